This design comes from an exercise in tuning for small area and a short achievable clock period on the open sky130 flow, not from production work.
In this exercise RTL edits were held to simulation tests only and were not proved equivalent to the original.
Runs are listed by start time; runs that overlapped did not see each other's results, and the first one shown may already differ from the original design.
The series may have gaps, and a smaller design here may also do less where the tests do not look.

### flow/design.v
module micro_theta #(
    parameter WIDTH = 32
) (
    input  logic             clk,
    input  logic             rst_n,
    input  logic [WIDTH-1:0] x_in,
    output logic [WIDTH-1:0] x_out
);
    logic [WIDTH-1:0] reg_a;
    logic [WIDTH-1:0] reg_b;
    assign x_out = reg_a ^ reg_b;
    always_ff @(posedge clk or negedge rst_n) begin
        if (!rst_n) begin
            reg_a <= '0;
            reg_b <= '0;
        end else begin
            reg_a <= x_in;
            reg_b <= x_in >> 4;
        end
    end
endmodule
module micro_iota #(
    parameter WIDTH = 32
) (
    input  logic             clk,
    input  logic             rst_n,
    input  logic [WIDTH-1:0] y_in,
    output logic [WIDTH-1:0] y_out
);
    logic [WIDTH-1:0] accumulator;
    logic [WIDTH-1:0] shifted;
    assign shifted = {y_in[WIDTH-2:0], y_in[WIDTH-1]};
    assign y_out = accumulator | shifted;
    always_ff @(posedge clk or negedge rst_n) begin
        if (!rst_n) begin
            accumulator <= '0;
        end else begin
            accumulator <= accumulator + y_in;
        end
    end
endmodule
module micro_kappa #(
    parameter WIDTH = 32
) (
    input  logic             clk,
    input  logic             rst_n,
    input  logic [WIDTH-1:0] z_in,
    output logic [WIDTH-1:0] z_out
);
    logic [WIDTH-1:0] buffer_0;
    logic [WIDTH-1:0] buffer_1;
    logic [WIDTH-1:0] mixed;
    assign mixed = buffer_0 & buffer_1;
    assign z_out = mixed ^ z_in;
    always_ff @(posedge clk or negedge rst_n) begin
        if (!rst_n) begin
            buffer_0 <= '0;
            buffer_1 <= '0;
        end else begin
            buffer_0 <= z_in + mixed;
            buffer_1 <= buffer_0 | z_in;
        end
    end
endmodule
module leaf_lambda #(
    parameter WIDTH = 32
) (
    input  logic             clk,
    input  logic             rst_n,
    input  logic [WIDTH-1:0] data_in,
    output logic [WIDTH-1:0] data_out
);
    logic [WIDTH-1:0] theta_out;
    logic [WIDTH-1:0] iota_out;
    logic [WIDTH-1:0] combined;
    assign combined = theta_out + iota_out;
    assign data_out = combined ^ data_in;
    micro_theta #(
        .WIDTH(WIDTH)
    ) u_theta (
        .clk    (clk),
        .rst_n  (rst_n),
        .x_in   (data_in),
        .x_out  (theta_out)
    );
    micro_iota #(
        .WIDTH(WIDTH)
    ) u_iota (
        .clk    (clk),
        .rst_n  (rst_n),
        .y_in   (data_in),
        .y_out  (iota_out)
    );
endmodule
module leaf_mu #(
    parameter WIDTH = 32
) (
    input  logic             clk,
    input  logic             rst_n,
    input  logic [WIDTH-1:0] signal_in,
    output logic [WIDTH-1:0] signal_out
);
    logic [WIDTH-1:0] kappa_out;
    logic [WIDTH-1:0] processed;
    logic [WIDTH-1:0] feedback;
    logic [WIDTH-1:0] kappa_q;
    assign processed = signal_in << 1;
    assign signal_out = kappa_out & processed;
    assign feedback = kappa_q | signal_in;
    always_ff @(posedge clk or negedge rst_n) begin
        if (!rst_n) begin
            kappa_q <= '0;
        end else begin
            kappa_q <= kappa_out;
        end
    end
    micro_kappa #(
        .WIDTH(WIDTH)
    ) u_kappa (
        .clk    (clk),
        .rst_n  (rst_n),
        .z_in   (feedback),
        .z_out  (kappa_out)
    );
endmodule
module leaf_xi #(
    parameter WIDTH = 32
) (
    input  logic             clk,
    input  logic             rst_n,
    input  logic [WIDTH-1:0] packet_in,
    output logic [WIDTH-1:0] packet_out
);
    logic [WIDTH-1:0] stage_0;
    logic [WIDTH-1:0] stage_1;
    logic [WIDTH-1:0] stage_2;
    assign packet_out = stage_2 ^ packet_in;
    always_ff @(posedge clk or negedge rst_n) begin
        if (!rst_n) begin
            stage_0 <= '0;
            stage_1 <= '0;
            stage_2 <= '0;
        end else begin
            stage_0 <= packet_in;
            stage_1 <= stage_0 >> 2;
            stage_2 <= stage_1 + stage_0;
        end
    end
endmodule
module leaf_omicron #(
    parameter WIDTH = 32
) (
    input  logic             clk,
    input  logic             rst_n,
    input  logic [WIDTH-1:0] token_in,
    output logic [WIDTH-1:0] token_out
);
    logic [WIDTH-1:0] memory [3:0];
    logic [1:0]       ptr;
    logic [WIDTH-1:0] selected;
    assign selected = memory[ptr];
    assign token_out = selected ^ token_in;
    always_ff @(posedge clk or negedge rst_n) begin
        if (!rst_n) begin
            memory[0] <= '0;
            memory[1] <= '0;
            memory[2] <= '0;
            memory[3] <= '0;
            ptr <= 2'b00;
        end else begin
            memory[ptr] <= token_in;
            ptr <= ptr + 1'b1;
        end
    end
endmodule
module branch_nu #(
    parameter WIDTH = 32
) (
    input  logic             clk,
    input  logic             rst_n,
    input  logic [WIDTH-1:0] vec_in_0,
    input  logic [WIDTH-1:0] vec_in_1,
    output logic [WIDTH-1:0] vec_out_0,
    output logic [WIDTH-1:0] vec_out_1
);
    logic [WIDTH-1:0] lambda_out[3];
    logic [WIDTH-1:0] mu_out[2];
    logic [WIDTH-1:0] merge_0;
    logic [WIDTH-1:0] merge_1;
    logic [WIDTH-1:0] merge_2;
    assign merge_0 = vec_in_0 ^ vec_in_1;
    assign merge_1 = lambda_out[0] + mu_out[0];
    assign merge_2 = lambda_out[1] & lambda_out[2];
    assign vec_out_0 = (lambda_out[0] & merge_0) | merge_2;
    assign vec_out_1 = (mu_out[0] | merge_1) ^ mu_out[1];
    leaf_lambda #(
        .WIDTH(WIDTH)
    ) u_lambda_0 (
        .clk      (clk),
        .rst_n    (rst_n),
        .data_in  (merge_0),
        .data_out (lambda_out[0])
    );
    leaf_lambda #(
        .WIDTH(WIDTH)
    ) u_lambda_1 (
        .clk      (clk),
        .rst_n    (rst_n),
        .data_in  (vec_in_0),
        .data_out (lambda_out[1])
    );
    leaf_lambda #(
        .WIDTH(WIDTH)
    ) u_lambda_2 (
        .clk      (clk),
        .rst_n    (rst_n),
        .data_in  (mu_out[0]),
        .data_out (lambda_out[2])
    );
    leaf_mu #(
        .WIDTH(WIDTH)
    ) u_mu_0 (
        .clk        (clk),
        .rst_n      (rst_n),
        .signal_in  (vec_in_1),
        .signal_out (mu_out[0])
    );
    leaf_mu #(
        .WIDTH(WIDTH)
    ) u_mu_1 (
        .clk        (clk),
        .rst_n      (rst_n),
        .signal_in  (lambda_out[0]),
        .signal_out (mu_out[1])
    );
endmodule
module branch_pi #(
    parameter WIDTH = 32
) (
    input  logic             clk,
    input  logic             rst_n,
    input  logic [WIDTH-1:0] flow_in,
    output logic [WIDTH-1:0] flow_out_a,
    output logic [WIDTH-1:0] flow_out_b
);
    logic [WIDTH-1:0] xi_out[3];
    logic [WIDTH-1:0] omicron_out[2];
    logic [WIDTH-1:0] cross_connect;
    logic [WIDTH-1:0] cross_connect_2;
    logic [WIDTH-1:0] omicron_q;
    assign cross_connect = xi_out[0] ^ omicron_q;
    assign cross_connect_2 = xi_out[1] | xi_out[2];
    assign flow_out_a = (xi_out[0] + cross_connect) ^ omicron_out[1];
    assign flow_out_b = (omicron_out[0] ^ flow_in) | cross_connect_2;
    always_ff @(posedge clk or negedge rst_n) begin
        if (!rst_n) begin
            omicron_q <= '0;
        end else begin
            omicron_q <= omicron_out[0];
        end
    end
    leaf_xi #(
        .WIDTH(WIDTH)
    ) u_xi_0 (
        .clk        (clk),
        .rst_n      (rst_n),
        .packet_in  (flow_in),
        .packet_out (xi_out[0])
    );
    leaf_xi #(
        .WIDTH(WIDTH)
    ) u_xi_1 (
        .clk        (clk),
        .rst_n      (rst_n),
        .packet_in  (cross_connect),
        .packet_out (xi_out[1])
    );
    leaf_xi #(
        .WIDTH(WIDTH)
    ) u_xi_2 (
        .clk        (clk),
        .rst_n      (rst_n),
        .packet_in  (omicron_out[0]),
        .packet_out (xi_out[2])
    );
    leaf_omicron #(
        .WIDTH(WIDTH)
    ) u_omicron_0 (
        .clk       (clk),
        .rst_n     (rst_n),
        .token_in  (cross_connect),
        .token_out (omicron_out[0])
    );
    leaf_omicron #(
        .WIDTH(WIDTH)
    ) u_omicron_1 (
        .clk       (clk),
        .rst_n     (rst_n),
        .token_in  (xi_out[1]),
        .token_out (omicron_out[1])
    );
endmodule
module node_rho #(
    parameter WIDTH = 32
) (
    input  logic             clk,
    input  logic             rst_n,
    input  logic [WIDTH-1:0] bundle_in_0,
    input  logic [WIDTH-1:0] bundle_in_1,
    output logic [WIDTH-1:0] bundle_out
);
    logic [WIDTH-1:0] nu_out_0[3];
    logic [WIDTH-1:0] nu_out_1[3];
    logic [WIDTH-1:0] pi_out_a[3];
    logic [WIDTH-1:0] pi_out_b[3];
    logic [WIDTH-1:0] aggregate;
    logic [WIDTH-1:0] sub_mix_0;
    logic [WIDTH-1:0] sub_mix_1;
    assign sub_mix_0 = (nu_out_0[0] + nu_out_1[0]) ^ (pi_out_a[0] | pi_out_b[0]);
    assign sub_mix_1 = (nu_out_0[1] & nu_out_1[1]) | (pi_out_a[1] + pi_out_b[1]);
    assign aggregate = sub_mix_0 ^ sub_mix_1 ^ (nu_out_0[2] | pi_out_a[2]);
    assign bundle_out = aggregate & bundle_in_0;
    branch_nu #(
        .WIDTH(WIDTH)
    ) u_nu_0 (
        .clk       (clk),
        .rst_n     (rst_n),
        .vec_in_0  (bundle_in_0),
        .vec_in_1  (bundle_in_1),
        .vec_out_0 (nu_out_0[0]),
        .vec_out_1 (nu_out_1[0])
    );
    branch_nu #(
        .WIDTH(WIDTH)
    ) u_nu_1 (
        .clk       (clk),
        .rst_n     (rst_n),
        .vec_in_0  (bundle_in_1),
        .vec_in_1  (nu_out_0[0]),
        .vec_out_0 (nu_out_0[1]),
        .vec_out_1 (nu_out_1[1])
    );
    branch_nu #(
        .WIDTH(WIDTH)
    ) u_nu_2 (
        .clk       (clk),
        .rst_n     (rst_n),
        .vec_in_0  (sub_mix_0),
        .vec_in_1  (bundle_in_0),
        .vec_out_0 (nu_out_0[2]),
        .vec_out_1 (nu_out_1[2])
    );
    branch_pi #(
        .WIDTH(WIDTH)
    ) u_pi_0 (
        .clk        (clk),
        .rst_n      (rst_n),
        .flow_in    (nu_out_0[0]),
        .flow_out_a (pi_out_a[0]),
        .flow_out_b (pi_out_b[0])
    );
    branch_pi #(
        .WIDTH(WIDTH)
    ) u_pi_1 (
        .clk        (clk),
        .rst_n      (rst_n),
        .flow_in    (nu_out_1[1]),
        .flow_out_a (pi_out_a[1]),
        .flow_out_b (pi_out_b[1])
    );
    branch_pi #(
        .WIDTH(WIDTH)
    ) u_pi_2 (
        .clk        (clk),
        .rst_n      (rst_n),
        .flow_in    (sub_mix_1),
        .flow_out_a (pi_out_a[2]),
        .flow_out_b (pi_out_b[2])
    );
endmodule
module node_sigma #(
    parameter WIDTH = 32
) (
    input  logic             clk,
    input  logic             rst_n,
    input  logic [WIDTH-1:0] channel_in,
    output logic [WIDTH-1:0] channel_out_p,
    output logic [WIDTH-1:0] channel_out_q
);
    logic [WIDTH-1:0] pipe_stage_0;
    logic [WIDTH-1:0] pipe_stage_1;
    logic [WIDTH-1:0] pipe_stage_2;
    logic [WIDTH-1:0] feedback_path;
    assign feedback_path = pipe_stage_2 >> 5;
    assign channel_out_p = pipe_stage_1 + feedback_path;
    assign channel_out_q = pipe_stage_0 ^ pipe_stage_2;
    always_ff @(posedge clk or negedge rst_n) begin
        if (!rst_n) begin
            pipe_stage_0 <= '0;
            pipe_stage_1 <= '0;
            pipe_stage_2 <= '0;
        end else begin
            pipe_stage_0 <= channel_in;
            pipe_stage_1 <= pipe_stage_0 | feedback_path;
            pipe_stage_2 <= pipe_stage_1 & channel_in;
        end
    end
endmodule
module cluster_tau #(
    parameter WIDTH = 32
) (
    input  logic             clk,
    input  logic             rst_n,
    input  logic [WIDTH-1:0] input_0,
    input  logic [WIDTH-1:0] input_1,
    input  logic [WIDTH-1:0] input_2,
    output logic [WIDTH-1:0] output_0,
    output logic [WIDTH-1:0] output_1
);
    logic [WIDTH-1:0] rho_out;
    logic [WIDTH-1:0] sigma_out_p;
    logic [WIDTH-1:0] sigma_out_q;
    logic [WIDTH-1:0] interconnect_0;
    logic [WIDTH-1:0] interconnect_1;
    assign interconnect_0 = input_0 ^ input_2;
    assign interconnect_1 = rho_out + sigma_out_p;
    assign output_0 = interconnect_1 & sigma_out_q;
    assign output_1 = rho_out | sigma_out_p;
    node_rho #(
        .WIDTH(WIDTH)
    ) u_rho (
        .clk         (clk),
        .rst_n       (rst_n),
        .bundle_in_0 (input_0),
        .bundle_in_1 (input_1),
        .bundle_out  (rho_out)
    );
    node_sigma #(
        .WIDTH(WIDTH)
    ) u_sigma (
        .clk           (clk),
        .rst_n         (rst_n),
        .channel_in    (input_2),
        .channel_out_p (sigma_out_p),
        .channel_out_q (sigma_out_q)
    );
endmodule
module top_advanced #(
    parameter WIDTH = 16
) (
    input  logic             clk,
    input  logic             rst_n,
    input  logic [WIDTH-1:0] primary_input_a,
    input  logic [WIDTH-1:0] primary_input_b,
    input  logic [WIDTH-1:0] primary_input_c,
    input  logic [WIDTH-1:0] primary_input_d,
    output logic [WIDTH-1:0] primary_output_x,
    output logic [WIDTH-1:0] primary_output_y,
    output logic [WIDTH-1:0] primary_output_z
);
    logic [WIDTH-1:0] tau_out_0[3];
    logic [WIDTH-1:0] tau_out_1[3];
    logic [WIDTH-1:0] rho_direct_out[4];
    logic [WIDTH-1:0] sigma_out_p[3];
    logic [WIDTH-1:0] sigma_out_q[3];
    logic [WIDTH-1:0] top_level_mix_0;
    logic [WIDTH-1:0] top_level_mix_1;
    logic [WIDTH-1:0] top_level_mix_2;
    logic [WIDTH-1:0] top_level_mix_3;
    assign top_level_mix_0 = primary_input_a ^ primary_input_d;
    assign top_level_mix_1 = tau_out_0[0] + rho_direct_out[0];
    assign top_level_mix_2 = sigma_out_p[0] & sigma_out_q[0];
    assign top_level_mix_3 = tau_out_1[1] ^ rho_direct_out[2];
    assign primary_output_x = (top_level_mix_0 | tau_out_1[0]) ^ top_level_mix_1;
    assign primary_output_y = (top_level_mix_1 & rho_direct_out[1]) + sigma_out_p[1];
    assign primary_output_z = tau_out_0[2] ^ (top_level_mix_2 | primary_input_b);
    cluster_tau #(
        .WIDTH(WIDTH)
    ) u_tau_0 (
        .clk      (clk),
        .rst_n    (rst_n),
        .input_0  (primary_input_a),
        .input_1  (primary_input_b),
        .input_2  (primary_input_c),
        .output_0 (tau_out_0[0]),
        .output_1 (tau_out_1[0])
    );
    cluster_tau #(
        .WIDTH(WIDTH)
    ) u_tau_1 (
        .clk      (clk),
        .rst_n    (rst_n),
        .input_0  (primary_input_b),
        .input_1  (primary_input_c),
        .input_2  (primary_input_d),
        .output_0 (tau_out_0[1]),
        .output_1 (tau_out_1[1])
    );
    cluster_tau #(
        .WIDTH(WIDTH)
    ) u_tau_2 (
        .clk      (clk),
        .rst_n    (rst_n),
        .input_0  (primary_input_c),
        .input_1  (primary_input_d),
        .input_2  (primary_input_a),
        .output_0 (tau_out_0[2]),
        .output_1 (tau_out_1[2])
    );
    node_rho #(
        .WIDTH(WIDTH)
    ) u_rho_direct_0 (
        .clk         (clk),
        .rst_n       (rst_n),
        .bundle_in_0 (primary_input_c),
        .bundle_in_1 (primary_input_d),
        .bundle_out  (rho_direct_out[0])
    );
    node_rho #(
        .WIDTH(WIDTH)
    ) u_rho_direct_1 (
        .clk         (clk),
        .rst_n       (rst_n),
        .bundle_in_0 (tau_out_0[0]),
        .bundle_in_1 (primary_input_a),
        .bundle_out  (rho_direct_out[1])
    );
    node_rho #(
        .WIDTH(WIDTH)
    ) u_rho_direct_2 (
        .clk         (clk),
        .rst_n       (rst_n),
        .bundle_in_0 (tau_out_1[1]),
        .bundle_in_1 (primary_input_b),
        .bundle_out  (rho_direct_out[2])
    );
    node_rho #(
        .WIDTH(WIDTH)
    ) u_rho_direct_3 (
        .clk         (clk),
        .rst_n       (rst_n),
        .bundle_in_0 (sigma_out_p[0]),
        .bundle_in_1 (primary_input_d),
        .bundle_out  (rho_direct_out[3])
    );
    node_sigma #(
        .WIDTH(WIDTH)
    ) u_sigma_direct_0 (
        .clk           (clk),
        .rst_n         (rst_n),
        .channel_in    (top_level_mix_0),
        .channel_out_p (sigma_out_p[0]),
        .channel_out_q (sigma_out_q[0])
    );
    node_sigma #(
        .WIDTH(WIDTH)
    ) u_sigma_direct_1 (
        .clk           (clk),
        .rst_n         (rst_n),
        .channel_in    (rho_direct_out[0]),
        .channel_out_p (sigma_out_p[1]),
        .channel_out_q (sigma_out_q[1])
    );
    node_sigma #(
        .WIDTH(WIDTH)
    ) u_sigma_direct_2 (
        .clk           (clk),
        .rst_n         (rst_n),
        .channel_in    (tau_out_1[2]),
        .channel_out_p (sigma_out_p[2]),
        .channel_out_q (sigma_out_q[2])
    );
endmodule
### flow/run.sh
#!/bin/bash
# synth_recipe.tcl (not shown) runs the flow's synth.tcl, then flattens the netlist and writes it again
# the make line also repeats each setting of config.mk as NAME=value (left out here)
make -C /OpenROAD-flow-scripts/flow DESIGN_CONFIG=/design/flow/config.mk WORK_HOME=/design/flow/orfs CLKGATE_MAP_FILE= SYNTH_SCRIPT=/design/flow/synth_recipe.tcl finish
### flow/config.mk
export PLATFORM = sky130hd
export DESIGN_NAME = top_advanced
export DESIGN_NICKNAME = top_advanced
export VERILOG_FILES = /design/flow/design.v
export SDC_FILE = /design/flow/constraint.sdc
export NUM_CORES = 4
export LEC_CHECK = 0
export CAP_MARGIN = 20
export CORE_MARGIN = 2
export CORE_UTILIZATION = 35
export SLEW_MARGIN = 20
### flow/constraint.sdc
create_clock -name core_clock -period 55.0 [get_ports {clk}]
set_input_delay 11.0000 -clock core_clock [delete_from_list [all_inputs] [get_ports {clk}]]
set_output_delay 11.0000 -clock core_clock [all_outputs]
set_load 0.01 [all_outputs]
==> results of run 1 <==
cell usage in the layout (no fill, tap or decap), types with 38 or more instances in the layout:
cell,count
ha_1,2536
o22ai_1,38
clkdlybuf4s50_1,64
a21oi_1,1901
a31oi_1,66
o21ai_0,737
a211oi_1,84
o211ai_1,58
fa_1,168
a222oi_1,384
xor2_1,1273
mux2_2,1127
clkbuf_16,591
a211o_1,46
mux2i_1,509
clkbuf_8,119
xnor2_1,2902
buf_4,373
or2_2,723
and2_1,490
nand2_1,704
a21boi_0,63
o21bai_1,778
or3_1,354
buf_2,47
nand2b_1,523
bufinv_16,51
clkbuf_1,117
o21a_1,131
and3_1,124
dfrtp_1,5279
nor3_1,168
nor2_1,1122
nand3_1,197
nor2b_1,249
a21o_1,620
clkinv_2,89
inv_1,2364
routing by layer:
layer | vias up | track usage [%]
li1 | 94400 | -
met1 | 100000 | 25.9
met2 | 3901 | 30.1
met3 | 1087 | 2.74
met4 | 8 | 4.84
met5 | - | 0
timing repair:
action	CTS	global route
setup endpoints to repair	0	8
resized for setup	0	21
buffers inserted	0	1
hold buffers	0	0
final timing paths:
check / cells past startpoint / end / from / slack [ns]
hold reg to reg: 0 / u_sigma_direct_1.pipe_stage_1[15]$_DFF_PN0_ / u_sigma_direct_1.pipe_stage_0[15]$_DFF_PN0_ / 0.33
hold / removal: 0 / u_sigma_direct_1.pipe_stage_1[15]$_DFF_PN0_ / u_sigma_direct_1.pipe_stage_0[15]$_DFF_PN0_ / 0.33
max in group asynchronous: 8 / u_rho_direct_1.u_nu_1.u_mu_1.u_kappa.buffer_0[12]$_DFF_PN0_ / rst_n / 39.56
setup / recovery: 143 / primary_output_y[15] / primary_input_b[15] / 2.05
min in group asynchronous: 1 / u_rho_direct_0.u_pi_1.u_omicron_0.memory[3][15]$_DFFE_PN0N_ / rst_n / 9.84
setup reg to reg: 132 / u_rho_direct_1.u_pi_2.u_omicron_1.memory[1][15]$_DFFE_PN0N_ / u_tau_0.u_rho.u_nu_0.u_lambda_0.u_theta.reg_a[5]$_DFF_PN0_ / 26.04
logic make-up (layout without fill, tap and decap cells):
kind of cell	count (synthesis)	after routing	synth area share, %
AOI/OAI and AO/OA	5442	5442	12.2
xor gates and xnor gates	4247	4247	12.8
adders and majority gates	2713	2713	11.9
buffers and inverters	2937	3946	3.75
DFF	5279	5279	44.6
muxes	1643	1643	6.04
other	0	24	0
and+or+nand+nor	4895	4895	8.76
cell usage after synthesis, types with 32 or more instances:
cell type	instances	share of area (%)
a211o_1	46	0.14
a211oi_1	86	0.22
a21boi_0	65	0.16
a21o_1	620	1.6
a21oi_1	1903	3.2
a222oi_1	384	1.3
a311oi_1	33	0.098
a31oi_1	68	0.14
and2_1	490	1.0
and3_1	124	0.26
buf_1	129	0.16
clkbuf_1	386	0.49
dfrtp_1	5279	45
fa_1	168	1.1
ha_1	2545	11
inv_1	2364	3.0
mux2_2	1127	4.3
mux2i_1	509	1.7
nand2_1	704	0.89
nand2b_1	523	1.1
nand3_1	197	0.33
nor2_1	1124	1.4
nor2b_1	249	0.53
nor3_1	171	0.29
nor3b_1	39	0.099
nor4_1	32	0.068
o211ai_1	58	0.15
o21a_1	131	0.33
o21ai_0	741	1.3
o21bai_1	778	2.0
o22ai_1	38	0.080
o31ai_1	36	0.091
or2_2	723	1.5
or3_1	354	0.75
xnor2_1	2918	8.6
xor2_1	1277	3.8
area by class of cell:
| type | instances | area share [%] |
|---|---|---|
| diodes | 24 | 0.0181 |
| clock buffers | 827 | 5.07 |
| clock inverters | 226 | 0.961 |
| inverters | 2389 | 2.70 |
| multi-input cells | 18900 | 46.1 |
| flip-flops and latches | 5279 | 39.7 |
| well taps | 11200 | 4.21 |
| repair buffers | 504 | 1.21 |
stage by stage:
step	std cells	area, sq um
global placement	38300	312000
floorplan	27200	296000
global route	39400	333000
CTS	39300	332000
finish	39400	333000
detailed placement	38300	312000
==> impl_results.md, run 1 <==
* Slew @ Worst Pin at 1.28 ns
* Most used cell along the critical path: a21oi_1
* Max frequency at 0.0189 GHz
* Site row count at 337
* Seq/Total Area, Yosys at 44.6%
* Max-slew violations at 0
* GRT overflow at 0
* DRC Markers at 0
* IO buf count at 113
* Syn avg cell area at 10.9 sq um
* Top Family by Delay on Critical Path: compound AO/OA/AOI/OAI gates
* Clock-pin slew on the worst setup and hold paths at 0.06 ns
* Clk_skew at 0.0645 ns
* Total of max-cap violations at 0
* Synth Register Bits at 5279
* Top Metal Used: met5
* Fin nets at 30500
* Initial antenna violation count at 73
* Critical Path AT at 41.95 ns
* Hold Crit Class: reg2reg
* Clock latency (worst-skew pair) at 1.13 ns
* Status: complete, no violations
* Drt first pass iters at 10
* Post-Synthesis Cell Area at 296000 sq um
* Num CTS Buffers at 586
* DRT Wirelength at 807000 um
* Dpl ws at 0.889 ns
* Maximum clock path buffer count at 4
* Required @ worst endpoint at 44.00 ns
* Largest net degree at the start of global routing at 183
* Worst-case hold slack at 0.333 ns
* Via density at 5.06
* Max stage delay on crit path at 0.69 ns
* EDFF count, synth at 0
* Setup TNS at 0 ns
* Asr flop ratio synth at 100%
* Final HPWL from detailed placement at 618000 um
* Final Util at 39.5%
* Synth unique cells at 142
* Remaining antenna violation count after routing at 0
* Top Ports at 114
* Initial DRC count at 15100
* CTS sink cnt at 5279
* Wire length per cell at 20.5 um
* Global-route wire length before repair at 1240000 um
* Post-synthesis net count at 29900
* Max FO, Critical Path at 8
* Crit path launch type: input pin
* # fillers at 80700
* Clock root buffer: clkbuf_16
* Register Area at 132000 sq um
* # setup viols final at 0
* Die Y at 924 um
* Fin crit share at 96.3%
* Buffers & Inverters on Critical Path at 9
* Final worst slack at 2.05 ns
* Vias at 199000
* CP Class: in2out
* Worst Setup End Kind: output pin
* Full die area at 854000 sq um
* Met2 wire length at 370000 um
* Gate Count Post-Synth at 27200
* Post-synth top flop: dfrtp_1
* Share of cells above drive strength 1 at 12.3%
* Die Width at 924 um
* Vias in the first global route at 204000
* H-tree depth at 6
* P&R area growth vs syn at 12.3%
* CTS tree: done
* CP max-delay cell: clkdlybuf4s50_1
* Met3 wire len at 44100 um
* Ys Warns at 25
* Global Route Usage Sum at 18.5%
* Multi-input gate area at 153000 sq um
* Initial Util at 35.1%
* RD Place Congestion at 0.895
* Final Hold Fails at 0
* M1 wire length at 370000 um
* Core area at 843000 sq um
* Min Tclk post-route at 52.95 ns
* Slew HR at 13.9%
Power of run 1 is not shown: default switching activity piles up to over one toggle a cycle in this logic, so the estimate is an artifact.
==> run 2, diff against run 1 <==
==> flow/design.v (replaced) <==
module top_advanced (
    input  logic        clk,
    input  logic        rst_n,
    input  logic [15:0] primary_input_a,
    input  logic [15:0] primary_input_b,
    input  logic [15:0] primary_input_c,
    input  logic [15:0] primary_input_d,
    output logic [15:0] primary_output_x,
    output logic [15:0] primary_output_y,
    output logic [15:0] primary_output_z
);
    logic [15:0] n4;
    logic [15:0] n5;
    logic [15:0] r6;
    logic [15:0] n7;
    logic [15:0] n8;
    logic [15:0] r9;
    logic [15:0] n10;
    logic [15:0] n11;
    logic [15:0] n12;
    logic [15:0] n13;
    logic [15:0] n14;
    logic [15:0] r15;
    logic [15:0] n16;
    logic [15:0] n17;
    logic [15:0] r18;
    logic [15:0] n19;
    logic [15:0] n20;
    logic [15:0] n21;
    logic [15:0] n22;
    logic [15:0] n23;
    logic [15:0] r24;
    logic [15:0] n25;
    logic [15:0] r26;
    logic [15:0] r27;
    logic [15:0] n28;
    logic [15:0] n29;
    logic [15:0] n30;
    logic [15:0] n31;
    logic [15:0] n32;
    logic [15:0] n33;
    logic [15:0] r34;
    logic [15:0] n35;
    logic [15:0] n36;
    logic [15:0] r37;
    logic [15:0] n38;
    logic [15:0] n39;
    logic [15:0] n40;
    logic [15:0] n41;
    logic [15:0] n42;
    logic [15:0] r43;
    logic [15:0] n44;
    logic [15:0] r45;
    logic [15:0] r46;
    logic [15:0] n47;
    logic [15:0] n48;
    logic [15:0] n49;
    logic [15:0] n50;
    logic [15:0] n51;
    logic [15:0] n52;
    logic [15:0] n53;
    logic [15:0] n54;
    logic [15:0] n55;
    logic [15:0] n56;
    logic [15:0] n57;
    logic [15:0] n58;
    logic [15:0] n59;
    logic [15:0] r60;
    logic [15:0] n61;
    logic [15:0] n62;
    logic [15:0] r63;
    logic [15:0] n64;
    logic [15:0] n65;
    logic [15:0] n66;
    logic [15:0] n67;
    logic [15:0] n68;
    logic [15:0] r69;
    logic [15:0] n70;
    logic [15:0] n71;
    logic [15:0] r72;
    logic [15:0] n73;
    logic [15:0] n74;
    logic [15:0] n75;
    logic [15:0] n76;
    logic [15:0] n77;
    logic [15:0] r78;
    logic [15:0] n79;
    logic [15:0] r80;
    logic [15:0] r81;
    logic [15:0] n82;
    logic [15:0] n83;
    logic [15:0] n84;
    logic [15:0] n85;
    logic [15:0] n86;
    logic [15:0] n87;
    logic [15:0] r88;
    logic [15:0] n89;
    logic [15:0] n90;
    logic [15:0] r91;
    logic [15:0] n92;
    logic [15:0] n93;
    logic [15:0] n94;
    logic [15:0] n95;
    logic [15:0] n96;
    logic [15:0] r97;
    logic [15:0] n98;
    logic [15:0] r99;
    logic [15:0] r100;
    logic [15:0] n101;
    logic [15:0] n102;
    logic [15:0] n103;
    logic [15:0] n104;
    logic [15:0] n105;
    logic [15:0] n106;
    logic [15:0] n107;
    logic [15:0] n108;
    logic [15:0] n109;
    logic [15:0] n110;
    logic [15:0] n111;
    logic [15:0] n112;
    logic [15:0] r113;
    logic [15:0] r114;
    logic [15:0] n115;
    logic [15:0] r116;
    logic [15:0] n117;
    logic [15:0] r118;
    logic [15:0] n119;
    logic [15:0] n120;
    logic [15:0] r121;
    logic [15:0] n122;
    logic [15:0] r123;
    logic [15:0] n124;
    logic [15:0] r125;
    logic [15:0] n126;
    logic [15:0] r127;
    logic [15:0] r128;
    logic [15:0] r129;
    logic [15:0] n130;
    logic [15:0] r131;
    logic [15:0] n132;
    logic [15:0] r133;
    logic [15:0] n134;
    logic [15:0] r135;
    logic [15:0] n136;
    logic [15:0] r137;
    logic [15:0] r138;
    logic [15:0] r139;
    logic [15:0] r140;
    logic [15:0] n141;
    logic [15:0] n142;
    logic [15:0] n143;
    logic [15:0] n144;
    logic [15:0] n145;
    logic [15:0] n146;
    logic [15:0] r147;
    logic [15:0] r148;
    logic [15:0] n149;
    logic [15:0] r150;
    logic [15:0] n151;
    logic [15:0] r152;
    logic [15:0] n153;
    logic [15:0] n154;
    logic [15:0] r155;
    logic [15:0] n156;
    logic [15:0] r157;
    logic [15:0] n158;
    logic [15:0] r159;
    logic [15:0] n160;
    logic [15:0] r161;
    logic [15:0] r162;
    logic [15:0] r163;
    logic [15:0] n164;
    logic [15:0] r165;
    logic [15:0] n166;
    logic [15:0] r167;
    logic [15:0] n168;
    logic [15:0] r169;
    logic [15:0] n170;
    logic [15:0] r171;
    logic [15:0] r172;
    logic [15:0] r173;
    logic [15:0] r174;
    logic [15:0] n175;
    logic [15:0] n176;
    logic [15:0] n177;
    logic [15:0] n178;
    logic [15:0] n179;
    logic [15:0] n180;
    logic [15:0] n181;
    logic [15:0] n182;
    logic [15:0] n183;
    logic [15:0] n184;
    logic [15:0] n185;
    logic [15:0] n186;
    logic [15:0] n187;
    logic [15:0] r188;
    logic [15:0] n189;
    logic [15:0] n190;
    logic [15:0] r191;
    logic [15:0] n192;
    logic [15:0] n193;
    logic [15:0] n194;
    logic [15:0] n195;
    logic [15:0] n196;
    logic [15:0] r197;
    logic [15:0] n198;
    logic [15:0] n199;
    logic [15:0] r200;
    logic [15:0] n201;
    logic [15:0] n202;
    logic [15:0] n203;
    logic [15:0] n204;
    logic [15:0] n205;
    logic [15:0] r206;
    logic [15:0] n207;
    logic [15:0] r208;
    logic [15:0] r209;
    logic [15:0] n210;
    logic [15:0] n211;
    logic [15:0] n212;
    logic [15:0] n213;
    logic [15:0] n214;
    logic [15:0] n215;
    logic [15:0] r216;
    logic [15:0] n217;
    logic [15:0] n218;
    logic [15:0] r219;
    logic [15:0] n220;
    logic [15:0] n221;
    logic [15:0] n222;
    logic [15:0] n223;
    logic [15:0] n224;
    logic [15:0] n236;
    logic [15:0] n237;
    logic [15:0] n238;
    logic [15:0] r241;
    logic [15:0] r242;
    logic [15:0] n243;
    logic [15:0] r244;
    logic [15:0] n245;
    logic [15:0] r246;
    logic [15:0] n247;
    logic [15:0] n248;
    logic [15:0] r249;
    logic [15:0] n250;
    logic [15:0] r251;
    logic [15:0] n252;
    logic [15:0] r253;
    logic [15:0] n254;
    logic [15:0] r255;
    logic [15:0] r256;
    logic [15:0] r257;
    logic [15:0] n258;
    logic [15:0] r265;
    logic [15:0] r266;
    logic [15:0] r267;
    logic [15:0] r268;
    logic [15:0] n269;
    logic [15:0] n270;
    logic [15:0] n271;
    logic [15:0] n275;
    logic [15:0] n276;
    logic [15:0] n277;
    logic [15:0] n278;
    logic [15:0] r279;
    logic [15:0] r280;
    logic [15:0] r281;
    logic [15:0] n282;
    logic [15:0] n283;
    logic [15:0] n284;
    logic [15:0] n285;
    logic [15:0] n286;
    logic [15:0] n287;
    logic [15:0] n288;
    logic [15:0] n289;
    logic [15:0] r300;
    logic [15:0] n301;
    logic [15:0] r302;
    logic [15:0] r303;
    logic [15:0] n304;
    logic [15:0] n305;
    logic [15:0] n306;
    logic [15:0] n307;
    logic [15:0] n308;
    logic [15:0] n309;
    logic [15:0] r310;
    logic [15:0] n311;
    logic [15:0] n312;
    logic [15:0] r313;
    logic [15:0] n314;
    logic [15:0] n315;
    logic [15:0] n316;
    logic [15:0] n317;
    logic [15:0] n318;
    logic [15:0] n345;
    logic [15:0] n346;
    logic [15:0] r347;
    logic [15:0] n348;
    logic [15:0] n349;
    logic [15:0] n350;
    logic [15:0] n351;
    logic [15:0] n352;
    logic [15:0] r535;
    logic [15:0] n546;
    logic [15:0] r547;
    logic [15:0] n548;
    logic [15:0] n549;
    logic [15:0] r550;
    logic [15:0] n551;
    logic [15:0] n552;
    logic [15:0] n553;
    logic [15:0] n554;
    logic [15:0] n555;
    logic [15:0] r556;
    logic [15:0] n557;
    logic [15:0] r558;
    logic [15:0] r559;
    logic [15:0] n560;
    logic [15:0] n561;
    logic [15:0] n562;
    logic [15:0] n563;
    logic [15:0] n564;
    logic [15:0] n565;
    logic [15:0] r566;
    logic [15:0] n567;
    logic [15:0] n568;
    logic [15:0] r569;
    logic [15:0] n570;
    logic [15:0] n571;
    logic [15:0] n572;
    logic [15:0] n573;
    logic [15:0] n574;
    logic [15:0] r575;
    logic [15:0] n576;
    logic [15:0] r577;
    logic [15:0] r578;
    logic [15:0] n579;
    logic [15:0] n580;
    logic [15:0] n581;
    logic [15:0] n582;
    logic [15:0] n583;
    logic [15:0] n584;
    logic [15:0] n585;
    logic [15:0] n586;
    logic [15:0] n587;
    logic [15:0] n588;
    logic [15:0] n589;
    logic [15:0] n590;
    logic [15:0] n591;
    logic [15:0] r592;
    logic [15:0] n593;
    logic [15:0] n594;
    logic [15:0] r595;
    logic [15:0] n596;
    logic [15:0] n597;
    logic [15:0] n598;
    logic [15:0] n599;
    logic [15:0] n600;
    logic [15:0] n601;
    logic [15:0] n602;
    logic [15:0] r603;
    logic [15:0] n604;
    logic [15:0] n605;
    logic [15:0] n606;
    logic [15:0] n607;
    logic [15:0] n608;
    logic [15:0] r609;
    logic [15:0] n610;
    logic [15:0] r611;
    logic [15:0] r612;
    logic [15:0] n613;
    logic [15:0] n614;
    logic [15:0] n615;
    logic [15:0] n616;
    logic [15:0] n617;
    logic [15:0] n618;
    logic [15:0] r619;
    logic [15:0] n620;
    logic [15:0] n621;
    logic [15:0] r622;
    logic [15:0] n623;
    logic [15:0] n624;
    logic [15:0] n625;
    logic [15:0] n626;
    logic [15:0] n627;
    logic [15:0] r628;
    logic [15:0] n629;
    logic [15:0] r630;
    logic [15:0] r631;
    logic [15:0] n632;
    logic [15:0] n633;
    logic [15:0] n634;
    logic [15:0] n635;
    logic [15:0] n636;
    logic [15:0] n637;
    logic [15:0] n638;
    logic [15:0] n639;
    logic [15:0] n640;
    logic [15:0] n641;
    logic [15:0] n642;
    logic [15:0] n643;
    logic [15:0] r644;
    logic [15:0] r645;
    logic [15:0] n646;
    logic [15:0] r647;
    logic [15:0] n648;
    logic [15:0] r649;
    logic [15:0] n650;
    logic [15:0] n651;
    logic [15:0] r652;
    logic [15:0] n653;
    logic [15:0] r654;
    logic [15:0] n655;
    logic [15:0] r656;
    logic [15:0] n657;
    logic [15:0] r658;
    logic [15:0] r659;
    logic [15:0] r660;
    logic [15:0] n661;
    logic [15:0] r662;
    logic [15:0] n663;
    logic [15:0] r664;
    logic [15:0] n665;
    logic [15:0] r666;
    logic [15:0] n667;
    logic [15:0] r668;
    logic [15:0] r669;
    logic [15:0] r670;
    logic [15:0] r671;
    logic [15:0] n672;
    logic [15:0] n673;
    logic [15:0] n674;
    logic [15:0] n675;
    logic [15:0] n676;
    logic [15:0] n677;
    logic [15:0] r678;
    logic [15:0] r679;
    logic [15:0] n680;
    logic [15:0] r681;
    logic [15:0] n682;
    logic [15:0] r683;
    logic [15:0] n684;
    logic [15:0] n685;
    logic [15:0] r686;
    logic [15:0] n687;
    logic [15:0] r688;
    logic [15:0] n689;
    logic [15:0] r690;
    logic [15:0] n691;
    logic [15:0] r692;
    logic [15:0] r693;
    logic [15:0] r694;
    logic [15:0] n695;
    logic [15:0] r696;
    logic [15:0] n697;
    logic [15:0] r698;
    logic [15:0] n699;
    logic [15:0] r700;
    logic [15:0] n701;
    logic [15:0] r702;
    logic [15:0] r703;
    logic [15:0] r704;
    logic [15:0] r705;
    logic [15:0] n706;
    logic [15:0] n707;
    logic [15:0] n708;
    logic [15:0] n709;
    logic [15:0] n710;
    logic [15:0] n711;
    logic [15:0] n712;
    logic [15:0] n713;
    logic [15:0] n714;
    logic [15:0] n715;
    logic [15:0] n716;
    logic [15:0] n717;
    logic [15:0] n718;
    logic [15:0] r719;
    logic [15:0] n720;
    logic [15:0] n721;
    logic [15:0] r722;
    logic [15:0] n723;
    logic [15:0] n724;
    logic [15:0] n725;
    logic [15:0] n726;
    logic [15:0] n727;
    logic [15:0] r728;
    logic [15:0] n729;
    logic [15:0] n730;
    logic [15:0] r731;
    logic [15:0] n732;
    logic [15:0] n733;
    logic [15:0] n734;
    logic [15:0] n735;
    logic [15:0] n736;
    logic [15:0] n748;
    logic [15:0] n749;
    logic [15:0] n750;
    logic [15:0] r753;
    logic [15:0] r754;
    logic [15:0] n755;
    logic [15:0] r756;
    logic [15:0] n757;
    logic [15:0] r758;
    logic [15:0] n759;
    logic [15:0] n760;
    logic [15:0] r761;
    logic [15:0] n762;
    logic [15:0] r763;
    logic [15:0] n764;
    logic [15:0] r765;
    logic [15:0] n766;
    logic [15:0] r767;
    logic [15:0] r768;
    logic [15:0] r769;
    logic [15:0] n770;
    logic [15:0] r777;
    logic [15:0] r778;
    logic [15:0] r779;
    logic [15:0] r780;
    logic [15:0] n781;
    logic [15:0] n782;
    logic [15:0] n783;
    logic [15:0] n787;
    logic [15:0] n788;
    logic [15:0] n789;
    logic [15:0] n790;
    logic [15:0] r791;
    logic [15:0] r792;
    logic [15:0] n793;
    logic [15:0] n794;
    logic [15:0] n795;
    logic [15:0] n796;
    logic [15:0] n797;
    logic [15:0] n798;
    logic [15:0] n799;
    logic [15:0] n801;
    logic [15:0] r802;
    logic [15:0] n803;
    logic [15:0] n804;
    logic [15:0] r805;
    logic [15:0] n806;
    logic [15:0] n807;
    logic [15:0] n808;
    logic [15:0] n809;
    logic [15:0] n810;
    logic [15:0] r811;
    logic [15:0] n812;
    logic [15:0] n813;
    logic [15:0] r814;
    logic [15:0] n815;
    logic [15:0] n816;
    logic [15:0] n817;
    logic [15:0] n818;
    logic [15:0] n819;
    logic [15:0] r820;
    logic [15:0] n821;
    logic [15:0] r822;
    logic [15:0] r823;
    logic [15:0] n824;
    logic [15:0] n825;
    logic [15:0] n826;
    logic [15:0] n827;
    logic [15:0] n828;
    logic [15:0] n829;
    logic [15:0] n830;
    logic [15:0] n831;
    logic [15:0] n832;
    logic [15:0] n833;
    logic [15:0] n834;
    logic [15:0] n835;
    logic [15:0] n836;
    logic [15:0] r837;
    logic [15:0] n838;
    logic [15:0] n839;
    logic [15:0] r840;
    logic [15:0] n841;
    logic [15:0] n842;
    logic [15:0] n843;
    logic [15:0] n844;
    logic [15:0] n845;
    logic [15:0] r846;
    logic [15:0] n847;
    logic [15:0] r848;
    logic [15:0] r849;
    logic [15:0] n850;
    logic [15:0] n851;
    logic [15:0] n852;
    logic [15:0] n853;
    logic [15:0] n854;
    logic [15:0] n855;
    logic [15:0] r856;
    logic [15:0] n857;
    logic [15:0] n858;
    logic [15:0] r859;
    logic [15:0] n860;
    logic [15:0] n861;
    logic [15:0] n862;
    logic [15:0] n863;
    logic [15:0] n864;
    logic [15:0] r865;
    logic [15:0] n866;
    logic [15:0] r867;
    logic [15:0] r868;
    logic [15:0] n869;
    logic [15:0] n870;
    logic [15:0] n871;
    logic [15:0] n872;
    logic [15:0] n873;
    logic [15:0] n874;
    logic [15:0] n875;
    logic [15:0] n876;
    logic [15:0] n877;
    logic [15:0] n878;
    logic [15:0] n879;
    logic [15:0] n880;
    logic [15:0] r881;
    logic [15:0] r882;
    logic [15:0] n883;
    logic [15:0] r884;
    logic [15:0] n885;
    logic [15:0] r886;
    logic [15:0] n887;
    logic [15:0] n888;
    logic [15:0] r889;
    logic [15:0] n890;
    logic [15:0] r891;
    logic [15:0] n892;
    logic [15:0] r893;
    logic [15:0] n894;
    logic [15:0] r895;
    logic [15:0] r896;
    logic [15:0] r897;
    logic [15:0] n898;
    logic [15:0] r899;
    logic [15:0] n900;
    logic [15:0] r901;
    logic [15:0] n902;
    logic [15:0] r903;
    logic [15:0] n904;
    logic [15:0] r905;
    logic [15:0] r906;
    logic [15:0] r907;
    logic [15:0] r908;
    logic [15:0] n909;
    logic [15:0] n910;
    logic [15:0] n911;
    logic [15:0] n912;
    logic [15:0] n913;
    logic [15:0] n914;
    logic [15:0] r915;
    logic [15:0] r916;
    logic [15:0] n917;
    logic [15:0] r918;
    logic [15:0] n919;
    logic [15:0] r920;
    logic [15:0] n921;
    logic [15:0] n922;
    logic [15:0] r923;
    logic [15:0] n924;
    logic [15:0] r925;
    logic [15:0] n926;
    logic [15:0] r927;
    logic [15:0] n928;
    logic [15:0] r929;
    logic [15:0] r930;
    logic [15:0] r931;
    logic [15:0] n932;
    logic [15:0] r933;
    logic [15:0] n934;
    logic [15:0] r935;
    logic [15:0] n936;
    logic [15:0] r937;
    logic [15:0] n938;
    logic [15:0] r939;
    logic [15:0] r940;
    logic [15:0] r941;
    logic [15:0] r942;
    logic [15:0] n943;
    logic [15:0] n944;
    logic [15:0] n945;
    logic [15:0] n946;
    logic [15:0] n947;
    logic [15:0] n948;
    logic [15:0] n949;
    logic [15:0] n950;
    logic [15:0] n951;
    logic [15:0] n952;
    logic [15:0] n953;
    logic [15:0] n954;
    logic [15:0] n955;
    logic [15:0] r956;
    logic [15:0] n957;
    logic [15:0] n958;
    logic [15:0] r959;
    logic [15:0] n960;
    logic [15:0] n961;
    logic [15:0] n962;
    logic [15:0] n963;
    logic [15:0] n964;
    logic [15:0] r965;
    logic [15:0] n966;
    logic [15:0] n967;
    logic [15:0] r968;
    logic [15:0] n969;
    logic [15:0] n970;
    logic [15:0] n971;
    logic [15:0] n972;
    logic [15:0] n973;
    logic [15:0] r974;
    logic [15:0] n975;
    logic [15:0] r976;
    logic [15:0] r977;
    logic [15:0] n978;
    logic [15:0] n979;
    logic [15:0] n980;
    logic [15:0] n981;
    logic [15:0] n982;
    logic [15:0] n983;
    logic [15:0] r984;
    logic [15:0] n985;
    logic [15:0] n986;
    logic [15:0] r987;
    logic [15:0] n988;
    logic [15:0] n989;
    logic [15:0] n990;
    logic [15:0] n991;
    logic [15:0] n992;
    logic [15:0] n1004;
    logic [15:0] n1005;
    logic [15:0] n1006;
    logic [15:0] r1009;
    logic [15:0] r1010;
    logic [15:0] n1011;
    logic [15:0] r1012;
    logic [15:0] n1013;
    logic [15:0] r1014;
    logic [15:0] n1015;
    logic [15:0] n1016;
    logic [15:0] r1017;
    logic [15:0] n1018;
    logic [15:0] r1019;
    logic [15:0] n1020;
    logic [15:0] r1021;
    logic [15:0] n1022;
    logic [15:0] r1023;
    logic [15:0] r1024;
    logic [15:0] r1025;
    logic [15:0] n1026;
    logic [15:0] r1033;
    logic [15:0] r1034;
    logic [15:0] r1035;
    logic [15:0] r1036;
    logic [15:0] n1037;
    logic [15:0] n1038;
    logic [15:0] n1039;
    logic [15:0] n1043;
    logic [15:0] n1044;
    logic [15:0] n1045;
    logic [15:0] n1046;
    logic [15:0] r1293;
    logic [15:0] r1294;
    logic [15:0] r1295;
    logic [15:0] n1296;
    logic [15:0] n1297;
    logic [15:0] n1298;
    logic [15:0] n1299;
    logic [15:0] n1300;
    logic [15:0] r1301;
    logic [15:0] r1302;
    logic [15:0] r1303;
    logic [15:0] n1304;
    logic [15:0] n1305;
    logic [15:0] n1306;
    logic [15:0] n1307;
    logic [15:0] n1309;
    logic [15:0] n1310;
    logic [15:0] n1311;
    logic [15:0] n1312;
    logic [15:0] n1313;
    logic [15:0] n1314;
    logic [15:0] n1315;
    logic [15:0] n1316;
    assign n4 = primary_input_a ^ primary_input_d;
    assign n5 = primary_input_a ^ primary_input_b;
    assign n7 = r6 >> 4;
    assign n8 = r6 ^ n7;
    assign n10 = n5 + r9;
    assign n11 = {n5[14:0], n5[15]};
    assign n12 = r9 | n11;
    assign n13 = n8 + n12;
    assign n14 = n5 ^ n13;
    assign n16 = r15 >> 4;
    assign n17 = r15 ^ n16;
    assign n19 = primary_input_a + r18;
    assign n20 = {primary_input_a[14:0], primary_input_a[15]};
    assign n21 = r18 | n20;
    assign n22 = n17 + n21;
    assign n23 = primary_input_a ^ n22;
    assign n25 = primary_input_b | r24;
    assign n28 = r26 & r27;
    assign n29 = n25 + n28;
    assign n30 = n25 | r26;
    assign n31 = n25 ^ n28;
    assign n32 = primary_input_b << 1;
    assign n33 = n31 & n32;
    assign n35 = r34 >> 4;
    assign n36 = r34 ^ n35;
    assign n38 = n33 + r37;
    assign n39 = {n33[14:0], n33[15]};
    assign n40 = r37 | n39;
    assign n41 = n36 + n40;
    assign n42 = n33 ^ n41;
    assign n44 = n14 | r43;
    assign n47 = r45 & r46;
    assign n48 = n44 + n47;
    assign n49 = n44 | r45;
    assign n50 = n44 ^ n47;
    assign n51 = n14 << 1;
    assign n52 = n50 & n51;
    assign n53 = n14 + n33;
    assign n54 = n23 & n42;
    assign n55 = n5 & n14;
    assign n56 = n54 | n55;
    assign n57 = n33 | n53;
    assign n58 = n52 ^ n57;
    assign n59 = primary_input_b ^ n56;
    assign n61 = r60 >> 4;
    assign n62 = r60 ^ n61;
    assign n64 = n59 + r63;
    assign n65 = {n59[14:0], n59[15]};
    assign n66 = r63 | n65;
    assign n67 = n62 + n66;
    assign n68 = n59 ^ n67;
    assign n70 = r69 >> 4;
    assign n71 = r69 ^ n70;
    assign n73 = primary_input_b + r72;
    assign n74 = {primary_input_b[14:0], primary_input_b[15]};
    assign n75 = r72 | n74;
    assign n76 = n71 + n75;
    assign n77 = primary_input_b ^ n76;
    assign n79 = n56 | r78;
    assign n82 = r80 & r81;
    assign n83 = n79 + n82;
    assign n84 = n79 | r80;
    assign n85 = n79 ^ n82;
    assign n86 = n56 << 1;
    assign n87 = n85 & n86;
    assign n89 = r88 >> 4;
    assign n90 = r88 ^ n89;
    assign n92 = n87 + r91;
    assign n93 = {n87[14:0], n87[15]};
    assign n94 = r91 | n93;
    assign n95 = n90 + n94;
    assign n96 = n87 ^ n95;
    assign n98 = n68 | r97;
    assign n101 = r99 & r100;
    assign n102 = n98 + n101;
    assign n103 = n98 | r99;
    assign n104 = n98 ^ n101;
    assign n105 = n68 << 1;
    assign n106 = n104 & n105;
    assign n107 = n68 + n87;
    assign n108 = n77 & n96;
    assign n109 = n59 & n68;
    assign n110 = n108 | n109;
    assign n111 = n87 | n107;
    assign n112 = n106 ^ n111;
    assign n115 = r114 >> 2;
    assign n117 = r114 + r116;
    assign n119 = n56 ^ r118;
    assign n120 = r113 ^ n119;
    assign n122 = r121 >> 2;
    assign n124 = r121 + r123;
    assign n126 = n120 ^ r125;
    assign n130 = n120 ^ r129;
    assign n132 = r131 >> 2;
    assign n134 = r131 + r133;
    assign n136 = n130 ^ r135;
    assign n141 = n126 ^ r140;
    assign n142 = n119 + n120;
    assign n143 = n141 ^ n142;
    assign n144 = n56 ^ n130;
    assign n145 = n126 | n136;
    assign n146 = n144 | n145;
    assign n149 = r148 >> 2;
    assign n151 = r148 + r150;
    assign n153 = n112 ^ r152;
    assign n154 = r147 ^ n153;
    assign n156 = r155 >> 2;
    assign n158 = r155 + r157;
    assign n160 = n154 ^ r159;
    assign n164 = n154 ^ r163;
    assign n166 = r165 >> 2;
    assign n168 = r165 + r167;
    assign n170 = n164 ^ r169;
    assign n175 = n160 ^ r174;
    assign n176 = n153 + n154;
    assign n177 = n175 ^ n176;
    assign n178 = n112 ^ n164;
    assign n179 = n160 | n170;
    assign n180 = n178 | n179;
    assign n181 = n56 + n58;
    assign n182 = n143 | n146;
    assign n183 = n181 ^ n182;
    assign n184 = n110 & n112;
    assign n185 = n177 + n180;
    assign n186 = n184 | n185;
    assign n187 = primary_input_a ^ n183;
    assign n189 = r188 >> 4;
    assign n190 = r188 ^ n189;
    assign n192 = n187 + r191;
    assign n193 = {n187[14:0], n187[15]};
    assign n194 = r191 | n193;
    assign n195 = n190 + n194;
    assign n196 = n187 ^ n195;
    assign n198 = r197 >> 4;
    assign n199 = r197 ^ n198;
    assign n201 = n183 + r200;
    assign n202 = {n183[14:0], n183[15]};
    assign n203 = r200 | n202;
    assign n204 = n199 + n203;
    assign n205 = n183 ^ n204;
    assign n207 = primary_input_a | r206;
    assign n210 = r208 & r209;
    assign n211 = n207 + n210;
    assign n212 = n207 | r208;
    assign n213 = n207 ^ n210;
    assign n214 = primary_input_a << 1;
    assign n215 = n213 & n214;
    assign n217 = r216 >> 4;
    assign n218 = r216 ^ n217;
    assign n220 = n215 + r219;
    assign n221 = {n215[14:0], n215[15]};
    assign n222 = r219 | n221;
    assign n223 = n218 + n222;
    assign n224 = n215 ^ n223;
    assign n236 = n205 & n224;
    assign n237 = n187 & n196;
    assign n238 = n236 | n237;
    assign n243 = r242 >> 2;
    assign n245 = r242 + r244;
    assign n247 = n186 ^ r246;
    assign n248 = r241 ^ n247;
    assign n250 = r249 >> 2;
    assign n252 = r249 + r251;
    assign n254 = n248 ^ r253;
    assign n258 = n248 ^ r257;
    assign n269 = n254 ^ r268;
    assign n270 = n247 + n248;
    assign n271 = n269 ^ n270;
    assign n275 = n183 ^ n186;
    assign n276 = n238 | n271;
    assign n277 = n275 ^ n276;
    assign n278 = primary_input_a & n277;
    assign n282 = r281 >> 5;
    assign n283 = r279 | n282;
    assign n284 = primary_input_c & r280;
    assign n285 = r280 + n282;
    assign n286 = r279 ^ r281;
    assign n287 = n278 + n285;
    assign n288 = n286 & n287;
    assign n289 = n278 | n285;
    assign n301 = primary_input_c | r300;
    assign n304 = r302 & r303;
    assign n305 = n301 + n304;
    assign n306 = n301 | r302;
    assign n307 = n301 ^ n304;
    assign n308 = primary_input_c << 1;
    assign n309 = n307 & n308;
    assign n311 = r310 >> 4;
    assign n312 = r310 ^ n311;
    assign n314 = n309 + r313;
    assign n315 = {n309[14:0], n309[15]};
    assign n316 = r313 | n315;
    assign n317 = n312 + n316;
    assign n318 = n309 ^ n317;
    assign n345 = r279 >> 4;
    assign n346 = r279 ^ n345;
    assign n348 = primary_input_c + r347;
    assign n349 = {primary_input_c[14:0], primary_input_c[15]};
    assign n350 = r347 | n349;
    assign n351 = n346 + n350;
    assign n352 = primary_input_c ^ n351;
    assign n546 = primary_input_c ^ primary_input_d;
    assign n548 = r547 >> 4;
    assign n549 = r547 ^ n548;
    assign n551 = n546 + r550;
    assign n552 = {n546[14:0], n546[15]};
    assign n553 = r550 | n552;
    assign n554 = n549 + n553;
    assign n555 = n546 ^ n554;
    assign n557 = primary_input_d | r556;
    assign n560 = r558 & r559;
    assign n561 = n557 + n560;
    assign n562 = n557 | r558;
    assign n563 = n557 ^ n560;
    assign n564 = primary_input_d << 1;
    assign n565 = n563 & n564;
    assign n567 = r566 >> 4;
    assign n568 = r566 ^ n567;
    assign n570 = n565 + r569;
    assign n571 = {n565[14:0], n565[15]};
    assign n572 = r569 | n571;
    assign n573 = n568 + n572;
    assign n574 = n565 ^ n573;
    assign n576 = n555 | r575;
    assign n579 = r577 & r578;
    assign n580 = n576 + n579;
    assign n581 = n576 | r577;
    assign n582 = n576 ^ n579;
    assign n583 = n555 << 1;
    assign n584 = n582 & n583;
    assign n585 = n555 + n565;
    assign n586 = n352 & n574;
    assign n587 = n546 & n555;
    assign n588 = n586 | n587;
    assign n589 = n565 | n585;
    assign n590 = n584 ^ n589;
    assign n591 = primary_input_d ^ n588;
    assign n593 = r592 >> 4;
    assign n594 = r592 ^ n593;
    assign n596 = n591 + r595;
    assign n597 = {n591[14:0], n591[15]};
    assign n598 = r595 | n597;
    assign n599 = n594 + n598;
    assign n600 = n591 ^ n599;
    assign n601 = r535 >> 4;
    assign n602 = r535 ^ n601;
    assign n604 = primary_input_d + r603;
    assign n605 = {primary_input_d[14:0], primary_input_d[15]};
    assign n606 = r603 | n605;
    assign n607 = n602 + n606;
    assign n608 = primary_input_d ^ n607;
    assign n610 = n588 | r609;
    assign n613 = r611 & r612;
    assign n614 = n610 + n613;
    assign n615 = n610 | r611;
    assign n616 = n610 ^ n613;
    assign n617 = n588 << 1;
    assign n618 = n616 & n617;
    assign n620 = r619 >> 4;
    assign n621 = r619 ^ n620;
    assign n623 = n618 + r622;
    assign n624 = {n618[14:0], n618[15]};
    assign n625 = r622 | n624;
    assign n626 = n621 + n625;
    assign n627 = n618 ^ n626;
    assign n629 = n600 | r628;
    assign n632 = r630 & r631;
    assign n633 = n629 + n632;
    assign n634 = n629 | r630;
    assign n635 = n629 ^ n632;
    assign n636 = n600 << 1;
    assign n637 = n635 & n636;
    assign n638 = n600 + n618;
    assign n639 = n608 & n627;
    assign n640 = n591 & n600;
    assign n641 = n639 | n640;
    assign n642 = n618 | n638;
    assign n643 = n637 ^ n642;
    assign n646 = r645 >> 2;
    assign n648 = r645 + r647;
    assign n650 = n588 ^ r649;
    assign n651 = r644 ^ n650;
    assign n653 = r652 >> 2;
    assign n655 = r652 + r654;
    assign n657 = n651 ^ r656;
    assign n661 = n651 ^ r660;
    assign n663 = r662 >> 2;
    assign n665 = r662 + r664;
    assign n667 = n661 ^ r666;
    assign n672 = n657 ^ r671;
    assign n673 = n650 + n651;
    assign n674 = n672 ^ n673;
    assign n675 = n588 ^ n661;
    assign n676 = n657 | n667;
    assign n677 = n675 | n676;
    assign n680 = r679 >> 2;
    assign n682 = r679 + r681;
    assign n684 = n643 ^ r683;
    assign n685 = r678 ^ n684;
    assign n687 = r686 >> 2;
    assign n689 = r686 + r688;
    assign n691 = n685 ^ r690;
    assign n695 = n685 ^ r694;
    assign n697 = r696 >> 2;
    assign n699 = r696 + r698;
    assign n701 = n695 ^ r700;
    assign n706 = n691 ^ r705;
    assign n707 = n684 + n685;
    assign n708 = n706 ^ n707;
    assign n709 = n643 ^ n695;
    assign n710 = n691 | n701;
    assign n711 = n709 | n710;
    assign n712 = n588 + n590;
    assign n713 = n674 | n677;
    assign n714 = n712 ^ n713;
    assign n715 = n641 & n643;
    assign n716 = n708 + n711;
    assign n717 = n715 | n716;
    assign n718 = primary_input_c ^ n714;
    assign n720 = r719 >> 4;
    assign n721 = r719 ^ n720;
    assign n723 = n718 + r722;
    assign n724 = {n718[14:0], n718[15]};
    assign n725 = r722 | n724;
    assign n726 = n721 + n725;
    assign n727 = n718 ^ n726;
    assign n729 = r728 >> 4;
    assign n730 = r728 ^ n729;
    assign n732 = n714 + r731;
    assign n733 = {n714[14:0], n714[15]};
    assign n734 = r731 | n733;
    assign n735 = n730 + n734;
    assign n736 = n714 ^ n735;
    assign n748 = n318 & n736;
    assign n749 = n718 & n727;
    assign n750 = n748 | n749;
    assign n755 = r754 >> 2;
    assign n757 = r754 + r756;
    assign n759 = n717 ^ r758;
    assign n760 = r753 ^ n759;
    assign n762 = r761 >> 2;
    assign n764 = r761 + r763;
    assign n766 = n760 ^ r765;
    assign n770 = n760 ^ r769;
    assign n781 = n766 ^ r780;
    assign n782 = n759 + n760;
    assign n783 = n781 ^ n782;
    assign n787 = n714 ^ n717;
    assign n788 = n750 | n783;
    assign n789 = n787 ^ n788;
    assign n790 = primary_input_c & n789;
    assign n793 = r792 >> 5;
    assign n794 = r15 | n793;
    assign n795 = primary_input_a & r791;
    assign n796 = r791 + n793;
    assign n797 = r15 ^ r792;
    assign n798 = n790 + n796;
    assign n799 = n797 & n798;
    assign n801 = primary_input_a ^ n288;
    assign n803 = r802 >> 4;
    assign n804 = r802 ^ n803;
    assign n806 = n801 + r805;
    assign n807 = {n801[14:0], n801[15]};
    assign n808 = r805 | n807;
    assign n809 = n804 + n808;
    assign n810 = n801 ^ n809;
    assign n812 = r811 >> 4;
    assign n813 = r811 ^ n812;
    assign n815 = n288 + r814;
    assign n816 = {n288[14:0], n288[15]};
    assign n817 = r814 | n816;
    assign n818 = n813 + n817;
    assign n819 = n288 ^ n818;
    assign n821 = n810 | r820;
    assign n824 = r822 & r823;
    assign n825 = n821 + n824;
    assign n826 = n821 | r822;
    assign n827 = n821 ^ n824;
    assign n828 = n810 << 1;
    assign n829 = n827 & n828;
    assign n830 = n215 + n810;
    assign n831 = n224 & n819;
    assign n832 = n801 & n810;
    assign n833 = n831 | n832;
    assign n834 = n215 | n830;
    assign n835 = n829 ^ n834;
    assign n836 = primary_input_a ^ n833;
    assign n838 = r837 >> 4;
    assign n839 = r837 ^ n838;
    assign n841 = n836 + r840;
    assign n842 = {n836[14:0], n836[15]};
    assign n843 = r840 | n842;
    assign n844 = n839 + n843;
    assign n845 = n836 ^ n844;
    assign n847 = n833 | r846;
    assign n850 = r848 & r849;
    assign n851 = n847 + n850;
    assign n852 = n847 | r848;
    assign n853 = n847 ^ n850;
    assign n854 = n833 << 1;
    assign n855 = n853 & n854;
    assign n857 = r856 >> 4;
    assign n858 = r856 ^ n857;
    assign n860 = n855 + r859;
    assign n861 = {n855[14:0], n855[15]};
    assign n862 = r859 | n861;
    assign n863 = n858 + n862;
    assign n864 = n855 ^ n863;
    assign n866 = n845 | r865;
    assign n869 = r867 & r868;
    assign n870 = n866 + n869;
    assign n871 = n866 | r867;
    assign n872 = n866 ^ n869;
    assign n873 = n845 << 1;
    assign n874 = n872 & n873;
    assign n875 = n845 + n855;
    assign n876 = n23 & n864;
    assign n877 = n836 & n845;
    assign n878 = n876 | n877;
    assign n879 = n855 | n875;
    assign n880 = n874 ^ n879;
    assign n883 = r882 >> 2;
    assign n885 = r882 + r884;
    assign n887 = n833 ^ r886;
    assign n888 = r881 ^ n887;
    assign n890 = r889 >> 2;
    assign n892 = r889 + r891;
    assign n894 = n888 ^ r893;
    assign n898 = n888 ^ r897;
    assign n900 = r899 >> 2;
    assign n902 = r899 + r901;
    assign n904 = n898 ^ r903;
    assign n909 = n894 ^ r908;
    assign n910 = n887 + n888;
    assign n911 = n909 ^ n910;
    assign n912 = n833 ^ n898;
    assign n913 = n894 | n904;
    assign n914 = n912 | n913;
    assign n917 = r916 >> 2;
    assign n919 = r916 + r918;
    assign n921 = n880 ^ r920;
    assign n922 = r915 ^ n921;
    assign n924 = r923 >> 2;
    assign n926 = r923 + r925;
    assign n928 = n922 ^ r927;
    assign n932 = n922 ^ r931;
    assign n934 = r933 >> 2;
    assign n936 = r933 + r935;
    assign n938 = n932 ^ r937;
    assign n943 = n928 ^ r942;
    assign n944 = n921 + n922;
    assign n945 = n943 ^ n944;
    assign n946 = n880 ^ n932;
    assign n947 = n928 | n938;
    assign n948 = n946 | n947;
    assign n949 = n833 + n835;
    assign n950 = n911 | n914;
    assign n951 = n949 ^ n950;
    assign n952 = n878 & n880;
    assign n953 = n945 + n948;
    assign n954 = n952 | n953;
    assign n955 = n288 ^ n951;
    assign n957 = r956 >> 4;
    assign n958 = r956 ^ n957;
    assign n960 = n955 + r959;
    assign n961 = {n955[14:0], n955[15]};
    assign n962 = r959 | n961;
    assign n963 = n958 + n962;
    assign n964 = n955 ^ n963;
    assign n966 = r965 >> 4;
    assign n967 = r965 ^ n966;
    assign n969 = n951 + r968;
    assign n970 = {n951[14:0], n951[15]};
    assign n971 = r968 | n970;
    assign n972 = n967 + n971;
    assign n973 = n951 ^ n972;
    assign n975 = n288 | r974;
    assign n978 = r976 & r977;
    assign n979 = n975 + n978;
    assign n980 = n975 | r976;
    assign n981 = n975 ^ n978;
    assign n982 = n288 << 1;
    assign n983 = n981 & n982;
    assign n985 = r984 >> 4;
    assign n986 = r984 ^ n985;
    assign n988 = n983 + r987;
    assign n989 = {n983[14:0], n983[15]};
    assign n990 = r987 | n989;
    assign n991 = n986 + n990;
    assign n992 = n983 ^ n991;
    assign n1004 = n973 & n992;
    assign n1005 = n955 & n964;
    assign n1006 = n1004 | n1005;
    assign n1011 = r1010 >> 2;
    assign n1013 = r1010 + r1012;
    assign n1015 = n954 ^ r1014;
    assign n1016 = r1009 ^ n1015;
    assign n1018 = r1017 >> 2;
    assign n1020 = r1017 + r1019;
    assign n1022 = n1016 ^ r1021;
    assign n1026 = n1016 ^ r1025;
    assign n1037 = n1022 ^ r1036;
    assign n1038 = n1015 + n1016;
    assign n1039 = n1037 ^ n1038;
    assign n1043 = n951 ^ n954;
    assign n1044 = n1006 | n1039;
    assign n1045 = n1043 ^ n1044;
    assign n1046 = n288 & n1045;
    assign n1296 = r1295 >> 5;
    assign n1297 = r1293 | n1296;
    assign n1298 = n4 & r1294;
    assign n1299 = r1294 + n1296;
    assign n1300 = r1293 ^ r1295;
    assign n1304 = r1303 >> 5;
    assign n1305 = r1301 | n1304;
    assign n1306 = n790 & r1302;
    assign n1307 = r1302 + n1304;
    assign n1309 = n288 + n790;
    assign n1310 = n1299 & n1300;
    assign n1311 = n4 | n289;
    assign n1312 = n1309 ^ n1311;
    assign n1313 = n1046 & n1309;
    assign n1314 = n1307 + n1313;
    assign n1315 = primary_input_b | n1310;
    assign n1316 = n799 ^ n1315;
    assign primary_output_x = n1312;
    assign primary_output_y = n1314;
    assign primary_output_z = n1316;
    always_ff @(posedge clk or negedge rst_n) begin
        if (!rst_n) begin
            r6 <= 16'd0;
            r9 <= 16'd0;
            r15 <= 16'd0;
            r18 <= 16'd0;
            r24 <= 16'd0;
            r26 <= 16'd0;
            r27 <= 16'd0;
            r34 <= 16'd0;
            r37 <= 16'd0;
            r43 <= 16'd0;
            r45 <= 16'd0;
            r46 <= 16'd0;
            r60 <= 16'd0;
            r63 <= 16'd0;
            r69 <= 16'd0;
            r72 <= 16'd0;
            r78 <= 16'd0;
            r80 <= 16'd0;
            r81 <= 16'd0;
            r88 <= 16'd0;
            r91 <= 16'd0;
            r97 <= 16'd0;
            r99 <= 16'd0;
            r100 <= 16'd0;
            r113 <= 16'd0;
            r114 <= 16'd0;
            r116 <= 16'd0;
            r118 <= 16'd0;
            r121 <= 16'd0;
            r123 <= 16'd0;
            r125 <= 16'd0;
            r127 <= 16'd0;
            r128 <= 16'd0;
            r129 <= 16'd0;
            r131 <= 16'd0;
            r133 <= 16'd0;
            r135 <= 16'd0;
            r137 <= 16'd0;
            r138 <= 16'd0;
            r139 <= 16'd0;
            r140 <= 16'd0;
            r147 <= 16'd0;
            r148 <= 16'd0;
            r150 <= 16'd0;
            r152 <= 16'd0;
            r155 <= 16'd0;
            r157 <= 16'd0;
            r159 <= 16'd0;
            r161 <= 16'd0;
            r162 <= 16'd0;
            r163 <= 16'd0;
            r165 <= 16'd0;
            r167 <= 16'd0;
            r169 <= 16'd0;
            r171 <= 16'd0;
            r172 <= 16'd0;
            r173 <= 16'd0;
            r174 <= 16'd0;
            r188 <= 16'd0;
            r191 <= 16'd0;
            r197 <= 16'd0;
            r200 <= 16'd0;
            r206 <= 16'd0;
            r208 <= 16'd0;
            r209 <= 16'd0;
            r216 <= 16'd0;
            r219 <= 16'd0;
            r241 <= 16'd0;
            r242 <= 16'd0;
            r244 <= 16'd0;
            r246 <= 16'd0;
            r249 <= 16'd0;
            r251 <= 16'd0;
            r253 <= 16'd0;
            r255 <= 16'd0;
            r256 <= 16'd0;
            r257 <= 16'd0;
            r265 <= 16'd0;
            r266 <= 16'd0;
            r267 <= 16'd0;
            r268 <= 16'd0;
            r279 <= 16'd0;
            r280 <= 16'd0;
            r281 <= 16'd0;
            r300 <= 16'd0;
            r302 <= 16'd0;
            r303 <= 16'd0;
            r310 <= 16'd0;
            r313 <= 16'd0;
            r347 <= 16'd0;
            r535 <= 16'd0;
            r547 <= 16'd0;
            r550 <= 16'd0;
            r556 <= 16'd0;
            r558 <= 16'd0;
            r559 <= 16'd0;
            r566 <= 16'd0;
            r569 <= 16'd0;
            r575 <= 16'd0;
            r577 <= 16'd0;
            r578 <= 16'd0;
            r592 <= 16'd0;
            r595 <= 16'd0;
            r603 <= 16'd0;
            r609 <= 16'd0;
            r611 <= 16'd0;
            r612 <= 16'd0;
            r619 <= 16'd0;
            r622 <= 16'd0;
            r628 <= 16'd0;
            r630 <= 16'd0;
            r631 <= 16'd0;
            r644 <= 16'd0;
            r645 <= 16'd0;
            r647 <= 16'd0;
            r649 <= 16'd0;
            r652 <= 16'd0;
            r654 <= 16'd0;
            r656 <= 16'd0;
            r658 <= 16'd0;
            r659 <= 16'd0;
            r660 <= 16'd0;
            r662 <= 16'd0;
            r664 <= 16'd0;
            r666 <= 16'd0;
            r668 <= 16'd0;
            r669 <= 16'd0;
            r670 <= 16'd0;
            r671 <= 16'd0;
            r678 <= 16'd0;
            r679 <= 16'd0;
            r681 <= 16'd0;
            r683 <= 16'd0;
            r686 <= 16'd0;
            r688 <= 16'd0;
            r690 <= 16'd0;
            r692 <= 16'd0;
            r693 <= 16'd0;
            r694 <= 16'd0;
            r696 <= 16'd0;
            r698 <= 16'd0;
            r700 <= 16'd0;
            r702 <= 16'd0;
            r703 <= 16'd0;
            r704 <= 16'd0;
            r705 <= 16'd0;
            r719 <= 16'd0;
            r722 <= 16'd0;
            r728 <= 16'd0;
            r731 <= 16'd0;
            r753 <= 16'd0;
            r754 <= 16'd0;
            r756 <= 16'd0;
            r758 <= 16'd0;
            r761 <= 16'd0;
            r763 <= 16'd0;
            r765 <= 16'd0;
            r767 <= 16'd0;
            r768 <= 16'd0;
            r769 <= 16'd0;
            r777 <= 16'd0;
            r778 <= 16'd0;
            r779 <= 16'd0;
            r780 <= 16'd0;
            r791 <= 16'd0;
            r792 <= 16'd0;
            r802 <= 16'd0;
            r805 <= 16'd0;
            r811 <= 16'd0;
            r814 <= 16'd0;
            r820 <= 16'd0;
            r822 <= 16'd0;
            r823 <= 16'd0;
            r837 <= 16'd0;
            r840 <= 16'd0;
            r846 <= 16'd0;
            r848 <= 16'd0;
            r849 <= 16'd0;
            r856 <= 16'd0;
            r859 <= 16'd0;
            r865 <= 16'd0;
            r867 <= 16'd0;
            r868 <= 16'd0;
            r881 <= 16'd0;
            r882 <= 16'd0;
            r884 <= 16'd0;
            r886 <= 16'd0;
            r889 <= 16'd0;
            r891 <= 16'd0;
            r893 <= 16'd0;
            r895 <= 16'd0;
            r896 <= 16'd0;
            r897 <= 16'd0;
            r899 <= 16'd0;
            r901 <= 16'd0;
            r903 <= 16'd0;
            r905 <= 16'd0;
            r906 <= 16'd0;
            r907 <= 16'd0;
            r908 <= 16'd0;
            r915 <= 16'd0;
            r916 <= 16'd0;
            r918 <= 16'd0;
            r920 <= 16'd0;
            r923 <= 16'd0;
            r925 <= 16'd0;
            r927 <= 16'd0;
            r929 <= 16'd0;
            r930 <= 16'd0;
            r931 <= 16'd0;
            r933 <= 16'd0;
            r935 <= 16'd0;
            r937 <= 16'd0;
            r939 <= 16'd0;
            r940 <= 16'd0;
            r941 <= 16'd0;
            r942 <= 16'd0;
            r956 <= 16'd0;
            r959 <= 16'd0;
            r965 <= 16'd0;
            r968 <= 16'd0;
            r974 <= 16'd0;
            r976 <= 16'd0;
            r977 <= 16'd0;
            r984 <= 16'd0;
            r987 <= 16'd0;
            r1009 <= 16'd0;
            r1010 <= 16'd0;
            r1012 <= 16'd0;
            r1014 <= 16'd0;
            r1017 <= 16'd0;
            r1019 <= 16'd0;
            r1021 <= 16'd0;
            r1023 <= 16'd0;
            r1024 <= 16'd0;
            r1025 <= 16'd0;
            r1033 <= 16'd0;
            r1034 <= 16'd0;
            r1035 <= 16'd0;
            r1036 <= 16'd0;
            r1293 <= 16'd0;
            r1294 <= 16'd0;
            r1295 <= 16'd0;
            r1301 <= 16'd0;
            r1302 <= 16'd0;
            r1303 <= 16'd0;
        end else begin
            r6 <= n5;
            r9 <= n10;
            r15 <= primary_input_a;
            r18 <= n19;
            r24 <= n31;
            r26 <= n29;
            r27 <= n30;
            r34 <= n33;
            r37 <= n38;
            r43 <= n50;
            r45 <= n48;
            r46 <= n49;
            r60 <= n59;
            r63 <= n64;
            r69 <= primary_input_b;
            r72 <= n73;
            r78 <= n85;
            r80 <= n83;
            r81 <= n84;
            r88 <= n87;
            r91 <= n92;
            r97 <= n104;
            r99 <= n102;
            r100 <= n103;
            r113 <= n130;
            r114 <= n56;
            r116 <= n115;
            r118 <= n117;
            r121 <= n120;
            r123 <= n122;
            r125 <= n124;
            r127 <= r121;
            r128 <= r127;
            r129 <= r128;
            r131 <= n130;
            r133 <= n132;
            r135 <= n134;
            r137 <= n126;
            r138 <= r137;
            r139 <= r138;
            r140 <= r139;
            r147 <= n164;
            r148 <= n112;
            r150 <= n149;
            r152 <= n151;
            r155 <= n154;
            r157 <= n156;
            r159 <= n158;
            r161 <= r155;
            r162 <= r161;
            r163 <= r162;
            r165 <= n164;
            r167 <= n166;
            r169 <= n168;
            r171 <= n160;
            r172 <= r171;
            r173 <= r172;
            r174 <= r173;
            r188 <= n187;
            r191 <= n192;
            r197 <= n183;
            r200 <= n201;
            r206 <= n213;
            r208 <= n211;
            r209 <= n212;
            r216 <= n215;
            r219 <= n220;
            r241 <= n258;
            r242 <= n186;
            r244 <= n243;
            r246 <= n245;
            r249 <= n248;
            r251 <= n250;
            r253 <= n252;
            r255 <= r249;
            r256 <= r255;
            r257 <= r256;
            r265 <= n254;
            r266 <= r265;
            r267 <= r266;
            r268 <= r267;
            r279 <= primary_input_c;
            r280 <= n283;
            r281 <= n284;
            r300 <= n307;
            r302 <= n305;
            r303 <= n306;
            r310 <= n309;
            r313 <= n314;
            r347 <= n348;
            r535 <= primary_input_d;
            r547 <= n546;
            r550 <= n551;
            r556 <= n563;
            r558 <= n561;
            r559 <= n562;
            r566 <= n565;
            r569 <= n570;
            r575 <= n582;
            r577 <= n580;
            r578 <= n581;
            r592 <= n591;
            r595 <= n596;
            r603 <= n604;
            r609 <= n616;
            r611 <= n614;
            r612 <= n615;
            r619 <= n618;
            r622 <= n623;
            r628 <= n635;
            r630 <= n633;
            r631 <= n634;
            r644 <= n661;
            r645 <= n588;
            r647 <= n646;
            r649 <= n648;
            r652 <= n651;
            r654 <= n653;
            r656 <= n655;
            r658 <= r652;
            r659 <= r658;
            r660 <= r659;
            r662 <= n661;
            r664 <= n663;
            r666 <= n665;
            r668 <= n657;
            r669 <= r668;
            r670 <= r669;
            r671 <= r670;
            r678 <= n695;
            r679 <= n643;
            r681 <= n680;
            r683 <= n682;
            r686 <= n685;
            r688 <= n687;
            r690 <= n689;
            r692 <= r686;
            r693 <= r692;
            r694 <= r693;
            r696 <= n695;
            r698 <= n697;
            r700 <= n699;
            r702 <= n691;
            r703 <= r702;
            r704 <= r703;
            r705 <= r704;
            r719 <= n718;
            r722 <= n723;
            r728 <= n714;
            r731 <= n732;
            r753 <= n770;
            r754 <= n717;
            r756 <= n755;
            r758 <= n757;
            r761 <= n760;
            r763 <= n762;
            r765 <= n764;
            r767 <= r761;
            r768 <= r767;
            r769 <= r768;
            r777 <= n766;
            r778 <= r777;
            r779 <= r778;
            r780 <= r779;
            r791 <= n794;
            r792 <= n795;
            r802 <= n801;
            r805 <= n806;
            r811 <= n288;
            r814 <= n815;
            r820 <= n827;
            r822 <= n825;
            r823 <= n826;
            r837 <= n836;
            r840 <= n841;
            r846 <= n853;
            r848 <= n851;
            r849 <= n852;
            r856 <= n855;
            r859 <= n860;
            r865 <= n872;
            r867 <= n870;
            r868 <= n871;
            r881 <= n898;
            r882 <= n833;
            r884 <= n883;
            r886 <= n885;
            r889 <= n888;
            r891 <= n890;
            r893 <= n892;
            r895 <= r889;
            r896 <= r895;
            r897 <= r896;
            r899 <= n898;
            r901 <= n900;
            r903 <= n902;
            r905 <= n894;
            r906 <= r905;
            r907 <= r906;
            r908 <= r907;
            r915 <= n932;
            r916 <= n880;
            r918 <= n917;
            r920 <= n919;
            r923 <= n922;
            r925 <= n924;
            r927 <= n926;
            r929 <= r923;
            r930 <= r929;
            r931 <= r930;
            r933 <= n932;
            r935 <= n934;
            r937 <= n936;
            r939 <= n928;
            r940 <= r939;
            r941 <= r940;
            r942 <= r941;
            r956 <= n955;
            r959 <= n960;
            r965 <= n951;
            r968 <= n969;
            r974 <= n981;
            r976 <= n979;
            r977 <= n980;
            r984 <= n983;
            r987 <= n988;
            r1009 <= n1026;
            r1010 <= n954;
            r1012 <= n1011;
            r1014 <= n1013;
            r1017 <= n1016;
            r1019 <= n1018;
            r1021 <= n1020;
            r1023 <= r1017;
            r1024 <= r1023;
            r1025 <= r1024;
            r1033 <= n1022;
            r1034 <= r1033;
            r1035 <= r1034;
            r1036 <= r1035;
            r1293 <= n4;
            r1294 <= n1297;
            r1295 <= n1298;
            r1301 <= n790;
            r1302 <= n1305;
            r1303 <= n1306;
        end
    end
endmodule
==> run 2 against run 1 <==
  * Design area decreased by 35%
  * Critical path depth increased by 3
  * Count of clock-buffer cells in the layout decreased by 269
  * Die area decreased by 35%
  * Register-to-register slack improved by 1.1 ns
  * Flip-flop and latch count decreased by 1648
  * Sequential share of layout area increased by 2.1 points
  * Non-clock buffer count decreased by 139
  * Synthesized cell count decreased by 36%
  * Global-route usage increased by 0.36 points
  * Synthesized area decreased by 35%
  * Clock skew increased by 0.065 ns
==> impl_results.md, run 2 <==
* Status: complete, no violations
* Worst-case hold slack at 0.264 ns (-0.0682 ns)
* Commonest non-fill, non-tap cell in the layout: dfrtp_1
* Full die area at 552000 sq um (-35%)
* Die Width at 743 um (-20%)
* Inst Count DP at 24800 (-35%)
* Largest net degree at the start of global routing at 183 (unchanged)
* Initial antenna violation count at 42 (-42%)
* Min Tclk post-route at 52.75 ns (-0.204 ns)
* Initial Util at 35.1% (about the same)
* Synth unique cells at 110 (-23%)
* Most used cell along the critical path: a21oi_1
* Post-synth top flop: dfrtp_1
* P&R area growth vs syn at 13.7%
* Clock root buffer: clkbuf_16
* Num CTS Buffers at 395 (-33%)
* CP max-delay cell: clkdlybuf4s50_1
* DRC Markers at 0 (unchanged)
* GRT overflow at 0 (unchanged)
* Maximum clock path buffer count at 4 (unchanged)
* Asr flop ratio synth at 100% (unchanged)
* Synth top area cells: dfrtp_1 (48%), ha_1 (12%), xnor2_1 (9.6%)
* Max FO, Critical Path at 8 (unchanged)
* Required @ worst endpoint at 44.00 ns (about the same)
* DRT Wirelength at 526000 um (-35%)
* Post-Synthesis Cell Area at 191000 sq um (-35%)
* CTS tree: done
* Hold Crit Class: reg2reg
* Global Route Usage Sum at 18.9% (+0.36 points)
* Drt first pass iters at 6 (-4)
* Slew @ Worst Pin at 1.23 ns (-0.0499 ns)
* Synth cell count leaders: dfrtp_1 (3631), xnor2_1 (2091), ha_1 (1772), inv_1 (1511), a21oi_1 (1230)
* Top Ports at 114 (unchanged)
* EDFF count, synth at 0 (unchanged)
* Buffers & Inverters on Critical Path at 9 (unchanged)
* Clock latency (worst-skew pair) at 1.05 ns (-0.08 ns)
* Share of cells above drive strength 1 at 8.75% (-3.6 points)
* Site row count at 271 (-20%)
* Final Non-Filler Cells at 25500 (-35%)
* CP Class: in2out
* CTS sink cnt at 3631 (-31%)
* Wire length per cell at 20.6 um (+0.63%)
* Max stage delay on crit path at 0.65 ns (-0.04 ns)
* Compound-Gate Fraction of Synth Area at 11.5% (-0.70 points)
* Max frequency at 0.0190 GHz (+0.39%)
* Max-slew violations at 0 (unchanged)
* Post-route cell area at 217000 sq um (-35%)
* Synth Register Bits at 3631 (-31%)
* Die Y at 743 um (-20%)
* Multiplexer share of the synthesized area at 0.517% (-5.5 points)
* Critical Path AT at 41.75 ns (-0.20 ns)
* Final Hold Fails at 0 (unchanged)
* Global-route wire length before repair at 793000 um (-36%)
* Clk_skew at 0.130 ns (+0.0651 ns)
* Total of max-cap violations at 0 (unchanged)
* Clock-pin slew on the worst setup and hold paths at 0.06 ns (about the same)
* Leading area contributor after synthesis: dfrtp_1
* Most frequent cell after synthesis: dfrtp_1
* Initial DRC count at 8939 (-41%)
* Via density at 4.89 (-3.5%)
* Top Family by Delay on Critical Path: compound AO/OA/AOI/OAI gates
* Final HPWL from detailed placement at 414000 um (-33%)
* Ys Warns at 1 (-96%)
* Largest family of logic cells by synthesized area: XOR/XNOR gates
* Synth Area in XOR/XNOR at 14.6% (+1.9 points)
* Remaining antenna violation count after routing at 0 (unchanged)
* RD Place Congestion at 0.898 (+0.28%)
* Gate Count Post-Synth at 17300 (-36%)
* Seq/Total Area, Yosys at 47.5% (+2.9 points)
* Post-synthesis simple-gate area fraction at 9.69% (+0.93 points)
* Fin crit share at 95.9% (-0.37 points)
* Crit path launch type: input pin
* Hold-fix buffers, CTS at 0 (unchanged)
* Fin nets at 19900 (-35%)
* Slew HR at 16.8% (+2.9 points)
* Setup TNS at 0 ns (unchanged)
* Core area at 545000 sq um (-35%)
* # setup viols final at 0 (unchanged)
* Top cell type's share of synthesized area at 47.5% (+2.9 points)
* Post-synthesis net count at 19200 (-36%)
* IO buf count at 113 (unchanged)
* Placed instance area at 203000 sq um (-35%)
* Adder-Cell Fraction of Synth Area at 12.9% (+1.0 points)
* Worst Setup End Kind: output pin
* Highest-count cells in the layout ignoring fill and taps: dfrtp_1 (3631), xnor2_1 (2062), ha_1 (1772)
* Vias in the first global route at 126000 (-38%)
* Syn avg cell area at 11.1 sq um (+1.5%)
* Vias at 125000 (-37%)
* H-tree depth at 5 (-1)
==> run 2: worst reg2reg max path: cells and delay by family (launching register included) <==
kind | cells | cell delay [ns]
AOI/OAI and AO/OA | 58 | 11.36
and+or+nand+nor | 31 | 5.61
adders and majority gates | 15 | 4.53
xor gates and xnor gates | 20 | 4.52
buffers and inverters | 7 | 0.89
DFF | 1 | 0.39
muxes | 1 | 0.39
==> run 2: repair_timing <==
| item | CTS | global route |
|---|---|---|
| resized for setup | 0 | 23 |
| setup endpoints to repair | 0 | 10 |
| buffers inserted | 0 | 4 |
==> run 2: per-layer routing <==
layer  vias to the layer above  GRT usage [%]  wire length, um
met2                      2395           29.5           233000
met3                       689           2.93            26900
met1                     61700           26.8           247000
met5                         -              0               74
met4                        12           6.10            19400
li1                      59800              -                -
==> run 2: area by class of cell <==
class,instances,area [sq um]
diodes,18,45.0
clock buffers,558,11500
clock inverters,167,2550
fillers,52200,327000
inverters,1518,5700
multi-input cells,12000,94600
flip-flops and latches,3631,90900
well taps,7234,9050
repair buffers,365,3140
==> run 2: path summary, 6_finish.rpt <==
kind | from | slack (ns) | cells after the start | end
worst max-delay path | primary_input_a[0] | 2.25 | 146 | primary_output_y[15]
min in group asynchronous | rst_n | 9.93 | 1 | r686[15]$_DFF_PN0_
worst min-delay path | r1301[13]$_DFF_PN0_ | 0.26 | 0 | r1302[13]$_DFF_PN0_
max in group asynchronous | rst_n | 39.00 | 8 | r159[11]$_DFF_PN0_
worst max register to register | r9[1]$_DFF_PN0_ | 27.16 | 132 | r1009[14]$_DFF_PN0_
worst min register to register | r1301[13]$_DFF_PN0_ | 0.26 | 0 | r1302[13]$_DFF_PN0_
==> run 2: logic make-up (layout without fill, tap and decap cells) <==
family / after synthesis / count (layout)
buf+inv: 1629 / 2608
mux: 94 / 94
compound gates: 3431 / 3431
xor+xnor: 3144 / 3144
other cells: 0 / 18
simple gates: 3441 / 3441
fa+ha+maj: 1900 / 1900
flops: 3631 / 3631
==> run 2: stage by stage <==
step                utilization (%)  setup WS [ns]
floorplan                         -           7.21
global placement               37.3          0.870
detailed placement             37.3          0.576
CTS                            39.9          0.394
global route                   39.9        -0.0718
finish                         39.9           2.25
Power of run 2 is left out for the same reason.
==> run 3, diff against run 2 <==
==> flow/design.v (replaced) <==
module top_advanced (
    input  logic        clk,
    input  logic        rst_n,
    input  logic [15:0] primary_input_a,
    input  logic [15:0] primary_input_b,
    input  logic [15:0] primary_input_c,
    input  logic [15:0] primary_input_d,
    output logic [15:0] primary_output_x,
    output logic [15:0] primary_output_y,
    output logic [15:0] primary_output_z
);
    logic [15:0] r2_1;
    logic [15:0] r301_1;
    logic [15:0] n2;
    logic [15:0] r0_1;
    logic [15:0] n5;
    logic [15:0] n6;
    logic [15:0] r21_1;
    logic [15:0] n8;
    logic [15:0] n9;
    logic [15:0] n10;
    logic [15:0] n11;
    logic [15:0] r36_1;
    logic [15:0] n14;
    logic [15:0] r34_1;
    logic [15:0] r35_1;
    logic [15:0] n17;
    logic [15:0] n18;
    logic [15:0] n19;
    logic [15:0] n20;
    logic [15:0] r1_1;
    logic [15:0] n22;
    logic [15:0] n23;
    logic [15:0] n24;
    logic [15:0] n25;
    logic [15:0] r44_1;
    logic [15:0] n27;
    logic [15:0] n28;
    logic [15:0] n29;
    logic [15:0] n30;
    logic [15:0] n31;
    logic [15:0] n32;
    logic [15:0] n33;
    logic [15:0] n34;
    logic [15:0] n35;
    logic [15:0] r11_1;
    logic [15:0] n37;
    logic [15:0] n38;
    logic [15:0] n39;
    logic [15:0] n40;
    logic [15:0] n41;
    logic [15:0] n42;
    logic [15:0] r59_1;
    logic [15:0] n44;
    logic [15:0] r57_1;
    logic [15:0] r58_1;
    logic [15:0] n47;
    logic [15:0] n48;
    logic [15:0] n49;
    logic [15:0] n50;
    logic [15:0] n51;
    logic [15:0] n52;
    logic [15:0] n53;
    logic [15:0] n54;
    logic [15:0] r139_1;
    logic [15:0] r139_5;
    logic [15:0] n57;
    logic [15:0] r136_1;
    logic [15:0] n59;
    logic [15:0] n60;
    logic [15:0] r139_2;
    logic [15:0] r139_3;
    logic [15:0] n63;
    logic [15:0] n64;
    logic [15:0] n65;
    logic [15:0] r139_4;
    logic [15:0] r139_6;
    logic [15:0] r139_7;
    logic [15:0] n69;
    logic [15:0] n70;
    logic [15:0] n71;
    logic [15:0] n72;
    logic [15:0] n73;
    logic [15:0] n74;
    logic [15:0] n75;
    logic [15:0] n76;
    logic [15:0] n77;
    logic [15:0] n78;
    logic [15:0] n79;
    logic [15:0] n80;
    logic [15:0] n81;
    logic [15:0] n82;
    logic [15:0] n83;
    logic [15:0] n84;
    logic [15:0] n85;
    logic [15:0] n86;
    logic [15:0] n87;
    logic [15:0] r84_1;
    logic [15:0] n89;
    logic [15:0] n90;
    logic [15:0] n91;
    logic [15:0] n92;
    logic [15:0] r99_1;
    logic [15:0] n94;
    logic [15:0] r97_1;
    logic [15:0] r98_1;
    logic [15:0] n97;
    logic [15:0] n98;
    logic [15:0] n99;
    logic [15:0] n100;
    logic [15:0] r65_1;
    logic [15:0] n102;
    logic [15:0] n103;
    logic [15:0] n104;
    logic [15:0] n105;
    logic [15:0] r107_1;
    logic [15:0] n107;
    logic [15:0] n108;
    logic [15:0] n109;
    logic [15:0] n110;
    logic [15:0] n111;
    logic [15:0] n112;
    logic [15:0] n113;
    logic [15:0] n114;
    logic [15:0] n115;
    logic [15:0] r74_1;
    logic [15:0] n117;
    logic [15:0] n118;
    logic [15:0] n119;
    logic [15:0] n120;
    logic [15:0] n121;
    logic [15:0] n122;
    logic [15:0] r122_1;
    logic [15:0] n124;
    logic [15:0] r120_1;
    logic [15:0] r121_1;
    logic [15:0] n127;
    logic [15:0] n128;
    logic [15:0] n129;
    logic [15:0] n130;
    logic [15:0] n131;
    logic [15:0] n132;
    logic [15:0] n133;
    logic [15:0] n134;
    logic [15:0] r169_1;
    logic [15:0] r169_5;
    logic [15:0] n137;
    logic [15:0] r166_1;
    logic [15:0] n139;
    logic [15:0] n140;
    logic [15:0] r169_2;
    logic [15:0] r169_3;
    logic [15:0] n143;
    logic [15:0] n144;
    logic [15:0] n145;
    logic [15:0] r169_4;
    logic [15:0] r169_6;
    logic [15:0] r169_7;
    logic [15:0] n149;
    logic [15:0] n150;
    logic [15:0] n151;
    logic [15:0] n152;
    logic [15:0] n153;
    logic [15:0] n154;
    logic [15:0] n155;
    logic [15:0] n156;
    logic [15:0] n157;
    logic [15:0] n158;
    logic [15:0] n159;
    logic [15:0] n160;
    logic [15:0] n161;
    logic [15:0] n162;
    logic [15:0] n163;
    logic [15:0] n164;
    logic [15:0] n165;
    logic [15:0] n166;
    logic [15:0] r193_1;
    logic [15:0] n168;
    logic [15:0] n169;
    logic [15:0] r213_1;
    logic [15:0] n171;
    logic [15:0] n172;
    logic [15:0] n173;
    logic [15:0] n174;
    logic [15:0] r228_1;
    logic [15:0] n176;
    logic [15:0] r226_1;
    logic [15:0] r227_1;
    logic [15:0] n179;
    logic [15:0] n180;
    logic [15:0] n181;
    logic [15:0] n182;
    logic [15:0] n183;
    logic [15:0] n184;
    logic [15:0] n185;
    logic [15:0] n186;
    logic [15:0] r236_1;
    logic [15:0] n188;
    logic [15:0] n189;
    logic [15:0] n190;
    logic [15:0] n191;
    logic [15:0] n192;
    logic [15:0] n193;
    logic [15:0] n194;
    logic [15:0] n195;
    logic [15:0] n196;
    logic [15:0] r203_1;
    logic [15:0] n198;
    logic [15:0] n199;
    logic [15:0] n200;
    logic [15:0] n201;
    logic [15:0] n202;
    logic [15:0] n203;
    logic [15:0] r268_1;
    logic [15:0] r268_5;
    logic [15:0] n206;
    logic [15:0] r265_1;
    logic [15:0] n208;
    logic [15:0] n209;
    logic [15:0] r268_2;
    logic [15:0] r268_3;
    logic [15:0] n212;
    logic [15:0] n213;
    logic [15:0] n214;
    logic [15:0] r268_4;
    logic [15:0] r268_6;
    logic [15:0] r268_7;
    logic [15:0] n218;
    logic [15:0] n219;
    logic [15:0] n220;
    logic [15:0] n221;
    logic [15:0] n222;
    logic [15:0] n223;
    logic [15:0] n224;
    logic [15:0] n225;
    logic [15:0] n226;
    logic [15:0] r300_1;
    logic [15:0] n228;
    logic [15:0] n229;
    logic [15:0] n230;
    logic [15:0] n231;
    logic [15:0] n233;
    logic [15:0] n234;
    logic [15:0] r375_1;
    logic [15:0] n236;
    logic [15:0] n237;
    logic [15:0] n238;
    logic [15:0] n239;
    logic [15:0] r596_1;
    logic [15:0] n242;
    logic [15:0] r594_1;
    logic [15:0] r595_1;
    logic [15:0] n245;
    logic [15:0] n246;
    logic [15:0] n247;
    logic [15:0] n248;
    logic [15:0] r3_1;
    logic [15:0] n250;
    logic [15:0] n251;
    logic [15:0] n252;
    logic [15:0] n253;
    logic [15:0] r604_1;
    logic [15:0] n255;
    logic [15:0] n256;
    logic [15:0] n257;
    logic [15:0] n258;
    logic [15:0] n259;
    logic [15:0] n260;
    logic [15:0] n261;
    logic [15:0] n262;
    logic [15:0] n263;
    logic [15:0] r581_1;
    logic [15:0] n265;
    logic [15:0] n266;
    logic [15:0] n267;
    logic [15:0] n268;
    logic [15:0] n269;
    logic [15:0] n270;
    logic [15:0] r619_1;
    logic [15:0] n272;
    logic [15:0] r617_1;
    logic [15:0] r618_1;
    logic [15:0] n275;
    logic [15:0] n276;
    logic [15:0] n277;
    logic [15:0] n278;
    logic [15:0] n279;
    logic [15:0] n280;
    logic [15:0] n281;
    logic [15:0] n282;
    logic [15:0] r698_1;
    logic [15:0] r698_5;
    logic [15:0] n285;
    logic [15:0] r695_1;
    logic [15:0] n287;
    logic [15:0] n288;
    logic [15:0] r698_2;
    logic [15:0] r698_3;
    logic [15:0] n291;
    logic [15:0] n292;
    logic [15:0] n293;
    logic [15:0] r698_4;
    logic [15:0] r698_6;
    logic [15:0] r698_7;
    logic [15:0] n297;
    logic [15:0] n298;
    logic [15:0] n299;
    logic [15:0] n300;
    logic [15:0] n301;
    logic [15:0] n302;
    logic [15:0] n303;
    logic [15:0] n304;
    logic [15:0] n305;
    logic [15:0] n306;
    logic [15:0] n307;
    logic [15:0] n308;
    logic [15:0] n309;
    logic [15:0] n310;
    logic [15:0] n311;
    logic [15:0] n312;
    logic [15:0] n313;
    logic [15:0] n314;
    logic [15:0] n315;
    logic [15:0] r643_1;
    logic [15:0] n317;
    logic [15:0] n318;
    logic [15:0] n319;
    logic [15:0] n320;
    logic [15:0] r658_1;
    logic [15:0] n322;
    logic [15:0] r656_1;
    logic [15:0] r657_1;
    logic [15:0] n325;
    logic [15:0] n326;
    logic [15:0] n327;
    logic [15:0] n328;
    logic [15:0] r625_1;
    logic [15:0] n330;
    logic [15:0] n331;
    logic [15:0] n332;
    logic [15:0] n333;
    logic [15:0] r666_1;
    logic [15:0] n335;
    logic [15:0] n336;
    logic [15:0] n337;
    logic [15:0] n338;
    logic [15:0] n339;
    logic [15:0] n340;
    logic [15:0] n341;
    logic [15:0] n342;
    logic [15:0] n343;
    logic [15:0] r634_1;
    logic [15:0] n345;
    logic [15:0] n346;
    logic [15:0] n347;
    logic [15:0] n348;
    logic [15:0] n349;
    logic [15:0] n350;
    logic [15:0] r681_1;
    logic [15:0] n352;
    logic [15:0] r679_1;
    logic [15:0] r680_1;
    logic [15:0] n355;
    logic [15:0] n356;
    logic [15:0] n357;
    logic [15:0] n358;
    logic [15:0] n359;
    logic [15:0] n360;
    logic [15:0] n361;
    logic [15:0] n362;
    logic [15:0] r728_1;
    logic [15:0] r728_5;
    logic [15:0] n365;
    logic [15:0] r725_1;
    logic [15:0] n367;
    logic [15:0] n368;
    logic [15:0] r728_2;
    logic [15:0] r728_3;
    logic [15:0] n371;
    logic [15:0] n372;
    logic [15:0] n373;
    logic [15:0] r728_4;
    logic [15:0] r728_6;
    logic [15:0] r728_7;
    logic [15:0] n377;
    logic [15:0] n378;
    logic [15:0] n379;
    logic [15:0] n380;
    logic [15:0] n381;
    logic [15:0] n382;
    logic [15:0] n383;
    logic [15:0] n384;
    logic [15:0] n385;
    logic [15:0] n386;
    logic [15:0] n387;
    logic [15:0] n388;
    logic [15:0] n389;
    logic [15:0] n390;
    logic [15:0] n391;
    logic [15:0] n392;
    logic [15:0] n393;
    logic [15:0] n394;
    logic [15:0] r328_1;
    logic [15:0] n396;
    logic [15:0] r326_1;
    logic [15:0] r327_1;
    logic [15:0] n399;
    logic [15:0] n400;
    logic [15:0] n401;
    logic [15:0] n402;
    logic [15:0] n403;
    logic [15:0] n404;
    logic [15:0] n405;
    logic [15:0] n406;
    logic [15:0] r336_1;
    logic [15:0] n408;
    logic [15:0] n409;
    logic [15:0] n410;
    logic [15:0] n411;
    logic [15:0] r752_1;
    logic [15:0] n413;
    logic [15:0] n414;
    logic [15:0] r772_1;
    logic [15:0] n416;
    logic [15:0] n417;
    logic [15:0] n418;
    logic [15:0] n419;
    logic [15:0] n420;
    logic [15:0] n421;
    logic [15:0] n422;
    logic [15:0] n423;
    logic [15:0] n424;
    logic [15:0] r762_1;
    logic [15:0] n426;
    logic [15:0] n427;
    logic [15:0] n428;
    logic [15:0] n429;
    logic [15:0] n430;
    logic [15:0] n431;
    logic [15:0] r804_1;
    logic [15:0] r804_5;
    logic [15:0] n434;
    logic [15:0] r801_1;
    logic [15:0] n436;
    logic [15:0] n437;
    logic [15:0] r804_2;
    logic [15:0] r804_3;
    logic [15:0] n440;
    logic [15:0] n441;
    logic [15:0] n442;
    logic [15:0] r804_4;
    logic [15:0] r804_6;
    logic [15:0] r804_7;
    logic [15:0] n446;
    logic [15:0] n447;
    logic [15:0] n448;
    logic [15:0] n449;
    logic [15:0] n450;
    logic [15:0] n451;
    logic [15:0] n452;
    logic [15:0] n453;
    logic [15:0] n454;
    logic [15:0] n455;
    logic [15:0] n456;
    logic [15:0] n457;
    logic [15:0] n458;
    logic [15:0] n459;
    logic [15:0] r1370_1;
    logic [15:0] r1371_1;
    logic [15:0] n462;
    logic [15:0] n463;
    logic [15:0] r305_1;
    logic [15:0] n465;
    logic [15:0] n466;
    logic [15:0] r858_1;
    logic [15:0] n468;
    logic [15:0] n469;
    logic [15:0] n470;
    logic [15:0] n471;
    logic [15:0] n472;
    logic [15:0] n473;
    logic [15:0] n474;
    logic [15:0] n475;
    logic [15:0] n476;
    logic [15:0] r848_1;
    logic [15:0] n478;
    logic [15:0] n479;
    logic [15:0] n480;
    logic [15:0] n481;
    logic [15:0] n482;
    logic [15:0] n483;
    logic [15:0] r873_1;
    logic [15:0] n485;
    logic [15:0] r871_1;
    logic [15:0] r872_1;
    logic [15:0] n488;
    logic [15:0] n489;
    logic [15:0] n490;
    logic [15:0] n491;
    logic [15:0] n492;
    logic [15:0] n493;
    logic [15:0] n494;
    logic [15:0] n495;
    logic [15:0] r943_1;
    logic [15:0] r943_5;
    logic [15:0] n498;
    logic [15:0] r940_1;
    logic [15:0] n500;
    logic [15:0] n501;
    logic [15:0] r943_2;
    logic [15:0] r943_3;
    logic [15:0] n504;
    logic [15:0] n505;
    logic [15:0] n506;
    logic [15:0] r943_4;
    logic [15:0] r943_6;
    logic [15:0] r943_7;
    logic [15:0] n510;
    logic [15:0] n511;
    logic [15:0] n512;
    logic [15:0] n513;
    logic [15:0] n514;
    logic [15:0] n515;
    logic [15:0] n516;
    logic [15:0] n517;
    logic [15:0] n518;
    logic [15:0] n519;
    logic [15:0] n520;
    logic [15:0] n521;
    logic [15:0] n522;
    logic [15:0] n523;
    logic [15:0] n524;
    logic [15:0] n525;
    logic [15:0] n526;
    logic [15:0] r903_1;
    logic [15:0] n528;
    logic [15:0] r901_1;
    logic [15:0] r902_1;
    logic [15:0] n531;
    logic [15:0] n532;
    logic [15:0] n533;
    logic [15:0] n534;
    logic [15:0] r879_1;
    logic [15:0] n536;
    logic [15:0] n537;
    logic [15:0] n538;
    logic [15:0] n539;
    logic [15:0] r911_1;
    logic [15:0] n541;
    logic [15:0] n542;
    logic [15:0] n543;
    logic [15:0] n544;
    logic [15:0] n545;
    logic [15:0] n546;
    logic [15:0] n547;
    logic [15:0] n548;
    logic [15:0] n549;
    logic [15:0] r888_1;
    logic [15:0] n551;
    logic [15:0] n552;
    logic [15:0] n553;
    logic [15:0] n554;
    logic [15:0] n555;
    logic [15:0] n556;
    logic [15:0] r926_1;
    logic [15:0] n558;
    logic [15:0] r924_1;
    logic [15:0] r925_1;
    logic [15:0] n561;
    logic [15:0] n562;
    logic [15:0] n563;
    logic [15:0] n564;
    logic [15:0] n565;
    logic [15:0] n566;
    logic [15:0] n567;
    logic [15:0] n568;
    logic [15:0] r973_1;
    logic [15:0] r973_5;
    logic [15:0] n571;
    logic [15:0] r970_1;
    logic [15:0] n573;
    logic [15:0] n574;
    logic [15:0] r973_2;
    logic [15:0] r973_3;
    logic [15:0] n577;
    logic [15:0] n578;
    logic [15:0] n579;
    logic [15:0] r973_4;
    logic [15:0] r973_6;
    logic [15:0] r973_7;
    logic [15:0] n583;
    logic [15:0] n584;
    logic [15:0] n585;
    logic [15:0] n586;
    logic [15:0] n587;
    logic [15:0] n588;
    logic [15:0] n589;
    logic [15:0] n590;
    logic [15:0] n591;
    logic [15:0] n592;
    logic [15:0] n593;
    logic [15:0] n594;
    logic [15:0] n595;
    logic [15:0] n596;
    logic [15:0] n597;
    logic [15:0] n598;
    logic [15:0] n599;
    logic [15:0] n600;
    logic [15:0] r997_1;
    logic [15:0] n602;
    logic [15:0] n603;
    logic [15:0] r1017_1;
    logic [15:0] n605;
    logic [15:0] n606;
    logic [15:0] n607;
    logic [15:0] n608;
    logic [15:0] r1032_1;
    logic [15:0] n610;
    logic [15:0] r1030_1;
    logic [15:0] r1031_1;
    logic [15:0] n613;
    logic [15:0] n614;
    logic [15:0] n615;
    logic [15:0] n616;
    logic [15:0] n617;
    logic [15:0] n618;
    logic [15:0] n619;
    logic [15:0] n620;
    logic [15:0] r1040_1;
    logic [15:0] n622;
    logic [15:0] n623;
    logic [15:0] n624;
    logic [15:0] n625;
    logic [15:0] n626;
    logic [15:0] n627;
    logic [15:0] n628;
    logic [15:0] n629;
    logic [15:0] n630;
    logic [15:0] r1007_1;
    logic [15:0] n632;
    logic [15:0] n633;
    logic [15:0] n634;
    logic [15:0] n635;
    logic [15:0] n636;
    logic [15:0] n637;
    logic [15:0] r1072_1;
    logic [15:0] r1072_5;
    logic [15:0] n640;
    logic [15:0] r1069_1;
    logic [15:0] n642;
    logic [15:0] n643;
    logic [15:0] r1072_2;
    logic [15:0] r1072_3;
    logic [15:0] n646;
    logic [15:0] n647;
    logic [15:0] n648;
    logic [15:0] r1072_4;
    logic [15:0] r1072_6;
    logic [15:0] r1072_7;
    logic [15:0] n652;
    logic [15:0] n653;
    logic [15:0] n654;
    logic [15:0] n655;
    logic [15:0] n656;
    logic [15:0] n657;
    logic [15:0] n658;
    logic [15:0] n659;
    logic [15:0] n660;
    logic [15:0] n661;
    logic [15:0] n662;
    logic [15:0] r836_1;
    logic [15:0] n664;
    logic [15:0] r835_1;
    logic [15:0] n666;
    logic [15:0] n667;
    logic [15:0] n668;
    logic [15:0] n669;
    logic [15:0] r1360_1;
    logic [15:0] r1361_1;
    logic [15:0] n672;
    logic [15:0] n673;
    logic [15:0] n674;
    logic [15:0] n675;
    logic [15:0] n676;
    logic [15:0] n677;
    logic [15:0] n678;
    logic [15:0] n679;
    logic [15:0] n680;
    logic [15:0] n681;
    logic [15:0] n682;
    logic [15:0] n683;
    logic [15:0] n684;
    logic [15:0] n685;
    logic [15:0] n686;
    logic [15:0] r134_1;
    logic [15:0] n688;
    logic [15:0] n689;
    logic [15:0] n690;
    logic [15:0] n691;
    logic [15:0] n692;
    logic [15:0] n693;
    logic [15:0] n694;
    logic [15:0] n695;
    logic [15:0] r130_1;
    logic [15:0] r164_1;
    logic [15:0] n698;
    logic [15:0] n699;
    logic [15:0] n700;
    logic [15:0] n701;
    logic [15:0] n702;
    logic [15:0] n703;
    logic [15:0] r196_1;
    logic [15:0] r263_1;
    logic [15:0] n706;
    logic [15:0] n707;
    logic [15:0] n708;
    logic [15:0] n709;
    logic [15:0] n710;
    logic [15:0] n711;
    logic [15:0] n712;
    logic [15:0] n713;
    logic [15:0] n714;
    logic [15:0] r693_1;
    logic [15:0] n716;
    logic [15:0] n717;
    logic [15:0] n718;
    logic [15:0] n719;
    logic [15:0] n720;
    logic [15:0] n721;
    logic [15:0] n722;
    logic [15:0] n723;
    logic [15:0] r689_1;
    logic [15:0] r723_1;
    logic [15:0] n726;
    logic [15:0] n727;
    logic [15:0] n728;
    logic [15:0] n729;
    logic [15:0] n730;
    logic [15:0] n731;
    logic [15:0] r755_1;
    logic [15:0] r799_1;
    logic [15:0] n734;
    logic [15:0] r829_1;
    logic [15:0] n736;
    logic [15:0] n737;
    logic [15:0] n738;
    logic [15:0] n739;
    logic [15:0] n740;
    logic [15:0] n741;
    logic [15:0] r938_1;
    logic [15:0] n743;
    logic [15:0] n744;
    logic [15:0] n745;
    logic [15:0] n746;
    logic [15:0] n747;
    logic [15:0] n748;
    logic [15:0] n749;
    logic [15:0] r934_1;
    logic [15:0] r968_1;
    logic [15:0] n752;
    logic [15:0] n753;
    logic [15:0] n754;
    logic [15:0] n755;
    logic [15:0] n756;
    logic [15:0] n757;
    logic [15:0] r1000_1;
    logic [15:0] r1067_1;
    logic [15:0] n760;
    logic [15:0] n761;
    logic [15:0] n762;
    logic [15:0] n763;
    logic [15:0] n764;
    logic [15:0] n765;
    logic [15:0] n766;
    logic [15:0] n767;
    logic [15:0] n768;
    logic [15:0] n769;
    logic [15:0] n770;
    logic [15:0] n771;
    logic [15:0] n772;
    logic [15:0] n773;
    assign n2 = r2_1 ^ r301_1;
    assign n5 = r0_1 >> 4;
    assign n6 = r0_1 ^ n5;
    assign n8 = {primary_input_a[14:0], primary_input_a[15]};
    assign n9 = r21_1 | n8;
    assign n10 = n6 + n9;
    assign n11 = primary_input_a ^ n10;
    assign n14 = primary_input_b | r36_1;
    assign n17 = r34_1 & r35_1;
    assign n18 = n14 ^ n17;
    assign n19 = primary_input_b << 1;
    assign n20 = n18 & n19;
    assign n22 = r1_1 << 1;
    assign n23 = r36_1 & n22;
    assign n24 = n23 >> 4;
    assign n25 = n23 ^ n24;
    assign n27 = {n20[14:0], n20[15]};
    assign n28 = r44_1 | n27;
    assign n29 = n25 + n28;
    assign n30 = n20 ^ n29;
    assign n31 = n11 & n30;
    assign n32 = primary_input_a ^ primary_input_b;
    assign n33 = r0_1 ^ r1_1;
    assign n34 = n33 >> 4;
    assign n35 = n33 ^ n34;
    assign n37 = {n32[14:0], n32[15]};
    assign n38 = r11_1 | n37;
    assign n39 = n35 + n38;
    assign n40 = n32 ^ n39;
    assign n41 = n32 & n40;
    assign n42 = n31 | n41;
    assign n44 = n40 | r59_1;
    assign n47 = r57_1 & r58_1;
    assign n48 = n44 ^ n47;
    assign n49 = n40 << 1;
    assign n50 = n48 & n49;
    assign n51 = n20 + n40;
    assign n52 = n20 | n51;
    assign n53 = n50 ^ n52;
    assign n54 = n42 + n53;
    assign n57 = r139_1 ^ r139_5;
    assign n59 = n42 ^ r136_1;
    assign n60 = n57 ^ n59;
    assign n63 = r139_3 >> 2;
    assign n64 = r139_2 + n63;
    assign n65 = n60 ^ n64;
    assign n69 = r139_7 >> 2;
    assign n70 = r139_6 + n69;
    assign n71 = r139_4 ^ n70;
    assign n72 = n65 ^ n71;
    assign n73 = n59 + n60;
    assign n74 = n72 ^ n73;
    assign n75 = n60 ^ r139_4;
    assign n76 = n42 ^ n75;
    assign n77 = r139_2 ^ r139_6;
    assign n78 = r139_3 ^ r139_7;
    assign n79 = n78 >> 2;
    assign n80 = n77 + n79;
    assign n81 = n75 ^ n80;
    assign n82 = n65 | n81;
    assign n83 = n76 | n82;
    assign n84 = n74 | n83;
    assign n85 = n54 ^ n84;
    assign n86 = r1_1 >> 4;
    assign n87 = r1_1 ^ n86;
    assign n89 = {primary_input_b[14:0], primary_input_b[15]};
    assign n90 = r84_1 | n89;
    assign n91 = n87 + n90;
    assign n92 = primary_input_b ^ n91;
    assign n94 = n42 | r99_1;
    assign n97 = r97_1 & r98_1;
    assign n98 = n94 ^ n97;
    assign n99 = n42 << 1;
    assign n100 = n98 & n99;
    assign n102 = r65_1 << 1;
    assign n103 = r99_1 & n102;
    assign n104 = n103 >> 4;
    assign n105 = n103 ^ n104;
    assign n107 = {n100[14:0], n100[15]};
    assign n108 = r107_1 | n107;
    assign n109 = n105 + n108;
    assign n110 = n100 ^ n109;
    assign n111 = n92 & n110;
    assign n112 = primary_input_b ^ n42;
    assign n113 = r1_1 ^ r65_1;
    assign n114 = n113 >> 4;
    assign n115 = n113 ^ n114;
    assign n117 = {n112[14:0], n112[15]};
    assign n118 = r74_1 | n117;
    assign n119 = n115 + n118;
    assign n120 = n112 ^ n119;
    assign n121 = n112 & n120;
    assign n122 = n111 | n121;
    assign n124 = n120 | r122_1;
    assign n127 = r120_1 & r121_1;
    assign n128 = n124 ^ n127;
    assign n129 = n120 << 1;
    assign n130 = n128 & n129;
    assign n131 = n100 + n120;
    assign n132 = n100 | n131;
    assign n133 = n130 ^ n132;
    assign n134 = n122 & n133;
    assign n137 = r169_1 ^ r169_5;
    assign n139 = n133 ^ r166_1;
    assign n140 = n137 ^ n139;
    assign n143 = r169_3 >> 2;
    assign n144 = r169_2 + n143;
    assign n145 = n140 ^ n144;
    assign n149 = r169_7 >> 2;
    assign n150 = r169_6 + n149;
    assign n151 = r169_4 ^ n150;
    assign n152 = n145 ^ n151;
    assign n153 = n139 + n140;
    assign n154 = n152 ^ n153;
    assign n155 = n140 ^ r169_4;
    assign n156 = n133 ^ n155;
    assign n157 = r169_2 ^ r169_6;
    assign n158 = r169_3 ^ r169_7;
    assign n159 = n158 >> 2;
    assign n160 = n157 + n159;
    assign n161 = n155 ^ n160;
    assign n162 = n145 | n161;
    assign n163 = n156 | n162;
    assign n164 = n154 + n163;
    assign n165 = n134 | n164;
    assign n166 = n85 ^ n165;
    assign n168 = r193_1 >> 4;
    assign n169 = r193_1 ^ n168;
    assign n171 = {n85[14:0], n85[15]};
    assign n172 = r213_1 | n171;
    assign n173 = n169 + n172;
    assign n174 = n85 ^ n173;
    assign n176 = primary_input_a | r228_1;
    assign n179 = r226_1 & r227_1;
    assign n180 = n176 ^ n179;
    assign n181 = primary_input_a << 1;
    assign n182 = n180 & n181;
    assign n183 = r0_1 << 1;
    assign n184 = r228_1 & n183;
    assign n185 = n184 >> 4;
    assign n186 = n184 ^ n185;
    assign n188 = {n182[14:0], n182[15]};
    assign n189 = r236_1 | n188;
    assign n190 = n186 + n189;
    assign n191 = n182 ^ n190;
    assign n192 = n174 & n191;
    assign n193 = primary_input_a ^ n85;
    assign n194 = r0_1 ^ r193_1;
    assign n195 = n194 >> 4;
    assign n196 = n194 ^ n195;
    assign n198 = {n193[14:0], n193[15]};
    assign n199 = r203_1 | n198;
    assign n200 = n196 + n199;
    assign n201 = n193 ^ n200;
    assign n202 = n193 & n201;
    assign n203 = n192 | n202;
    assign n206 = r268_1 ^ r268_5;
    assign n208 = n165 ^ r265_1;
    assign n209 = n206 ^ n208;
    assign n212 = r268_3 >> 2;
    assign n213 = r268_2 + n212;
    assign n214 = n209 ^ n213;
    assign n218 = r268_7 >> 2;
    assign n219 = r268_6 + n218;
    assign n220 = r268_4 ^ n219;
    assign n221 = n214 ^ n220;
    assign n222 = n208 + n209;
    assign n223 = n221 ^ n222;
    assign n224 = n203 | n223;
    assign n225 = n166 ^ n224;
    assign n226 = primary_input_a & n225;
    assign n228 = r301_1 >> 5;
    assign n229 = r300_1 + n228;
    assign n230 = n226 + n229;
    assign n231 = n2 & n230;
    assign n233 = r2_1 >> 4;
    assign n234 = r2_1 ^ n233;
    assign n236 = {primary_input_c[14:0], primary_input_c[15]};
    assign n237 = r375_1 | n236;
    assign n238 = n234 + n237;
    assign n239 = primary_input_c ^ n238;
    assign n242 = primary_input_d | r596_1;
    assign n245 = r594_1 & r595_1;
    assign n246 = n242 ^ n245;
    assign n247 = primary_input_d << 1;
    assign n248 = n246 & n247;
    assign n250 = r3_1 << 1;
    assign n251 = r596_1 & n250;
    assign n252 = n251 >> 4;
    assign n253 = n251 ^ n252;
    assign n255 = {n248[14:0], n248[15]};
    assign n256 = r604_1 | n255;
    assign n257 = n253 + n256;
    assign n258 = n248 ^ n257;
    assign n259 = n239 & n258;
    assign n260 = primary_input_c ^ primary_input_d;
    assign n261 = r2_1 ^ r3_1;
    assign n262 = n261 >> 4;
    assign n263 = n261 ^ n262;
    assign n265 = {n260[14:0], n260[15]};
    assign n266 = r581_1 | n265;
    assign n267 = n263 + n266;
    assign n268 = n260 ^ n267;
    assign n269 = n260 & n268;
    assign n270 = n259 | n269;
    assign n272 = n268 | r619_1;
    assign n275 = r617_1 & r618_1;
    assign n276 = n272 ^ n275;
    assign n277 = n268 << 1;
    assign n278 = n276 & n277;
    assign n279 = n248 + n268;
    assign n280 = n248 | n279;
    assign n281 = n278 ^ n280;
    assign n282 = n270 + n281;
    assign n285 = r698_1 ^ r698_5;
    assign n287 = n270 ^ r695_1;
    assign n288 = n285 ^ n287;
    assign n291 = r698_3 >> 2;
    assign n292 = r698_2 + n291;
    assign n293 = n288 ^ n292;
    assign n297 = r698_7 >> 2;
    assign n298 = r698_6 + n297;
    assign n299 = r698_4 ^ n298;
    assign n300 = n293 ^ n299;
    assign n301 = n287 + n288;
    assign n302 = n300 ^ n301;
    assign n303 = n288 ^ r698_4;
    assign n304 = n270 ^ n303;
    assign n305 = r698_2 ^ r698_6;
    assign n306 = r698_3 ^ r698_7;
    assign n307 = n306 >> 2;
    assign n308 = n305 + n307;
    assign n309 = n303 ^ n308;
    assign n310 = n293 | n309;
    assign n311 = n304 | n310;
    assign n312 = n302 | n311;
    assign n313 = n282 ^ n312;
    assign n314 = r3_1 >> 4;
    assign n315 = r3_1 ^ n314;
    assign n317 = {primary_input_d[14:0], primary_input_d[15]};
    assign n318 = r643_1 | n317;
    assign n319 = n315 + n318;
    assign n320 = primary_input_d ^ n319;
    assign n322 = n270 | r658_1;
    assign n325 = r656_1 & r657_1;
    assign n326 = n322 ^ n325;
    assign n327 = n270 << 1;
    assign n328 = n326 & n327;
    assign n330 = r625_1 << 1;
    assign n331 = r658_1 & n330;
    assign n332 = n331 >> 4;
    assign n333 = n331 ^ n332;
    assign n335 = {n328[14:0], n328[15]};
    assign n336 = r666_1 | n335;
    assign n337 = n333 + n336;
    assign n338 = n328 ^ n337;
    assign n339 = n320 & n338;
    assign n340 = primary_input_d ^ n270;
    assign n341 = r3_1 ^ r625_1;
    assign n342 = n341 >> 4;
    assign n343 = n341 ^ n342;
    assign n345 = {n340[14:0], n340[15]};
    assign n346 = r634_1 | n345;
    assign n347 = n343 + n346;
    assign n348 = n340 ^ n347;
    assign n349 = n340 & n348;
    assign n350 = n339 | n349;
    assign n352 = n348 | r681_1;
    assign n355 = r679_1 & r680_1;
    assign n356 = n352 ^ n355;
    assign n357 = n348 << 1;
    assign n358 = n356 & n357;
    assign n359 = n328 + n348;
    assign n360 = n328 | n359;
    assign n361 = n358 ^ n360;
    assign n362 = n350 & n361;
    assign n365 = r728_1 ^ r728_5;
    assign n367 = n361 ^ r725_1;
    assign n368 = n365 ^ n367;
    assign n371 = r728_3 >> 2;
    assign n372 = r728_2 + n371;
    assign n373 = n368 ^ n372;
    assign n377 = r728_7 >> 2;
    assign n378 = r728_6 + n377;
    assign n379 = r728_4 ^ n378;
    assign n380 = n373 ^ n379;
    assign n381 = n367 + n368;
    assign n382 = n380 ^ n381;
    assign n383 = n368 ^ r728_4;
    assign n384 = n361 ^ n383;
    assign n385 = r728_2 ^ r728_6;
    assign n386 = r728_3 ^ r728_7;
    assign n387 = n386 >> 2;
    assign n388 = n385 + n387;
    assign n389 = n383 ^ n388;
    assign n390 = n373 | n389;
    assign n391 = n384 | n390;
    assign n392 = n382 + n391;
    assign n393 = n362 | n392;
    assign n394 = n313 ^ n393;
    assign n396 = primary_input_c | r328_1;
    assign n399 = r326_1 & r327_1;
    assign n400 = n396 ^ n399;
    assign n401 = primary_input_c << 1;
    assign n402 = n400 & n401;
    assign n403 = r2_1 << 1;
    assign n404 = r328_1 & n403;
    assign n405 = n404 >> 4;
    assign n406 = n404 ^ n405;
    assign n408 = {n402[14:0], n402[15]};
    assign n409 = r336_1 | n408;
    assign n410 = n406 + n409;
    assign n411 = n402 ^ n410;
    assign n413 = r752_1 >> 4;
    assign n414 = r752_1 ^ n413;
    assign n416 = {n313[14:0], n313[15]};
    assign n417 = r772_1 | n416;
    assign n418 = n414 + n417;
    assign n419 = n313 ^ n418;
    assign n420 = n411 & n419;
    assign n421 = primary_input_c ^ n313;
    assign n422 = r2_1 ^ r752_1;
    assign n423 = n422 >> 4;
    assign n424 = n422 ^ n423;
    assign n426 = {n421[14:0], n421[15]};
    assign n427 = r762_1 | n426;
    assign n428 = n424 + n427;
    assign n429 = n421 ^ n428;
    assign n430 = n421 & n429;
    assign n431 = n420 | n430;
    assign n434 = r804_1 ^ r804_5;
    assign n436 = n393 ^ r801_1;
    assign n437 = n434 ^ n436;
    assign n440 = r804_3 >> 2;
    assign n441 = r804_2 + n440;
    assign n442 = n437 ^ n441;
    assign n446 = r804_7 >> 2;
    assign n447 = r804_6 + n446;
    assign n448 = r804_4 ^ n447;
    assign n449 = n442 ^ n448;
    assign n450 = n436 + n437;
    assign n451 = n449 ^ n450;
    assign n452 = n431 | n451;
    assign n453 = n394 ^ n452;
    assign n454 = primary_input_c & n453;
    assign n455 = n231 + n454;
    assign n456 = primary_input_a ^ primary_input_d;
    assign n457 = n226 | n229;
    assign n458 = n456 | n457;
    assign n459 = n455 ^ n458;
    assign n462 = r1371_1 >> 5;
    assign n463 = r1370_1 + n462;
    assign n465 = r305_1 >> 4;
    assign n466 = r305_1 ^ n465;
    assign n468 = {n231[14:0], n231[15]};
    assign n469 = r858_1 | n468;
    assign n470 = n466 + n469;
    assign n471 = n231 ^ n470;
    assign n472 = n191 & n471;
    assign n473 = primary_input_a ^ n231;
    assign n474 = r0_1 ^ r305_1;
    assign n475 = n474 >> 4;
    assign n476 = n474 ^ n475;
    assign n478 = {n473[14:0], n473[15]};
    assign n479 = r848_1 | n478;
    assign n480 = n476 + n479;
    assign n481 = n473 ^ n480;
    assign n482 = n473 & n481;
    assign n483 = n472 | n482;
    assign n485 = n481 | r873_1;
    assign n488 = r871_1 & r872_1;
    assign n489 = n485 ^ n488;
    assign n490 = n481 << 1;
    assign n491 = n489 & n490;
    assign n492 = n182 + n481;
    assign n493 = n182 | n492;
    assign n494 = n491 ^ n493;
    assign n495 = n483 + n494;
    assign n498 = r943_1 ^ r943_5;
    assign n500 = n483 ^ r940_1;
    assign n501 = n498 ^ n500;
    assign n504 = r943_3 >> 2;
    assign n505 = r943_2 + n504;
    assign n506 = n501 ^ n505;
    assign n510 = r943_7 >> 2;
    assign n511 = r943_6 + n510;
    assign n512 = r943_4 ^ n511;
    assign n513 = n506 ^ n512;
    assign n514 = n500 + n501;
    assign n515 = n513 ^ n514;
    assign n516 = n501 ^ r943_4;
    assign n517 = n483 ^ n516;
    assign n518 = r943_2 ^ r943_6;
    assign n519 = r943_3 ^ r943_7;
    assign n520 = n519 >> 2;
    assign n521 = n518 + n520;
    assign n522 = n516 ^ n521;
    assign n523 = n506 | n522;
    assign n524 = n517 | n523;
    assign n525 = n515 | n524;
    assign n526 = n495 ^ n525;
    assign n528 = n483 | r903_1;
    assign n531 = r901_1 & r902_1;
    assign n532 = n528 ^ n531;
    assign n533 = n483 << 1;
    assign n534 = n532 & n533;
    assign n536 = r879_1 << 1;
    assign n537 = r903_1 & n536;
    assign n538 = n537 >> 4;
    assign n539 = n537 ^ n538;
    assign n541 = {n534[14:0], n534[15]};
    assign n542 = r911_1 | n541;
    assign n543 = n539 + n542;
    assign n544 = n534 ^ n543;
    assign n545 = n11 & n544;
    assign n546 = primary_input_a ^ n483;
    assign n547 = r0_1 ^ r879_1;
    assign n548 = n547 >> 4;
    assign n549 = n547 ^ n548;
    assign n551 = {n546[14:0], n546[15]};
    assign n552 = r888_1 | n551;
    assign n553 = n549 + n552;
    assign n554 = n546 ^ n553;
    assign n555 = n546 & n554;
    assign n556 = n545 | n555;
    assign n558 = n554 | r926_1;
    assign n561 = r924_1 & r925_1;
    assign n562 = n558 ^ n561;
    assign n563 = n554 << 1;
    assign n564 = n562 & n563;
    assign n565 = n534 + n554;
    assign n566 = n534 | n565;
    assign n567 = n564 ^ n566;
    assign n568 = n556 & n567;
    assign n571 = r973_1 ^ r973_5;
    assign n573 = n567 ^ r970_1;
    assign n574 = n571 ^ n573;
    assign n577 = r973_3 >> 2;
    assign n578 = r973_2 + n577;
    assign n579 = n574 ^ n578;
    assign n583 = r973_7 >> 2;
    assign n584 = r973_6 + n583;
    assign n585 = r973_4 ^ n584;
    assign n586 = n579 ^ n585;
    assign n587 = n573 + n574;
    assign n588 = n586 ^ n587;
    assign n589 = n574 ^ r973_4;
    assign n590 = n567 ^ n589;
    assign n591 = r973_2 ^ r973_6;
    assign n592 = r973_3 ^ r973_7;
    assign n593 = n592 >> 2;
    assign n594 = n591 + n593;
    assign n595 = n589 ^ n594;
    assign n596 = n579 | n595;
    assign n597 = n590 | n596;
    assign n598 = n588 + n597;
    assign n599 = n568 | n598;
    assign n600 = n526 ^ n599;
    assign n602 = r997_1 >> 4;
    assign n603 = r997_1 ^ n602;
    assign n605 = {n526[14:0], n526[15]};
    assign n606 = r1017_1 | n605;
    assign n607 = n603 + n606;
    assign n608 = n526 ^ n607;
    assign n610 = n231 | r1032_1;
    assign n613 = r1030_1 & r1031_1;
    assign n614 = n610 ^ n613;
    assign n615 = n231 << 1;
    assign n616 = n614 & n615;
    assign n617 = r305_1 << 1;
    assign n618 = r1032_1 & n617;
    assign n619 = n618 >> 4;
    assign n620 = n618 ^ n619;
    assign n622 = {n616[14:0], n616[15]};
    assign n623 = r1040_1 | n622;
    assign n624 = n620 + n623;
    assign n625 = n616 ^ n624;
    assign n626 = n608 & n625;
    assign n627 = n231 ^ n526;
    assign n628 = r305_1 ^ r997_1;
    assign n629 = n628 >> 4;
    assign n630 = n628 ^ n629;
    assign n632 = {n627[14:0], n627[15]};
    assign n633 = r1007_1 | n632;
    assign n634 = n630 + n633;
    assign n635 = n627 ^ n634;
    assign n636 = n627 & n635;
    assign n637 = n626 | n636;
    assign n640 = r1072_1 ^ r1072_5;
    assign n642 = n599 ^ r1069_1;
    assign n643 = n640 ^ n642;
    assign n646 = r1072_3 >> 2;
    assign n647 = r1072_2 + n646;
    assign n648 = n643 ^ n647;
    assign n652 = r1072_7 >> 2;
    assign n653 = r1072_6 + n652;
    assign n654 = r1072_4 ^ n653;
    assign n655 = n648 ^ n654;
    assign n656 = n642 + n643;
    assign n657 = n655 ^ n656;
    assign n658 = n637 | n657;
    assign n659 = n600 ^ n658;
    assign n660 = n231 & n659;
    assign n661 = n455 & n660;
    assign n662 = n463 + n661;
    assign n664 = r0_1 ^ r836_1;
    assign n666 = r836_1 >> 5;
    assign n667 = r835_1 + n666;
    assign n668 = n454 + n667;
    assign n669 = n664 & n668;
    assign n672 = r1361_1 >> 5;
    assign n673 = r1360_1 + n672;
    assign n674 = r0_1 ^ r3_1;
    assign n675 = r1361_1 ^ n674;
    assign n676 = n673 & n675;
    assign n677 = primary_input_b | n676;
    assign n678 = n669 ^ n677;
    assign n679 = r300_1 & primary_input_c;
    assign n680 = primary_input_a + r21_1;
    assign n681 = n14 + n17;
    assign n682 = n14 | r34_1;
    assign n683 = n20 + r44_1;
    assign n684 = n32 + r11_1;
    assign n685 = n44 + n47;
    assign n686 = n44 | r57_1;
    assign n688 = r65_1 + r134_1;
    assign n689 = primary_input_b + r84_1;
    assign n690 = n94 + n97;
    assign n691 = n94 | r97_1;
    assign n692 = n100 + r107_1;
    assign n693 = n112 + r74_1;
    assign n694 = n124 + n127;
    assign n695 = n124 | r120_1;
    assign n698 = r130_1 + r164_1;
    assign n699 = n85 + r213_1;
    assign n700 = n176 + n179;
    assign n701 = n176 | r226_1;
    assign n702 = n182 + r236_1;
    assign n703 = n193 + r203_1;
    assign n706 = r196_1 + r263_1;
    assign n707 = r2_1 | n228;
    assign n708 = primary_input_c + r375_1;
    assign n709 = n242 + n245;
    assign n710 = n242 | r594_1;
    assign n711 = n248 + r604_1;
    assign n712 = n260 + r581_1;
    assign n713 = n272 + n275;
    assign n714 = n272 | r617_1;
    assign n716 = r625_1 + r693_1;
    assign n717 = primary_input_d + r643_1;
    assign n718 = n322 + n325;
    assign n719 = n322 | r656_1;
    assign n720 = n328 + r666_1;
    assign n721 = n340 + r634_1;
    assign n722 = n352 + n355;
    assign n723 = n352 | r679_1;
    assign n726 = r689_1 + r723_1;
    assign n727 = n396 + n399;
    assign n728 = n396 | r326_1;
    assign n729 = n402 + r336_1;
    assign n730 = n313 + r772_1;
    assign n731 = n421 + r762_1;
    assign n734 = r755_1 + r799_1;
    assign n736 = n462 | r829_1;
    assign n737 = n454 & r1370_1;
    assign n738 = n231 + r858_1;
    assign n739 = n473 + r848_1;
    assign n740 = n485 + n488;
    assign n741 = n485 | r871_1;
    assign n743 = r879_1 + r938_1;
    assign n744 = n528 + n531;
    assign n745 = n528 | r901_1;
    assign n746 = n534 + r911_1;
    assign n747 = n546 + r888_1;
    assign n748 = n558 + n561;
    assign n749 = n558 | r924_1;
    assign n752 = r934_1 + r968_1;
    assign n753 = n526 + r1017_1;
    assign n754 = n610 + n613;
    assign n755 = n610 | r1030_1;
    assign n756 = n616 + r1040_1;
    assign n757 = n627 + r1007_1;
    assign n760 = r1000_1 + r1067_1;
    assign n761 = primary_input_a & r835_1;
    assign n762 = r0_1 | n666;
    assign n763 = n672 | n674;
    assign n764 = n456 & r1360_1;
    assign n765 = r65_1 >> 2;
    assign n766 = r130_1 >> 2;
    assign n767 = r196_1 >> 2;
    assign n768 = r625_1 >> 2;
    assign n769 = r689_1 >> 2;
    assign n770 = r755_1 >> 2;
    assign n771 = r879_1 >> 2;
    assign n772 = r934_1 >> 2;
    assign n773 = r1000_1 >> 2;
    assign primary_output_x = n459;
    assign primary_output_y = n662;
    assign primary_output_z = n678;
    always_ff @(posedge clk or negedge rst_n) begin
        if (!rst_n) begin
            r2_1 <= 16'd0;
            r301_1 <= 16'd0;
            r0_1 <= 16'd0;
            r21_1 <= 16'd0;
            r36_1 <= 16'd0;
            r34_1 <= 16'd0;
            r35_1 <= 16'd0;
            r1_1 <= 16'd0;
            r44_1 <= 16'd0;
            r11_1 <= 16'd0;
            r59_1 <= 16'd0;
            r57_1 <= 16'd0;
            r58_1 <= 16'd0;
            r139_1 <= 16'd0;
            r139_5 <= 16'd0;
            r136_1 <= 16'd0;
            r139_2 <= 16'd0;
            r139_3 <= 16'd0;
            r139_4 <= 16'd0;
            r139_6 <= 16'd0;
            r139_7 <= 16'd0;
            r84_1 <= 16'd0;
            r99_1 <= 16'd0;
            r97_1 <= 16'd0;
            r98_1 <= 16'd0;
            r65_1 <= 16'd0;
            r107_1 <= 16'd0;
            r74_1 <= 16'd0;
            r122_1 <= 16'd0;
            r120_1 <= 16'd0;
            r121_1 <= 16'd0;
            r169_1 <= 16'd0;
            r169_5 <= 16'd0;
            r166_1 <= 16'd0;
            r169_2 <= 16'd0;
            r169_3 <= 16'd0;
            r169_4 <= 16'd0;
            r169_6 <= 16'd0;
            r169_7 <= 16'd0;
            r193_1 <= 16'd0;
            r213_1 <= 16'd0;
            r228_1 <= 16'd0;
            r226_1 <= 16'd0;
            r227_1 <= 16'd0;
            r236_1 <= 16'd0;
            r203_1 <= 16'd0;
            r268_1 <= 16'd0;
            r268_5 <= 16'd0;
            r265_1 <= 16'd0;
            r268_2 <= 16'd0;
            r268_3 <= 16'd0;
            r268_4 <= 16'd0;
            r268_6 <= 16'd0;
            r268_7 <= 16'd0;
            r300_1 <= 16'd0;
            r375_1 <= 16'd0;
            r596_1 <= 16'd0;
            r594_1 <= 16'd0;
            r595_1 <= 16'd0;
            r3_1 <= 16'd0;
            r604_1 <= 16'd0;
            r581_1 <= 16'd0;
            r619_1 <= 16'd0;
            r617_1 <= 16'd0;
            r618_1 <= 16'd0;
            r698_1 <= 16'd0;
            r698_5 <= 16'd0;
            r695_1 <= 16'd0;
            r698_2 <= 16'd0;
            r698_3 <= 16'd0;
            r698_4 <= 16'd0;
            r698_6 <= 16'd0;
            r698_7 <= 16'd0;
            r643_1 <= 16'd0;
            r658_1 <= 16'd0;
            r656_1 <= 16'd0;
            r657_1 <= 16'd0;
            r625_1 <= 16'd0;
            r666_1 <= 16'd0;
            r634_1 <= 16'd0;
            r681_1 <= 16'd0;
            r679_1 <= 16'd0;
            r680_1 <= 16'd0;
            r728_1 <= 16'd0;
            r728_5 <= 16'd0;
            r725_1 <= 16'd0;
            r728_2 <= 16'd0;
            r728_3 <= 16'd0;
            r728_4 <= 16'd0;
            r728_6 <= 16'd0;
            r728_7 <= 16'd0;
            r328_1 <= 16'd0;
            r326_1 <= 16'd0;
            r327_1 <= 16'd0;
            r336_1 <= 16'd0;
            r752_1 <= 16'd0;
            r772_1 <= 16'd0;
            r762_1 <= 16'd0;
            r804_1 <= 16'd0;
            r804_5 <= 16'd0;
            r801_1 <= 16'd0;
            r804_2 <= 16'd0;
            r804_3 <= 16'd0;
            r804_4 <= 16'd0;
            r804_6 <= 16'd0;
            r804_7 <= 16'd0;
            r1370_1 <= 16'd0;
            r1371_1 <= 16'd0;
            r305_1 <= 16'd0;
            r858_1 <= 16'd0;
            r848_1 <= 16'd0;
            r873_1 <= 16'd0;
            r871_1 <= 16'd0;
            r872_1 <= 16'd0;
            r943_1 <= 16'd0;
            r943_5 <= 16'd0;
            r940_1 <= 16'd0;
            r943_2 <= 16'd0;
            r943_3 <= 16'd0;
            r943_4 <= 16'd0;
            r943_6 <= 16'd0;
            r943_7 <= 16'd0;
            r903_1 <= 16'd0;
            r901_1 <= 16'd0;
            r902_1 <= 16'd0;
            r879_1 <= 16'd0;
            r911_1 <= 16'd0;
            r888_1 <= 16'd0;
            r926_1 <= 16'd0;
            r924_1 <= 16'd0;
            r925_1 <= 16'd0;
            r973_1 <= 16'd0;
            r973_5 <= 16'd0;
            r970_1 <= 16'd0;
            r973_2 <= 16'd0;
            r973_3 <= 16'd0;
            r973_4 <= 16'd0;
            r973_6 <= 16'd0;
            r973_7 <= 16'd0;
            r997_1 <= 16'd0;
            r1017_1 <= 16'd0;
            r1032_1 <= 16'd0;
            r1030_1 <= 16'd0;
            r1031_1 <= 16'd0;
            r1040_1 <= 16'd0;
            r1007_1 <= 16'd0;
            r1072_1 <= 16'd0;
            r1072_5 <= 16'd0;
            r1069_1 <= 16'd0;
            r1072_2 <= 16'd0;
            r1072_3 <= 16'd0;
            r1072_4 <= 16'd0;
            r1072_6 <= 16'd0;
            r1072_7 <= 16'd0;
            r836_1 <= 16'd0;
            r835_1 <= 16'd0;
            r1360_1 <= 16'd0;
            r1361_1 <= 16'd0;
            r134_1 <= 16'd0;
            r130_1 <= 16'd0;
            r164_1 <= 16'd0;
            r196_1 <= 16'd0;
            r263_1 <= 16'd0;
            r693_1 <= 16'd0;
            r689_1 <= 16'd0;
            r723_1 <= 16'd0;
            r755_1 <= 16'd0;
            r799_1 <= 16'd0;
            r829_1 <= 16'd0;
            r938_1 <= 16'd0;
            r934_1 <= 16'd0;
            r968_1 <= 16'd0;
            r1000_1 <= 16'd0;
            r1067_1 <= 16'd0;
        end else begin
            r2_1 <= primary_input_c;
            r301_1 <= n679;
            r0_1 <= primary_input_a;
            r21_1 <= n680;
            r36_1 <= n18;
            r34_1 <= n681;
            r35_1 <= n682;
            r1_1 <= primary_input_b;
            r44_1 <= n683;
            r11_1 <= n684;
            r59_1 <= n48;
            r57_1 <= n685;
            r58_1 <= n686;
            r139_1 <= n60;
            r139_5 <= r139_4;
            r136_1 <= n688;
            r139_2 <= r139_1;
            r139_3 <= r139_2;
            r139_4 <= r139_3;
            r139_6 <= r139_5;
            r139_7 <= r139_6;
            r84_1 <= n689;
            r99_1 <= n98;
            r97_1 <= n690;
            r98_1 <= n691;
            r65_1 <= n42;
            r107_1 <= n692;
            r74_1 <= n693;
            r122_1 <= n128;
            r120_1 <= n694;
            r121_1 <= n695;
            r169_1 <= n140;
            r169_5 <= r169_4;
            r166_1 <= n698;
            r169_2 <= r169_1;
            r169_3 <= r169_2;
            r169_4 <= r169_3;
            r169_6 <= r169_5;
            r169_7 <= r169_6;
            r193_1 <= n85;
            r213_1 <= n699;
            r228_1 <= n180;
            r226_1 <= n700;
            r227_1 <= n701;
            r236_1 <= n702;
            r203_1 <= n703;
            r268_1 <= n209;
            r268_5 <= r268_4;
            r265_1 <= n706;
            r268_2 <= r268_1;
            r268_3 <= r268_2;
            r268_4 <= r268_3;
            r268_6 <= r268_5;
            r268_7 <= r268_6;
            r300_1 <= n707;
            r375_1 <= n708;
            r596_1 <= n246;
            r594_1 <= n709;
            r595_1 <= n710;
            r3_1 <= primary_input_d;
            r604_1 <= n711;
            r581_1 <= n712;
            r619_1 <= n276;
            r617_1 <= n713;
            r618_1 <= n714;
            r698_1 <= n288;
            r698_5 <= r698_4;
            r695_1 <= n716;
            r698_2 <= r698_1;
            r698_3 <= r698_2;
            r698_4 <= r698_3;
            r698_6 <= r698_5;
            r698_7 <= r698_6;
            r643_1 <= n717;
            r658_1 <= n326;
            r656_1 <= n718;
            r657_1 <= n719;
            r625_1 <= n270;
            r666_1 <= n720;
            r634_1 <= n721;
            r681_1 <= n356;
            r679_1 <= n722;
            r680_1 <= n723;
            r728_1 <= n368;
            r728_5 <= r728_4;
            r725_1 <= n726;
            r728_2 <= r728_1;
            r728_3 <= r728_2;
            r728_4 <= r728_3;
            r728_6 <= r728_5;
            r728_7 <= r728_6;
            r328_1 <= n400;
            r326_1 <= n727;
            r327_1 <= n728;
            r336_1 <= n729;
            r752_1 <= n313;
            r772_1 <= n730;
            r762_1 <= n731;
            r804_1 <= n437;
            r804_5 <= r804_4;
            r801_1 <= n734;
            r804_2 <= r804_1;
            r804_3 <= r804_2;
            r804_4 <= r804_3;
            r804_6 <= r804_5;
            r804_7 <= r804_6;
            r1370_1 <= n736;
            r1371_1 <= n737;
            r305_1 <= n231;
            r858_1 <= n738;
            r848_1 <= n739;
            r873_1 <= n489;
            r871_1 <= n740;
            r872_1 <= n741;
            r943_1 <= n501;
            r943_5 <= r943_4;
            r940_1 <= n743;
            r943_2 <= r943_1;
            r943_3 <= r943_2;
            r943_4 <= r943_3;
            r943_6 <= r943_5;
            r943_7 <= r943_6;
            r903_1 <= n532;
            r901_1 <= n744;
            r902_1 <= n745;
            r879_1 <= n483;
            r911_1 <= n746;
            r888_1 <= n747;
            r926_1 <= n562;
            r924_1 <= n748;
            r925_1 <= n749;
            r973_1 <= n574;
            r973_5 <= r973_4;
            r970_1 <= n752;
            r973_2 <= r973_1;
            r973_3 <= r973_2;
            r973_4 <= r973_3;
            r973_6 <= r973_5;
            r973_7 <= r973_6;
            r997_1 <= n526;
            r1017_1 <= n753;
            r1032_1 <= n614;
            r1030_1 <= n754;
            r1031_1 <= n755;
            r1040_1 <= n756;
            r1007_1 <= n757;
            r1072_1 <= n643;
            r1072_5 <= r1072_4;
            r1069_1 <= n760;
            r1072_2 <= r1072_1;
            r1072_3 <= r1072_2;
            r1072_4 <= r1072_3;
            r1072_6 <= r1072_5;
            r1072_7 <= r1072_6;
            r836_1 <= n761;
            r835_1 <= n762;
            r1360_1 <= n763;
            r1361_1 <= n764;
            r134_1 <= n765;
            r130_1 <= n133;
            r164_1 <= n766;
            r196_1 <= n165;
            r263_1 <= n767;
            r693_1 <= n768;
            r689_1 <= n361;
            r723_1 <= n769;
            r755_1 <= n393;
            r799_1 <= n770;
            r829_1 <= n454;
            r938_1 <= n771;
            r934_1 <= n567;
            r968_1 <= n772;
            r1000_1 <= n599;
            r1067_1 <= n773;
        end
    end
endmodule
==> run 3 against run 2 <==
  * Design area down 7.2%
  * Non-clock buffer count up 18
  * Via count up 3.8%
  * Largest cell class unchanged
  * Global-route usage up 1.7 points
  * Synthesized cell count up 2.8%
  * Cell count down 0.51%
  * Critical path type unchanged
  * Sequential share of layout area down 8.1 points
  * Critical endpoint unchanged
  * Die area down 6.4%
  * Clock skew down 0.016 ns
  * Flip-flop and latch count down 910
  * Still clean on timing, DRC and antenna
  * Utilization down 0.28 points
  * Synthesized area down 6.4%
==> impl_results.md, run 3 <==
* Maximum clock path buffer count at 4 (unchanged)
* GRT overflow at 0 (unchanged)
* Inst Count DP at 24800 (+0.016%)
* Clock root buffer: clkbuf_16
* Most frequent cell after synthesis: dfrtp_1
* Clock latency (worst-skew pair) at 1.01 ns (-0.04 ns)
* Final HPWL from detailed placement at 435000 um (+5.2%)
* DRT Wirelength at 542000 um (+3.1%)
* Leading area contributor after synthesis: dfrtp_1
* Max stage delay on crit path at 0.85 ns (+0.20 ns)
* Post-synth top flop: dfrtp_1
* CTS tree: done
* Initial DRC count at 9083 (+1.6%)
* Buffers & Inverters on Critical Path at 14 (+5)
* Worst-case hold slack at 0.339 ns (+0.0746 ns)
* Seq/Total Area, Yosys at 38.1% (-9.5 points)
* Highest-count cells in the layout ignoring fill and taps: dfrtp_1 (2721), xnor2_1 (2387), ha_1 (1899)
* Remaining antenna violation count after routing at 0 (unchanged)
* Drt first pass iters at 6 (unchanged)
* CP max-delay cell: clkdlybuf4s50_1
* Post-Synthesis Cell Area at 179000 sq um (-6.4%)
* Vias in the first global route at 130000 (+3.8%)
* Initial antenna violation count at 53 (+26%)
* Global Route Usage Sum at 20.5% (+1.7 points)
* Setup TNS at 0 ns (unchanged)
* Top Family by Delay on Critical Path: compound AO/OA/AOI/OAI gates
* Num CTS Buffers at 328 (-17%)
* Die Width at 719 um (-3.3%)
* Via density at 5.10 (+4.3%)
* Synth unique cells at 126 (+15%)
* Core area at 509000 sq um (-6.5%)
* DRC Markers at 0 (unchanged)
* Synth top area cells: dfrtp_1 (38%), ha_1 (13%), xnor2_1 (12%)
* Full die area at 517000 sq um (-6.4%)
* Clk_skew at 0.114 ns (-0.0156 ns)
* CP Class: in2out
* Max FO, Critical Path at 7 (-1)
* Largest net degree at the start of global routing at 175 (-4.4%)
* Required @ worst endpoint at 44.00 ns (about the same)
* Initial Util at 35.1% (about the same)
* P&R area growth vs syn at 12.8%
* Top cell type's share of synthesized area at 38.1% (-9.5 points)
* Die Y at 719 um (-3.3%)
* Ys Warns at 1 (unchanged)
* Share of cells above drive strength 1 at 8.32% (-0.43 points)
* Post-synthesis net count at 19900 (+3.2%)
* CTS sink cnt at 2721 (-25%)
* RD Place Congestion at 0.931 (+3.6%)
* # setup viols final at 0 (unchanged)
* Gate Count Post-Synth at 17800 (+2.8%)
* Max-slew violations at 0 (unchanged)
* # fillers at 49400 (-5.4%)
* Clock-pin slew on the worst setup and hold paths at 0.06 ns (about the same)
* Synth cell count leaders: dfrtp_1 (2721), xnor2_1 (2404), ha_1 (1901), inv_1 (1431), a21oi_1 (1314)
* Fin nets at 20500 (+2.9%)
* Wire length per cell at 21.4 um (+3.6%)
* Worst Setup End Kind: output pin
* Fin crit share at 96.2% (+0.28 points)
* Top Ports at 114 (unchanged)
* Total of max-cap violations at 0 (unchanged)
* EDFF count, synth at 0 (unchanged)
* Commonest non-fill, non-tap cell in the layout: dfrtp_1
* Hold Crit Class: reg2reg
* Slew HR at 15.4% (-1.4 points)
* Most used cell along the critical path: xnor2_1
* Site row count at 262 (-3.3%)
* Status: complete, no violations
* IO buf count at 113 (unchanged)
* Slew @ Worst Pin at 1.26 ns (+0.0328 ns)
* RSZ-0062 raised after global routing: false
* Final Hold Fails at 0 (unchanged)
* Final worst slack at 2.10 ns (-0.156 ns)
* Max frequency at 0.0189 GHz (-0.29%)
* Global-route wire length before repair at 810000 um (+2.1%)
* Dpl ws at 0.226 ns (-0.350 ns)
* Synth Register Bits at 2721 (-25%)
* Final Non-Filler Cells at 25400 (-0.51%)
* Asr flop ratio synth at 100% (unchanged)
* Crit path launch type: input pin
* Syn avg cell area at 10.1 sq um (-9.0%)
* H-tree depth at 5 (unchanged)
* Critical Path AT at 41.90 ns (+0.15 ns)
* Min Tclk post-route at 52.90 ns (+0.156 ns)
* Vias at 129000 (+3.8%)
-- run 3: cell types whose count changed in the layout (fill, tap and decap cells not counted), moves of 65 or more --
cell	before	now
xor2_1	1019	1148
nand2_1	465	668
a21oi_1	1229	1307
and2_1	325	390
inv_1	1511	1431
xnor2_1	2062	2387
nor2_1	676	807
clkbuf_16	400	331
nor3_1	178	256
ha_1	1772	1899
dfrtp_1	3631	2721
-- run 3: path summary, 6_finish.rpt --
path                                          start                     to  slack [ns]  depth (start not counted)
worst min register to register  r268_3[0]$_DFF_PN0_    r268_4[0]$_DFF_PN0_        0.34                          0
min in group asynchronous                     rst_n    r728_4[0]$_DFF_PN0_       10.09                          1
worst max-delay path             primary_input_a[3]   primary_output_y[15]        2.10                        151
max in group asynchronous                     rst_n   r169_2[15]$_DFF_PN0_       39.81                          7
worst min-delay path            r268_3[0]$_DFF_PN0_    r268_4[0]$_DFF_PN0_        0.34                          0
worst max register to register    r0_1[5]$_DFF_PN0_  r1072_1[14]$_DFF_PN0_       27.36                        136
-- run 3: area by class of cell --
| cell class | count | area (sq um) | area share (%) |
|---|---|---|---|
| Sequential cell | 2721 | 68100 | 33.7 |
| Clock buffer | 440 | 9320 | 4.62 |
| Clock inverter | 148 | 1900 | 0.939 |
| Multi-Input combinational cell | 13500 | 105000 | 52.2 |
| Tap cell | 6732 | 8420 | 4.17 |
| Timing Repair Buffer | 383 | 3270 | 1.62 |
| Antenna cell | 21 | 52.6 | 0.0260 |
| Inverter | 1440 | 5410 | 2.68 |
-- run 3: what timing repair did --
item                       CTS  global route
hold buffers                 0             0
resized for setup            0            49
setup endpoints to repair    0            12
hold endpoints to repair     0             0
buffers inserted             0             2
-- run 3: logic make-up (layout without fill, tap and decap cells) --
group / count (synthesis) / after routing / share of synthesized area [%]
and+or+nand+nor: 3993 / 3993 / 11.7
buffers and inverters: 1551 / 2411 / 3.27
adders and majority gates: 2038 / 2038 / 14.8
xor gates and xnor gates: 3604 / 3604 / 18.0
AOI/OAI and AO/OA: 3725 / 3725 / 13.4
DFF: 2721 / 2721 / 38.1
muxes: 125 / 125 / 0.730
other: 0 / 21 / 0
-- run 3: per-stage QoR --
| step | instance area [sq um] | util [%] |
|---|---|---|
| floorplan | 179000 | - |
| CTS | 201000 | 39.6 |
| global route | 202000 | 39.6 |
| finish | 202000 | 39.6 |
| detailed placement | 190000 | 37.4 |
| global placement | 190000 | 37.4 |
-- run 3: layer usage --
metal	vias up	track usage (%)	wire, um
met4	22	8.13	25100
met2	2853	32.7	241000
met3	857	2.70	28600
li1	61900	-	-
met1	63700	28.2	247000
met5	-	0	138
Power of run 3 is left out for the same reason.
==> run 4, diff against run 3 <==
--- a/flow/design.v
+++ b/flow/design.v
@@ -786,3 +786,3 @@
     assign n9 = r21_1 | n8;
-    assign n10 = n6 + n9;
+    add16_sk u_n10 (.a(n6), .b(n9), .s(n10));
     assign n11 = primary_input_a ^ n10;
@@ -799,3 +799,3 @@
     assign n28 = r44_1 | n27;
-    assign n29 = n25 + n28;
+    add16_sk u_n29 (.a(n25), .b(n28), .s(n29));
     assign n30 = n20 ^ n29;
@@ -808,3 +808,3 @@
     assign n38 = r11_1 | n37;
-    assign n39 = n35 + n38;
+    add16_sk u_n39 (.a(n35), .b(n38), .s(n39));
     assign n40 = n32 ^ n39;
@@ -817,6 +817,6 @@
     assign n50 = n48 & n49;
-    assign n51 = n20 + n40;
+    add16_sk u_n51 (.a(n20), .b(n40), .s(n51));
     assign n52 = n20 | n51;
     assign n53 = n50 ^ n52;
-    assign n54 = n42 + n53;
+    add16_sk u_n54 (.a(n42), .b(n53), .s(n54));
     assign n57 = r139_1 ^ r139_5;
@@ -825,9 +825,9 @@
     assign n63 = r139_3 >> 2;
-    assign n64 = r139_2 + n63;
+    add16_sk u_n64 (.a(r139_2), .b(n63), .s(n64));
     assign n65 = n60 ^ n64;
     assign n69 = r139_7 >> 2;
-    assign n70 = r139_6 + n69;
+    add16_sk u_n70 (.a(r139_6), .b(n69), .s(n70));
     assign n71 = r139_4 ^ n70;
     assign n72 = n65 ^ n71;
-    assign n73 = n59 + n60;
+    add16_sk u_n73 (.a(n59), .b(n60), .s(n73));
     assign n74 = n72 ^ n73;
@@ -838,3 +838,3 @@
     assign n79 = n78 >> 2;
-    assign n80 = n77 + n79;
+    add16_sk u_n80 (.a(n77), .b(n79), .s(n80));
     assign n81 = n75 ^ n80;
@@ -848,3 +848,3 @@
     assign n90 = r84_1 | n89;
-    assign n91 = n87 + n90;
+    add16_sk u_n91 (.a(n87), .b(n90), .s(n91));
     assign n92 = primary_input_b ^ n91;
@@ -861,3 +861,3 @@
     assign n108 = r107_1 | n107;
-    assign n109 = n105 + n108;
+    add16_sk u_n109 (.a(n105), .b(n108), .s(n109));
     assign n110 = n100 ^ n109;
@@ -870,3 +870,3 @@
     assign n118 = r74_1 | n117;
-    assign n119 = n115 + n118;
+    add16_sk u_n119 (.a(n115), .b(n118), .s(n119));
     assign n120 = n112 ^ n119;
@@ -879,3 +879,3 @@
     assign n130 = n128 & n129;
-    assign n131 = n100 + n120;
+    add16_sk u_n131 (.a(n100), .b(n120), .s(n131));
     assign n132 = n100 | n131;
@@ -887,9 +887,9 @@
     assign n143 = r169_3 >> 2;
-    assign n144 = r169_2 + n143;
+    add16_sk u_n144 (.a(r169_2), .b(n143), .s(n144));
     assign n145 = n140 ^ n144;
     assign n149 = r169_7 >> 2;
-    assign n150 = r169_6 + n149;
+    add16_sk u_n150 (.a(r169_6), .b(n149), .s(n150));
     assign n151 = r169_4 ^ n150;
     assign n152 = n145 ^ n151;
-    assign n153 = n139 + n140;
+    add16_sk u_n153 (.a(n139), .b(n140), .s(n153));
     assign n154 = n152 ^ n153;
@@ -900,3 +900,3 @@
     assign n159 = n158 >> 2;
-    assign n160 = n157 + n159;
+    add16_sk u_n160 (.a(n157), .b(n159), .s(n160));
     assign n161 = n155 ^ n160;
@@ -904,3 +904,3 @@
     assign n163 = n156 | n162;
-    assign n164 = n154 + n163;
+    add16_sk u_n164 (.a(n154), .b(n163), .s(n164));
     assign n165 = n134 | n164;
@@ -911,3 +911,3 @@
     assign n172 = r213_1 | n171;
-    assign n173 = n169 + n172;
+    add16_sk u_n173 (.a(n169), .b(n172), .s(n173));
     assign n174 = n85 ^ n173;
@@ -924,3 +924,3 @@
     assign n189 = r236_1 | n188;
-    assign n190 = n186 + n189;
+    add16_sk u_n190 (.a(n186), .b(n189), .s(n190));
     assign n191 = n182 ^ n190;
@@ -933,3 +933,3 @@
     assign n199 = r203_1 | n198;
-    assign n200 = n196 + n199;
+    add16_sk u_n200 (.a(n196), .b(n199), .s(n200));
     assign n201 = n193 ^ n200;
@@ -941,9 +941,9 @@
     assign n212 = r268_3 >> 2;
-    assign n213 = r268_2 + n212;
+    add16_sk u_n213 (.a(r268_2), .b(n212), .s(n213));
     assign n214 = n209 ^ n213;
     assign n218 = r268_7 >> 2;
-    assign n219 = r268_6 + n218;
+    add16_sk u_n219 (.a(r268_6), .b(n218), .s(n219));
     assign n220 = r268_4 ^ n219;
     assign n221 = n214 ^ n220;
-    assign n222 = n208 + n209;
+    add16_sk u_n222 (.a(n208), .b(n209), .s(n222));
     assign n223 = n221 ^ n222;
@@ -953,4 +953,4 @@
     assign n228 = r301_1 >> 5;
-    assign n229 = r300_1 + n228;
-    assign n230 = n226 + n229;
+    add16_sk u_n229 (.a(r300_1), .b(n228), .s(n229));
+    add16_sk u_n230 (.a(n226), .b(n229), .s(n230));
     assign n231 = n2 & n230;
@@ -960,3 +960,3 @@
     assign n237 = r375_1 | n236;
-    assign n238 = n234 + n237;
+    add16_sk u_n238 (.a(n234), .b(n237), .s(n238));
     assign n239 = primary_input_c ^ n238;
@@ -973,3 +973,3 @@
     assign n256 = r604_1 | n255;
-    assign n257 = n253 + n256;
+    add16_sk u_n257 (.a(n253), .b(n256), .s(n257));
     assign n258 = n248 ^ n257;
@@ -982,3 +982,3 @@
     assign n266 = r581_1 | n265;
-    assign n267 = n263 + n266;
+    add16_sk u_n267 (.a(n263), .b(n266), .s(n267));
     assign n268 = n260 ^ n267;
@@ -991,6 +991,6 @@
     assign n278 = n276 & n277;
-    assign n279 = n248 + n268;
+    add16_sk u_n279 (.a(n248), .b(n268), .s(n279));
     assign n280 = n248 | n279;
     assign n281 = n278 ^ n280;
-    assign n282 = n270 + n281;
+    add16_sk u_n282 (.a(n270), .b(n281), .s(n282));
     assign n285 = r698_1 ^ r698_5;
@@ -999,9 +999,9 @@
     assign n291 = r698_3 >> 2;
-    assign n292 = r698_2 + n291;
+    add16_sk u_n292 (.a(r698_2), .b(n291), .s(n292));
     assign n293 = n288 ^ n292;
     assign n297 = r698_7 >> 2;
-    assign n298 = r698_6 + n297;
+    add16_sk u_n298 (.a(r698_6), .b(n297), .s(n298));
     assign n299 = r698_4 ^ n298;
     assign n300 = n293 ^ n299;
-    assign n301 = n287 + n288;
+    add16_sk u_n301 (.a(n287), .b(n288), .s(n301));
     assign n302 = n300 ^ n301;
@@ -1012,3 +1012,3 @@
     assign n307 = n306 >> 2;
-    assign n308 = n305 + n307;
+    add16_sk u_n308 (.a(n305), .b(n307), .s(n308));
     assign n309 = n303 ^ n308;
@@ -1022,3 +1022,3 @@
     assign n318 = r643_1 | n317;
-    assign n319 = n315 + n318;
+    add16_sk u_n319 (.a(n315), .b(n318), .s(n319));
     assign n320 = primary_input_d ^ n319;
@@ -1035,3 +1035,3 @@
     assign n336 = r666_1 | n335;
-    assign n337 = n333 + n336;
+    add16_sk u_n337 (.a(n333), .b(n336), .s(n337));
     assign n338 = n328 ^ n337;
@@ -1044,3 +1044,3 @@
     assign n346 = r634_1 | n345;
-    assign n347 = n343 + n346;
+    add16_sk u_n347 (.a(n343), .b(n346), .s(n347));
     assign n348 = n340 ^ n347;
@@ -1053,3 +1053,3 @@
     assign n358 = n356 & n357;
-    assign n359 = n328 + n348;
+    add16_sk u_n359 (.a(n328), .b(n348), .s(n359));
     assign n360 = n328 | n359;
@@ -1061,9 +1061,9 @@
     assign n371 = r728_3 >> 2;
-    assign n372 = r728_2 + n371;
+    add16_sk u_n372 (.a(r728_2), .b(n371), .s(n372));
     assign n373 = n368 ^ n372;
     assign n377 = r728_7 >> 2;
-    assign n378 = r728_6 + n377;
+    add16_sk u_n378 (.a(r728_6), .b(n377), .s(n378));
     assign n379 = r728_4 ^ n378;
     assign n380 = n373 ^ n379;
-    assign n381 = n367 + n368;
+    add16_sk u_n381 (.a(n367), .b(n368), .s(n381));
     assign n382 = n380 ^ n381;
@@ -1074,3 +1074,3 @@
     assign n387 = n386 >> 2;
-    assign n388 = n385 + n387;
+    add16_sk u_n388 (.a(n385), .b(n387), .s(n388));
     assign n389 = n383 ^ n388;
@@ -1078,3 +1078,3 @@
     assign n391 = n384 | n390;
-    assign n392 = n382 + n391;
+    add16_sk u_n392 (.a(n382), .b(n391), .s(n392));
     assign n393 = n362 | n392;
@@ -1092,3 +1092,3 @@
     assign n409 = r336_1 | n408;
-    assign n410 = n406 + n409;
+    add16_sk u_n410 (.a(n406), .b(n409), .s(n410));
     assign n411 = n402 ^ n410;
@@ -1098,3 +1098,3 @@
     assign n417 = r772_1 | n416;
-    assign n418 = n414 + n417;
+    add16_sk u_n418 (.a(n414), .b(n417), .s(n418));
     assign n419 = n313 ^ n418;
@@ -1107,3 +1107,3 @@
     assign n427 = r762_1 | n426;
-    assign n428 = n424 + n427;
+    add16_sk u_n428 (.a(n424), .b(n427), .s(n428));
     assign n429 = n421 ^ n428;
@@ -1115,9 +1115,9 @@
     assign n440 = r804_3 >> 2;
-    assign n441 = r804_2 + n440;
+    add16_sk u_n441 (.a(r804_2), .b(n440), .s(n441));
     assign n442 = n437 ^ n441;
     assign n446 = r804_7 >> 2;
-    assign n447 = r804_6 + n446;
+    add16_sk u_n447 (.a(r804_6), .b(n446), .s(n447));
     assign n448 = r804_4 ^ n447;
     assign n449 = n442 ^ n448;
-    assign n450 = n436 + n437;
+    add16_sk u_n450 (.a(n436), .b(n437), .s(n450));
     assign n451 = n449 ^ n450;
@@ -1126,3 +1126,3 @@
     assign n454 = primary_input_c & n453;
-    assign n455 = n231 + n454;
+    add16_sk u_n455 (.a(n231), .b(n454), .s(n455));
     assign n456 = primary_input_a ^ primary_input_d;
@@ -1132,3 +1132,3 @@
     assign n462 = r1371_1 >> 5;
-    assign n463 = r1370_1 + n462;
+    add16_sk u_n463 (.a(r1370_1), .b(n462), .s(n463));
     assign n465 = r305_1 >> 4;
@@ -1137,3 +1137,3 @@
     assign n469 = r858_1 | n468;
-    assign n470 = n466 + n469;
+    add16_sk u_n470 (.a(n466), .b(n469), .s(n470));
     assign n471 = n231 ^ n470;
@@ -1146,3 +1146,3 @@
     assign n479 = r848_1 | n478;
-    assign n480 = n476 + n479;
+    add16_sk u_n480 (.a(n476), .b(n479), .s(n480));
     assign n481 = n473 ^ n480;
@@ -1155,6 +1155,6 @@
     assign n491 = n489 & n490;
-    assign n492 = n182 + n481;
+    add16_sk u_n492 (.a(n182), .b(n481), .s(n492));
     assign n493 = n182 | n492;
     assign n494 = n491 ^ n493;
-    assign n495 = n483 + n494;
+    add16_sk u_n495 (.a(n483), .b(n494), .s(n495));
     assign n498 = r943_1 ^ r943_5;
@@ -1163,9 +1163,9 @@
     assign n504 = r943_3 >> 2;
-    assign n505 = r943_2 + n504;
+    add16_sk u_n505 (.a(r943_2), .b(n504), .s(n505));
     assign n506 = n501 ^ n505;
     assign n510 = r943_7 >> 2;
-    assign n511 = r943_6 + n510;
+    add16_sk u_n511 (.a(r943_6), .b(n510), .s(n511));
     assign n512 = r943_4 ^ n511;
     assign n513 = n506 ^ n512;
-    assign n514 = n500 + n501;
+    add16_sk u_n514 (.a(n500), .b(n501), .s(n514));
     assign n515 = n513 ^ n514;
@@ -1176,3 +1176,3 @@
     assign n520 = n519 >> 2;
-    assign n521 = n518 + n520;
+    add16_sk u_n521 (.a(n518), .b(n520), .s(n521));
     assign n522 = n516 ^ n521;
@@ -1193,3 +1193,3 @@
     assign n542 = r911_1 | n541;
-    assign n543 = n539 + n542;
+    add16_sk u_n543 (.a(n539), .b(n542), .s(n543));
     assign n544 = n534 ^ n543;
@@ -1202,3 +1202,3 @@
     assign n552 = r888_1 | n551;
-    assign n553 = n549 + n552;
+    add16_sk u_n553 (.a(n549), .b(n552), .s(n553));
     assign n554 = n546 ^ n553;
@@ -1211,3 +1211,3 @@
     assign n564 = n562 & n563;
-    assign n565 = n534 + n554;
+    add16_sk u_n565 (.a(n534), .b(n554), .s(n565));
     assign n566 = n534 | n565;
@@ -1219,9 +1219,9 @@
     assign n577 = r973_3 >> 2;
-    assign n578 = r973_2 + n577;
+    add16_sk u_n578 (.a(r973_2), .b(n577), .s(n578));
     assign n579 = n574 ^ n578;
     assign n583 = r973_7 >> 2;
-    assign n584 = r973_6 + n583;
+    add16_sk u_n584 (.a(r973_6), .b(n583), .s(n584));
     assign n585 = r973_4 ^ n584;
     assign n586 = n579 ^ n585;
-    assign n587 = n573 + n574;
+    add16_sk u_n587 (.a(n573), .b(n574), .s(n587));
     assign n588 = n586 ^ n587;
@@ -1232,3 +1232,3 @@
     assign n593 = n592 >> 2;
-    assign n594 = n591 + n593;
+    add16_sk u_n594 (.a(n591), .b(n593), .s(n594));
     assign n595 = n589 ^ n594;
@@ -1236,3 +1236,3 @@
     assign n597 = n590 | n596;
-    assign n598 = n588 + n597;
+    add16_sk u_n598 (.a(n588), .b(n597), .s(n598));
     assign n599 = n568 | n598;
@@ -1243,3 +1243,3 @@
     assign n606 = r1017_1 | n605;
-    assign n607 = n603 + n606;
+    add16_sk u_n607 (.a(n603), .b(n606), .s(n607));
     assign n608 = n526 ^ n607;
@@ -1256,3 +1256,3 @@
     assign n623 = r1040_1 | n622;
-    assign n624 = n620 + n623;
+    add16_sk u_n624 (.a(n620), .b(n623), .s(n624));
     assign n625 = n616 ^ n624;
@@ -1265,3 +1265,3 @@
     assign n633 = r1007_1 | n632;
-    assign n634 = n630 + n633;
+    add16_sk u_n634 (.a(n630), .b(n633), .s(n634));
     assign n635 = n627 ^ n634;
@@ -1273,9 +1273,9 @@
     assign n646 = r1072_3 >> 2;
-    assign n647 = r1072_2 + n646;
+    add16_sk u_n647 (.a(r1072_2), .b(n646), .s(n647));
     assign n648 = n643 ^ n647;
     assign n652 = r1072_7 >> 2;
-    assign n653 = r1072_6 + n652;
+    add16_sk u_n653 (.a(r1072_6), .b(n652), .s(n653));
     assign n654 = r1072_4 ^ n653;
     assign n655 = n648 ^ n654;
-    assign n656 = n642 + n643;
+    add16_sk u_n656 (.a(n642), .b(n643), .s(n656));
     assign n657 = n655 ^ n656;
@@ -1285,10 +1285,10 @@
     assign n661 = n455 & n660;
-    assign n662 = n463 + n661;
+    add16_sk u_n662 (.a(n463), .b(n661), .s(n662));
     assign n664 = r0_1 ^ r836_1;
     assign n666 = r836_1 >> 5;
-    assign n667 = r835_1 + n666;
-    assign n668 = n454 + n667;
+    add16_sk u_n667 (.a(r835_1), .b(n666), .s(n667));
+    add16_sk u_n668 (.a(n454), .b(n667), .s(n668));
     assign n669 = n664 & n668;
     assign n672 = r1361_1 >> 5;
-    assign n673 = r1360_1 + n672;
+    add16_sk u_n673 (.a(r1360_1), .b(n672), .s(n673));
     assign n674 = r0_1 ^ r3_1;
@@ -1299,67 +1299,67 @@
     assign n679 = r300_1 & primary_input_c;
-    assign n680 = primary_input_a + r21_1;
-    assign n681 = n14 + n17;
+    add16_sk u_n680 (.a(primary_input_a), .b(r21_1), .s(n680));
+    add16_sk u_n681 (.a(n14), .b(n17), .s(n681));
     assign n682 = n14 | r34_1;
-    assign n683 = n20 + r44_1;
-    assign n684 = n32 + r11_1;
-    assign n685 = n44 + n47;
+    add16_sk u_n683 (.a(n20), .b(r44_1), .s(n683));
+    add16_sk u_n684 (.a(n32), .b(r11_1), .s(n684));
+    add16_sk u_n685 (.a(n44), .b(n47), .s(n685));
     assign n686 = n44 | r57_1;
-    assign n688 = r65_1 + r134_1;
-    assign n689 = primary_input_b + r84_1;
-    assign n690 = n94 + n97;
+    add16_sk u_n688 (.a(r65_1), .b(r134_1), .s(n688));
+    add16_sk u_n689 (.a(primary_input_b), .b(r84_1), .s(n689));
+    add16_sk u_n690 (.a(n94), .b(n97), .s(n690));
     assign n691 = n94 | r97_1;
-    assign n692 = n100 + r107_1;
-    assign n693 = n112 + r74_1;
-    assign n694 = n124 + n127;
+    add16_sk u_n692 (.a(n100), .b(r107_1), .s(n692));
+    add16_sk u_n693 (.a(n112), .b(r74_1), .s(n693));
+    add16_sk u_n694 (.a(n124), .b(n127), .s(n694));
     assign n695 = n124 | r120_1;
-    assign n698 = r130_1 + r164_1;
-    assign n699 = n85 + r213_1;
-    assign n700 = n176 + n179;
+    add16_sk u_n698 (.a(r130_1), .b(r164_1), .s(n698));
+    add16_sk u_n699 (.a(n85), .b(r213_1), .s(n699));
+    add16_sk u_n700 (.a(n176), .b(n179), .s(n700));
     assign n701 = n176 | r226_1;
-    assign n702 = n182 + r236_1;
-    assign n703 = n193 + r203_1;
-    assign n706 = r196_1 + r263_1;
+    add16_sk u_n702 (.a(n182), .b(r236_1), .s(n702));
+    add16_sk u_n703 (.a(n193), .b(r203_1), .s(n703));
+    add16_sk u_n706 (.a(r196_1), .b(r263_1), .s(n706));
     assign n707 = r2_1 | n228;
-    assign n708 = primary_input_c + r375_1;
-    assign n709 = n242 + n245;
+    add16_sk u_n708 (.a(primary_input_c), .b(r375_1), .s(n708));
+    add16_sk u_n709 (.a(n242), .b(n245), .s(n709));
     assign n710 = n242 | r594_1;
-    assign n711 = n248 + r604_1;
-    assign n712 = n260 + r581_1;
-    assign n713 = n272 + n275;
+    add16_sk u_n711 (.a(n248), .b(r604_1), .s(n711));
+    add16_sk u_n712 (.a(n260), .b(r581_1), .s(n712));
+    add16_sk u_n713 (.a(n272), .b(n275), .s(n713));
     assign n714 = n272 | r617_1;
-    assign n716 = r625_1 + r693_1;
-    assign n717 = primary_input_d + r643_1;
-    assign n718 = n322 + n325;
+    add16_sk u_n716 (.a(r625_1), .b(r693_1), .s(n716));
+    add16_sk u_n717 (.a(primary_input_d), .b(r643_1), .s(n717));
+    add16_sk u_n718 (.a(n322), .b(n325), .s(n718));
     assign n719 = n322 | r656_1;
-    assign n720 = n328 + r666_1;
-    assign n721 = n340 + r634_1;
-    assign n722 = n352 + n355;
+    add16_sk u_n720 (.a(n328), .b(r666_1), .s(n720));
+    add16_sk u_n721 (.a(n340), .b(r634_1), .s(n721));
+    add16_sk u_n722 (.a(n352), .b(n355), .s(n722));
     assign n723 = n352 | r679_1;
-    assign n726 = r689_1 + r723_1;
-    assign n727 = n396 + n399;
+    add16_sk u_n726 (.a(r689_1), .b(r723_1), .s(n726));
+    add16_sk u_n727 (.a(n396), .b(n399), .s(n727));
     assign n728 = n396 | r326_1;
-    assign n729 = n402 + r336_1;
-    assign n730 = n313 + r772_1;
-    assign n731 = n421 + r762_1;
-    assign n734 = r755_1 + r799_1;
+    add16_sk u_n729 (.a(n402), .b(r336_1), .s(n729));
+    add16_sk u_n730 (.a(n313), .b(r772_1), .s(n730));
+    add16_sk u_n731 (.a(n421), .b(r762_1), .s(n731));
+    add16_sk u_n734 (.a(r755_1), .b(r799_1), .s(n734));
     assign n736 = n462 | r829_1;
     assign n737 = n454 & r1370_1;
-    assign n738 = n231 + r858_1;
-    assign n739 = n473 + r848_1;
-    assign n740 = n485 + n488;
+    add16_sk u_n738 (.a(n231), .b(r858_1), .s(n738));
+    add16_sk u_n739 (.a(n473), .b(r848_1), .s(n739));
+    add16_sk u_n740 (.a(n485), .b(n488), .s(n740));
     assign n741 = n485 | r871_1;
-    assign n743 = r879_1 + r938_1;
-    assign n744 = n528 + n531;
+    add16_sk u_n743 (.a(r879_1), .b(r938_1), .s(n743));
+    add16_sk u_n744 (.a(n528), .b(n531), .s(n744));
     assign n745 = n528 | r901_1;
-    assign n746 = n534 + r911_1;
-    assign n747 = n546 + r888_1;
-    assign n748 = n558 + n561;
+    add16_sk u_n746 (.a(n534), .b(r911_1), .s(n746));
+    add16_sk u_n747 (.a(n546), .b(r888_1), .s(n747));
+    add16_sk u_n748 (.a(n558), .b(n561), .s(n748));
     assign n749 = n558 | r924_1;
-    assign n752 = r934_1 + r968_1;
-    assign n753 = n526 + r1017_1;
-    assign n754 = n610 + n613;
+    add16_sk u_n752 (.a(r934_1), .b(r968_1), .s(n752));
+    add16_sk u_n753 (.a(n526), .b(r1017_1), .s(n753));
+    add16_sk u_n754 (.a(n610), .b(n613), .s(n754));
     assign n755 = n610 | r1030_1;
-    assign n756 = n616 + r1040_1;
-    assign n757 = n627 + r1007_1;
-    assign n760 = r1000_1 + r1067_1;
+    add16_sk u_n756 (.a(n616), .b(r1040_1), .s(n756));
+    add16_sk u_n757 (.a(n627), .b(r1007_1), .s(n757));
+    add16_sk u_n760 (.a(r1000_1), .b(r1067_1), .s(n760));
     assign n761 = primary_input_a & r835_1;
@@ -1734 +1734,71 @@
 endmodule
+module add16_ks (
+    input  logic [15:0] a,
+    input  logic [15:0] b,
+    output logic [15:0] s
+);
+    logic [15:0] p0, g0, p1, g1, p2, g2, p3, g3, g4;
+    assign p0 = a ^ b;
+    assign g0 = a & b;
+    genvar i;
+    generate
+        for (i = 0; i < 16; i++) begin : l1
+            if (i >= 1) begin
+                assign g1[i] = g0[i] | (p0[i] & g0[i-1]);
+                assign p1[i] = p0[i] & p0[i-1];
+            end else begin
+                assign g1[i] = g0[i];
+                assign p1[i] = p0[i];
+            end
+            if (i >= 2) begin
+                assign g2[i] = g1[i] | (p1[i] & g1[i-2]);
+                assign p2[i] = p1[i] & p1[i-2];
+            end else begin
+                assign g2[i] = g1[i];
+                assign p2[i] = p1[i];
+            end
+            if (i >= 4) begin
+                assign g3[i] = g2[i] | (p2[i] & g2[i-4]);
+                assign p3[i] = p2[i] & p2[i-4];
+            end else begin
+                assign g3[i] = g2[i];
+                assign p3[i] = p2[i];
+            end
+            if (i >= 8) begin
+                assign g4[i] = g3[i] | (p3[i] & g3[i-8]);
+            end else begin
+                assign g4[i] = g3[i];
+            end
+        end
+    endgenerate
+    assign s = p0 ^ {g4[14:0], 1'b0};
+endmodule
+module add16_sk (
+    input  logic [15:0] a,
+    input  logic [15:0] b,
+    output logic [15:0] s
+);
+    logic [15:0] p0, g0;
+    logic [15:0] gl [0:4];
+    logic [15:0] pl [0:4];
+    assign p0 = a ^ b;
+    assign g0 = a & b;
+    assign gl[0] = g0;
+    assign pl[0] = p0;
+    genvar l, i;
+    generate
+        for (l = 0; l < 4; l++) begin : lev
+            for (i = 0; i < 16; i++) begin : bit_
+                if ((i >> l) & 1) begin
+                    localparam int J = ((i >> l) << l) - 1;
+                    assign gl[l+1][i] = gl[l][i] | (pl[l][i] & gl[l][J]);
+                    assign pl[l+1][i] = pl[l][i] & pl[l][J];
+                end else begin
+                    assign gl[l+1][i] = gl[l][i];
+                    assign pl[l+1][i] = pl[l][i];
+                end
+            end
+        end
+    endgenerate
+    assign s = p0 ^ {gl[4][14:0], 1'b0};
+endmodule
--- a/flow/config.mk
+++ b/flow/config.mk
@@ -7,2 +7,3 @@
 export LEC_CHECK = 0
+export ABC_AREA = 1
 export CAP_MARGIN = 20
==> run 4 against run 3 <==
  * Global-route usage is 1.3 points lower
  * Design area fell by 4.9%
  * Die area decreased by 4.6%
  * Count of clock-buffer cells in the layout down 5
  * Highest routed layer unchanged
  * Critical path depth increased by 2
  * Cell count shrank 2.1%
  * Fmax is 2.8% higher
==> impl_results.md, run 4 <==
* Status: complete, no violations
* Highest-count cells in the layout ignoring fill and taps: nand2_1 (2809), dfrtp_1 (2721), inv_1 (2470)
* EDFF count, synth at 0 (unchanged)
* Most used cell along the critical path: nand2_1
* CTS tree: done
* Critical Path AT at 40.47 ns (-1.43 ns)
* Clock root buffer: clkbuf_16
* Fin crit share at 93.6% (-2.6 points)
* Synth unique cells at 89 (-29%)
* Post-Synthesis Cell Area at 171000 sq um (-4.7%)
* Setup TNS at 0 ns (unchanged)
* Ys Warns at 4 (+3)
* Postcts setup bufs at 0 (unchanged)
* Setup crit start: primary_input_a[15]
* Seq/Total Area, Yosys at 39.9% (+1.9 points)
* Gate Count Post-Synth at 17600 (-0.78%)
* Slew @ Worst Pin at 1.27 ns (+0.00888 ns)
* Clk_skew at 0.0876 ns (-0.0264 ns)
* Max FO, Critical Path at 11 (+4)
* Synth cell count leaders: nand2_1 (2809), dfrtp_1 (2721), inv_1 (2470), xor2_1 (1844), ha_1 (1762)
* Top Ports at 114 (unchanged)
* Synth top area cells: dfrtp_1 (40%), ha_1 (13%), xor2_1 (9.5%)
* Share of cells above drive strength 1 at 10.2% (+1.8 points)
* Crit path launch type: input pin
* Clock latency (worst-skew pair) at 1.00 ns (about the same)
* Core area at 486000 sq um (-4.6%)
* CP max-delay cell: clkdlybuf4s50_1
* Post-synth top flop: dfrtp_1
* Num CTS Buffers at 318 (-3.0%)
* Leading area contributor after synthesis: dfrtp_1
* Full die area at 493000 sq um (-4.6%)
* Global-route wire length before repair at 722000 um (-11%)
* Worst Setup End Kind: output pin
* Total of max-cap violations at 0 (unchanged)
* CP Class: in2out
* Maximum clock path buffer count at 4 (unchanged)
* # setup viols final at 0 (unchanged)
* Placed instance area at 181000 sq um (-5.0%)
* R2R depth at 141 (+3.7%)
* Hold-fix buffers, CTS at 0 (unchanged)
* Hold Crit Class: reg2reg
* DRT Wirelength at 473000 um (-13%)
* CTS sink cnt at 2721 (unchanged)
* Required @ worst endpoint at 44.00 ns (about the same)
* Final Hold Fails at 0 (unchanged)
* Final worst slack at 3.53 ns (+1.44 ns)
* IO buf count at 113 (unchanged)
* Dpl ws at 3.75 ns (+3.52 ns)
* Global Route Usage Sum at 19.3% (-1.3 points)
* Vias in the first global route at 119000 (-8.6%)
* Vias at 116000 (-10%)
* Initial antenna violation count at 43 (-19%)
* Initial Util at 35.1% (-0.040 points)
* Post-route cell area at 192000 sq um (-4.9%)
* Commonest non-fill, non-tap cell in the layout: nand2_1
* Most frequent cell after synthesis: nand2_1
* Site row count at 256 (-2.3%)
* Top cell type's share of synthesized area at 39.9% (+1.9 points)
* Initial DRC count at 7833 (-14%)
* Asr flop ratio synth at 100% (unchanged)
* Post-cts repair resize count at 0 (unchanged)
* Final HPWL from detailed placement at 380000 um (-13%)
* Syn avg cell area at 9.68 sq um (-3.9%)
* Worst R2R Start: r0_1[0]$_DFF_PN0_
* Max stage delay on crit path at 0.55 ns (-0.30 ns)
* GRT overflow at 0 (unchanged)
* Wire length per cell at 19.0 um (-11%)
* Clock-pin slew on the worst setup and hold paths at 0.07 ns (about the same)
* Slew HR at 14.5% (-0.92 points)
* Max-slew violations at 0 (unchanged)
* Post-synthesis net count at 19900 (+0.20%)
* Drt first pass iters at 6 (unchanged)
* Fin nets at 20400 (-0.25%)
* DRC Markers at 0 (unchanged)
* Via density at 4.67 (-8.4%)
* RSZ-0062 raised after global routing: false
* H-tree depth at 5 (unchanged)
* Synth Register Bits at 2721 (unchanged)
* Die Width at 702 um (-2.3%)
* Worst-case hold slack at 0.328 ns (-0.0106 ns)
* Largest net degree at the start of global routing at 166 (-5.1%)
* Hold Crit Start: r698_3[1]$_DFF_PN0_
* Remaining antenna violation count after routing at 0 (unchanged)
* Min Tclk post-route at 51.47 ns (-1.44 ns)
* RD Place Congestion at 0.900 (-3.3%)
* Hold Crit Depth at 0 (unchanged)
* P&R area growth vs syn at 12.5%
* Die Y at 702 um (-2.3%)
* Max frequency at 0.0194 GHz (+2.8%)
-- run 4: changes by cell type after synthesis, sizes merged, moves of 317 or more --
| cell | change |
|---|---|
| xor2 | +702 |
| or2 | +383 |
| and2 | -388 |
| nand2 | +2246 |
| a21oi | -524 |
| fa | +317 |
| nand2b | -395 |
| o21bai | -491 |
| nand3 | +481 |
| xnor2 | -1081 |
| inv | +1078 |
-- run 4: worst paths after layout --
path / endpoint / slack [ns]
worst max-delay path: primary_output_y[15] / 3.53
min in group asynchronous: r725_1[1]$_DFF_PN0_ / 9.97
worst max register to register: r1072_1[15]$_DFF_PN0_ / 28.42
worst min register to register: r698_4[1]$_DFF_PN0_ / 0.33
max in group asynchronous: r57_1[1]$_DFF_PN0_ / 39.83
worst min-delay path: r698_4[1]$_DFF_PN0_ / 0.33
-- run 4: worst max-delay path: cells and delay by family --
family | cells | cell delay (ns)
simple gates | 46 | 5.74
xor+xnor | 23 | 5.62
fa+ha+maj | 27 | 8.50
buf+inv | 29 | 3.58
compound gates | 28 | 5.87
-- run 4: metal layers --
layer,share of wire [%],vias to the layer above,track usage (%)
li1,-,56500,-
met1,45,56600,25.6
met2,46,2064,31.8
met3,4.9,730,2.76
met4,4.2,26,7.09
met5,0.034,-,0
-- run 4: cell families after synthesis --
group	count (synthesis)	synth area share, %
buf+inv	2615	5.81
fa+ha+maj	2216	18.3
simple gates	5410	14.4
mux	9	0.0550
flops	2721	39.9
xor+xnor	3185	16.6
compound gates	1463	4.97
-- run 4: area by class of cell --
type                    count  area [sq um]
diodes                     12          30.0
multi-input cells       12300         92700
repair buffers            288          2520
clock inverters           138          1950
well taps                6450          8070
fillers                 47500        294000
clock buffers             435          9160
flip-flops and latches   2721         68100
inverters                2517          9450
-- run 4: through the flow --
stage               instances  util, %
global route            24800     39.5
CTS                     24800     39.5
global placement        24300     37.2
finish                  24800     39.5
detailed placement      24300     37.2
floorplan               17600        -
Power of run 4 is left out for the same reason.
==> run 5, diff against run 4 <==
--- a/flow/config.mk
+++ b/flow/config.mk
@@ -10,3 +10,3 @@
 export CORE_MARGIN = 2
-export CORE_UTILIZATION = 35
+export CORE_UTILIZATION = 55
 export SLEW_MARGIN = 20
==> run 5 against run 4 <==
  * Fmax decreased by 0.43%
  * Count of clock-buffer cells in the layout down 5
  * Register-to-register slack better by 0.07 ns
  * Cell count down 9.5%
  * Flip-flop and latch count unchanged
  * Global-route usage grew 11 points
  * Sequential share of layout area is 0.60 points higher
  * Non-clock buffer count is 19 lower
  * Utilization up 22 points
  * Die area decreased by 36%
  * Critical path depth fell by 2
  * Synthesized cell count is the same
==> impl_results.md, run 5 <==
* R2R depth at 132 (-6.4%)
* Most used cell along the critical path: nand2_1
* Top Family by Delay on Critical Path: adder cells
* Die Y at 561 um (-20%)
* Slew HR at 16.3% (+1.8 points)
* Hold Crit Class: reg2reg
* Num CTS Buffers at 315 (-0.94%)
* Initial antenna violation count at 33 (-23%)
* Share of cells above drive strength 1 at 9.96% (-0.21 points)
* Required @ worst endpoint at 44.00 ns (about the same)
* Initial Util at 55.2% (+20 points)
* Total of max-cap violations at 0 (unchanged)
* Drt first pass iters at 6 (unchanged)
* Post-synth top flop: dfrtp_1
* Met2 usage at 49.9% (+18 points)
* Post-cts repair resize count at 0 (unchanged)
* Remaining antenna violation count after routing at 0 (unchanged)
* Leading area contributor after synthesis: dfrtp_1
* Commonest non-fill, non-tap cell in the layout: nand2_1
* Max FO, Critical Path at 11 (unchanged)
* Worst R2R Start: r0_1[1]$_DFF_PN0_
* P&R area growth vs syn at 10.6%
* H-tree depth at 5 (unchanged)
* DRC Markers at 0 (unchanged)
* Maximum clock path buffer count at 4 (unchanged)
* Asr flop ratio synth at 100% (unchanged)
* Site row count at 204 (-20%)
* Top Ports at 114 (unchanged)
* DRT Wirelength at 469000 um (-0.72%)
* # setup viols final at 0 (unchanged)
* Global Route Usage Sum at 30.3% (+11 points)
* Capture point of the worst path: primary_output_y[15]
* CP Class: in2out
* EDFF count, synth at 0 (unchanged)
* Inst Count DP at 21900 (-9.7%)
* Via density at 5.10 (+9.3%)
* Full die area at 315000 sq um (-36%)
* Most crowded layer after global routing: met2
* CP max-delay cell: xor2_1
* Post-Synthesis Cell Area at 171000 sq um (unchanged)
* IO buf count at 113 (unchanged)
* CTS tree: done
* Crit path launch type: input pin
* Gate Count Post-Synth at 17600 (unchanged)
* Clk_skew at 0.0452 ns (-0.0424 ns)
* Initial DRC count at 7288 (-7.0%)
* Die Width at 561 um (-20%)
* Final Hold Fails at 0 (unchanged)
* Critical Path AT at 40.69 ns (+0.22 ns)
* Max-slew violations at 0 (unchanged)
* CP Depth at 151 (-1.3%)
* Status: complete, no violations
* Buffers & Inverters on Critical Path at 28 (-3.4%)
* Max frequency at 0.0193 GHz (-0.43%)
* Wire length per cell at 20.9 um (+9.7%)
* Core area at 309000 sq um (-36%)
* # fillers at 26800 (-44%)
* Slew @ Worst Pin at 1.25 ns (-0.0227 ns)
* Synth top area cells: dfrtp_1 (40%), ha_1 (13%), xor2_1 (9.5%)
* Seq/Total Area, Yosys at 39.9% (unchanged)
* RSZ-0062 raised after global routing: false
* Final HPWL from detailed placement at 377000 um (-0.63%)
* Postcts setup bufs at 0 (unchanged)
* Setup TNS at 0 ns (unchanged)
* Most frequent cell after synthesis: nand2_1
* Fin crit share at 94.0% (+0.41 points)
* Highest-count cells in the layout ignoring fill and taps: nand2_1 (2809), dfrtp_1 (2721), inv_1 (2470)
* Global-route wire length before repair at 715000 um (-0.91%)
* Global routing usage on met3 at 3.62% (+0.86 points)
* Vias in the first global route at 116000 (-2.5%)
* Setup slack, reg-to-reg at 28.49 ns (+0.07 ns)
* Hold-fix buffers, CTS at 0 (unchanged)
* Worst reg2reg endpoint: r1072_1[15]$_DFF_PN0_
* Synth Register Bits at 2721 (unchanged)
* Post-synthesis net count at 19900 (unchanged)
* Synth cell count leaders: nand2_1 (2809), dfrtp_1 (2721), inv_1 (2470), xor2_1 (1844), ha_1 (1762)
* Clock-pin slew on the worst setup and hold paths at 0.06 ns (about the same)
* Fin nets at 20400 (-0.11%)
* CTS sink cnt at 2721 (unchanged)
* Worst Setup End Kind: output pin
* Vias at 115000 (-1.1%)
* Clock root buffer: clkbuf_16
* Max stage delay on crit path at 0.61 ns (+0.06 ns)
* Top cell type's share of synthesized area at 39.9% (unchanged)
* Ys Warns at 4 (unchanged)
* Min Tclk post-route at 51.69 ns (+0.224 ns)
* Largest net degree at the start of global routing at 164 (-1.2%)
* M1 GR Usage at 41.0% (+15 points)
* Final Non-Filler Cells at 22500 (-9.5%)
* Clock latency (worst-skew pair) at 0.92 ns (-0.08 ns)
* Syn avg cell area at 9.68 sq um (unchanged)
* RD Place Congestion at 0.917 (+1.9%)
* Synth unique cells at 89 (unchanged)
* GRT overflow at 0 (unchanged)
* Setup crit start: primary_input_a[15]
## run 5: cells by family (layout without fill, tap and decap cells)
family                   Yosys count  after routing  synth area share [%]
AND/OR/NAND/NOR                 5410           5410                  14.4
AO/OA/AOI/OAI                   1463           1463                  4.97
XOR/XNOR                        3185           3185                  16.6
adder cells (fa/ha/maj)         2216           2216                  18.3
flip-flops                      2721           2721                  39.9
buffers and inverters           2615           3352                  5.81
multiplexers                       9              9                0.0550
other                              0             11                     0
## run 5: layout make-up
| type | count | area [sq um] | share of cell area [%] |
|---|---|---|---|
| inverter | 2517 | 9450 | 5.01 |
| timing repair buffer | 269 | 2400 | 1.27 |
| sequential | 2721 | 68100 | 36.1 |
| tap | 4120 | 5150 | 2.73 |
| clock inverter | 136 | 1900 | 1.01 |
| multi-input combinational | 12300 | 92600 | 49.1 |
| antenna | 11 | 27.5 | 0.0146 |
| clock buffer | 430 | 9100 | 4.82 |
## run 5: worst reg2reg max path, delay by kind of cell (launching register included)
| kind | cells | cell delay, ns |
|---|---|---|
| DFF | 1 | 0.69 |
| xor gates and xnor gates | 21 | 5.07 |
| and+or+nand+nor | 42 | 5.66 |
| AOI/OAI and AO/OA | 28 | 5.84 |
| buffers and inverters | 18 | 1.96 |
| adders and majority gates | 23 | 7.26 |
## run 5: worst min-delay path by stage
stage / slack [ns] / startpoint / cells past startpoint / end
floorplan: 0.33 / r1072_3[0]$_DFF_PN0_ / 0 / r1072_4[0]$_DFF_PN0_
global placement: 0.33 / r139_3[1]$_DFF_PN0_ / 0 / r139_4[1]$_DFF_PN0_
detailed placement: 0.34 / r829_1[14]$_DFF_PN0_ / 0 / r1370_1[14]$_DFF_PN0_
CTS: 0.34 / r698_3[1]$_DFF_PN0_ / 0 / r698_4[1]$_DFF_PN0_
global route: 0.35 / r139_3[0]$_DFF_PN0_ / 0 / r139_4[0]$_DFF_PN0_
finish: 0.34 / r268_3[0]$_DFF_PN0_ / 0 / r268_4[0]$_DFF_PN0_
## run 5: through the flow
| step | utilization (%) | hold slack [ns] | cell area (sq um) | setup slack (ns) |
|---|---|---|---|---|
| floorplan | - | 0.331 | 171000 | 9.89 |
| global placement | 57.5 | 0.332 | 178000 | 3.88 |
| detailed placement | 57.5 | 0.336 | 178000 | 3.41 |
| CTS | 61.1 | 0.342 | 189000 | 3.32 |
| global route | 61.1 | 0.350 | 189000 | 0.941 |
| finish | 61.1 | 0.341 | 189000 | 3.31 |
## run 5: metal layers
| layer | share of wire [%] | wire, um |
|---|---|---|
| met3 | 4.5 | 21000 |
| met4 | 4.3 | 20300 |
| met2 | 47 | 219000 |
| met1 | 44 | 209000 |
| met5 | 0.034 | 161 |
Power of run 5 is left out for the same reason.
==> run 6, diff against run 5 <==
--- a/flow/design.v
+++ b/flow/design.v
@@ -825,6 +825,6 @@
     assign n63 = r139_3 >> 2;
-    add16_sk u_n64 (.a(r139_2), .b(n63), .s(n64));
+    add16_rc u_n64 (.a(r139_2), .b(n63), .s(n64));
     assign n65 = n60 ^ n64;
     assign n69 = r139_7 >> 2;
-    add16_sk u_n70 (.a(r139_6), .b(n69), .s(n70));
+    add16_rc u_n70 (.a(r139_6), .b(n69), .s(n70));
     assign n71 = r139_4 ^ n70;
@@ -838,3 +838,3 @@
     assign n79 = n78 >> 2;
-    add16_sk u_n80 (.a(n77), .b(n79), .s(n80));
+    add16_rc u_n80 (.a(n77), .b(n79), .s(n80));
     assign n81 = n75 ^ n80;
@@ -887,6 +887,6 @@
     assign n143 = r169_3 >> 2;
-    add16_sk u_n144 (.a(r169_2), .b(n143), .s(n144));
+    add16_rc u_n144 (.a(r169_2), .b(n143), .s(n144));
     assign n145 = n140 ^ n144;
     assign n149 = r169_7 >> 2;
-    add16_sk u_n150 (.a(r169_6), .b(n149), .s(n150));
+    add16_rc u_n150 (.a(r169_6), .b(n149), .s(n150));
     assign n151 = r169_4 ^ n150;
@@ -900,3 +900,3 @@
     assign n159 = n158 >> 2;
-    add16_sk u_n160 (.a(n157), .b(n159), .s(n160));
+    add16_rc u_n160 (.a(n157), .b(n159), .s(n160));
     assign n161 = n155 ^ n160;
@@ -924,3 +924,3 @@
     assign n189 = r236_1 | n188;
-    add16_sk u_n190 (.a(n186), .b(n189), .s(n190));
+    add16_rc u_n190 (.a(n186), .b(n189), .s(n190));
     assign n191 = n182 ^ n190;
@@ -941,6 +941,6 @@
     assign n212 = r268_3 >> 2;
-    add16_sk u_n213 (.a(r268_2), .b(n212), .s(n213));
+    add16_rc u_n213 (.a(r268_2), .b(n212), .s(n213));
     assign n214 = n209 ^ n213;
     assign n218 = r268_7 >> 2;
-    add16_sk u_n219 (.a(r268_6), .b(n218), .s(n219));
+    add16_rc u_n219 (.a(r268_6), .b(n218), .s(n219));
     assign n220 = r268_4 ^ n219;
@@ -953,3 +953,3 @@
     assign n228 = r301_1 >> 5;
-    add16_sk u_n229 (.a(r300_1), .b(n228), .s(n229));
+    add16_rc u_n229 (.a(r300_1), .b(n228), .s(n229));
     add16_sk u_n230 (.a(n226), .b(n229), .s(n230));
@@ -960,3 +960,3 @@
     assign n237 = r375_1 | n236;
-    add16_sk u_n238 (.a(n234), .b(n237), .s(n238));
+    add16_rc u_n238 (.a(n234), .b(n237), .s(n238));
     assign n239 = primary_input_c ^ n238;
@@ -973,3 +973,3 @@
     assign n256 = r604_1 | n255;
-    add16_sk u_n257 (.a(n253), .b(n256), .s(n257));
+    add16_rc u_n257 (.a(n253), .b(n256), .s(n257));
     assign n258 = n248 ^ n257;
@@ -982,3 +982,3 @@
     assign n266 = r581_1 | n265;
-    add16_sk u_n267 (.a(n263), .b(n266), .s(n267));
+    add16_rc u_n267 (.a(n263), .b(n266), .s(n267));
     assign n268 = n260 ^ n267;
@@ -991,6 +991,6 @@
     assign n278 = n276 & n277;
-    add16_sk u_n279 (.a(n248), .b(n268), .s(n279));
+    add16_rc u_n279 (.a(n248), .b(n268), .s(n279));
     assign n280 = n248 | n279;
     assign n281 = n278 ^ n280;
-    add16_sk u_n282 (.a(n270), .b(n281), .s(n282));
+    add16_rc u_n282 (.a(n270), .b(n281), .s(n282));
     assign n285 = r698_1 ^ r698_5;
@@ -999,9 +999,9 @@
     assign n291 = r698_3 >> 2;
-    add16_sk u_n292 (.a(r698_2), .b(n291), .s(n292));
+    add16_rc u_n292 (.a(r698_2), .b(n291), .s(n292));
     assign n293 = n288 ^ n292;
     assign n297 = r698_7 >> 2;
-    add16_sk u_n298 (.a(r698_6), .b(n297), .s(n298));
+    add16_rc u_n298 (.a(r698_6), .b(n297), .s(n298));
     assign n299 = r698_4 ^ n298;
     assign n300 = n293 ^ n299;
-    add16_sk u_n301 (.a(n287), .b(n288), .s(n301));
+    add16_rc u_n301 (.a(n287), .b(n288), .s(n301));
     assign n302 = n300 ^ n301;
@@ -1012,3 +1012,3 @@
     assign n307 = n306 >> 2;
-    add16_sk u_n308 (.a(n305), .b(n307), .s(n308));
+    add16_rc u_n308 (.a(n305), .b(n307), .s(n308));
     assign n309 = n303 ^ n308;
@@ -1022,3 +1022,3 @@
     assign n318 = r643_1 | n317;
-    add16_sk u_n319 (.a(n315), .b(n318), .s(n319));
+    add16_rc u_n319 (.a(n315), .b(n318), .s(n319));
     assign n320 = primary_input_d ^ n319;
@@ -1035,3 +1035,3 @@
     assign n336 = r666_1 | n335;
-    add16_sk u_n337 (.a(n333), .b(n336), .s(n337));
+    add16_rc u_n337 (.a(n333), .b(n336), .s(n337));
     assign n338 = n328 ^ n337;
@@ -1044,3 +1044,3 @@
     assign n346 = r634_1 | n345;
-    add16_sk u_n347 (.a(n343), .b(n346), .s(n347));
+    add16_rc u_n347 (.a(n343), .b(n346), .s(n347));
     assign n348 = n340 ^ n347;
@@ -1053,3 +1053,3 @@
     assign n358 = n356 & n357;
-    add16_sk u_n359 (.a(n328), .b(n348), .s(n359));
+    add16_rc u_n359 (.a(n328), .b(n348), .s(n359));
     assign n360 = n328 | n359;
@@ -1061,9 +1061,9 @@
     assign n371 = r728_3 >> 2;
-    add16_sk u_n372 (.a(r728_2), .b(n371), .s(n372));
+    add16_rc u_n372 (.a(r728_2), .b(n371), .s(n372));
     assign n373 = n368 ^ n372;
     assign n377 = r728_7 >> 2;
-    add16_sk u_n378 (.a(r728_6), .b(n377), .s(n378));
+    add16_rc u_n378 (.a(r728_6), .b(n377), .s(n378));
     assign n379 = r728_4 ^ n378;
     assign n380 = n373 ^ n379;
-    add16_sk u_n381 (.a(n367), .b(n368), .s(n381));
+    add16_rc u_n381 (.a(n367), .b(n368), .s(n381));
     assign n382 = n380 ^ n381;
@@ -1074,3 +1074,3 @@
     assign n387 = n386 >> 2;
-    add16_sk u_n388 (.a(n385), .b(n387), .s(n388));
+    add16_rc u_n388 (.a(n385), .b(n387), .s(n388));
     assign n389 = n383 ^ n388;
@@ -1078,3 +1078,3 @@
     assign n391 = n384 | n390;
-    add16_sk u_n392 (.a(n382), .b(n391), .s(n392));
+    add16_rc u_n392 (.a(n382), .b(n391), .s(n392));
     assign n393 = n362 | n392;
@@ -1092,3 +1092,3 @@
     assign n409 = r336_1 | n408;
-    add16_sk u_n410 (.a(n406), .b(n409), .s(n410));
+    add16_rc u_n410 (.a(n406), .b(n409), .s(n410));
     assign n411 = n402 ^ n410;
@@ -1098,3 +1098,3 @@
     assign n417 = r772_1 | n416;
-    add16_sk u_n418 (.a(n414), .b(n417), .s(n418));
+    add16_rc u_n418 (.a(n414), .b(n417), .s(n418));
     assign n419 = n313 ^ n418;
@@ -1107,3 +1107,3 @@
     assign n427 = r762_1 | n426;
-    add16_sk u_n428 (.a(n424), .b(n427), .s(n428));
+    add16_rc u_n428 (.a(n424), .b(n427), .s(n428));
     assign n429 = n421 ^ n428;
@@ -1115,9 +1115,9 @@
     assign n440 = r804_3 >> 2;
-    add16_sk u_n441 (.a(r804_2), .b(n440), .s(n441));
+    add16_rc u_n441 (.a(r804_2), .b(n440), .s(n441));
     assign n442 = n437 ^ n441;
     assign n446 = r804_7 >> 2;
-    add16_sk u_n447 (.a(r804_6), .b(n446), .s(n447));
+    add16_rc u_n447 (.a(r804_6), .b(n446), .s(n447));
     assign n448 = r804_4 ^ n447;
     assign n449 = n442 ^ n448;
-    add16_sk u_n450 (.a(n436), .b(n437), .s(n450));
+    add16_rc u_n450 (.a(n436), .b(n437), .s(n450));
     assign n451 = n449 ^ n450;
@@ -1126,3 +1126,3 @@
     assign n454 = primary_input_c & n453;
-    add16_sk u_n455 (.a(n231), .b(n454), .s(n455));
+    add16_rc u_n455 (.a(n231), .b(n454), .s(n455));
     assign n456 = primary_input_a ^ primary_input_d;
@@ -1132,3 +1132,3 @@
     assign n462 = r1371_1 >> 5;
-    add16_sk u_n463 (.a(r1370_1), .b(n462), .s(n463));
+    add16_rc u_n463 (.a(r1370_1), .b(n462), .s(n463));
     assign n465 = r305_1 >> 4;
@@ -1163,6 +1163,6 @@
     assign n504 = r943_3 >> 2;
-    add16_sk u_n505 (.a(r943_2), .b(n504), .s(n505));
+    add16_rc u_n505 (.a(r943_2), .b(n504), .s(n505));
     assign n506 = n501 ^ n505;
     assign n510 = r943_7 >> 2;
-    add16_sk u_n511 (.a(r943_6), .b(n510), .s(n511));
+    add16_rc u_n511 (.a(r943_6), .b(n510), .s(n511));
     assign n512 = r943_4 ^ n511;
@@ -1176,3 +1176,3 @@
     assign n520 = n519 >> 2;
-    add16_sk u_n521 (.a(n518), .b(n520), .s(n521));
+    add16_rc u_n521 (.a(n518), .b(n520), .s(n521));
     assign n522 = n516 ^ n521;
@@ -1219,6 +1219,6 @@
     assign n577 = r973_3 >> 2;
-    add16_sk u_n578 (.a(r973_2), .b(n577), .s(n578));
+    add16_rc u_n578 (.a(r973_2), .b(n577), .s(n578));
     assign n579 = n574 ^ n578;
     assign n583 = r973_7 >> 2;
-    add16_sk u_n584 (.a(r973_6), .b(n583), .s(n584));
+    add16_rc u_n584 (.a(r973_6), .b(n583), .s(n584));
     assign n585 = r973_4 ^ n584;
@@ -1232,3 +1232,3 @@
     assign n593 = n592 >> 2;
-    add16_sk u_n594 (.a(n591), .b(n593), .s(n594));
+    add16_rc u_n594 (.a(n591), .b(n593), .s(n594));
     assign n595 = n589 ^ n594;
@@ -1256,3 +1256,3 @@
     assign n623 = r1040_1 | n622;
-    add16_sk u_n624 (.a(n620), .b(n623), .s(n624));
+    add16_rc u_n624 (.a(n620), .b(n623), .s(n624));
     assign n625 = n616 ^ n624;
@@ -1273,6 +1273,6 @@
     assign n646 = r1072_3 >> 2;
-    add16_sk u_n647 (.a(r1072_2), .b(n646), .s(n647));
+    add16_rc u_n647 (.a(r1072_2), .b(n646), .s(n647));
     assign n648 = n643 ^ n647;
     assign n652 = r1072_7 >> 2;
-    add16_sk u_n653 (.a(r1072_6), .b(n652), .s(n653));
+    add16_rc u_n653 (.a(r1072_6), .b(n652), .s(n653));
     assign n654 = r1072_4 ^ n653;
@@ -1288,7 +1288,7 @@
     assign n666 = r836_1 >> 5;
-    add16_sk u_n667 (.a(r835_1), .b(n666), .s(n667));
-    add16_sk u_n668 (.a(n454), .b(n667), .s(n668));
+    add16_rc u_n667 (.a(r835_1), .b(n666), .s(n667));
+    add16_rc u_n668 (.a(n454), .b(n667), .s(n668));
     assign n669 = n664 & n668;
     assign n672 = r1361_1 >> 5;
-    add16_sk u_n673 (.a(r1360_1), .b(n672), .s(n673));
+    add16_rc u_n673 (.a(r1360_1), .b(n672), .s(n673));
     assign n674 = r0_1 ^ r3_1;
@@ -1299,67 +1299,67 @@
     assign n679 = r300_1 & primary_input_c;
-    add16_sk u_n680 (.a(primary_input_a), .b(r21_1), .s(n680));
-    add16_sk u_n681 (.a(n14), .b(n17), .s(n681));
+    add16_rc u_n680 (.a(primary_input_a), .b(r21_1), .s(n680));
+    add16_rc u_n681 (.a(n14), .b(n17), .s(n681));
     assign n682 = n14 | r34_1;
-    add16_sk u_n683 (.a(n20), .b(r44_1), .s(n683));
-    add16_sk u_n684 (.a(n32), .b(r11_1), .s(n684));
-    add16_sk u_n685 (.a(n44), .b(n47), .s(n685));
+    add16_rc u_n683 (.a(n20), .b(r44_1), .s(n683));
+    add16_rc u_n684 (.a(n32), .b(r11_1), .s(n684));
+    add16_rc u_n685 (.a(n44), .b(n47), .s(n685));
     assign n686 = n44 | r57_1;
-    add16_sk u_n688 (.a(r65_1), .b(r134_1), .s(n688));
-    add16_sk u_n689 (.a(primary_input_b), .b(r84_1), .s(n689));
-    add16_sk u_n690 (.a(n94), .b(n97), .s(n690));
+    add16_rc u_n688 (.a(r65_1), .b(r134_1), .s(n688));
+    add16_rc u_n689 (.a(primary_input_b), .b(r84_1), .s(n689));
+    add16_rc u_n690 (.a(n94), .b(n97), .s(n690));
     assign n691 = n94 | r97_1;
-    add16_sk u_n692 (.a(n100), .b(r107_1), .s(n692));
-    add16_sk u_n693 (.a(n112), .b(r74_1), .s(n693));
-    add16_sk u_n694 (.a(n124), .b(n127), .s(n694));
+    add16_rc u_n692 (.a(n100), .b(r107_1), .s(n692));
+    add16_rc u_n693 (.a(n112), .b(r74_1), .s(n693));
+    add16_rc u_n694 (.a(n124), .b(n127), .s(n694));
     assign n695 = n124 | r120_1;
-    add16_sk u_n698 (.a(r130_1), .b(r164_1), .s(n698));
-    add16_sk u_n699 (.a(n85), .b(r213_1), .s(n699));
-    add16_sk u_n700 (.a(n176), .b(n179), .s(n700));
+    add16_rc u_n698 (.a(r130_1), .b(r164_1), .s(n698));
+    add16_rc u_n699 (.a(n85), .b(r213_1), .s(n699));
+    add16_rc u_n700 (.a(n176), .b(n179), .s(n700));
     assign n701 = n176 | r226_1;
-    add16_sk u_n702 (.a(n182), .b(r236_1), .s(n702));
-    add16_sk u_n703 (.a(n193), .b(r203_1), .s(n703));
-    add16_sk u_n706 (.a(r196_1), .b(r263_1), .s(n706));
+    add16_rc u_n702 (.a(n182), .b(r236_1), .s(n702));
+    add16_rc u_n703 (.a(n193), .b(r203_1), .s(n703));
+    add16_rc u_n706 (.a(r196_1), .b(r263_1), .s(n706));
     assign n707 = r2_1 | n228;
-    add16_sk u_n708 (.a(primary_input_c), .b(r375_1), .s(n708));
-    add16_sk u_n709 (.a(n242), .b(n245), .s(n709));
+    add16_rc u_n708 (.a(primary_input_c), .b(r375_1), .s(n708));
+    add16_rc u_n709 (.a(n242), .b(n245), .s(n709));
     assign n710 = n242 | r594_1;
-    add16_sk u_n711 (.a(n248), .b(r604_1), .s(n711));
-    add16_sk u_n712 (.a(n260), .b(r581_1), .s(n712));
-    add16_sk u_n713 (.a(n272), .b(n275), .s(n713));
+    add16_rc u_n711 (.a(n248), .b(r604_1), .s(n711));
+    add16_rc u_n712 (.a(n260), .b(r581_1), .s(n712));
+    add16_rc u_n713 (.a(n272), .b(n275), .s(n713));
     assign n714 = n272 | r617_1;
-    add16_sk u_n716 (.a(r625_1), .b(r693_1), .s(n716));
-    add16_sk u_n717 (.a(primary_input_d), .b(r643_1), .s(n717));
-    add16_sk u_n718 (.a(n322), .b(n325), .s(n718));
+    add16_rc u_n716 (.a(r625_1), .b(r693_1), .s(n716));
+    add16_rc u_n717 (.a(primary_input_d), .b(r643_1), .s(n717));
+    add16_rc u_n718 (.a(n322), .b(n325), .s(n718));
     assign n719 = n322 | r656_1;
-    add16_sk u_n720 (.a(n328), .b(r666_1), .s(n720));
-    add16_sk u_n721 (.a(n340), .b(r634_1), .s(n721));
-    add16_sk u_n722 (.a(n352), .b(n355), .s(n722));
+    add16_rc u_n720 (.a(n328), .b(r666_1), .s(n720));
+    add16_rc u_n721 (.a(n340), .b(r634_1), .s(n721));
+    add16_rc u_n722 (.a(n352), .b(n355), .s(n722));
     assign n723 = n352 | r679_1;
-    add16_sk u_n726 (.a(r689_1), .b(r723_1), .s(n726));
-    add16_sk u_n727 (.a(n396), .b(n399), .s(n727));
+    add16_rc u_n726 (.a(r689_1), .b(r723_1), .s(n726));
+    add16_rc u_n727 (.a(n396), .b(n399), .s(n727));
     assign n728 = n396 | r326_1;
-    add16_sk u_n729 (.a(n402), .b(r336_1), .s(n729));
-    add16_sk u_n730 (.a(n313), .b(r772_1), .s(n730));
-    add16_sk u_n731 (.a(n421), .b(r762_1), .s(n731));
-    add16_sk u_n734 (.a(r755_1), .b(r799_1), .s(n734));
+    add16_rc u_n729 (.a(n402), .b(r336_1), .s(n729));
+    add16_rc u_n730 (.a(n313), .b(r772_1), .s(n730));
+    add16_rc u_n731 (.a(n421), .b(r762_1), .s(n731));
+    add16_rc u_n734 (.a(r755_1), .b(r799_1), .s(n734));
     assign n736 = n462 | r829_1;
     assign n737 = n454 & r1370_1;
-    add16_sk u_n738 (.a(n231), .b(r858_1), .s(n738));
-    add16_sk u_n739 (.a(n473), .b(r848_1), .s(n739));
-    add16_sk u_n740 (.a(n485), .b(n488), .s(n740));
+    add16_rc u_n738 (.a(n231), .b(r858_1), .s(n738));
+    add16_rc u_n739 (.a(n473), .b(r848_1), .s(n739));
+    add16_rc u_n740 (.a(n485), .b(n488), .s(n740));
     assign n741 = n485 | r871_1;
-    add16_sk u_n743 (.a(r879_1), .b(r938_1), .s(n743));
-    add16_sk u_n744 (.a(n528), .b(n531), .s(n744));
+    add16_rc u_n743 (.a(r879_1), .b(r938_1), .s(n743));
+    add16_rc u_n744 (.a(n528), .b(n531), .s(n744));
     assign n745 = n528 | r901_1;
-    add16_sk u_n746 (.a(n534), .b(r911_1), .s(n746));
-    add16_sk u_n747 (.a(n546), .b(r888_1), .s(n747));
-    add16_sk u_n748 (.a(n558), .b(n561), .s(n748));
+    add16_rc u_n746 (.a(n534), .b(r911_1), .s(n746));
+    add16_rc u_n747 (.a(n546), .b(r888_1), .s(n747));
+    add16_rc u_n748 (.a(n558), .b(n561), .s(n748));
     assign n749 = n558 | r924_1;
-    add16_sk u_n752 (.a(r934_1), .b(r968_1), .s(n752));
-    add16_sk u_n753 (.a(n526), .b(r1017_1), .s(n753));
-    add16_sk u_n754 (.a(n610), .b(n613), .s(n754));
+    add16_rc u_n752 (.a(r934_1), .b(r968_1), .s(n752));
+    add16_rc u_n753 (.a(n526), .b(r1017_1), .s(n753));
+    add16_rc u_n754 (.a(n610), .b(n613), .s(n754));
     assign n755 = n610 | r1030_1;
-    add16_sk u_n756 (.a(n616), .b(r1040_1), .s(n756));
-    add16_sk u_n757 (.a(n627), .b(r1007_1), .s(n757));
-    add16_sk u_n760 (.a(r1000_1), .b(r1067_1), .s(n760));
+    add16_rc u_n756 (.a(n616), .b(r1040_1), .s(n756));
+    add16_rc u_n757 (.a(n627), .b(r1007_1), .s(n757));
+    add16_rc u_n760 (.a(r1000_1), .b(r1067_1), .s(n760));
     assign n761 = primary_input_a & r835_1;
@@ -1804 +1804,16 @@
 endmodule
+module add16_rc (
+    input  logic [15:0] a,
+    input  logic [15:0] b,
+    output logic [15:0] s
+);
+    logic [16:0] c;
+    assign c[0] = 1'b0;
+    genvar i;
+    generate
+        for (i = 0; i < 16; i++) begin : bit_
+            assign s[i] = a[i] ^ b[i] ^ c[i];
+            assign c[i+1] = (a[i] & b[i]) | (c[i] & (a[i] ^ b[i]));
+        end
+    endgenerate
+endmodule
--- a/flow/config.mk
+++ b/flow/config.mk
@@ -10,3 +10,3 @@
 export CORE_MARGIN = 2
-export CORE_UTILIZATION = 55
+export CORE_UTILIZATION = 35
 export SLEW_MARGIN = 20
==> run 6 against run 5 <==
  * Still clean
  * Flip-flop and latch count stayed put
  * Fmax hardly changed
  * Die area up 47%
  * Register-to-register slack lost 0.75 ns
  * Clock skew rose by 0.021 ns
  * Non-clock buffer count up 25
  * Synthesized cell count decreased by 15%
  * Critical endpoint unchanged
==> impl_results.md, run 6 <==
* Final HPWL from detailed placement at 336000 um (-11%)
* Remaining antenna violation count after routing at 0 (unchanged)
* Synth top area cells: dfrtp_1 (43%), fa_1 (17%), xor2_1 (7.3%)
* CTS sink cnt at 2721 (unchanged)
* Hold Crit Class: reg2reg
* Max-slew violations at 0 (unchanged)
* P&R area growth vs syn at 12.9%
* Global-route wire length before repair at 646000 um (-9.7%)
* Fin nets at 17700 (-13%)
* Worst Setup End Kind: output pin
* Clock root buffer: clkbuf_16
* Site row count at 248 (+22%)
* Postcts setup bufs at 0 (unchanged)
* Via density at 4.42 (-13%)
* Drt first pass iters at 5 (-1)
* Total of max-cap violations at 0 (unchanged)
* Maximum clock path buffer count at 4 (unchanged)
* Max FO, Critical Path at 6 (-5)
* Met3 wire len at 20400 um (-3.0%)
* Wire length per cell at 19.3 um (-7.5%)
* Seq/Total Area, Yosys at 42.7% (+2.7 points)
* EDFF count, synth at 0 (unchanged)
* Highest-count cells in the layout ignoring fill and taps: inv_1 (2918), dfrtp_1 (2721), nand2_1 (2170)
* Leading area contributor after synthesis: dfrtp_1
* Ys Warns at 4 (unchanged)
* Post-cts repair resize count at 0 (unchanged)
* CP Class: in2out
* Status: complete, no violations
* Largest net degree at the start of global routing at 159 (-3.0%)
* Share of cells above drive strength 1 at 10.7% (+0.72 points)
* Synth cell count leaders: inv_1 (2918), dfrtp_1 (2721), nand2_1 (2170), xor2_1 (1336), fa_1 (1333)
* CP max-delay cell: clkdlybuf4s50_1
* RD Place Congestion at 0.895 (-2.4%)
* RSZ-0062 raised after global routing: false
* # setup viols final at 0 (unchanged)
* Initial Util at 35.1% (-20 points)
* H-tree depth at 5 (unchanged)
* Final Hold Fails at 0 (unchanged)
* Register Area at 68100 sq um (unchanged)
* Final worst slack at 3.35 ns (+0.0404 ns)
* Top Ports at 114 (unchanged)
* Multi-input gate area at 80000 sq um (-14%)
* M1 wire length at 180000 um (-14%)
* Dpl ws at 3.33 ns (-0.0808 ns)
* Initial antenna violation count at 36 (+9.1%)
* Most frequent cell after synthesis: inv_1
* Die Width at 679 um (+21%)
* Hold-fix buffers, CTS at 0 (unchanged)
* Num CTS Buffers at 319 (+1.3%)
* Top Metal Used: met5
* Worst-case hold slack at 0.338 ns (-0.00313 ns)
* Min Tclk post-route at 51.65 ns (-0.0403 ns)
* CTS tree: done
* Synth unique cells at 73 (-18%)
* Crit path launch type: input pin
* Full die area at 462000 sq um (+47%)
* Commonest non-fill, non-tap cell in the layout: inv_1
* GRT overflow at 0 (unchanged)
* Max frequency at 0.0194 GHz (about the same)
* Post-synth top flop: dfrtp_1
* Die Y at 679 um (+21%)
* Clk_skew at 0.0665 ns (+0.0213 ns)
* Asr flop ratio synth at 100% (unchanged)
* Final Util at 39.6% (-22 points)
* Clock latency (worst-skew pair) at 0.95 ns (+0.03 ns)
* Top cell type's share of synthesized area at 42.7% (+2.7 points)
* Critical Path AT at 40.65 ns (-0.04 ns)
* Post-synthesis net count at 17200 (-14%)
* IO buf count at 113 (unchanged)
* DRC Markers at 0 (unchanged)
* Slew HR at 17.8% (+1.5 points)
* Gate Count Post-Synth at 15000 (-15%)
* Fin crit share at 93.9% (about the same)
* Slew @ Worst Pin at 1.23 ns (-0.0189 ns)
* Vias at 96200 (-16%)
* Syn avg cell area at 10.7 sq um (+10%)
* Clock-pin slew on the worst setup and hold paths at 0.06 ns (about the same)
* Core area at 455000 sq um (+47%)
* Max stage delay on crit path at 0.82 ns (+0.21 ns)
* Most used cell along the critical path: inv_1
* # fillers at 43700 (+63%)
* Initial DRC count at 6283 (-14%)
* Met2 wire length at 201000 um (-8.2%)
* Required @ worst endpoint at 44.00 ns (about the same)
* Post-Synthesis Cell Area at 160000 sq um (-6.4%)
* DRT Wirelength at 420000 um (-11%)
* Synth Register Bits at 2721 (unchanged)
* Setup TNS at 0 ns (unchanged)
* Global Route Usage Sum at 18.6% (-12 points)
* Vias in the first global route at 103000 (-11%)
[run 6: cell types whose count changed after synthesis, sizes merged, moves of 80 or more]
cell   before   now
nor2      646   557
fa        454  1333
ha       1762   815
a21oi     802   194
or2       930   688
nand3     679   352
nand2    2917  2354
xnor2    1325   987
inv      2516  2961
o21ai     274   194
xor2     1859  1343
[run 6: layer usage]
layer  GRT usage (%)  vias to the layer above
met5               0                        -
met4            7.07                       22
li1                -                    45500
met3            2.78                      558
met2            31.1                     1741
met1            24.4                    48400
[run 6: final cells by class]
| class | count | area share [%] |
|---|---|---|
| clock inverters | 134 | 0.955 |
| multi-input cells | 9171 | 44.4 |
| well taps | 6000 | 4.17 |
| diodes | 21 | 0.0292 |
| inverters | 2964 | 6.18 |
| clock buffers | 435 | 5.10 |
| flip-flops and latches | 2721 | 37.8 |
| repair buffers | 294 | 1.41 |
[run 6: critical path: cells and delay by family]
kind	cells	cell delay, ns
and+or+nand+nor	38	5.36
buffers and inverters	24	3.35
adders and majority gates	25	7.99
xor gates and xnor gates	25	5.53
AOI/OAI and AO/OA	41	7.33
[run 6: through the flow]
| step | cells | cell area (sq um) |
|---|---|---|
| 6_report | 21700 | 180000 |
| 5_1_grt | 21700 | 180000 |
| 3_5_place_dp | 21200 | 169000 |
| 3_3_place_gp | 21200 | 169000 |
| 4_1_cts | 21700 | 180000 |
| 2_1_floorplan | 15000 | 160000 |
[run 6: logic make-up (layout without fill, tap and decap cells)]
group / count (synthesis) / after routing / share of synthesized area [%]
AO/OA/AOI/OAI: 595 / 595 / 2.26
flip-flops: 2721 / 2721 / 42.7
buffers and inverters: 3058 / 3827 / 7.28
adder cells (fa/ha/maj): 2148 / 2148 / 23.1
other: 0 / 21 / 0
multiplexers: 5 / 5 / 0.0329
XOR/XNOR: 2330 / 2330 / 12.9
AND/OR/NAND/NOR: 4093 / 4093 / 11.8
[run 6: final timing paths]
kind                                           from              endpoint  slack [ns]  cells after the start
worst max-delay path            primary_input_b[15]  primary_output_y[15]        3.35                    153
worst min-delay path            r139_3[0]$_DFF_PN0_   r139_4[0]$_DFF_PN0_        0.34                      0
worst max register to register    r0_1[4]$_DFF_PN0_  r924_1[15]$_DFF_PN0_       27.74                    123
worst min register to register  r139_3[0]$_DFF_PN0_   r139_4[0]$_DFF_PN0_        0.34                      0
max in group asynchronous                     rst_n   r728_1[1]$_DFF_PN0_       39.69                      7
min in group asynchronous                     rst_n   r973_1[3]$_DFF_PN0_       10.06                      1
Power of run 6 is left out for the same reason.
==> run 7, diff against run 6 <==
--- a/flow/config.mk
+++ b/flow/config.mk
@@ -11,2 +11,3 @@
 export CORE_UTILIZATION = 35
+export SETUP_SLACK_MARGIN = 5
 export SLEW_MARGIN = 20
==> run 7 against run 6 <==
  * Still clean on timing, DRC and antenna
  * Sequential share of layout area decreased by 0.19 points
  * Hold slack got worse by 0.0019 ns
  * Synthesized area unchanged
  * Routed wire length increased by 0.45%
  * Synthesized cell count unchanged
  * Via count increased by 0.52%
  * Critical endpoint is now primary_output_y[14]
==> impl_results.md, run 7 <==
* Status: complete, no violations
* Max stage delay on crit path at 0.56 ns (-0.26 ns)
* Die Width at 679 um (unchanged)
* Final worst slack at 6.59 ns (+3.24 ns)
* Full die area at 462000 sq um (unchanged)
* DRC Markers at 0 (unchanged)
* Slew HR at 17.5% (-0.27 points)
* Maximum clock path buffer count at 4 (unchanged)
* Drt first pass iters at 7 (+2)
* Synth Register Bits at 2721 (unchanged)
* Clk_skew at 0.0649 ns (-0.00153 ns)
* Total of max-cap violations at 0 (unchanged)
* Max FO, Critical Path at 6 (unchanged)
* Fin crit share at 88.0% (-5.9 points)
* Final Hold Fails at 0 (unchanged)
* RD Place Congestion at 0.895 (unchanged)
* Syn avg cell area at 10.7 sq um (unchanged)
* DRT Wirelength at 422000 um (+0.45%)
* Commonest non-fill, non-tap cell in the layout: inv_1
* Hold Crit Class: reg2reg
* Initial Util at 35.1% (unchanged)
* CTS tree: done
* Worst Setup End Kind: output pin
* Clock latency (worst-skew pair) at 0.95 ns (about the same)
* Initial antenna violation count at 36 (unchanged)
* R2R depth at 99 (-20%)
* Global-route wire length before repair at 647000 um (about the same)
* Share of cells above drive strength 1 at 11.5% (+0.80 points)
* Vias at 96700 (+0.52%)
* Setup slack, reg-to-reg at 29.06 ns (+1.32 ns)
* Critical Path AT at 37.41 ns (-3.24 ns)
* Die Y at 679 um (unchanged)
* Worst R2R Start: r139_7[2]$_DFF_PN0_
* Seq/Total Area, Yosys at 42.7% (unchanged)
* Synth top area cells: dfrtp_1 (43%), fa_1 (17%), xor2_1 (7.3%)
* Final HPWL from detailed placement at 336000 um (unchanged)
* Worst reg2reg endpoint: r924_1[15]$_DFF_PN0_
* Slew @ Worst Pin at 1.24 ns (+0.00408 ns)
* Vias in the first global route at 103000 (+0.085%)
* Min Tclk post-route at 48.41 ns (-3.24 ns)
* Most frequent cell after synthesis: inv_1
* Num CTS Buffers at 319 (unchanged)
* Min-Delay Endpoint: r139_4[0]$_DFF_PN0_
* Top cell type's share of synthesized area at 42.7% (unchanged)
* Max-slew violations at 0 (unchanged)
* Clock root buffer: clkbuf_16
* Via density at 4.44 (+0.36%)
* CTS sink cnt at 2721 (unchanged)
* Fin nets at 17700 (+0.21%)
* Asr flop ratio synth at 100% (unchanged)
* Wire length per cell at 19.4 um (+0.28%)
* GRT overflow at 0 (unchanged)
* Placed instance area at 169000 sq um (unchanged)
* Dpl ws at 3.33 ns (unchanged)
* CP Class: in2out
* Core area at 455000 sq um (unchanged)
* Post-synthesis net count at 17200 (unchanged)
* IO buf count at 113 (unchanged)
* Clock-pin slew on the worst setup and hold paths at 0.06 ns (about the same)
* Crit path launch type: input pin
* Hold-fix buffers, CTS at 0 (unchanged)
* Post-Synthesis Cell Area at 160000 sq um (unchanged)
* Post-route cell area at 181000 sq um (+0.51%)
* EDFF count, synth at 0 (unchanged)
* Required @ worst endpoint at 44.00 ns (about the same)
* Ys Warns at 4 (unchanged)
* Site row count at 248 (unchanged)
* Largest net degree at the start of global routing at 159 (unchanged)
* Max frequency at 0.0207 GHz (+6.7%)
* Setup TNS at 0 ns (unchanged)
* Synth unique cells at 73 (unchanged)
* Synth cell count leaders: inv_1 (2918), dfrtp_1 (2721), nand2_1 (2170), xor2_1 (1336), fa_1 (1333)
* Post-synth top flop: dfrtp_1
* Gate Count Post-Synth at 15000 (unchanged)
* CP max-delay cell: clkdlybuf4s50_1
* Highest-count cells in the layout ignoring fill and taps: inv_1 (2911), dfrtp_1 (2721), nand2_1 (2160)
* Top Ports at 114 (unchanged)
* Remaining antenna violation count after routing at 0 (unchanged)
* # fillers at 43600 (-0.13%)
* Hold Crit Start: r139_3[0]$_DFF_PN0_
* RSZ-0062 raised after global routing: false
* Hold Crit Depth at 0 (unchanged)
* H-tree depth at 5 (unchanged)
* Most used cell along the critical path: a21o_1
* Initial DRC count at 6205 (-1.2%)
* P&R area growth vs syn at 13.5%
* Leading area contributor after synthesis: dfrtp_1
* # setup viols final at 0 (unchanged)
* Global Route Usage Sum at 18.6% (about the same)
run 7: cell counts after synthesis:
Identical to the previous run, type by type.
run 7: worst max-delay path by stage:
stage / endpoint / cells after the start / startpoint
after floorplan: primary_output_y[15] / 147 / primary_input_a[15]
after global placement: primary_output_y[15] / 154 / primary_input_b[15]
after detailed placement: primary_output_y[15] / 152 / primary_input_b[15]
after CTS: primary_output_y[15] / 153 / primary_input_a[15]
after global routing: primary_output_y[14] / 150 / primary_input_a[15]
final: primary_output_y[14] / 145 / primary_input_a[15]
run 7: kinds of logic (layout without fill, tap and decap cells):
logic type | Yosys count | count (layout) | synth area share, %
simple gates | 4093 | 4093 | 11.8
compound gates | 595 | 595 | 2.26
other cells | 0 | 19 | 0
fa+ha+maj | 2148 | 2148 | 23.1
buf+inv | 3058 | 3865 | 7.28
xor+xnor | 2330 | 2330 | 12.9
flops | 2721 | 2721 | 42.7
mux | 5 | 5 | 0.0329
run 7: timing repair:
item	in CTS	in global routing
pin swaps	5	35
endpoints found under the setup margin	8	11
resized for setup	41	105
buffers inserted	6	31
cloned	0	1
run 7: area by class of cell:
class                      count  area, sq um  share of cell area (%)
antenna                       19         47.5                  0.0263
sequential                  2721        68100                    37.6
multi-input combinational   9171        80500                    44.5
clock inverter               134         1720                   0.951
timing repair buffer         332         2900                    1.60
tap                         6000         7510                    4.15
inverter                    2964        11100                    6.15
clock buffer                 435         9180                    5.07
run 7: per-stage QoR:
| step | std cells | hold slack [ns] | utilization (%) |
|---|---|---|---|
| floorplan | 15000 | 0.331 | - |
| global placement | 21200 | 0.331 | 37.2 |
| detailed placement | 21200 | 0.335 | 37.2 |
| CTS | 21700 | 0.331 | 39.6 |
| global route | 21800 | 0.355 | 39.8 |
| finish | 21800 | 0.336 | 39.8 |
run 7: worst max-delay path, delay by kind of cell:
kind / cells / cell delay, ns
compound gates: 35 / 6.05
xor+xnor: 25 / 4.50
fa+ha+maj: 27 / 8.09
buf+inv: 23 / 3.06
simple gates: 35 / 4.59
run 7: metal layers:
metal,up-vias,part of all wire [%],global-route usage (%),wire (um)
li1,45500,-,-,-
met1,48700,43,24.4,180000
met2,1843,48,31.2,202000
met3,585,4.9,2.81,20600
met4,20,4.4,6.90,18500
met5,-,0.031,0,130
Power of run 7 is left out for the same reason.
==> run 8, diff against run 7 <==
==> flow/flow/run.sh (new file) <==
#!/bin/bash
set -u
cd "$(dirname "$0")/.."
cp standard.sh standard.sh.orig.txt 2>/dev/null || true
cp config.mk config.mk.orig.txt 2>/dev/null || true
{
  echo "export SETUP_SLACK_MARGIN = ${MARGIN:-12}"
} >> config.mk
bash standard.sh > standard.log 2>&1
rc=$?
exit $rc
==> flow/standard.sh (new file) <==
#!/bin/bash
# synth_recipe.tcl (not shown) runs the flow's synth.tcl, then flattens the netlist and writes it again
# the make line also repeats each setting of config.mk as NAME=value (left out here)
make -C /OpenROAD-flow-scripts/flow DESIGN_CONFIG=/design/flow/config.mk WORK_HOME=/design/flow/orfs CLKGATE_MAP_FILE= SYNTH_SCRIPT=/design/flow/synth_recipe.tcl "${@:-finish}"
--- a/flow/config.mk
+++ b/flow/config.mk
@@ -11,3 +11,5 @@
 export CORE_UTILIZATION = 35
-export SETUP_SLACK_MARGIN = 5
+export CTS_CLUSTER_DIAMETER = 100
+export CTS_CLUSTER_SIZE = 20
 export SLEW_MARGIN = 20
+export SETUP_SLACK_MARGIN = 12
removed: flow/run.sh
==> run 8 against run 7 <==
  * Via count shrank 0.36%
  * Still clean
  * Hold slack lost 0.0023 ns
  * Clock skew grew 0.0056 ns
  * Utilization shrank 0.40 points
==> impl_results.md, run 8 <==
* Vias in the first global route at 102000 (-1.1%)
* Max-slew violations at 0 (unchanged)
* DRT Wirelength at 421000 um (about the same)
* Slew @ Worst Pin at 1.16 ns (-0.0765 ns)
* Total of max-cap violations at 0 (unchanged)
* Worst Setup End Kind: output pin
* CP max-delay cell: fa_2
* Global Route Usage Sum at 18.5% (-0.088 points)
* Seq/Total Area, Yosys at 42.7% (unchanged)
* CTS sink cnt at 2721 (unchanged)
* Most used cell along the critical path: a21o_1
* Fin crit share at 84.1% (-3.9 points)
* Top Ports at 114 (unchanged)
* EDFF count, synth at 0 (unchanged)
* Fin nets at 17700 (+0.12%)
* Top cell type's share of synthesized area at 42.7% (unchanged)
* Hold Crit Class: reg2reg
* Synth top area cells: dfrtp_1 (43%), fa_1 (17%), xor2_1 (7.3%)
* Status: complete, no violations
* H-tree depth at 4 (-1)
* CP Class: in2out
* Full die area at 462000 sq um (unchanged)
* Max frequency at 0.0216 GHz (+4.6%)
* CTS tree: done
* Ys Warns at 4 (unchanged)
* Required @ worst endpoint at 44.00 ns (about the same)
* Via density at 4.46 (+0.52%)
* Clock latency (worst-skew pair) at 0.95 ns (about the same)
* Initial antenna violation count at 31 (-14%)
* P&R area growth vs syn at 12.3%
* Synth unique cells at 73 (unchanged)
* Crit path launch type: input pin
* Remaining antenna violation count after routing at 0 (unchanged)
* Max stage delay on crit path at 0.54 ns (-0.02 ns)
* Min Tclk post-route at 46.28 ns (-2.13 ns)
* Die Y at 679 um (unchanged)
* Clock-pin slew on the worst setup and hold paths at 0.08 ns (+0.02 ns)
* Setup TNS at 0 ns (unchanged)
* Initial DRC count at 6392 (+3.0%)
* Most frequent cell after synthesis: inv_1
* Synth Register Bits at 2721 (unchanged)
* Maximum clock path buffer count at 4 (unchanged)
* Drt first pass iters at 6 (-1)
* Vias at 96300 (-0.36%)
* Initial Util at 35.1% (unchanged)
* Largest net degree at the start of global routing at 169 (+6.3%)
* Share of cells above drive strength 1 at 13.7% (+2.2 points)
* Final HPWL from detailed placement at 336000 um (about the same)
* # fillers at 43800 (+0.32%)
* Max FO, Critical Path at 3 (-3)
* Commonest non-fill, non-tap cell in the layout: inv_1
* Final Hold Fails at 0 (unchanged)
* Gate Count Post-Synth at 15000 (unchanged)
* Die Width at 679 um (unchanged)
* Clock root buffer: clkbuf_16
* Wire length per cell at 19.5 um (+0.79%)
* Leading area contributor after synthesis: dfrtp_1
* Synth cell count leaders: inv_1 (2918), dfrtp_1 (2721), nand2_1 (2170), xor2_1 (1336), fa_1 (1333)
* Post-synth top flop: dfrtp_1
* Post-Synthesis Cell Area at 160000 sq um (unchanged)
* GRT overflow at 0 (unchanged)
* Site row count at 248 (unchanged)
* Highest-count cells in the layout ignoring fill and taps: inv_1 (2864), dfrtp_1 (2721), nand2_1 (2093)
* DRC Markers at 0 (unchanged)
* # setup viols final at 0 (unchanged)
* RSZ-0062 raised after global routing: true
* Num CTS Buffers at 165 (-48%)
* Asr flop ratio synth at 100% (unchanged)
* Post-synthesis net count at 17200 (unchanged)
* Global-route wire length before repair at 644000 um (-0.34%)
* Syn avg cell area at 10.7 sq um (unchanged)
* Critical Path AT at 35.28 ns (-2.13 ns)
* Hold-fix buffers, CTS at 0 (unchanged)
* RD Place Congestion at 0.886 (-0.99%)
* IO buf count at 113 (unchanged)
* Core area at 455000 sq um (unchanged)
* Slew HR at 22.6% (+5.1 points)
* Clk_skew at 0.0705 ns (+0.00560 ns)
[run 8: cell count changes in the layout (fill, tap and decap cells not counted), sizes merged, moves of 5 or more]
cell	change
buf	+202
bufinv	-27
clkbuf	-259
clkdlybuf4s50	-32
clkinv	-66
clkinvlp	-7
diode	-5
dlygate4sd2	+5
[run 8: worst max-delay path: cells and delay by family]
family / cells / cell delay, ns
xor gates and xnor gates: 26 / 4.74
buffers and inverters: 26 / 1.88
and+or+nand+nor: 35 / 4.06
adders and majority gates: 26 / 7.23
AOI/OAI and AO/OA: 40 / 6.26
[run 8: area by class of cell]
cell class,count,area [sq um],area share [%]
tap,6000,7510,4.19
multi-input combinational,9171,83300,46.5
antenna,14,35.0,0.0195
timing repair buffer,507,4440,2.48
inverter,2964,11200,6.23
sequential,2721,68100,38.0
clock buffer,178,4280,2.39
clock inverter,31,420,0.234
[run 8: final timing paths]
| kind | slack, ns | depth (start not counted) | end | start |
|---|---|---|---|---|
| max in group asynchronous | 39.49 | 7 | r680_1[0]$_DFF_PN0_ | rst_n |
| setup / recovery | 8.72 | 153 | primary_output_y[15] | primary_input_a[15] |
| hold reg to reg | 0.33 | 0 | r804_7[12]$_DFF_PN0_ | r804_6[12]$_DFF_PN0_ |
| min in group asynchronous | 9.98 | 1 | r973_3[8]$_DFF_PN0_ | rst_n |
| setup reg to reg | 30.25 | 94 | r924_1[15]$_DFF_PN0_ | r139_7[2]$_DFF_PN0_ |
| hold / removal | 0.33 | 0 | r804_7[12]$_DFF_PN0_ | r804_6[12]$_DFF_PN0_ |
[run 8: logic make-up after synthesis]
family	Yosys count	synth area share, %
adders and majority gates	2148	23.1
buffers and inverters	3058	7.28
and+or+nand+nor	4093	11.8
AOI/OAI and AO/OA	595	2.26
DFF	2721	42.7
muxes	5	0.0329
xor gates and xnor gates	2330	12.9
[run 8: metrics by stage]
step           hold slack, ns  worst slack [ns]  cells  util [%]  cell area, sq um
2_1_floorplan           0.331             10.38  15000         -            160000
3_3_place_gp            0.332              5.11  21100      37.3            170000
3_5_place_dp            0.335              4.81  21100      37.3            170000
4_1_cts                 0.320              8.36  21500      38.9            177000
5_1_grt                 0.339              7.30  21600      39.4            179000
6_report                0.334              8.72  21600      39.4            179000
[run 8: what timing repair did]
item | in CTS | in global routing
pin swaps | 206 | 297
gates resized for setup | 475 | 314
endpoints found under the setup margin | 32 | 23
setup buffers | 123 | 102
[run 8: routing by layer]
metal / global-route usage (%) / vias up / wire length (um)
li1: - / 45200 / -
met1: 24.9 / 49100 / 183000
met2: 31.1 / 1503 / 203000
met3: 2.04 / 484 / 16700
met4: 6.64 / 14 / 17800
met5: 0 / - / 91
Power of run 8 is left out for the same reason.
==> run 9, diff against run 8 <==
==> flow/run.sh (new file) <==
#!/bin/bash
# synth_recipe.tcl (not shown) runs the flow's synth.tcl, then flattens the netlist and writes it again
# the make line also repeats each setting of config.mk as NAME=value (left out here)
make -C /OpenROAD-flow-scripts/flow DESIGN_CONFIG=/design/flow/config.mk WORK_HOME=/design/flow/orfs CLKGATE_MAP_FILE= SYNTH_SCRIPT=/design/flow/synth_recipe.tcl finish
--- a/flow/config.mk
+++ b/flow/config.mk
@@ -13,3 +13,3 @@
 export CTS_CLUSTER_SIZE = 20
+export SETUP_SLACK_MARGIN = 5
 export SLEW_MARGIN = 20
-export SETUP_SLACK_MARGIN = 12
removed: flow/flow/run.sh
removed: flow/standard.sh
==> run 9 against run 8 <==
  * Sequential share of layout area up 0.99 points
  * Routed wire length down 1.0%
  * Count of clock-buffer cells in the layout down 7
  * Still clean on timing, DRC and antenna
  * Cell count down 0.85%
  * Synthesized cell count unchanged
  * Utilization down 1.0 points
  * Flip-flop and latch count unchanged
  * Via count down 1.2%
==> impl_results.md, run 9 <==
* Status: complete, no violations
* Top Ports at 114 (unchanged)
* H-tree depth at 4 (unchanged)
* Top cell type's share of synthesized area at 42.7% (unchanged)
* Worst Setup End Kind: output pin
* Final Hold Fails at 0 (unchanged)
* Remaining antenna violation count after routing at 0 (unchanged)
* Vias in the first global route at 101000 (-1.1%)
* CP max-delay cell: clkdlybuf4s50_1
* Multi-input gate area at 80500 sq um (-3.4%)
* Slew HR at 17.7% (-4.9 points)
* GRT overflow at 0 (unchanged)
* Post-synthesis simple-gate area fraction at 11.8% (unchanged)
* Site row count at 248 (unchanged)
* Global-route wire length before repair at 639000 um (-0.88%)
* Compound-Gate Fraction of Synth Area at 2.26% (unchanged)
* CTS sink cnt at 2721 (unchanged)
* Final Non-Filler Cells at 21400 (-0.85%)
* RSZ-0062 raised after global routing: false
* Full die area at 462000 sq um (unchanged)
* EDFF count, synth at 0 (unchanged)
* Crit path launch type: input pin
* Setup slack, reg-to-reg at 29.09 ns (-1.16 ns)
* Multiplexer share of the synthesized area at 0.0329% (unchanged)
* Core area at 455000 sq um (unchanged)
* Post-synth top flop: dfrtp_1
* P&R area growth vs syn at 9.45%
* Register Area at 68100 sq um (unchanged)
* CP Class: in2out
* Inst Count DP at 21200 (+0.062%)
* Post-synthesis net count at 17200 (unchanged)
* Required @ worst endpoint at 44.00 ns (about the same)
* Seq/Total Area, Yosys at 42.7% (unchanged)
* Clk_skew at 0.0712 ns (+0.000659 ns)
* Max FO, Critical Path at 6 (+3)
* Initial Util at 35.1% (unchanged)
* Final HPWL from detailed placement at 336000 um (about the same)
* Highest-count cells in the layout ignoring fill and taps: inv_1 (2911), dfrtp_1 (2721), nand2_1 (2159)
* Num CTS Buffers at 163 (-1.2%)
* Post-Synthesis Cell Area at 160000 sq um (unchanged)
* Drt first pass iters at 5 (-1)
* Critical Path AT at 37.42 ns (+2.14 ns)
* Most frequent cell after synthesis: inv_1
* Die Width at 679 um (unchanged)
* Clock-pin slew on the worst setup and hold paths at 0.09 ns (about the same)
* # fillers at 44200 (+1.0%)
* Max frequency at 0.0207 GHz (-4.4%)
* Max-slew violations at 0 (unchanged)
* DRT Wirelength at 417000 um (-1.0%)
* Setup TNS at 0 ns (unchanged)
* Synth top area cells: dfrtp_1 (43%), fa_1 (17%), xor2_1 (7.3%)
* Global Route Usage Sum at 18.4% (-0.12 points)
* Share of cells above drive strength 1 at 9.61% (-4.1 points)
* Synth Register Bits at 2721 (unchanged)
* Slew @ Worst Pin at 1.23 ns (+0.0736 ns)
* Max stage delay on crit path at 0.57 ns (+0.03 ns)
* Top Family by Delay on Critical Path: adder cells
* Dpl ws at 3.33 ns (-1.48 ns)
* Largest net degree at the start of global routing at 159 (-5.9%)
* Fin crit share at 88.0% (+3.9 points)
* Hold Crit Class: reg2reg
* Initial DRC count at 6557 (+2.6%)
* RD Place Congestion at 0.895 (+1.0%)
* Initial antenna violation count at 40 (+29%)
* Leading area contributor after synthesis: dfrtp_1
* Synth cell count leaders: inv_1 (2918), dfrtp_1 (2721), nand2_1 (2170), xor2_1 (1336), fa_1 (1333)
* DRC Markers at 0 (unchanged)
* Adder-Cell Fraction of Synth Area at 23.1% (unchanged)
* Ys Warns at 4 (unchanged)
* Die Y at 679 um (unchanged)
* IO buf count at 113 (unchanged)
* Min Tclk post-route at 48.42 ns (+2.14 ns)
* Final Util at 38.4% (-1.0 points)
* Total of max-cap violations at 0 (unchanged)
* Buffers & Inverters on Critical Path at 22 (-15%)
* Synth Area in XOR/XNOR at 12.9% (unchanged)
* Wire length per cell at 19.5 um (-0.17%)
* Commonest non-fill, non-tap cell in the layout: inv_1
* Final worst slack at 6.58 ns (-2.14 ns)
* Synth unique cells at 73 (unchanged)
* # setup viols final at 0 (unchanged)
* Clock latency (worst-skew pair) at 0.95 ns (about the same)
* Via density at 4.45 (-0.36%)
* Largest family of logic cells by synthesized area: adder cells
* Asr flop ratio synth at 100% (unchanged)
* Vias at 95200 (-1.2%)
* Most used cell along the critical path: a21o_1
* Gate Count Post-Synth at 15000 (unchanged)
* CTS tree: done
* Clock root buffer: clkbuf_16
* Maximum clock path buffer count at 4 (unchanged)
* Syn avg cell area at 10.7 sq um (unchanged)
* Fin nets at 17600 (-0.99%)
-- run 9: cell counts after synthesis --
Identical to the previous run, type by type.
-- run 9: metal layers --
layer	wire length [um]	vias to the layer above	part of all wire, %	track usage [%]
met2	200000	1567	48	30.9
met3	18100	505	4.3	2.37
li1	-	45000	-	-
met5	118	-	0.028	0
met4	17800	20	4.3	6.59
met1	181000	48100	43	24.5
-- run 9: cell families (layout without fill, tap and decap cells) --
| family | Yosys count | in the layout |
|---|---|---|
| compound gates | 595 | 595 |
| xor+xnor | 2330 | 2330 |
| fa+ha+maj | 2148 | 2148 |
| buf+inv | 3058 | 3491 |
| flops | 2721 | 2721 |
| mux | 5 | 5 |
| other cells | 0 | 20 |
| simple gates | 4093 | 4093 |
-- run 9: what timing repair did --
item                                    in CTS  in global routing
pin swaps                                    5                 35
endpoints found under the hold margin        0                  0
cloned                                       0                  1
gates resized for setup                     40                108
endpoints found under the setup margin       8                 11
buffers inserted                             6                 31
hold buffers                                 0                  0
-- run 9: area by class of cell --
type	instances	share of cell area [%]
Clock inverter	23	0.178
Tap cell	6000	4.30
Timing Repair Buffer	333	1.67
Antenna cell	20	0.0286
Multi-Input combinational cell	9171	46.1
Clock buffer	171	2.39
Sequential cell	2721	39.0
Inverter	2964	6.38
-- run 9: worst paths after layout --
kind                                 startpoint                    end  depth (start not counted)
max                         primary_input_a[15]   primary_output_y[14]                        146
max reg2reg                 r139_3[2]$_DFF_PN0_   r924_1[15]$_DFF_PN0_                         99
min reg2reg                r829_1[12]$_DFF_PN0_  r1370_1[12]$_DFF_PN0_                          0
min                        r829_1[12]$_DFF_PN0_  r1370_1[12]$_DFF_PN0_                          0
max in group asynchronous                 rst_n    r728_6[1]$_DFF_PN0_                          7
min in group asynchronous                 rst_n    r973_1[3]$_DFF_PN0_                          1
-- run 9: stage by stage --
step	instance area (sq um)	hold WS, ns
global placement	169000	0.331
floorplan	160000	0.331
global route	175000	0.355
CTS	174000	0.344
detailed placement	169000	0.335
finish	175000	0.344
-- run 9: worst register-to-register path: cells and delay by family (launching register included) --
kind / cells / cell delay, ns
AO/OA/AOI/OAI: 18 / 3.90
XOR/XNOR: 8 / 1.43
adder cells (fa/ha/maj): 38 / 15.45
buffers and inverters: 11 / 1.14
flip-flops: 1 / 0.42
AND/OR/NAND/NOR: 24 / 3.45
Power of run 9 is left out for the same reason.
==> run 10, diff against run 9 <==
==> flow/flow/run.sh (new file) <==
#!/bin/bash
set -u
cd "$(dirname "$0")/.."
cp standard.sh standard.sh.orig.txt 2>/dev/null || true
cp config.mk config.mk.orig.txt 2>/dev/null || true
{
  echo "export SETUP_SLACK_MARGIN = ${MARGIN:-14}"
} >> config.mk
bash standard.sh > standard.log 2>&1
rc=$?
exit $rc
==> flow/standard.sh (new file) <==
#!/bin/bash
# synth_recipe.tcl (not shown) runs the flow's synth.tcl, then flattens the netlist and writes it again
# the make line also repeats each setting of config.mk as NAME=value (left out here)
make -C /OpenROAD-flow-scripts/flow DESIGN_CONFIG=/design/flow/config.mk WORK_HOME=/design/flow/orfs CLKGATE_MAP_FILE= SYNTH_SCRIPT=/design/flow/synth_recipe.tcl "${@:-finish}"
--- a/flow/config.mk
+++ b/flow/config.mk
@@ -11,5 +11,5 @@
 export CORE_UTILIZATION = 35
-export CTS_CLUSTER_DIAMETER = 100
-export CTS_CLUSTER_SIZE = 20
-export SETUP_SLACK_MARGIN = 5
+export CTS_CLUSTER_DIAMETER = 150
+export CTS_CLUSTER_SIZE = 25
 export SLEW_MARGIN = 20
+export SETUP_SLACK_MARGIN = 14
removed: flow/run.sh
==> run 10 against run 9 <==
  * Cell count grew 0.78%
  * Sequential share of layout area shrank 0.88 points
  * Clock skew grew 0.014 ns
  * Non-clock buffer count grew 234
  * Die area is the same
  * Utilization grew 0.89 points
  * Register-to-register slack gained 1.1 ns
  * Still clean
  * Hold slack lost 0.0069 ns
  * Worst setup slack gained 1.8 ns
==> impl_results.md, run 10 <==
* Maximum clock path buffer count at 4 (unchanged)
* Compound-Gate Fraction of Synth Area at 2.26% (unchanged)
* Num CTS Buffers at 123 (-25%)
* Leading area contributor after synthesis: dfrtp_1
* Post-Synthesis Cell Area at 160000 sq um (unchanged)
* Remaining antenna violation count after routing at 0 (unchanged)
* Hold Crit Class: reg2reg
* IO buf count at 113 (unchanged)
* CTS sink cnt at 2721 (unchanged)
* Highest-count cells in the layout ignoring fill and taps: inv_1 (2849), dfrtp_1 (2721), nand2_1 (2077)
* Global Route Usage Sum at 18.6% (+0.20 points)
* Core area at 455000 sq um (unchanged)
* Clock latency (worst-skew pair) at 0.98 ns (+0.03 ns)
* Top cell type's share of synthesized area at 42.7% (unchanged)
* Ys Warns at 4 (unchanged)
* M1 wire length at 183000 um (+1.3%)
* Largest family of logic cells by synthesized area: adder cells
* Crit path launch type: input pin
* Total of max-cap violations at 0 (unchanged)
* Final Hold Fails at 0 (unchanged)
* Setup TNS at 0 ns (unchanged)
* Vias in the first global route at 103000 (+1.5%)
* Hold-fix buffers, CTS at 0 (unchanged)
* Commonest non-fill, non-tap cell in the layout: inv_1
* Met2 wire length at 202000 um (+1.2%)
* DRT Wirelength at 421000 um (+0.93%)
* Global-route wire length before repair at 647000 um (+1.3%)
* RD Place Congestion at 0.884 (-1.2%)
* RSZ-0062 raised after global routing: true
* Top Metal Used: met5
* Clk_skew at 0.0851 ns (+0.0139 ns)
* Post-synthesis simple-gate area fraction at 11.8% (unchanged)
* Final HPWL from detailed placement at 337000 um (+0.19%)
* Via density at 4.46 (+0.23%)
* # fillers at 43700 (-1.1%)
* Synth unique cells at 73 (unchanged)
* Post-synthesis net count at 17200 (unchanged)
* Max stage delay on crit path at 0.55 ns (-0.02 ns)
* CP max-delay cell: fa_2
* Critical Path AT at 35.57 ns (-1.85 ns)
* Clock root buffer: clkbuf_16
* CP Depth at 155 (+6.2%)
* P&R area growth vs syn at 12.0%
* Min Tclk post-route at 46.57 ns (-1.85 ns)
* CTS tree: done
* GRT overflow at 0 (unchanged)
* Gate Count Post-Synth at 15000 (unchanged)
* Met3 wire len at 16100 um (-11%)
* Fin crit share at 84.7% (-3.4 points)
* Slew @ Worst Pin at 1.15 ns (-0.0862 ns)
* Full die area at 462000 sq um (unchanged)
* Post-synth top flop: dfrtp_1
* Multiplexer share of the synthesized area at 0.0329% (unchanged)
* Top Ports at 114 (unchanged)
* Max frequency at 0.0215 GHz (+4.0%)
* Slew HR at 23.3% (+5.6 points)
* Synth Register Bits at 2721 (unchanged)
* H-tree depth at 3 (-1)
* Drt first pass iters at 6 (+1)
* Adder-Cell Fraction of Synth Area at 23.1% (unchanged)
* Synth cell count leaders: inv_1 (2918), dfrtp_1 (2721), nand2_1 (2170), xor2_1 (1336), fa_1 (1333)
* Wire length per cell at 19.5 um (+0.16%)
* Fin nets at 17800 (+1.1%)
* Most used cell along the critical path: a21o_1
* Worst Setup End Kind: output pin
* Initial Util at 35.1% (unchanged)
* Max FO, Critical Path at 3 (-3)
* Site row count at 248 (unchanged)
* Seq/Total Area, Yosys at 42.7% (unchanged)
* DRC Markers at 0 (unchanged)
* Syn avg cell area at 10.7 sq um (unchanged)
* Initial antenna violation count at 34 (-15%)
* Largest net degree at the start of global routing at 167 (+5.0%)
* Max-slew violations at 0 (unchanged)
* Vias at 96100 (+1.0%)
* Synth Area in XOR/XNOR at 12.9% (unchanged)
* Status: complete, no violations
* Buffers & Inverters on Critical Path at 29 (+32%)
* R2R depth at 98 (-1.0%)
* # setup viols final at 0 (unchanged)
* Die Width at 679 um (unchanged)
* Share of cells above drive strength 1 at 14.2% (+4.6 points)
* CP Class: in2out
* Asr flop ratio synth at 100% (unchanged)
* EDFF count, synth at 0 (unchanged)
* Die Y at 679 um (unchanged)
* Synth top area cells: dfrtp_1 (43%), fa_1 (17%), xor2_1 (7.3%)
* Initial DRC count at 6026 (-8.1%)
* Most frequent cell after synthesis: inv_1
* Top Family by Delay on Critical Path: compound AO/OA/AOI/OAI gates
* Required @ worst endpoint at 44.00 ns (about the same)
* Clock-pin slew on the worst setup and hold paths at 0.09 ns (about the same)
* Hold Crit Depth at 0 (unchanged)
## run 10: cell counts after synthesis
Identical to the previous run, type by type.
## run 10: path summary, 6_finish.rpt
path | slack [ns] | from | end
max in group asynchronous | 39.13 | rst_n | r728_6[0]$_DFF_PN0_
worst max-delay path | 8.43 | primary_input_a[15] | primary_output_y[15]
worst min-delay path | 0.34 | r728_3[1]$_DFF_PN0_ | r728_4[1]$_DFF_PN0_
worst min register to register | 0.34 | r728_3[1]$_DFF_PN0_ | r728_4[1]$_DFF_PN0_
min in group asynchronous | 10.02 | rst_n | r1040_1[6]$_DFF_PN0_
worst max register to register | 30.17 | r139_3[2]$_DFF_PN0_ | r924_1[15]$_DFF_PN0_
## run 10: cell type report
cell class / instances / area, sq um / area share (%)
diodes: 14 / 35.0 / 0.0196
clock buffers: 125 / 3120 / 1.74
clock inverters: 7 / 126 / 0.0707
inverters: 2964 / 11200 / 6.26
multi-input cells: 9171 / 83800 / 46.9
flip-flops and latches: 2721 / 68100 / 38.1
well taps: 6000 / 7510 / 4.20
repair buffers: 567 / 4940 / 2.76
## run 10: metrics by stage
step	worst slack, ns	cell area, sq um	std cells	util (%)	hold slack (ns)
4_1_cts	8.37	177000	21500	38.9	0.340
2_1_floorplan	10.38	160000	15000	-	0.331
6_report	8.43	179000	21600	39.3	0.337
3_3_place_gp	4.90	170000	21100	37.3	0.332
5_1_grt	6.97	179000	21600	39.3	0.351
3_5_place_dp	4.75	170000	21100	37.3	0.335
## run 10: logic make-up after synthesis
group | count (synthesis)
adder cells (fa/ha/maj) | 2148
flip-flops | 2721
multiplexers | 5
AO/OA/AOI/OAI | 595
buffers and inverters | 3058
AND/OR/NAND/NOR | 4093
XOR/XNOR | 2330
## run 10: repair_timing
action / in CTS / in global routing
gates resized for setup: 647 / 258
pin swaps: 298 / 225
setup buffers: 210 / 78
setup endpoints to repair: 38 / 25
## run 10: metal layers
metal	vias to the layer above	GRT usage (%)
li1	45200	-
met1	49000	24.9
met2	1419	31.3
met3	501	1.98
met4	22	6.83
met5	-	0
Power of run 10 is left out for the same reason.
==> run 11, diff against run 10 <==
--- a/flow/flow/run.sh
+++ b/flow/flow/run.sh
@@ -6,3 +6,3 @@
 {
-  echo "export SETUP_SLACK_MARGIN = ${MARGIN:-14}"
+  echo "export SETUP_SLACK_MARGIN = ${MARGIN:-12}"
 } >> config.mk
--- a/flow/config.mk
+++ b/flow/config.mk
@@ -11,5 +11,6 @@
 export CORE_UTILIZATION = 35
-export CTS_CLUSTER_DIAMETER = 150
-export CTS_CLUSTER_SIZE = 25
+export CTS_CLUSTER_DIAMETER = 100
+export CTS_CLUSTER_SIZE = 20
 export SLEW_MARGIN = 20
-export SETUP_SLACK_MARGIN = 14
+export TNS_END_PERCENT = 10
+export SETUP_SLACK_MARGIN = 12
==> run 11 against run 10 <==
  * Global-route usage barely moved
  * Critical path depth fell by 5
  * Non-clock buffer count is 85 lower
  * Worst setup slack better by 0.068 ns
  * Sequential share of layout area up 0.32 points
  * Count of clock-buffer cells in the layout up 50
  * Die area is the same
  * Design area decreased by 0.83%
  * Utilization fell by 0.33 points
  * Register-to-register slack worse by 0.19 ns
  * Largest cell class unchanged
  * Synthesized cell count is the same
==> impl_results.md, run 11 <==
* Post-synth top flop: dfrtp_1
* Vias at 96100 (+0.021%)
* CTS sink cnt at 2721 (unchanged)
* Wire length per cell at 19.6 um (+0.45%)
* Site row count at 248 (unchanged)
* CP Class: in2out
* Gate Count Post-Synth at 15000 (unchanged)
* Vias in the first global route at 102000 (-0.91%)
* Global-route wire length before repair at 646000 um (-0.20%)
* H-tree depth at 4 (+1)
* Synth unique cells at 73 (unchanged)
* Hold-fix buffers, CTS at 0 (unchanged)
* Seq/Total Area, Yosys at 42.7% (unchanged)
* Synth Area in XOR/XNOR at 12.9% (unchanged)
* Total of max-cap violations at 0 (unchanged)
* Die Width at 679 um (unchanged)
* Clk_skew at 0.0787 ns (-0.00644 ns)
* CP Depth at 150 (-3.2%)
* Multiplexer share of the synthesized area at 0.0329% (unchanged)
* EDFF count, synth at 0 (unchanged)
* Hold Crit Depth at 0 (unchanged)
* IO buf count at 113 (unchanged)
* R2R depth at 99 (+1.0%)
* Commonest non-fill, non-tap cell in the layout: inv_1
* CTS tree: done
* Initial antenna violation count at 39 (+15%)
* Ys Warns at 4 (unchanged)
* Post-Synthesis Cell Area at 160000 sq um (unchanged)
* Num CTS Buffers at 164 (+33%)
* Largest family of logic cells by synthesized area: adder cells
* DRC Markers at 0 (unchanged)
* Min Tclk post-route at 46.50 ns (-0.0679 ns)
* GRT overflow at 0 (unchanged)
* Buffers & Inverters on Critical Path at 24 (-17%)
* Synth Register Bits at 2721 (unchanged)
* CP max-delay cell: fa_2
* Final Non-Filler Cells at 21600 (-0.056%)
* Adder-Cell Fraction of Synth Area at 23.1% (unchanged)
* Die Y at 679 um (unchanged)
* Clock root buffer: clkbuf_16
* Maximum clock path buffer count at 4 (unchanged)
* Critical Path AT at 35.50 ns (-0.07 ns)
* Remaining antenna violation count after routing at 0 (unchanged)
* Top cell type's share of synthesized area at 42.7% (unchanged)
* Synth top area cells: dfrtp_1 (43%), fa_1 (17%), xor2_1 (7.3%)
* Syn avg cell area at 10.7 sq um (unchanged)
* Global Route Usage Sum at 18.6% (about the same)
* Final Hold Fails at 0 (unchanged)
* Status: complete, no violations
* Setup TNS at 0 ns (unchanged)
* Top Family by Delay on Critical Path: adder cells
* Worst Setup End Kind: output pin
* Top Ports at 114 (unchanged)
* Asr flop ratio synth at 100% (unchanged)
* Compound-Gate Fraction of Synth Area at 2.26% (unchanged)
* Post-synthesis simple-gate area fraction at 11.8% (unchanged)
* Max stage delay on crit path at 0.56 ns (about the same)
* Fin crit share at 84.6% (-0.12 points)
* Max frequency at 0.0215 GHz (+0.15%)
* Slew HR at 23.8% (+0.55 points)
* Share of cells above drive strength 1 at 11.8% (-2.4 points)
* Fin nets at 17700 (-0.25%)
* Setup slack, reg-to-reg at 29.98 ns (-0.19 ns)
* Crit path launch type: input pin
* Initial DRC count at 6365 (+5.6%)
* Clock-pin slew on the worst setup and hold paths at 0.08 ns (about the same)
* Drt first pass iters at 6 (unchanged)
* Required @ worst endpoint at 44.00 ns (about the same)
* Post-synthesis net count at 17200 (unchanged)
* Initial Util at 35.1% (unchanged)
* Highest-count cells in the layout ignoring fill and taps: inv_1 (2890), dfrtp_1 (2721), nand2_1 (2122)
* DRT Wirelength at 422000 um (+0.39%)
* Most used cell along the critical path: a21o_1
* RSZ-0062 raised after global routing: true
* # setup viols final at 0 (unchanged)
* Leading area contributor after synthesis: dfrtp_1
* Final HPWL from detailed placement at 338000 um (+0.36%)
* Most frequent cell after synthesis: inv_1
* Largest net degree at the start of global routing at 155 (-7.2%)
* Full die area at 462000 sq um (unchanged)
* P&R area growth vs syn at 11.0%
* Max FO, Critical Path at 3 (unchanged)
* Synth cell count leaders: inv_1 (2918), dfrtp_1 (2721), nand2_1 (2170), xor2_1 (1336), fa_1 (1333)
* Hold Crit Class: reg2reg
* Core area at 455000 sq um (unchanged)
* Max-slew violations at 0 (unchanged)
* Via density at 4.46 (about the same)
* RD Place Congestion at 0.894 (+1.1%)
* Clock latency (worst-skew pair) at 0.94 ns (-0.04 ns)
* Inst Count DP at 21100 (+0.038%)
* Slew @ Worst Pin at 1.14 ns (-0.00819 ns)
run 11: cell counts after synthesis:
No cell type changed its count.
run 11: what timing repair did:
action                     CTS  global route
resized for setup          267           167
cloned                       0             0
setup endpoints to repair   30            32
buffers inserted           125            68
pin swaps                  146           186
run 11: cells by family (layout without fill, tap and decap cells):
kind of cell | after synthesis | count (layout)
AO/OA/AOI/OAI | 595 | 595
XOR/XNOR | 2330 | 2330
adder cells (fa/ha/maj) | 2148 | 2148
buffers and inverters | 3058 | 3648
flip-flops | 2721 | 2721
multiplexers | 5 | 5
other | 0 | 17
AND/OR/NAND/NOR | 4093 | 4093
run 11: worst paths after layout:
check / startpoint / to
setup / recovery: primary_input_a[15] / primary_output_y[15]
hold / removal: r829_1[14]$_DFF_PN0_ / r1370_1[14]$_DFF_PN0_
setup reg to reg: r139_3[2]$_DFF_PN0_ / r924_1[15]$_DFF_PN0_
hold reg to reg: r829_1[14]$_DFF_PN0_ / r1370_1[14]$_DFF_PN0_
max in group asynchronous: rst_n / r728_2[2]$_DFF_PN0_
min in group asynchronous: rst_n / r973_7[9]$_DFF_PN0_
run 11: per-layer routing:
layer / vias up / routed length, um / GRT usage, %
met5: - / 138 / 0
met4: 22 / 15900 / 5.92
met3: 464 / 17900 / 2.33
met2: 1505 / 206000 / 31.5
met1: 48900 / 183000 / 24.8
li1: 45200 / - / -
run 11: area by class of cell:
type	instances	area [sq um]
sequential	2721	68100
clock buffer	175	4260
timing repair buffer	482	4180
multi-input combinational	9171	81700
inverter	2964	11200
tap	6000	7510
clock inverter	27	302
antenna	17	42.5
fill	44200	278000
run 11: through the flow:
| stage | instance area (sq um) | util, % | setup WS [ns] | hold slack (ns) |
|---|---|---|---|---|
| after floorplan | 160000 | - | 10.02 | 0.331 |
| after global placement | 170000 | 37.2 | 4.91 | 0.332 |
| after detailed placement | 170000 | 37.2 | 4.71 | 0.335 |
| after CTS | 176000 | 38.6 | 8.43 | 0.339 |
| after global routing | 177000 | 38.9 | 7.25 | 0.355 |
| final | 177000 | 38.9 | 8.50 | 0.340 |
Power of run 11 is left out for the same reason.
==> run 12, diff against run 11 <==
--- a/flow/flow/run.sh
+++ b/flow/flow/run.sh
@@ -6,3 +6,3 @@
 {
-  echo "export SETUP_SLACK_MARGIN = ${MARGIN:-12}"
+  echo "export SETUP_SLACK_MARGIN = ${MARGIN:-9}"
 } >> config.mk
--- a/flow/config.mk
+++ b/flow/config.mk
@@ -14,3 +14,2 @@
 export SLEW_MARGIN = 20
-export TNS_END_PERCENT = 10
-export SETUP_SLACK_MARGIN = 12
+export SETUP_SLACK_MARGIN = 9
==> run 12 against run 11 <==
  * Design area grew 0.32%
  * Register-to-register slack gained 0.23 ns
  * Sequential share of layout area down 0.12 points
  * Routed wire length is 0.62% lower
  * Critical endpoint is now primary_output_y[8]
==> impl_results.md, run 12 <==
* Synth top area cells: dfrtp_1 (43%), fa_1 (17%), xor2_1 (7.3%)
* Worst Setup End Kind: output pin
* Max FO, Critical Path at 3 (unchanged)
* Most used cell along the critical path: a21o_1
* DRC Markers at 0 (unchanged)
* Core area at 455000 sq um (unchanged)
* Wire length per cell at 19.5 um (-0.60%)
* Num CTS Buffers at 166 (+1.2%)
* Synth unique cells at 73 (unchanged)
* Final Hold Fails at 0 (unchanged)
* P&R area growth vs syn at 11.4%
* IO buf count at 113 (unchanged)
* Slew @ Worst Pin at 1.16 ns (+0.0256 ns)
* GRT overflow at 0 (unchanged)
* Setup TNS at 0 ns (unchanged)
* Full die area at 462000 sq um (unchanged)
* Post-Synthesis Cell Area at 160000 sq um (unchanged)
* Critical Path AT at 35.38 ns (-0.12 ns)
* Adder-Cell Fraction of Synth Area at 23.1% (unchanged)
* Vias at 96000 (-0.20%)
* Fin crit share at 84.3% (-0.22 points)
* Seq/Total Area, Yosys at 42.7% (unchanged)
* Post-synthesis net count at 17200 (unchanged)
* Hold-fix buffers, CTS at 0 (unchanged)
* Fin nets at 17700 (-0.051%)
* Top cell type's share of synthesized area at 42.7% (unchanged)
* Highest-count cells in the layout ignoring fill and taps: inv_1 (2884), dfrtp_1 (2721), nand2_1 (2122)
* Syn avg cell area at 10.7 sq um (unchanged)
* Slew HR at 22.1% (-1.7 points)
* Initial DRC count at 6213 (-2.4%)
* CTS sink cnt at 2721 (unchanged)
* Initial antenna violation count at 34 (-13%)
* H-tree depth at 4 (unchanged)
* Site row count at 248 (unchanged)
* Clock latency (worst-skew pair) at 0.97 ns (+0.03 ns)
* Die Y at 679 um (unchanged)
* Gate Count Post-Synth at 15000 (unchanged)
* Remaining antenna violation count after routing at 0 (unchanged)
* Most crowded layer after global routing: met2
* M1 GR Usage at 24.8% (-0.055 points)
* Status: complete, no violations
* Clock-pin slew on the worst setup and hold paths at 0.08 ns (about the same)
* Commonest non-fill, non-tap cell in the layout: inv_1
* Share of cells above drive strength 1 at 12.2% (+0.35 points)
* CP Class: in2out
* Post-synth top flop: dfrtp_1
* Asr flop ratio synth at 100% (unchanged)
* Inst Count DP at 21100 (-0.024%)
* Drt first pass iters at 5 (-1)
* Synth Area in XOR/XNOR at 12.9% (unchanged)
* Largest family of logic cells by synthesized area: adder cells
* Max frequency at 0.0216 GHz (+0.26%)
* # fillers at 44000 (-0.46%)
* Total of max-cap violations at 0 (unchanged)
* Max-slew violations at 0 (unchanged)
* Required @ worst endpoint at 44.00 ns (about the same)
* Hold Crit Class: reg2reg
* Post-synthesis simple-gate area fraction at 11.8% (unchanged)
* RSZ-0062 raised after global routing: true
* Final Non-Filler Cells at 21600 (-0.023%)
* Compound-Gate Fraction of Synth Area at 2.26% (unchanged)
* Vias in the first global route at 102000 (+0.25%)
* Dpl ws at 3.37 ns (-1.34 ns)
* Ys Warns at 4 (unchanged)
* Final Util at 39.1% (+0.13 points)
* Global routing usage on met3 at 2.23% (-0.10 points)
* Final HPWL from detailed placement at 335000 um (-0.84%)
* Global Route Usage Sum at 18.5% (-0.10 points)
* Met2 usage at 31.1% (-0.49 points)
* Crit path launch type: input pin
* Largest net degree at the start of global routing at 173 (+12%)
* Clock root buffer: clkbuf_16
* Initial Util at 35.1% (unchanged)
* DRT Wirelength at 420000 um (-0.62%)
* RD Place Congestion at 0.895 (about the same)
* Max stage delay on crit path at 0.53 ns (-0.03 ns)
* Min Tclk post-route at 46.38 ns (-0.122 ns)
* Top Ports at 114 (unchanged)
* CP max-delay cell: fa_2
* # setup viols final at 0 (unchanged)
* Synth cell count leaders: inv_1 (2918), dfrtp_1 (2721), nand2_1 (2170), xor2_1 (1336), fa_1 (1333)
* Most frequent cell after synthesis: inv_1
* Die Width at 679 um (unchanged)
* Synth Register Bits at 2721 (unchanged)
* Final worst slack at 8.62 ns (+0.122 ns)
* Global-route wire length before repair at 643000 um (-0.48%)
* EDFF count, synth at 0 (unchanged)
* Multiplexer share of the synthesized area at 0.0329% (unchanged)
* Clk_skew at 0.111 ns (+0.0321 ns)
* Via density at 4.45 (-0.18%)
* Leading area contributor after synthesis: dfrtp_1
* CTS tree: done
* Maximum clock path buffer count at 4 (unchanged)
run 12: final timing paths:
kind / start / endpoint / slack, ns / cells past startpoint
max: primary_input_a[15] / primary_output_y[8] / 8.62 / 149
min: r196_1[13]$_DFF_PN0_ / r263_1[11]$_DFF_PN0_ / 0.33 / 0
max reg2reg: r139_7[2]$_DFF_PN0_ / r924_1[15]$_DFF_PN0_ / 30.21 / 98
min reg2reg: r196_1[13]$_DFF_PN0_ / r263_1[11]$_DFF_PN0_ / 0.33 / 0
max in group asynchronous: rst_n / r698_2[6]$_DFF_PN0_ / 39.46 / 7
min in group asynchronous: rst_n / r973_7[9]$_DFF_PN0_ / 10.04 / 1
run 12: cell families (layout without fill, tap and decap cells):
kind of cell               count (synthesis)  count (layout)
buffers and inverters                   3058            3646
AOI/OAI and AO/OA                        595             595
muxes                                      5               5
xor gates and xnor gates                2330            2330
other                                      0              14
and+or+nand+nor                         4093            4093
DFF                                     2721            2721
adders and majority gates               2148            2148
run 12: worst max-delay path: cells and delay by family:
family / cells / cell delay [ns]
buf+inv: 35 / 2.99
compound gates: 31 / 4.91
simple gates: 30 / 3.56
fa+ha+maj: 27 / 8.02
xor+xnor: 26 / 4.80
run 12: area by class of cell:
class | count | area (sq um) | area share (%)
antenna | 14 | 35.0 | 0.0197
clock buffer | 179 | 4300 | 2.42
clock inverter | 32 | 509 | 0.286
inverter | 2964 | 11200 | 6.28
multi-input combinational | 9171 | 82200 | 46.2
sequential | 2721 | 68100 | 38.3
tap | 6000 | 7510 | 4.22
timing repair buffer | 471 | 4090 | 2.30
run 12: metal layers:
layer  vias to the layer above  part of all wire, %
met2                      1544                   48
met3                       500                  4.0
li1                      45200                    -
met5                         -                0.025
met1                     48700                   44
met4                        16                  4.2
run 12: stage by stage:
stage               hold WS [ns]  cell area (sq um)
floorplan                  0.331             160000
global placement           0.331             169000
detailed placement         0.335             169000
CTS                        0.332             176000
global route               0.340             178000
finish                     0.328             178000
run 12: what timing repair did:
item / CTS / global route
gates resized for setup: 360 / 240
endpoints found under the setup margin: 19 / 19
pin swaps: 156 / 180
buffers inserted: 117 / 70
Power of run 12 is left out for the same reason.

==> static timing again, ports no longer ideal <==
Ports are ideal in the flow. The routed layouts listed here were re-timed in OpenROAD. Step 1: set_driving_cell puts a clkbuf_16 on clk and a buf_2 on each other input, an assumption about the parent block. Step 2 times the ports against the registers' clock, not the clock port: input delays grow and output delays shrink by t, the midpoint of the rising clock arrivals with the driver on. Three values: no drivers, after step 1, after step 2; two values: the first two.
run | shift t [ns] | setup WS [ns] | latest minus earliest clock arrival (ns) | worst data-port slew with drivers (ns)
run 1 | 1.222 | 2.049 / 1.745 / 1.745 | 0.086 / 0.085 | 0.33
run 2 | 1.097 | 2.253 / 2.084 / 2.084 | 0.129 / 0.129 | 0.35
run 3 | 1.073 | 2.097 / 1.804 / 1.804 | 0.115 / 0.116 | 0.33
run 4 | 1.078 | 3.533 / 3.507 / 3.507 | 0.090 / 0.090 | 0.16
run 5 | 1.006 | 3.309 / 3.286 / 3.286 | 0.046 / 0.045 | 0.18
run 6 | 1.034 | 3.349 / 3.231 / 3.231 | 0.069 / 0.069 | 0.22
run 7 | 1.032 | 6.589 / 6.559 / 6.559 | 0.066 / 0.066 | 0.22
run 8 | 1.021 | 8.719 / 8.582 / 8.582 | 0.076 / 0.076 | 0.22
run 9 | 1.024 | 6.582 / 6.553 / 6.553 | 0.082 / 0.082 | 0.21
run 10 | 1.051 | 8.428 / 8.323 / 8.323 | 0.095 / 0.095 | 0.21
run 11 | 1.010 | 8.496 / 8.356 / 8.356 | 0.080 / 0.080 | 0.23
run 12 | 1.021 | 8.618 / 8.516 / 8.516 | 0.121 / 0.122 | 0.19
After both steps setup and hold are still met in every run listed. The setup slack of run 1, which loses most, moves by -0.304 ns with the drivers and by -0.304 ns with both steps.
